Source: an optimization exercise on an open RTL-to-GDS flow (aim: small area). Production flows keep margins and buffers that such runs may drop.
Function was checked by simulation only, so behaviour that the tests miss may differ from the original.
Runs are listed by start time; runs that overlapped did not see each other's results, and the first one shown may already differ from the original design.
The series may have gaps, and a smaller design here may also do less where the tests do not look.
No driver is modelled on the clock port, so clocking that relies on it looks cheaper here than on a real chip.
No activity file was given, so power comes from the tool's default toggle rates.

File: flow/config.mk
export PLATFORM = sky130hd
export DESIGN_NAME = VGA
export DESIGN_NICKNAME = VGA
export VERILOG_FILES = /design/flow/design.v
export SDC_FILE = /design/flow/constraint.sdc
export NUM_CORES = 4
export LEC_CHECK = 0
export CAP_MARGIN = 20
export CORE_MARGIN = 2
export CORE_UTILIZATION = 40
export SLEW_MARGIN = 20
File: flow/constraint.sdc
create_clock -name core_clock -period 10.0 [get_ports {clk}]
set_input_delay 2.0000 -clock core_clock [delete_from_list [all_inputs] [get_ports {clk}]]
set_output_delay 2.0000 -clock core_clock [all_outputs]
set_load 0.01 [all_outputs]
File: flow/design.v
module clk_divider
#(
	parameter DIVISOR = 2  
)
(
	input clk,  
	input rst_n,  
	output en  
);
reg [15:0] cnt;  
always @ (posedge clk, negedge rst_n) begin
	if (!rst_n) begin
		cnt <= 16'b0;
	end
	else begin
		cnt <= cnt + 16'b1;
		if (cnt >= (DIVISOR - 1)) begin
			cnt <= 16'b0;
		end
	end
end
assign en = (cnt == 16'b0);
endmodule
module synch
#(
	parameter HS_Tpw = 10'd95,
	parameter HS_Ts = 10'd799,
	parameter VS_Tpw = 10'd1,
	parameter VS_Ts = 10'd524,
	parameter HS_Tbp = 10'd48,
	parameter HS_Tfp = 10'd17,
	parameter VS_Tbp = 10'd33,
	parameter VS_Tfp = 10'd11
)
(
	input clk,  
	input en,  
	input rst_n,  
	output reg HS,  
	output reg VS,  
	output reg [15:0] cnt_x,  
	output reg [15:0] cnt_y  
);
reg [15:0] pixel_cnt;  
reg [15:0] line_cnt;  
always @ (posedge clk, negedge rst_n) begin
	if (!rst_n) begin
		pixel_cnt <= 16'd0;
		line_cnt <= 16'd0;
		HS <= 1'd0;
		VS <= 1'd0;
		cnt_x <= 0;
		cnt_y <= 0;
	end
	else if (en) begin
		pixel_cnt <= pixel_cnt + 16'd1;
		if (pixel_cnt == HS_Ts) begin
			pixel_cnt <= 16'd0;
			HS <= 1'd0;
			line_cnt <= line_cnt + 16'd1;
			if ((line_cnt >= (VS_Tpw + VS_Tbp)) && (line_cnt <= (VS_Ts - VS_Tfp))) begin
				cnt_y <= cnt_y + 1;
			end
			else begin 
				cnt_y <= 0;
			end
			if (line_cnt == VS_Ts) begin
				line_cnt <= 16'd0;
				VS <= 1'd0;
			end
			else if (line_cnt >= VS_Tpw)
				VS <= 1'd1;
		end
		else if (pixel_cnt >= HS_Tpw)
			HS <= 1'd1;
		if ((pixel_cnt >= (HS_Tpw + HS_Tbp)) && (pixel_cnt <= (HS_Ts - HS_Tfp))) begin
			cnt_x <= cnt_x + 1;
		end
		else
			cnt_x <= 0;
	end
end
endmodule
module controller
#(
	parameter VIDEO_W = 640,
	parameter VIDEO_H = 480,
	parameter HS_Tpw = 10'd95,
	parameter HS_Ts = 10'd799,
	parameter VS_Tpw = 10'd1,
	parameter VS_Ts = 10'd524,
	parameter HS_Tbp = 10'd48,
	parameter HS_Tfp = 10'd17,
	parameter VS_Tbp = 10'd33,
	parameter VS_Tfp = 10'd11
)
(
	input clk,  
	input en,  
	input rst_n,  
	output reg HS,  
	output reg VS,  
	output [5:0] VGA_B,  
	output [5:0] VGA_G,  
	output [5:0] VGA_R  
);
wire cHS, cVS;  
wire [15:0] pixel_cnt;  
wire [15:0] line_cnt;  
synch #( .HS_Tpw(HS_Tpw), 
			.HS_Ts(HS_Ts), 
			.VS_Tpw(VS_Tpw), 
			.VS_Ts(VS_Ts), 
			.HS_Tbp(HS_Tbp), 
			.HS_Tfp(HS_Tfp), 
			.VS_Tbp(VS_Tbp), 
			.VS_Tfp(VS_Tfp)) synchronyser
	(
		.clk(clk),
		.en(en),
		.rst_n(rst_n),
		.HS(cHS),
		.VS(cVS),
		.cnt_x(pixel_cnt),
		.cnt_y(line_cnt)
	);
integer j;
reg [3:0] squareX;  
reg [3:0] squareY;  
reg [5:0] blue;  
always @ (posedge clk, negedge rst_n) begin
	if (!rst_n) begin
		squareX <= 0;
		squareY <= 0;
		blue <= 0;
	end
	else if (en) begin
		for (j = 1; j < 17; j = j + 1) begin
			if (pixel_cnt == (VIDEO_W/16) * j) begin
				squareX <= squareX + 1;
			end
		end
		if (pixel_cnt > 0 && pixel_cnt <= VIDEO_W && line_cnt > 0 && line_cnt <= VIDEO_H/16)
			squareY <= 0;
		else if (pixel_cnt > 0 && pixel_cnt <= VIDEO_W && line_cnt > VIDEO_H/16 && line_cnt <= VIDEO_H*2/16)
			squareY <= 1;
		else if (pixel_cnt > 0 && pixel_cnt <= VIDEO_W && line_cnt > VIDEO_H*2/16 && line_cnt <= VIDEO_H*3/16)
			squareY <= 2;
		else if (pixel_cnt > 0 && pixel_cnt <= VIDEO_W && line_cnt > VIDEO_H*3/16 && line_cnt <= VIDEO_H*4/16)
			squareY <= 3;
		else if (pixel_cnt > 0 && pixel_cnt <= VIDEO_W && line_cnt > VIDEO_H*4/16 && line_cnt <= VIDEO_H*5/16)
			squareY <= 4;
		else if (pixel_cnt > 0 && pixel_cnt <= VIDEO_W && line_cnt > VIDEO_H*5/16 && line_cnt <= VIDEO_H*6/16)
			squareY <= 5;
		else if (pixel_cnt > 0 && pixel_cnt <= VIDEO_W && line_cnt > VIDEO_H*6/16 && line_cnt <= VIDEO_H*7/16)
			squareY <= 6;
		else if (pixel_cnt > 0 && pixel_cnt <= VIDEO_W && line_cnt > VIDEO_H*7/16 && line_cnt <= VIDEO_H*8/16)
			squareY <= 7;
		else if (pixel_cnt > 0 && pixel_cnt <= VIDEO_W && line_cnt > VIDEO_H*8/16 && line_cnt <= VIDEO_H*9/16)
			squareY <= 8;
		else if (pixel_cnt > 0 && pixel_cnt <= VIDEO_W && line_cnt > VIDEO_H*9/16 && line_cnt <= VIDEO_H*10/16)
			squareY <= 9;
		else if (pixel_cnt > 0 && pixel_cnt <= VIDEO_W && line_cnt > VIDEO_H*10/16 && line_cnt <= VIDEO_H*11/16)
			squareY <= 10;
		else if (pixel_cnt > 0 && pixel_cnt <= VIDEO_W && line_cnt > VIDEO_H*11/16 && line_cnt <= VIDEO_H*12/16)
			squareY <= 11;
		else if (pixel_cnt > 0 && pixel_cnt <= VIDEO_W && line_cnt > VIDEO_H*12/16 && line_cnt <= VIDEO_H*13/16)
			squareY <= 12;
		else if (pixel_cnt > 0 && pixel_cnt <= VIDEO_W && line_cnt > VIDEO_H*13/16 && line_cnt <= VIDEO_H*14/16)
			squareY <= 13;
		else if (pixel_cnt > 0 && pixel_cnt <= VIDEO_W && line_cnt > VIDEO_H*14/16 && line_cnt <= VIDEO_H*15/16)
			squareY <= 14;
		else if (pixel_cnt > 0 && pixel_cnt <= VIDEO_W && line_cnt > VIDEO_H*15/16 && line_cnt <= VIDEO_H)
			squareY <= 15;
		else 
			squareY <= 0;			
		if (pixel_cnt > 0 && pixel_cnt <= VIDEO_W && line_cnt > 0 && line_cnt <= VIDEO_H)
			blue <= 6'b000100;
		else
			blue <= 0;
	end
end
assign VGA_B = pixel_cnt <= VIDEO_W && line_cnt <= VIDEO_H ? blue : 0;
assign VGA_G = pixel_cnt <= VIDEO_W && line_cnt <= VIDEO_H ? {2'b00, squareY} : 0;
assign VGA_R = pixel_cnt <= VIDEO_W && line_cnt <= VIDEO_H ? {2'b00, squareX} : 0;
reg mHS, mVS;  
always @ (posedge clk, negedge rst_n) begin
	if (!rst_n) begin
		mHS <= 1'b0;
		mVS <= 1'b0;
		HS <= 1'b0;
		VS <= 1'b0;
	end
	else if (en) begin
		mHS <= cHS;
		mVS <= cVS;
		HS <= mHS;
		VS <= mVS;
	end
end
endmodule
module VGA
#(
	parameter HS_Tpw640_480 = 16'd95,  
	parameter HS_Ts640_480 = 16'd799,  
	parameter VS_Tpw640_480 = 16'd1,  
	parameter VS_Ts640_480 = 16'd524,  
	parameter HS_Tbp640_480 = 16'd48,  
	parameter HS_Tfp640_480 = 16'd17,  
	parameter VS_Tbp640_480 = 16'd33,  
	parameter VS_Tfp640_480 = 16'd11,  
	parameter HS_Tpw800_600 = 16'd119,  
	parameter HS_Ts800_600 = 16'd1039,  
	parameter VS_Tpw800_600 = 16'd5,  
	parameter VS_Ts800_600 = 16'd665,  
	parameter HS_Tbp800_600 = 16'd64,  
	parameter HS_Tfp800_600 = 16'd57,  
	parameter VS_Tbp800_600 = 16'd23,  
	parameter VS_Tfp800_600 = 16'd38  
)
(
	input clk,  
	input rst_n,  
	(*mark_debug = "true"*) input sw,  
	(*mark_debug = "true"*) output [5:0] VGA_B,  
	(*mark_debug = "true"*) output [5:0] VGA_G,  
	(*mark_debug = "true"*) output [5:0] VGA_R,  
	(*mark_debug = "true"*) output VGA_HS,  
	(*mark_debug = "true"*) output VGA_VS  
);
wire VGA_clk640_480;  
(*mark_debug = "true"*) wire [5:0] VGA_B640_480;  
(*mark_debug = "true"*) wire [5:0] VGA_G640_480;  
(*mark_debug = "true"*) wire [5:0] VGA_R640_480;  
wire VGA_HS640_480;  
wire VGA_VS640_480;  
wire VGA_clk800_600;  
(*mark_debug = "true"*) wire [5:0] VGA_B800_600;  
(*mark_debug = "true"*) wire [5:0] VGA_G800_600;  
(*mark_debug = "true"*) wire [5:0] VGA_R800_600;  
wire VGA_HS800_600;  
wire VGA_VS800_600;  
clk_divider #(.DIVISOR(4)) divider640_480 
	(
		.clk(clk),
		.rst_n(rst_n),
		.en(VGA_clk640_480)
	);
clk_divider #(.DIVISOR(2)) divider800_600
	(
		.clk(clk),
		.rst_n(rst_n),
		.en(VGA_clk800_600)
	);
controller #( 
			.VIDEO_W(640),
			.VIDEO_H(480),
			.HS_Tpw(HS_Tpw640_480), 
			.HS_Ts(HS_Ts640_480), 
			.VS_Tpw(VS_Tpw640_480), 
			.VS_Ts(VS_Ts640_480), 
			.HS_Tbp(HS_Tbp640_480), 
			.HS_Tfp(HS_Tfp640_480), 
			.VS_Tbp(VS_Tbp640_480), 
			.VS_Tfp(VS_Tfp640_480)) controller640_480
	(
		.clk(clk),
		.en(VGA_clk640_480),
		.rst_n(rst_n),
		.HS(VGA_HS640_480),
		.VS(VGA_VS640_480),
		.VGA_B(VGA_B640_480),
		.VGA_G(VGA_G640_480),
		.VGA_R(VGA_R640_480)
	);
controller #( 
			.VIDEO_W(800),
			.VIDEO_H(600),
			.HS_Tpw(HS_Tpw800_600), 
			.HS_Ts(HS_Ts800_600), 
			.VS_Tpw(VS_Tpw800_600), 
			.VS_Ts(VS_Ts800_600), 
			.HS_Tbp(HS_Tbp800_600), 
			.HS_Tfp(HS_Tfp800_600), 
			.VS_Tbp(VS_Tbp800_600), 
			.VS_Tfp(VS_Tfp800_600)) controller800_600
	(
		.clk(clk),
		.en(VGA_clk800_600),
		.rst_n(rst_n),
		.HS(VGA_HS800_600),
		.VS(VGA_VS800_600),
		.VGA_B(VGA_B800_600),
		.VGA_G(VGA_G800_600),
		.VGA_R(VGA_R800_600)
	);
assign VGA_B = !sw ? VGA_B640_480 : VGA_B800_600;
assign VGA_G = !sw ? VGA_G640_480 : VGA_G800_600;
assign VGA_R = !sw ? VGA_R640_480 : VGA_R800_600;
assign VGA_HS = !sw ? VGA_HS640_480 : VGA_HS800_600;
assign VGA_VS = !sw ? VGA_VS640_480 : VGA_VS800_600;
endmodule
File: flow/run.sh
#!/bin/bash
# synth_recipe.tcl (not shown) runs the flow's synth.tcl, then flattens the netlist and writes it again
# the make line also repeats each setting of config.mk as NAME=value (left out here)
make -C /OpenROAD-flow-scripts/flow DESIGN_CONFIG=/design/flow/config.mk WORK_HOME=/design/flow/orfs CLKGATE_MAP_FILE= SYNTH_SCRIPT=/design/flow/synth_recipe.tcl finish
==> results of run 1 <==
## worst max path at each step
stage	from	endpoint	slack, ns	cells after the start
2_1_floorplan	sw	VGA_B[2]	5.13	3
3_3_place_gp	sw	VGA_G[3]	3.58	5
3_5_place_dp	sw	VGA_G[1]	3.54	5
4_1_cts	sw	VGA_G[2]	3.54	5
5_1_grt	sw	VGA_G[0]	3.48	5
6_report	sw	VGA_G[1]	3.55	5
## metal layers
layer | GRT usage, % | vias up | routed length, um
met5 | 0 | - | 0
met4 | 5.35 | 0 | 320
met3 | 2.64 | 29 | 729
met2 | 28.4 | 143 | 11200
met1 | 24.2 | 4309 | 11800
li1 | - | 4386 | -
## worst max-delay path: cells and delay by family
| family | cells | cell delay (ns) |
|---|---|---|
| buffers and inverters | 3 | 1.19 |
| and+or+nand+nor | 1 | 0.97 |
| AOI/OAI and AO/OA | 1 | 0.29 |
## registers in the layout (all words and copies together), names as in the netlist, 4 cells and up
name	count
controller640_480.squareX	4
controller640_480.squareY	4
controller640_480.synchronyser.cnt_x	16
controller640_480.synchronyser.cnt_y	16
controller640_480.synchronyser.line_cnt	16
controller640_480.synchronyser.pixel_cnt	16
controller800_600.squareX	4
controller800_600.squareY	4
controller800_600.synchronyser.cnt_x	16
controller800_600.synchronyser.cnt_y	16
controller800_600.synchronyser.line_cnt	16
controller800_600.synchronyser.pixel_cnt	16
divider640_480.cnt	16
divider800_600.cnt	16
## kinds of logic (layout without fill, tap and decap cells)
group,count (synthesis),in the layout,share of synthesized area (%)
simple gates,565,565,27.0
compound gates,234,234,14.5
flops,190,190,43.5
buf+inv,119,100,4.41
xor+xnor,83,83,6.65
fa+ha+maj,29,29,3.32
mux,5,5,0.515
other cells,1,36,0.0343
## final cells by class
type,instances,share of cell area (%)
Multi-Input combinational cell,952,48.7
Inverter,47,1.47
Clock inverter,11,1.24
Clock buffer,21,3.76
Tap cell,341,3.56
Sequential cell,190,39.7
Timing Repair Buffer,21,1.62
## cell usage after synthesis, types with 15 or more instances
cell type	n	area share (%)
dfrtp_1	190	44
nand2_1	126	4.3
nor2_1	104	3.6
o21ai_0	73	3.3
nand3_1	66	3.0
clkbuf_1	59	2.0
xnor2_1	55	4.4
inv_1	47	1.6
nor3_1	44	2.0
and3_1	35	2.0
nand4_1	35	2.0
nor4_1	31	1.8
o31ai_1	31	2.1
ha_1	29	3.3
xor2_1	28	2.2
a21oi_1	27	1.2
nor2b_1	17	0.97
or3_1	15	0.86
## metrics by stage
step,hold WS (ns),cells,area (sq um),util [%]
6_report,0.472,1583,12000,44.6
5_1_grt,0.492,1583,12000,44.6
4_1_cts,0.475,1583,12000,44.6
3_5_place_dp,0.457,1551,11400,42.4
3_3_place_gp,0.447,1551,11400,42.4
2_1_floorplan,0.435,1261,11100,-
## power groups by stage
stage | clock network [mW] | registers, mW | logic, mW
finish | 0.693 | 0.775 | 0.0223
global route | 0.743 | 0.775 | 0.0273
CTS | 0.714 | 0.775 | 0.0237
detailed placement | 0 | 0.790 | 0.0237
global placement | 0 | 0.790 | 0.0235
floorplan | 0 | 0.790 | 0.00750
==> summary.txt, run 1 <==
STA
  – Worst clock skew: 0.0130 ns
  – Post-Route Setup TNS: 0 ns
  – Fin crit period: about 6.4 ns
  – Max Fclk: 0.155 GHz
  – RSZ-0062 raised after global routing: no
  – # setup viols final: 0
  – Fin. max-slew vios: 0
  – Worst slew margin: 25.4%
  – Final WS setup: between 3 and 4 ns
  – Final Cycle Share: 64.5%
  – Tightest Pin Transition: 1.11 ns
  – Final hold vios: 0

Placement
  – DPL Wire Length: 16,700 um
  – Post-place setup slack: 3.54 ns
  – GP Congestion: approximately 0.86
  – I/O Buffers: 13

Worst setup path
  – R2R Setup Slk: 6.82 ns
  – Most frequent CP cell: clkdlybuf4s50_1
  – Critical path type: primary input to output port
  – Slowest stage cell, crit path: nor4_2
  – CP Data Arrival Time: 4.45 ns
  – Critical path endpoint category: output port
  – Reg2Reg Depth: 7
  – CP required: 8.00 ns
  – Worst reg2reg endpoint: controller800_600.synchronyser.cnt_y[13]
  – Startpoint Class: primary input
  – Crit path largest cell delay: 0.97 ns
  – Worst R2R Start: divider800_600.cnt[0]
  – Largest fanout on the critical path: 9
  – Critical-path cell list: clkdlybuf4s50_1 -> inv_1 -> nor4_2 -> a22o_1 -> clkdlybuf4s50_1

Detailed routing
  – Antenna viol nets, final: 0
  – Post-Route WL: 24,000 um
  – Via count: 8,867
  – Routed len/inst: 15.1 um
  – Via density: 5.60
  – Starting DRT DRC Count: between 700 and 800
  – DRC errors left: 0
  – First-pass DRT Iterations: 5

Power
  – Leakage: 5.26 nW
  – Clock power frac: 46.5%
  – Comb power frac: 1.5%
  – VDD IR-drop max: 101 uV
  – Pint: 1.16 mW
  – Sequential Power Share: between 50 and 60%
  – Sw frac: 22.2%
  – Net Switching: 0.331 mW
  – Total power: 1.49 mW
  – Cell Pwr Density: 124 nW/um^2

Status
  – Run status: no timing/DRC/antenna violations

Floorplan
  – Area of the core: 26,900 sq um
  – Initial Util: 40.7%
  – Die Height: 169 um
  – Core Rows: 60
  – Die ar.: 28,700 sq um
  – DIE WIDTH: around 170 um
  – Top Ports: 23

Logic synthesis
  – Post-synth EDFFs: 0
  – Commonest register cell after synthesis: dfrtp_1
  – Syn Inst Count: approximately 1.2k
  – Seq/Total Area, Yosys: a little over two fifths
  – Synth Cell Area: 10,900 sq um
  – Async S/R FF share, synth: 100%
  – Ys Warns: 6
  – Synth Register Bits: 190
  – Synth unique cells: 76
  – Avg Inst Size Synth: 8.91 sq um

Cells and area
  – Diodes inserted: 0
  – # nets final: 1,261
  – Share of layout cells above drive strength 1: around 5.3%
  – Fill cells: about 2.6k
  – Storage element area: 4750 sq um
  – Area taken by multi-input logic gates: 5830 sq um
  – Commonest non-fill, non-tap cells in the layout: dfrtp_1, nand2_1, nor2_1
  – Synthesis-to-finish area growth: 9.63%
  – Most common cell after layout, fill and taps aside: dfrtp_1

Global route
  – First-pass GRT wire length: 41,400 um
  – Overall routing resource usage: 17.5%
  – Overflow after GRT: 0
  – Initial antenna violation count: 0
  – Vias in the first global route: 8,464
  – Largest net degree at the start of global routing: 81

Clock network
  – CTS buffer count: 17
  – CTS tree: yes
  – H-tree depth: 4
  – Cts repair resizes: 0
  – # Post-CTS Setup Buffers: 0
  – CTS max path bufs: 2
  – Hold-fix buffers, CTS: 0
  – Root buffer cell: clkbuf_16
  – Sink Count: 190
  – Clock slew at reported path FFs: 0.06 ns
  – Clock latency at the later pin of the worst-skew pair: approximately 0.44 ns

Flow run
  – Maxcap violations: 0

Min path
  – Hold crit path type: flip-flop to flip-flop
  – Hold path depth: 2
  – Hold EP: controller640_480.mVS
  – Hold path start: controller640_480.mVS
==> inputs of run 2 (changes only) <==
==> flow/design.v (replaced) <==
module VGA
#(
	parameter HS_Tpw640_480 = 16'd95,
	parameter HS_Ts640_480 = 16'd799,
	parameter VS_Tpw640_480 = 16'd1,
	parameter VS_Ts640_480 = 16'd524,
	parameter HS_Tbp640_480 = 16'd48,
	parameter HS_Tfp640_480 = 16'd17,
	parameter VS_Tbp640_480 = 16'd33,
	parameter VS_Tfp640_480 = 16'd11,
	parameter HS_Tpw800_600 = 16'd119,
	parameter HS_Ts800_600 = 16'd1039,
	parameter VS_Tpw800_600 = 16'd5,
	parameter VS_Ts800_600 = 16'd665,
	parameter HS_Tbp800_600 = 16'd64,
	parameter HS_Tfp800_600 = 16'd57,
	parameter VS_Tbp800_600 = 16'd23,
	parameter VS_Tfp800_600 = 16'd38
)
(
	input clk,
	input rst_n,
	input sw,
	output [5:0] VGA_B,
	output [5:0] VGA_G,
	output [5:0] VGA_R,
	output VGA_HS,
	output VGA_VS
);
reg [1:0] ph;
wire ta = (ph == 2'd0);
wire tb = ~ph[0];
always @(posedge clk, negedge rst_n)
	if (!rst_n) ph <= 2'd0;
	else ph <= ph + 2'd1;
reg [5:0] ahs;
reg [4:0] ahm;
reg [4:0] avs;
reg [4:0] avm;
reg ahsync, avsync;
wire ahs_end = (ahs == 6'd39);
wire ah_wrap = ahs_end && (ahm == 5'd19);
wire a_line  = (ahm == 5'd16) && (ahs == 6'd15);  
wire a_sync  = (ahm == 5'd16) && (ahs == 6'd17);  
wire a_hson  = (ahm == 5'd18) && (ahs == 6'd33);  
wire avs_end = (avs == 5'd29);
wire av_wrap = (avm == 5'd17) && (avs == 5'd14);
always @(posedge clk, negedge rst_n)
	if (!rst_n) begin
		ahs <= 6'd16;
		ahm <= 5'd16;
		avs <= 5'd10;
		avm <= 5'd16;
		ahsync <= 1'b0;
		avsync <= 1'b0;
	end
	else if (ta) begin
		if (ahs_end) begin
			ahs <= 6'd0;
			ahm <= ah_wrap ? 5'd0 : ahm + 5'd1;
		end
		else
			ahs <= ahs + 6'd1;
		if (a_line) begin
			if (av_wrap) begin
				avs <= 5'd0;
				avm <= 5'd0;
			end
			else if (avs_end) begin
				avs <= 5'd0;
				avm <= avm + 5'd1;
			end
			else
				avs <= avs + 5'd1;
		end
		if (a_sync)
			ahsync <= 1'b0;
		else if (a_hson)
			ahsync <= 1'b1;
		if (a_sync && avm == 5'd16 && avs == 5'd10)       
			avsync <= 1'b0;
		else if (a_sync && avm == 5'd16 && avs == 5'd12)  
			avsync <= 1'b1;
	end
wire a_hwin = (ahm < 5'd16 && !(ahm == 5'd0 && ahs == 6'd0)) || (ahm == 5'd16 && ahs == 6'd0);
wire a_on = a_hwin && !avm[4];
wire [3:0] a_r = ahm[4] ? 4'd0 : ahm[3:0];
wire [3:0] a_g = a_on ? avm[3:0] : 4'd0;
reg [5:0] bhs;
reg [4:0] bhm;
reg [5:0] bvs;
reg [4:0] bvm;
reg bhsync, bvsync;
wire bhs_end = (bhs == 6'd49);
wire bh_wrap = (bhm == 5'd20) && (bhs == 6'd39);
wire b_line  = (bhm == 5'd17) && (bhs == 6'd5);   
wire b_sync  = (bhm == 5'd17) && (bhs == 6'd7);   
wire b_hson  = (bhm == 5'd19) && (bhs == 6'd27);  
wire bvs_end = (bvs == {5'b10010, bvm[0]});        
wire bv_wrap = (bvm == 5'd17) && (bvs == 6'd28);
always @(posedge clk, negedge rst_n)
	if (!rst_n) begin
		bhs <= 6'd6;
		bhm <= 5'd17;
		bvs <= 6'd0;
		bvm <= 5'd17;
		bhsync <= 1'b0;
		bvsync <= 1'b0;
	end
	else if (tb) begin
		if (bh_wrap) begin
			bhs <= 6'd0;
			bhm <= 5'd0;
		end
		else if (bhs_end) begin
			bhs <= 6'd0;
			bhm <= bhm + 5'd1;
		end
		else
			bhs <= bhs + 6'd1;
		if (b_line) begin
			if (bv_wrap) begin
				bvs <= 6'd0;
				bvm <= 5'd0;
			end
			else if (bvs_end) begin
				bvs <= 6'd0;
				bvm <= bvm + 5'd1;
			end
			else
				bvs <= bvs + 6'd1;
		end
		if (b_sync)
			bhsync <= 1'b0;
		else if (b_hson)
			bhsync <= 1'b1;
		if (b_sync && bvm == 5'd17 && bvs == 6'd0)       
			bvsync <= 1'b0;
		else if (b_sync && bvm == 5'd17 && bvs == 6'd6)  
			bvsync <= 1'b1;
	end
wire b_hwin = (bhm < 5'd16 && !(bhm == 5'd0 && bhs == 6'd0)) || (bhm == 5'd16 && bhs == 6'd0);
wire b_on = b_hwin && !bvm[4];
wire [3:0] b_r = bhm[4] ? 4'd0 : bhm[3:0];
wire [3:0] b_g = b_on ? bvm[3:0] : 4'd0;
assign VGA_R = {2'b00, sw ? b_r : a_r};
assign VGA_G = {2'b00, sw ? b_g : a_g};
assign VGA_B = {3'b000, sw ? b_on : a_on, 2'b00};
assign VGA_HS = sw ? bhsync : ahsync;
assign VGA_VS = sw ? bvsync : avsync;
endmodule
==> run 2 against run 1 <==
Effect of this change:
- still clean
- maximum frequency is 6.6% higher
- flip-flop and latch count shrank 141
- synthesized area down 71%
- sequential share of layout area shrank 3.3 points
- largest power group unchanged
- highest routed layer unchanged
==> summary.txt, run 2 <==
Global route
  – Largest net degree at the start of global routing: 50
  – Overall routing resource usage: between 10% and 20%
  – Vias in the first global route: 2,355
  – Overflow after GRT: 0
  – First-pass GRT wire length: approximately 11,000 um
  – Initial antenna violation count: 0

Logic synthesis
  – Synth Cell Area: ~3100 sq um
  – Seq/Total Area, Yosys: 39.5%
  – Synth Area in Simple Gates: 24.0%
  – Largest family of logic cells by synthesized area: simple AND/OR/NAND/NOR gates
  – Avg Inst Size Synth: 9.34 sq um
  – Post-synth top area share: 30.3%
  – Commonest register cell after synthesis: dfrtp_1
  – Top cells by area, synth: dfrtp_1, ha_1, dfstp_2
  – Count leader, synth: dfrtp_1
  – Post-synth EDFFs: 0
  – Synth unique cells: slightly below 60
  – Adder and majority gate portion of the synthesized area: 9.97%
  – Synth Register Bits: 49
  – Syn Inst Count: 336
  – Async S/R FF share, synth: 100%
  – Synth Area in XOR/XNOR: 2.79%
  – Ys Warns: 1
  – Compound-Gate Fraction of Synth Area: 14.2%
  – Post-synth top cells: dfrtp_1, nand2_1, o21ai_0, ha_1, inv_1
  – Mux share of post-synthesis cell area: 2.35%
  – Area leader, netlist: dfrtp_1

Power
  – Net Switching: 0.0734 mW
  – Sequential Power Share: a little under three fifths
  – Sw frac: between 20% and 30%
  – Total power: 0.355 mW
  – Leakage: around 1.4 nW
  – Comb power frac: 2.3%
  – VDD IR-drop max: 43.5 uV
  – Pint: 0.281 mW
  – Cell Pwr Density: 104 nW/um^2
  – Clock power frac: 41.8%

Floorplan
  – Area of the core: 7650 sq um
  – Die ar.: 8570 sq um
  – Die Height: a little over 90 um
  – Core Rows: 32
  – Initial Util: between 40% and 50%
  – DIE WIDTH: 92.6 um
  – Top Ports: 23

STA
  – Worst clock skew: 0.00679 ns
  – Final hold vios: 0
  – RSZ-0062 raised after global routing: no
  – Fin crit period: ~6.0 ns
  – Post-Route Setup TNS: 0 ns
  – Worst slew margin: 58.8%
  – Tightest Pin Transition: just over 0.6 ns
  – # setup viols final: 0
  – Max Fclk: 0.165 GHz
  – Fin. max-slew vios: 0
  – Final Cycle Share: 60.5%

Cells and area
  – Share of layout cells above drive strength 1: roughly a tenth
  – Most common cell after layout, fill and taps aside: dfrtp_1
  – Commonest non-fill, non-tap cells in the layout: dfrtp_1, nand2_1, o21ai_0
  – Synthesis-to-finish area growth: 8.73%
  – # nets final: 372
  – Diodes inserted: 0
  – Design area: roughly 3400 sq um
  – Top Registers: ahs x6, bhs x6, bvs x6
  – Fin cells: about 450

Min path
  – Hold crit path type: flip-flop to flip-flop
  – Hold path start: ahsync

Worst setup path
  – Critical path type: primary input to output port
  – CP required: 8.00 ns
  – Largest fanout on the critical path: 12
  – Worst R2R Start: ph[0]
  – Critical path origin: sw
  – Slowest stage cell, crit path: clkdlybuf4s50_1
  – Critical path endpoint category: output port
  – CP Data Arrival Time: 4.05 ns
  – Crit path largest cell delay: slightly below 0.8 ns
  – Critical-path cell list: clkdlybuf4s50_1 -> nor3b_1 -> a22o_1 -> clkdlybuf4s50_1
  – Startpoint Class: primary input
  – Most frequent CP cell: clkdlybuf4s50_1

Clock network
  – H-tree depth: 2
  – Clock slew at reported path FFs: ~0.090 ns
  – Cts repair resizes: 0
  – CTS tree: yes
  – Clock latency at the later pin of the worst-skew pair: 0.30 ns
  – Sink Count: 49
  – Root buffer cell: clkbuf_8
  – # Post-CTS Setup Buffers: 0
  – CTS max path bufs: 2
  – CTS buffer count: 5
  – Hold-fix buffers, CTS: 0

Placement
  – GP Congestion: 0.817
  – DPL Wire Length: 4500 um
  – I/O Buffers: 13
  – # placed instances: 439
  – Post-DP Area: 3300 sq um

Flow run
  – Maxcap violations: 0

Detailed routing
  – Via count: 2,430
  – Via density: 5.44
  – Routed len/inst: 13.7 um
  – First-pass DRT Iterations: 4
  – Starting DRT DRC Count: 50
  – DRC errors left: 0
  – Post-Route WL: 6140 um
  – Antenna viol nets, final: 0

Status
  – Run status: no timing/DRC/antenna violations
==> run 2: critical path: cells and delay by family <==
family	cells	cell delay [ns]
AOI/OAI and AO/OA	1	0.22
buffers and inverters	2	1.32
and+or+nand+nor	1	0.50
==> run 2: path summary, 6_finish.rpt <==
check	to	slack [ns]	depth (start not counted)
hold reg to reg	ahsync	0.50	1
setup reg to reg	avs[4]	7.35	7
hold / removal	ahsync	0.50	1
setup / recovery	VGA_G[0]	3.95	4
min in group asynchronous	avs[2]	1.79	2
max in group asynchronous	ahm[2]	7.80	2
==> run 2: cell type report <==
| cell class | count | area (sq um) |
|---|---|---|
| inverters | 24 | 90.1 |
| clock inverters | 1 | 30.0 |
| multi-input cells | 250 | 1710 |
| well taps | 102 | 128 |
| fillers | 740 | 4240 |
| clock buffers | 7 | 86.3 |
| repair buffers | 14 | 133 |
| flip-flops and latches | 49 | 1240 |
==> run 2: through the flow <==
| step | setup WS [ns] | util (%) | hold WS [ns] |
|---|---|---|---|
| 3_3_place_gp | 4.08 | 43.1 | 0.503 |
| 5_1_grt | 3.84 | 44.6 | 0.542 |
| 2_1_floorplan | 5.34 | - | 0.458 |
| 6_report | 3.95 | 44.6 | 0.505 |
| 4_1_cts | 3.99 | 44.6 | 0.507 |
| 3_5_place_dp | 4.00 | 43.1 | 0.485 |
==> run 2: logic make-up (layout without fill, tap and decap cells) <==
logic type / after synthesis / after routing
AOI/OAI and AO/OA: 70 / 70
buffers and inverters: 45 / 46
other: 1 / 9
xor gates and xnor gates: 10 / 10
muxes: 7 / 7
and+or+nand+nor: 129 / 129
DFF: 49 / 49
adders and majority gates: 25 / 25
==> run 2: routing by layer <==
metal	vias to the layer above	GRT usage (%)	routed length, um	part of all wire [%]
li1	1197	-	-	-
met1	1185	20.7	3050	50
met2	39	26.0	2840	46
met3	9	2.60	176	2.9
met4	0	4.85	78	1.3
met5	-	0	0	0
==> run 2: power groups by stage <==
stage | Clock (mW) | Sequential [mW] | Combinational, mW
5_1_grt | 0.161 | 0.198 | 0.00988
4_1_cts | 0.154 | 0.198 | 0.00869
2_1_floorplan | 0 | 0.202 | 0.00558
3_3_place_gp | 0 | 0.202 | 0.00866
3_5_place_dp | 0 | 0.202 | 0.00865
6_report | 0.148 | 0.198 | 0.00833
==> inputs of run 3 (changes only) <==
--- a/flow/config.mk
+++ b/flow/config.mk
@@ -9,3 +9,6 @@
 export CORE_MARGIN = 2
-export CORE_UTILIZATION = 40
+export CORE_UTILIZATION = 70
+export CTS_BUF_LIST = sky130_fd_sc_hd__clkbuf_8 sky130_fd_sc_hd__clkbuf_16
+export CTS_CLUSTER_DIAMETER = 500
+export CTS_CLUSTER_SIZE = 60
 export SLEW_MARGIN = 20
==> run 3 against run 2 <==
Effect of this change:
- cell count decreased by 11%
- combinational power shrank 3.0%
- setup slack improved by 0.019 ns
- synthesized area is the same
- global-route usage up 12 points
- total power shrank 7.7%
- clock power down 18%
- core utilization is 32 points higher
- first-iteration DRC count rose to 3.5 times the previous value
- still clean
- largest power group unchanged
==> summary.txt, run 3 <==
Status
  – Run status: no timing/DRC/antenna violations

Clock network
  – CTS tree: yes
  – CTS buffer count: 5
  – CTS max path bufs: 2
  – Hold-fix buffers, CTS: 0
  – Clock slew at reported path FFs: 0.08 ns
  – Root buffer cell: clkbuf_8
  – H-tree depth: 2
  – Clock latency at the later pin of the worst-skew pair: around 0.31 ns
  – # Post-CTS Setup Buffers: 0
  – Cts repair resizes: 0
  – Sink Count: 49

Logic synthesis
  – Count leader, synth: dfrtp_1
  – Ys Warns: 1
  – Post-synth EDFFs: 0
  – Avg Inst Size Synth: 9.34 sq um
  – Synth Cell Area: 3140 sq um
  – Seq/Total Area, Yosys: 39.5%
  – Async S/R FF share, synth: 100%
  – Top cells by area, synth: dfrtp_1, ha_1, dfstp_2
  – Commonest register cell after synthesis: dfrtp_1
  – Post-synth top area share: 30.3%
  – Synth unique cells: 58
  – Synth Register Bits: 49
  – Area leader, netlist: dfrtp_1
  – Post-synth top cells: dfrtp_1, nand2_1, o21ai_0, ha_1, inv_1
  – Syn Inst Count: 336

Min path
  – Hold crit path type: flip-flop to flip-flop

Cells and area
  – Fin cells: around 400
  – # nets final: 371
  – Diodes inserted: 0
  – Commonest non-fill, non-tap cells in the layout: dfrtp_1, nand2_1, o21ai_0
  – Most common cell after layout, fill and taps aside: dfrtp_1
  – Synthesis-to-finish area growth: 5.74%
  – Utilization after layout: 76.7%
  – Top Registers: ahs x6, bhs x6, bvs x6
  – Share of layout cells above drive strength 1: a little under a tenth
  – Design area: 3320 sq um

Placement
  – # placed instances: 388
  – Post-DP Area: 3230 sq um
  – GP Congestion: 0.810
  – I/O Buffers: 13
  – DPL Wire Length: about 4500 um
  – Post-place setup slack: around 4 ns

Worst setup path
  – Critical path endpoint category: output port
  – CP Data Arrival Time: 4.03 ns
  – Slowest stage cell, crit path: clkdlybuf4s50_1
  – Crit path largest cell delay: 0.77 ns
  – Critical path type: primary input to output port
  – Buffers and inverters on the worst path: 2
  – CP required: 8.00 ns
  – Largest fanout on the critical path: 12
  – Startpoint Class: primary input
  – Most frequent CP cell: clkdlybuf4s50_1
  – Critical-path cell list: clkdlybuf4s50_1 -> nor3b_1 -> a22o_1 -> clkdlybuf4s50_1
  – Worst path top cell family by delay: buffers and inverters

STA
  – # setup viols final: 0
  – Worst clock skew: between 0.01 and 0.015 ns
  – Worst hold slack: 0.499 ns
  – Max Fclk: 0.166 GHz
  – Post-Route Setup TNS: 0 ns
  – Final hold vios: 0
  – Worst slew margin: 58.9%
  – Fin. max-slew vios: 0
  – Final Cycle Share: 60.3%
  – Fin crit period: 6.03 ns
  – RSZ-0062 raised after global routing: no
  – Final WS setup: approximately 4.0 ns
  – Tightest Pin Transition: 0.617 ns

Power
  – Pint: approximately 0.25 mW
  – Sw frac: ~22%
  – Comb power frac: 2.5%
  – Total power: 0.327 mW
  – Clock power frac: 37.0%
  – Cell Pwr Density: 98.6 nW/um^2
  – Leakage: 1.40 nW
  – VDD IR-drop max: ~58 uV
  – Sequential Power Share: 60.6%
  – Net Switching: 0.0731 mW

Global route
  – Overall routing resource usage: between 20% and 30%
  – Largest net degree at the start of global routing: 50
  – Vias in the first global route: 2,389
  – Overflow after GRT: 0
  – First-pass GRT wire length: 11,000 um
  – Initial antenna violation count: 0

Detailed routing
  – Routed len/inst: around 16 um
  – Post-Route WL: ~6300 um
  – First-pass DRT Iterations: 4
  – DRC errors left: 0
  – Via density: 6.10
  – Antenna viol nets, final: 0
  – Starting DRT DRC Count: 176
  – Via count: about 2.4k

Floorplan
  – Die Height: 71.0 um
  – Die ar.: between 5000 and 6000 sq um
  – Initial Util: between 70 and 80%
  – DIE WIDTH: 71.0 um
  – Top Ports: 23
  – Core Rows: 24
  – Area of the core: 4320 sq um

Flow run
  – Maxcap violations: 0
-- run 3: changes by cell type in the layout (fill, tap and decap cells not counted), sizes merged --
cell    before  now
bufinv       1    0
clkbuf       7    6
inv         23   25
buf          2    1
-- run 3: worst register-to-register path: stages, from the launching register on --
cell      delay [ns]
dfrtp_1         0.47
clkinv_1        0.19
ha_1            0.34
and4_1          0.28
nand4b_1        0.44
inv_1           0.36
o21ai_1         0.17
o41ai_1         0.25
-- run 3: per-layer routing --
layer  wire, um  GRT usage (%)  vias up
met5          0              0        -
met4         84           7.76        0
met3        180           3.42        8
met2       3110           47.1       41
met1       2880           36.4     1170
li1           -              -     1198
-- run 3: layout make-up --
| cell class | instances | area, sq um |
|---|---|---|
| repair buffers | 13 | 128 |
| clock inverters | 2 | 7.51 |
| clock buffers | 6 | 82.6 |
| well taps | 52 | 65.1 |
| fillers | 327 | 1010 |
| multi-input cells | 250 | 1710 |
| inverters | 24 | 90.1 |
| flip-flops and latches | 49 | 1240 |
-- run 3: path summary, 6_finish.rpt --
path | startpoint | to | slack (ns) | cells past startpoint
max | sw | VGA_G[0] | 3.97 | 4
min | bhsync | bhsync | 0.50 | 1
max reg2reg | ph[0] | avs[4] | 7.41 | 7
min reg2reg | bhsync | bhsync | 0.50 | 1
max in group asynchronous | rst_n | ahs[0] | 7.88 | 1
min in group asynchronous | rst_n | avm[3] | 1.69 | 1
-- run 3: power groups by stage --
stage | logic (mW) | registers, mW | clock network [mW]
after global placement | 0.00804 | 0.202 | 0
after detailed placement | 0.00825 | 0.202 | 0
after floorplan | 0.00558 | 0.202 | 0
final | 0.00808 | 0.198 | 0.121
after CTS | 0.00825 | 0.198 | 0.122
after global routing | 0.00935 | 0.198 | 0.128
-- run 3: logic make-up after synthesis --
family,Yosys count,synth area share (%)
AOI/OAI and AO/OA,70,14.2
muxes,7,2.35
xor gates and xnor gates,10,2.79
buffers and inverters,45,7.10
and+or+nand+nor,129,24.0
DFF,49,39.5
other,1,0.120
adders and majority gates,25,9.97
==> inputs of run 4 (changes only) <==
==> flow/flow/run.sh (new file) <==
#!/bin/bash
# Standard layout with a lighter clock tree (no dummy loads, one cluster)
# and minimum-size port buffers. Output of each make step goes to the ORFS
# logs; the overall output goes to flow.log here.
set -euo pipefail
export CTS_ARGS="-sink_clustering_enable -repair_clock_nets -sink_clustering_size 100 -sink_clustering_max_diameter 500 -buf_list sky130_fd_sc_hd__clkbuf_16 -dont_use_dummy_load"
export BUFFER_PORTS_ARGS="-buffer_cell sky130_fd_sc_hd__buf_1"
bash standard.sh > flow.log 2>&1
==> flow/standard.sh (new file) <==
#!/bin/bash
# synth_recipe.tcl (not shown) runs the flow's synth.tcl, then flattens the netlist and writes it again
# the make line also repeats each setting of config.mk as NAME=value (left out here)
make -C /OpenROAD-flow-scripts/flow DESIGN_CONFIG=/design/flow/config.mk WORK_HOME=/design/flow/orfs CLKGATE_MAP_FILE= SYNTH_SCRIPT=/design/flow/synth_recipe.tcl "${@:-finish}"
--- a/flow/config.mk
+++ b/flow/config.mk
@@ -9,6 +9,3 @@
 export CORE_MARGIN = 2
-export CORE_UTILIZATION = 70
-export CTS_BUF_LIST = sky130_fd_sc_hd__clkbuf_8 sky130_fd_sc_hd__clkbuf_16
-export CTS_CLUSTER_DIAMETER = 500
-export CTS_CLUSTER_SIZE = 60
+export CORE_UTILIZATION = 40
 export SLEW_MARGIN = 20
removed: flow/run.sh
==> run 4 against run 3 <==
Effect of this change:
- still clean
- maximum frequency grew 13%
- hold slack gained 0.0014 ns
- synthesized cell count is the same
- sequential share of layout area shrank 0.31 points
- total power grew 12%
- flip-flop and latch count is the same
- wire length grew 2.4%
- critical endpoint is now VGA_G[1]
- largest power group unchanged
==> summary.txt, run 4 <==
Clock network
  – CTS tree: yes
  – Sink Count: 49
  – H-tree depth: 2
  – Clock slew at reported path FFs: 0.06 ns
  – Hold-fix buffers, CTS: 0
  – Clock latency at the later pin of the worst-skew pair: 0.29 ns
  – CTS max path bufs: 2
  – # Post-CTS Setup Buffers: 0
  – Root buffer cell: clkbuf_16
  – CTS buffer count: 5
  – Cts repair resizes: 0

Detailed routing
  – DR WL met2: 2920 um
  – WL met3: 199 um
  – First-pass DRT Iterations: 4
  – Via count: ~2.4k
  – DRC errors left: 0
  – Antenna viol nets, final: 0
  – Routed len/inst: between 10 and 15 um
  – Via density: roughly 5.4
  – Post-Route WL: 6410 um
  – DR top layer: met4
  – Starting DRT DRC Count: 85
  – M1 wire length: between 3000 and 4000 um

Power
  – Clock power frac: between 40% and 50%
  – Sequential Power Share: 54.2%
  – Sw frac: a little over a fifth
  – Cell Pwr Density: 109 nW/um^2
  – Comb power frac: 2.2%
  – VDD IR-drop max: 56.0 uV
  – Net Switching: 0.0778 mW
  – Leakage: 1.38 nW
  – Pint: about 0.29 mW

Logic synthesis
  – Synth Area in XOR/XNOR: 2.79%
  – Mux share of post-synthesis cell area: 2.35%
  – Post-synth top area share: between 30% and 40%
  – Syn Inst Count: 336
  – Largest family of logic cells by synthesized area: simple AND/OR/NAND/NOR gates
  – Synth Area in Simple Gates: 24.0%
  – Commonest register cell after synthesis: dfrtp_1
  – Seq/Total Area, Yosys: 39.5%
  – Synth Cell Area: 3140 sq um
  – Synth Register Bits: 49
  – Post-synth EDFFs: 0
  – Count leader, synth: dfrtp_1
  – Area leader, netlist: dfrtp_1
  – Post-synth top cells: dfrtp_1, nand2_1, o21ai_0, ha_1, inv_1
  – Ys Warns: 1
  – Avg Inst Size Synth: 9.34 sq um
  – Top cells by area, synth: dfrtp_1, ha_1, dfstp_2
  – Adder and majority gate portion of the synthesized area: 9.97%
  – Async S/R FF share, synth: 100%
  – Compound-Gate Fraction of Synth Area: ~14%
  – Synth unique cells: 58

Worst setup path
  – Startpoint Class: primary input
  – Critical path endpoint category: output port
  – Largest fanout on the critical path: 12
  – Critical path origin: sw
  – CP Data Arrival Time: between 3 and 4 ns
  – Worst reg2reg endpoint: avs[4]
  – Reg2Reg Depth: 7
  – R2R Setup Slk: between 7 and 8 ns
  – CP required: around 8 ns
  – Critical Path End: VGA_G[1]
  – Worst R2R Start: ph[0]
  – Critical path type: primary input to output port

Min path
  – Hold path depth: 1
  – Hold crit path type: flip-flop to flip-flop

Global route
  – Largest net degree at the start of global routing: 50
  – Initial antenna violation count: 0
  – First-pass GRT wire length: 10,900 um
  – Overflow after GRT: 0
  – Overall routing resource usage: 15.7%
  – Vias in the first global route: 2,285

STA
  – # setup viols final: 0
  – Tightest Pin Transition: between 0.6 and 0.7 ns
  – Final hold vios: 0
  – Post-Route Setup TNS: 0 ns
  – Worst clock skew: 0.0142 ns
  – Final Cycle Share: 53.5%
  – Fin. max-slew vios: 0
  – Max Fclk: 0.187 GHz
  – Fin crit period: 5.35 ns
  – RSZ-0062 raised after global routing: no
  – Worst slew margin: 57.9%

Floorplan
  – Core Rows: 32
  – Initial Util: between 40% and 50%
  – DIE WIDTH: 92.6 um
  – Top Ports: 23
  – Area of the core: 7650 sq um
  – Die ar.: about 8600 sq um
  – Die Height: 92.6 um

Cells and area
  – Storage element area: 1240 sq um
  – Fill cells: 756
  – Top Registers: ahs x6, bhs x6, bvs x6
  – Diodes inserted: 0
  – Area taken by multi-input logic gates: 1710 sq um
  – Synthesis-to-finish area growth: 6.62%
  – Most common cell after layout, fill and taps aside: dfrtp_1
  – Commonest non-fill, non-tap cells in the layout: dfrtp_1, nand2_1, o21ai_0
  – Fin cells: around 440
  – # nets final: 372
  – Share of layout cells above drive strength 1: 9.36%

Status
  – Run status: no timing/DRC/antenna violations

Placement
  – I/O Buffers: 13
  – GP Congestion: approximately 0.8
  – # placed instances: 439
  – DPL Wire Length: 4600 um

Flow run
  – Maxcap violations: 0
==> run 4: worst min-delay path by stage <==
stage,startpoint,end
2_1_floorplan,bhsync,bhsync
3_3_place_gp,avm[4],avm[4]
3_5_place_dp,ahsync,ahsync
4_1_cts,ahsync,ahsync
5_1_grt,ahsync,ahsync
6_report,ahsync,ahsync
==> run 4: power groups by stage <==
| stage | clock [mW] | sequential [mW] | combinational, mW |
|---|---|---|---|
| 5_1_grt | 0.171 | 0.198 | 0.00921 |
| 6_report | 0.160 | 0.198 | 0.00789 |
| 3_3_place_gp | 0 | 0.202 | 0.00801 |
| 2_1_floorplan | 0 | 0.202 | 0.00558 |
| 4_1_cts | 0.165 | 0.198 | 0.00825 |
| 3_5_place_dp | 0 | 0.202 | 0.00822 |
==> run 4: stage by stage <==
stage	instance area, sq um	util, %	setup WS [ns]	hold slack (ns)	total power [mW]
3_3_place_gp	3220	42.1	4.81	0.501	0.210
4_1_cts	3350	43.8	4.67	0.504	0.371
6_report	3350	43.8	4.65	0.501	0.366
3_5_place_dp	3220	42.1	4.68	0.480	0.210
2_1_floorplan	3170	-	5.34	0.458	0.208
5_1_grt	3350	43.8	4.51	0.531	0.379
==> run 4: logic make-up (layout without fill, tap and decap cells) <==
group,after synthesis,in the layout
flip-flops,49,49
AO/OA/AOI/OAI,70,70
AND/OR/NAND/NOR,129,129
XOR/XNOR,10,10
buffers and inverters,45,43
other,1,9
multiplexers,7,7
adder cells (fa/ha/maj),25,25
==> run 4: cell type report <==
type	count	share of cell area [%]
multi-input cells	250	51.0
flip-flops and latches	49	37.1
well taps	102	3.81
clock buffers	5	3.74
inverters	24	2.69
repair buffers	14	1.72
==> run 4: metal layers <==
metal	GRT usage, %	vias to the layer above
li1	-	1198
met1	21.6	1171
met2	25.4	34
met3	2.85	5
met4	4.35	0
met5	0	-
==> run 4: worst max-delay path, cell delays in order <==
cell and delay (ns):
buf_1 0.45, nor3b_1 0.53, a22o_1 0.22, buf_1 0.15
==> inputs of run 5 (changes only) <==
==> flow/design.v (replaced) <==
module VGA
#(
	parameter HS_Tpw640_480 = 16'd95,
	parameter HS_Ts640_480 = 16'd799,
	parameter VS_Tpw640_480 = 16'd1,
	parameter VS_Ts640_480 = 16'd524,
	parameter HS_Tbp640_480 = 16'd48,
	parameter HS_Tfp640_480 = 16'd17,
	parameter VS_Tbp640_480 = 16'd33,
	parameter VS_Tfp640_480 = 16'd11,
	parameter HS_Tpw800_600 = 16'd119,
	parameter HS_Ts800_600 = 16'd1039,
	parameter VS_Tpw800_600 = 16'd5,
	parameter VS_Ts800_600 = 16'd665,
	parameter HS_Tbp800_600 = 16'd64,
	parameter HS_Tfp800_600 = 16'd57,
	parameter VS_Tbp800_600 = 16'd23,
	parameter VS_Tfp800_600 = 16'd38
)
(
	input clk,
	input rst_n,
	input sw,
	output [5:0] VGA_B,
	output [5:0] VGA_G,
	output [5:0] VGA_R,
	output VGA_HS,
	output VGA_VS
);
reg [7:0] as;
reg [4:0] am;
reg [4:0] avs;   
reg [4:0] avm;   
reg ahsync, ahw;
reg ff;          
wire a_f    = as[7] ^ as[0] ^ (~as[5] & as[6]);
wire a_end  = (as & 8'd233) == (8'd86 & 8'd233);    
wire a_s71  = (as & 8'd190) == (8'd73 & 8'd190);    
wire a_s135 = (as & 8'd159) == (8'd193 & 8'd159);   
wire a_s3   = (as & 8'd157) == (8'd106 & 8'd157);   
wire a_ev   = a_s71 && am == 5'd16;     
wire a_hson = a_s135 && am == 5'd18;    
wire avs_end = (avs == 5'd29);
wire av_wrap = (avm == 5'd17) && (avs == 5'd14);
always @(posedge clk, negedge rst_n)
	if (!rst_n) begin
		as <= 8'd244;   
		am <= 5'd16;
		avs <= 5'd9;
		avm <= 5'd16;
		ahsync <= 1'b0;
		ahw <= 1'b0;
		ff <= 1'b1;
	end
	else begin
		as <= {as[6:0], a_f};
		ff <= ff & as[7];
		if (a_end)
			am <= (am == 5'd19) ? 5'd0 : am + 5'd1;
		if (a_ev) begin
			if (av_wrap) begin
				avs <= 5'd0;
				avm <= 5'd0;
			end
			else if (avs_end) begin
				avs <= 5'd0;
				avm <= avm + 5'd1;
			end
			else
				avs <= avs + 5'd1;
		end
		if (a_ev)
			ahsync <= 1'b0;
		else if (a_hson)
			ahsync <= 1'b1;
		if (a_s3 && am[3:0] == 4'd0)
			ahw <= ~am[4];
	end
wire a_on = ahw && !avm[4];
wire [3:0] a_r = am[4] ? 4'd0 : am[3:0];
wire [3:0] a_g = a_on ? avm[3:0] : 4'd0;
wire a_vs = !ff && !(avm == 5'd16 && avs[4:1] == 4'b0101);
reg [6:0] bs;
reg [4:0] bm;
reg [5:0] bvs;   
reg [4:0] bvm;   
reg bhsync, bhw;
wire b_short = bm[4] & bm[2];                       
wire b_s79  = (bs & 7'd47) == (7'd100 & 7'd47);     
wire b_jump = b_short & b_s79;
wire b_f    = bs[6] ^ bs[1] ^ (bs[0] & ~bs[4]) ^ b_jump;
wire b_end  = (bs & 7'd109) == (7'd36 & 7'd109);    
wire b_s15  = (bs & 7'd95) == (7'd9 & 7'd95);       
wire b_s55  = (bs & 7'd126) == (7'd25 & 7'd126);    
wire b_s1   = (bs & 7'd63) == (7'd17 & 7'd63);      
wire b_ev   = b_s15 && bm == 5'd17;     
wire b_hson = b_s55 && bm == 5'd19;     
wire bvs_end = (bvs == {5'b10010, bvm[0]});         
wire bv_wrap = (bvm == 5'd17) && (bvs == 6'd28);
always @(posedge clk, negedge rst_n)
	if (!rst_n) begin
		bs <= 7'd98;    
		bm <= 5'd17;
		bvs <= 6'd36;
		bvm <= 5'd16;
		bhsync <= 1'b0;
		bhw <= 1'b0;
	end
	else begin
		bs <= {bs[5:0], b_f};
		if (b_jump)
			bm <= 5'd0;
		else if (b_end)
			bm <= bm + 5'd1;
		if (b_ev) begin
			if (bv_wrap) begin
				bvs <= 6'd0;
				bvm <= 5'd0;
			end
			else if (bvs_end) begin
				bvs <= 6'd0;
				bvm <= bvm + 5'd1;
			end
			else
				bvs <= bvs + 6'd1;
		end
		if (b_ev)
			bhsync <= 1'b0;
		else if (b_hson)
			bhsync <= 1'b1;
		if (b_s1 && bm[3:0] == 4'd0)
			bhw <= ~bm[4];
	end
wire b_on = bhw && !bvm[4];
wire [3:0] b_r = bm[4] ? 4'd0 : bm[3:0];
wire [3:0] b_g = b_on ? bvm[3:0] : 4'd0;
wire b_vs = !ff && !(bvm == 5'd17 && bvs <= 6'd5);
assign VGA_R = {2'b00, sw ? b_r : a_r};
assign VGA_G = {2'b00, sw ? b_g : a_g};
assign VGA_B = {3'b000, sw ? b_on : a_on, 2'b00};
assign VGA_HS = sw ? bhsync : ahsync;
assign VGA_VS = sw ? b_vs : a_vs;
endmodule
==> flow/flow/run.sh (replaced) <==
#!/bin/bash
# Own layout flow:
#  1. the standard synthesis (standard.sh synth);
#  2. the logic between its registers re-mapped by Yosys/ABC for area, every
#     register kept as the standard synthesis made it (same cells, same names);
#  3. the standard layout of that netlist, with port buffers of the
#     smallest buffer and a clock tree without dummy loads.
# Each tool's output goes to a log file in this folder.
set -euo pipefail
W=$PWD
R=$W/orfs/results/$FLOW_PLATFORM/VGA/base
LIB=$FLOW_HOME/platforms/$FLOW_PLATFORM/lib/sky130_fd_sc_hd__tt_025C_1v80.lib

bash standard.sh synth > std_synth.log 2>&1

python3 flow/mkcells.py $LIB $W/cells_comb.v $W/abc_dont_use.txt > mkcells.log 2>&1
cp $R/1_2_yosys.v $W/std_netlist.v
cat > $W/resyn.ys <<Y
read_liberty -lib $LIB
read_verilog -overwrite $W/cells_comb.v
read_verilog $W/std_netlist.v
hierarchy -top $FLOW_TOP
flatten
techmap
opt -purge
abc -liberty $LIB $(cat $W/abc_dont_use.txt) -script "+strash;&get,-n;&deepsyn,-T,20;&put;dc2;dch,-f;amap;topo"
rename -hide w:*.*
opt_clean -purge
hilomap -singleton -hicell sky130_fd_sc_hd__conb_1 HI -locell sky130_fd_sc_hd__conb_1 LO
splitnets
opt_clean -purge
stat -liberty $LIB
write_verilog -noattr -noexpr -nohex -nodec $W/resyn.v
Y
yosys -l $W/resyn.log -q $W/resyn.ys > /dev/null 2>&1
cp $W/resyn.v $R/1_2_yosys.v
touch $R/1_2_yosys.v

export CTS_ARGS="-sink_clustering_enable -repair_clock_nets -buf_list sky130_fd_sc_hd__clkbuf_8 -dont_use_dummy_load"
export BUFFER_PORTS_ARGS="-buffer_cell sky130_fd_sc_hd__buf_1"
bash standard.sh > std_layout.log 2>&1
==> flow/flow/mkcells.py (new file) <==
# Writes, from the platform's liberty file:
#   argv[2]: Verilog models of its combinational cells (so Yosys can re-map the
#            logic between the registers of the standard synthesis), and
#   argv[3]: ABC -dont_use arguments that leave only the size-1 logic cells.
import re, sys
lib = open(sys.argv[1]).read()
models, dont = [], []
for m in re.finditer(r'\n    cell \("(sky130_fd_sc_hd__(\w+))"\) \{(.*?)\n    \}', lib, re.S):
    name, short, body = m.group(1), m.group(2), m.group(3)
    seq = 'ff (' in body or 'latch (' in body or 'statetable' in body
    keep = (not seq and re.search(r'_(0|1)$', short) and not short.startswith((
        'lpflow', 'probe', 'clk', 'dly', 'ebuf', 'einv', 'buf', 'fill', 'tap', 'decap',
        'diode', 'conb', 'macro', 'sdf', 'sdl', 'df', 'dl', 'edf', 'sedf', 'bufinv'))
        and 'dont_use : true' not in body)
    if not keep:
        dont.append(name)
    if seq:
        continue
    pins = re.findall(r'pin \("(\w+)"\) \{(.*?)\n        \}', body, re.S)
    ins = [p for p, b in pins if 'direction : "input"' in b]
    outs = [(p, re.search(r'function : "(.*?)"', b)) for p, b in pins if 'direction : "output"' in b]
    if not outs or any(f is None for _, f in outs):
        continue
    decl = ', '.join(['input ' + i for i in ins] + ['output ' + o for o, _ in outs])
    assigns = ''.join(f"  assign {o} = {f.group(1).replace('!', '~')};\n" for o, f in outs)
    models.append(f"module {name}({decl});\n{assigns}endmodule")
open(sys.argv[2], 'w').write('\n'.join(models) + '\n')
open(sys.argv[3], 'w').write(' '.join('-dont_use ' + n for n in dont) + '\n')
print(len(models), 'models,', len(dont), 'cells not used')
==> run 5 against run 4 <==
Effect of this change:
- clock skew increased by 0.0048 ns
- flip-flop and latch count rose by 2
- sequential power increased by 5%
==> summary.txt, run 5 <==
Detailed routing
  – First-pass DRT Iterations: 4
  – Via density: 4.89
  – Routed len/inst: between 10 and 15 um
  – Post-Route WL: 3990 um
  – Antenna viol nets, final: 0
  – Starting DRT DRC Count: 89
  – Via count: between 1.5k and 2k
  – DRC errors left: 0

Worst setup path
  – Worst reg2reg endpoint: avm[4]
  – Slowest stage cell, crit path: a2111oi_0
  – Critical path origin: sw
  – Critical path type: primary input to output port
  – Critical path endpoint category: output port
  – Critical-path cell list: buf_1 -> inv_1 -> a2111oi_0 -> nor3_1 -> buf_1
  – Reg2Reg Depth: 15
  – CP Data Arrival Time: ~3.1 ns
  – Largest fanout on the critical path: 6
  – Worst R2R Start: am[0]
  – Startpoint Class: primary input
  – CP required: around 8.0 ns
  – Most frequent CP cell: buf_1
  – Crit path largest cell delay: 0.43 ns
  – R2R Setup Slk: 7.04 ns

Clock network
  – H-tree depth: 2
  – CTS buffer count: 5
  – # Post-CTS Setup Buffers: 0
  – CTS max path bufs: 2
  – CTS tree: yes
  – Clock slew at reported path FFs: 0.10 ns
  – Cts repair resizes: 0
  – Sink Count: ~50
  – Root buffer cell: clkbuf_8
  – Hold-fix buffers, CTS: 0
  – Clock latency at the later pin of the worst-skew pair: 0.30 ns

Global route
  – Vias in the first global route: 1,595
  – Largest net degree at the start of global routing: 52
  – Overall routing resource usage: 14.9%
  – Initial antenna violation count: 0
  – Overflow after GRT: 0
  – First-pass GRT wire length: 7190 um

Cells and area
  – Fill cells: about 520
  – Largest register FFs: 8
  – # nets final: 265
  – Area taken by multi-input logic gates: 782 sq um
  – Synthesis-to-finish area growth: 11.2%
  – Top Registers: as x8, bs x7, bvs x6
  – Diodes inserted: 0
  – Share of layout cells above drive strength 1: 9.62%
  – Most common cell after layout, fill and taps aside: inv_1
  – Storage element area: 1300 sq um
  – Commonest non-fill, non-tap cells in the layout: inv_1, nor2_1, dfrtp_1
  – Most flops, register: as

STA
  – Final hold vios: 0
  – Final WS setup: 4.92 ns
  – Worst clock skew: 0.0190 ns
  – Worst slew margin: 35.9%
  – Tightest Pin Transition: 0.953 ns
  – Final Cycle Share: between 50% and 60%
  – Fin. max-slew vios: 0
  – RSZ-0062 raised after global routing: no
  – Fin crit period: around 5.1 ns
  – # setup viols final: 0
  – Worst hold slack: 0.372 ns
  – Max Fclk: just under 0.2 GHz
  – Post-Route Setup TNS: 0 ns

Placement
  – I/O Buffers: 13
  – DPL Wire Length: 2950 um
  – GP Congestion: 0.794
  – Post-place setup slack: 4.89 ns

Floorplan
  – Top Ports: 23
  – Core Rows: 27
  – DIE WIDTH: about 78 um
  – Die ar.: roughly 6100 sq um
  – Initial Util: 40.8%
  – Area of the core: 5410 sq um
  – Die Height: ~78 um

Logic synthesis
  – Ys Warns: 1
  – Syn Inst Count: ~230
  – Synth Cell Area: 2200 sq um
  – Avg Inst Size Synth: roughly 9.5 sq um

Min path
  – Hold path start: as[6]
  – Hold crit path type: flip-flop to flip-flop
  – Hold path depth: 0
  – Hold EP: as[7]

Status
  – Run status: no timing/DRC/antenna violations

Flow run
  – Maxcap violations: 0

Power
  – VDD IR-drop max: 73.1 uV
  – Leakage: 0.955 nW
  – Cell Pwr Density: roughly 130 nW/um^2
run 5: how the worst max path moves through the flow:
stage / end / slack, ns / cells after the start
6_report: VGA_VS / 4.92 / 5
3_5_place_dp: VGA_VS / 4.89 / 5
3_3_place_gp: VGA_VS / 4.95 / 5
5_1_grt: VGA_VS / 4.82 / 5
2_1_floorplan: VGA_VS / 5.47 / 3
4_1_cts: VGA_VS / 4.88 / 5
run 5: where the power goes:
part,internal (mW),switching [mW]
Combinational,0.000848,0.00658
Sequential,0.207,0
Clock,0.0452,0.0591
Total,0.253,0.0657
run 5: through the flow:
step                cells  area [sq um]  total power, mW  util (%)
detailed placement    327          2380            0.218      44.1
finish                332          2450            0.318      45.3
CTS                   332          2450            0.325      45.3
global placement      327          2380            0.218      44.1
floorplan             241          2230            0.213         -
global route          332          2450            0.332      45.3
run 5: layout make-up:
type / instances / area share [%]
clock buffer: 5 / 2.81
inverter: 41 / 6.28
multi-input combinational: 149 / 31.9
sequential: 51 / 53.0
tap: 72 / 3.68
timing repair buffer: 14 / 2.35
run 5: worst max-delay path: cells and delay by family:
kind	cells	cell delay, ns
compound gates	1	0.43
buf+inv	3	0.53
simple gates	1	0.12
run 5: metal layers:
layer	vias up	share of wire [%]	global-route usage [%]	wire, um
met5	-	0	0	0
met4	0	1.6	5.26	65
met3	7	3.2	3.45	129
met2	23	45	23.4	1800
met1	739	50	20.2	1990
li1	854	-	-	-
==> inputs of run 6 (changes only) <==
--- a/flow/flow/run.sh
+++ b/flow/flow/run.sh
@@ -6,3 +6,6 @@
 #  3. the standard layout of that netlist, with port buffers of the
-#     smallest buffer and a clock tree without dummy loads.
+#     smallest buffer, one tie cell for all constant outputs, and the clock
+#     net split into four groups of flip-flops by position, each driven by
+#     one clock buffer (flow/clktree.tcl, run before CTS, which then has no
+#     clock net left to buffer).
 # Each tool's output goes to a log file in this folder.
@@ -38,3 +41,4 @@
 
-export CTS_ARGS="-sink_clustering_enable -repair_clock_nets -buf_list sky130_fd_sc_hd__clkbuf_8 -dont_use_dummy_load"
+export PRE_CTS_TCL=$W/flow/clktree.tcl
+export SKIP_REPAIR_TIE_FANOUT=1
 export BUFFER_PORTS_ARGS="-buffer_cell sky130_fd_sc_hd__buf_1"
==> flow/flow/clktree.tcl (new file) <==
# Clock distribution: the flip-flops are split into NCLK groups by position
# (k-means), each group driven by one clock buffer placed at its centre; the
# buffers' inputs hang directly on the clock port's net.
proc clk_groups {} {
  set k 4
  set cell sky130_fd_sc_hd__clkbuf_8
  set net [get_nets clk]
  set pins {}
  foreach p [get_pins -of_objects $net] {
    if {[get_property $p direction] eq "input"} { lappend pins $p }
  }
  set pts {}
  foreach p $pins {
    set inst [[sta::sta_to_db_pin $p] getInst]
    set bb [$inst getBBox]
    lappend pts [list [expr {([$bb xMin]+[$bb xMax])/2.0}] [expr {([$bb yMin]+[$bb yMax])/2.0}]]
  }
  set n [llength $pts]
  # init centres: spread along sorted x+y
  set order [lsort -real -indices [lmap q $pts {expr {[lindex $q 0]+[lindex $q 1]}}]]
  set cs {}
  for {set i 0} {$i < $k} {incr i} { lappend cs [lindex $pts [lindex $order [expr {int(($i+0.5)*$n/$k)}]]] }
  for {set it 0} {$it < 50} {incr it} {
    set asg {}
    foreach q $pts {
      set best 0; set bd 1e30
      for {set i 0} {$i < $k} {incr i} {
        set c [lindex $cs $i]
        set d [expr {abs([lindex $q 0]-[lindex $c 0]) + abs([lindex $q 1]-[lindex $c 1])}]
        if {$d < $bd} { set bd $d; set best $i }
      }
      lappend asg $best
    }
    set ncs {}
    for {set i 0} {$i < $k} {incr i} {
      set sx 0; set sy 0; set m 0
      foreach q $pts a $asg { if {$a == $i} { set sx [expr {$sx+[lindex $q 0]}]; set sy [expr {$sy+[lindex $q 1]}]; incr m } }
      if {$m > 0} { lappend ncs [list [expr {$sx/$m}] [expr {$sy/$m}]] } else { lappend ncs [lindex $cs $i] }
    }
    set cs $ncs
  }
  set dbu [[ord::get_db_block] getDbUnitsPerMicron]
  for {set i 0} {$i < $k} {incr i} {
    set g {}
    foreach p $pins a $asg { if {$a == $i} { lappend g $p } }
    if {[llength $g] == 0} continue
    set c [lindex $cs $i]
    insert_buffer -buffer_cell $cell -net clk -load_pins $g -location [list [expr {[lindex $c 0]/$dbu}] [expr {[lindex $c 1]/$dbu}]] -buffer_name clkbuf_g$i -net_name clknet_g$i
    puts "clock group $i: [llength $g] flip-flops"
  }
}
clk_groups
==> run 6 against run 5 <==
Effect of this change:
- hold slack got worse by 0.017 ns
- first-iteration DRC count is 11% lower
- wire length up 1.9%
- synthesized cell count unchanged
- critical path depth unchanged
- register-to-register slack gained 0.03 ns
- highest routed layer unchanged
- core utilization decreased by 0.81 points
- combinational power about the same
- maximum frequency rose by 0.40%
==> summary.txt, run 6 <==
Detailed routing
  – Via count: 1,598
  – DRC errors left: 0
  – Routed len/inst: 12.6 um
  – Antenna viol nets, final: 0
  – Via density: 4.95
  – Starting DRT DRC Count: 79
  – Post-Route WL: 4060 um
  – First-pass DRT Iterations: 4

Global route
  – Overall routing resource usage: 13.9%
  – Vias in the first global route: 1,567
  – Overflow after GRT: 0
  – Largest net degree at the start of global routing: 52
  – First-pass GRT wire length: 7230 um
  – Initial antenna violation count: 0

Placement
  – DPL Wire Length: 2990 um
  – # placed instances: 319
  – I/O Buffers: 13
  – GP Congestion: 0.825

Cells and area
  – # nets final: 256
  – Diodes inserted: 0
  – Top Registers: as x8, bs x7, bvs x6
  – Largest register FFs: 8
  – Storage element area: 1300 sq um
  – Fin cells: 323
  – Commonest non-fill, non-tap cells in the layout: inv_1, nor2_1, dfrtp_1
  – Share of layout cells above drive strength 1: 9.56%
  – Fill cells: 541
  – Most common cell after layout, fill and taps aside: inv_1
  – Utilization after layout: 44.5%
  – Synthesis-to-finish area growth: 9.19%
  – Most flops, register: as
  – Area taken by multi-input logic gates: between 700 and 800 sq um

STA
  – Worst slew margin: 39.1%
  – Post-Route Setup TNS: 0 ns
  – Max Fclk: 0.198 GHz
  – Fin crit period: between 5 and 6 ns
  – # setup viols final: 0
  – RSZ-0062 raised after global routing: no
  – Final hold vios: 0
  – Worst clock skew: around 0.015 ns
  – Fin. max-slew vios: 0
  – Tightest Pin Transition: 0.905 ns
  – Final Cycle Share: approximately 50%

Logic synthesis
  – Synth Cell Area: 2200 sq um
  – Ys Warns: 1
  – Avg Inst Size Synth: 9.46 sq um
  – Syn Inst Count: 233

Worst setup path
  – Startpoint Class: primary input
  – Worst path top cell family by delay: buffers and inverters
  – Reg2Reg Depth: 15
  – CP Data Arrival Time: 3.06 ns
  – Critical path endpoint category: output port
  – Critical path type: primary input to output port
  – CP required: roughly 8.0 ns
  – Slowest stage cell, crit path: a2111oi_0
  – Largest fanout on the critical path: 6
  – Crit path largest cell delay: 0.39 ns
  – R2R Setup Slk: 7.07 ns
  – Buffers and inverters on the worst path: 3
  – Critical-path cell list: buf_1 -> inv_1 -> a2111oi_0 -> nor3_1 -> buf_1
  – Critical Path Stages: 5
  – Most frequent CP cell: buf_1

Clock network
  – Hold-fix buffers, CTS: 0
  – Clock latency at the later pin of the worst-skew pair: 0.15 ns
  – Cts repair resizes: 0
  – Clock slew at reported path FFs: 0.09 ns
  – # Post-CTS Setup Buffers: 0

Min path
  – Hold path depth: 0
  – Hold crit path type: flip-flop to flip-flop

Floorplan
  – Core Rows: 27
  – Area of the core: 5410 sq um
  – DIE WIDTH: 78.2 um
  – Top Ports: 23
  – Die Height: just under 80 um
  – Die ar.: 6120 sq um
  – Initial Util: 40.8%

Power
  – VDD IR-drop max: 67.9 uV
  – Cell Pwr Density: about 130 nW/um^2
  – Leakage: approximately 0.92 nW
  – Total power: 0.303 mW

Status
  – Run status: no timing/DRC/antenna violations

Flow run
  – Maxcap violations: 0
[run 6: per-layer routing]
| layer | wire length [um] | global-route usage [%] |
|---|---|---|
| met5 | 0 | 0 |
| met4 | 59 | 1.58 |
| met3 | 93 | 0.920 |
| met2 | 1790 | 22.4 |
| met1 | 2120 | 21.4 |
[run 6: worst paths after layout]
path                       start     end
min in group asynchronous  rst_n  ahsync
max in group asynchronous  rst_n  avs[1]
setup reg to reg           am[0]  avm[4]
hold / removal             bs[5]   bs[6]
hold reg to reg            bs[5]   bs[6]
setup / recovery              sw  VGA_VS
[run 6: final cells by class, without the clock buffers]
cell class,count,area share (%)
flip-flops and latches,51,54.0
multi-input cells,141,31.2
inverters,41,6.39
well taps,72,3.74
repair buffers,14,2.39
[run 6: metrics by stage]
step	cell area [sq um]	hold WS, ns	setup slack [ns]
floorplan	2200	0.348	5.47
global placement	2350	0.356	4.95
detailed placement	2350	0.359	4.95
CTS	2410	0.359	4.94
global route	2410	0.370	4.87
finish	2410	0.355	4.94
[run 6: where the power goes]
group | leakage, nW | total, mW | switching, mW | internal, mW
Combinational | 0.246 | 0.00743 | 0.00658 | 0.000848
Clock | 0.0288 | 0.0891 | 0.0523 | 0.0368
Sequential | 0.647 | 0.206 | 0 | 0.206
==> inputs of run 7 (changes only) <==
--- a/flow/design.v
+++ b/flow/design.v
@@ -40,6 +40,6 @@
 wire a_s3   = (as & 8'd157) == (8'd106 & 8'd157);   
-wire a_ev   = a_s71 && am == 5'd16;     
-wire a_hson = a_s135 && am == 5'd18;    
-wire avs_end = (avs == 5'd29);
-wire av_wrap = (avm == 5'd17) && (avs == 5'd14);
+wire a_ev   = a_s71 && am[4] && !am[1] && !am[0];   
+wire a_hson = a_s135 && am[4] && am[1] && !am[0];  
+wire avs_end = avs[4] && avs[3] && avs[2] && avs[0];   
+wire av_wrap = avm[4] && avm[0] && avs[3] && avs[2] && avs[1];   
 always @(posedge clk, negedge rst_n)
@@ -58,3 +58,3 @@
 		if (a_end)
-			am <= (am == 5'd19) ? 5'd0 : am + 5'd1;
+			am <= (am[4] && am[1] && am[0]) ? 5'd0 : am + 5'd1;   
 		if (a_ev) begin
@@ -81,3 +81,3 @@
 wire [3:0] a_g = a_on ? avm[3:0] : 4'd0;
-wire a_vs = !ff && !(avm == 5'd16 && avs[4:1] == 4'b0101);
+wire a_vs = !ff && !(avm[4] && !avm[0] && avs[4:1] == 4'b0101);   
 reg [6:0] bs;
@@ -95,6 +95,6 @@
 wire b_s1   = (bs & 7'd63) == (7'd17 & 7'd63);      
-wire b_ev   = b_s15 && bm == 5'd17;     
-wire b_hson = b_s55 && bm == 5'd19;     
-wire bvs_end = (bvs == {5'b10010, bvm[0]});         
-wire bv_wrap = (bvm == 5'd17) && (bvs == 6'd28);
+wire b_ev   = b_s15 && bm[4] && !bm[1] && bm[0];   
+wire b_hson = b_s55 && bm[4] && bm[1] && bm[0];    
+wire bvs_end = bvs[5] && bvs[2] && (bvs[0] == bvm[0]);   
+wire bv_wrap = bvm[4] && bvm[0] && bvs[4] && bvs[3] && bvs[2];   
 always @(posedge clk, negedge rst_n)
@@ -136,3 +136,3 @@
 wire [3:0] b_g = b_on ? bvm[3:0] : 4'd0;
-wire b_vs = !ff && !(bvm == 5'd17 && bvs <= 6'd5);
+wire b_vs = !ff && !(bvm[4] && bvm[0] && !bvs[4] && !bvs[3] && !(bvs[2] && bvs[1]));   
 assign VGA_R = {2'b00, sw ? b_r : a_r};
--- a/flow/flow/run.sh
+++ b/flow/flow/run.sh
@@ -5,2 +5,3 @@
 #     register kept as the standard synthesis made it (same cells, same names);
+#     the register-free logic is rebuilt from the standard netlist's cells.
 #  3. the standard layout of that netlist, with port buffers of the
@@ -20,3 +21,6 @@
 cp $R/1_2_yosys.v $W/std_netlist.v
-cat > $W/resyn.ys <<Y
+# Three ABC runs (different random seeds) in parallel; the smallest netlist
+# is kept.
+for S in 0 1 2; do
+cat > $W/resyn_$S.ys <<Y
 read_liberty -lib $LIB
@@ -28,3 +32,3 @@
 opt -purge
-abc -liberty $LIB $(cat $W/abc_dont_use.txt) -script "+strash;&get,-n;&deepsyn,-T,20;&put;dc2;dch,-f;amap;topo"
+abc -liberty $LIB $(cat $W/abc_dont_use.txt) -script "+strash;&get,-n;&deepsyn,-T,40,-S,$S;&put;dc2;dch,-f;amap;topo"
 rename -hide w:*.*
@@ -34,10 +38,14 @@
 opt_clean -purge
-stat -liberty $LIB
-write_verilog -noattr -noexpr -nohex -nodec $W/resyn.v
+tee -o $W/resyn_$S.area stat -liberty $LIB
+write_verilog -noattr -noexpr -nohex -nodec $W/resyn_$S.v
 Y
-yosys -l $W/resyn.log -q $W/resyn.ys > /dev/null 2>&1
-cp $W/resyn.v $R/1_2_yosys.v
+yosys -l $W/resyn_$S.log -q $W/resyn_$S.ys > /dev/null 2>&1 &
+done
+wait
+BEST=$(for S in 0 1 2; do echo "$(grep 'Chip area' $W/resyn_$S.area | awk '{print $NF}') $S"; done | sort -g | head -1 | awk '{print $2}')
+echo "smallest netlist: seed $BEST" > resyn_choice.log
+cp $W/resyn_$BEST.v $R/1_2_yosys.v
 touch $R/1_2_yosys.v
 
-export PRE_CTS_TCL=$W/flow/clktree.tcl
+export PRE_CTS_TCL=$W/flow/clktree.tcl CLK_GROUPS=4 CLK_BUF=sky130_fd_sc_hd__clkbuf_8
 export SKIP_REPAIR_TIE_FANOUT=1
--- a/flow/flow/clktree.tcl
+++ b/flow/flow/clktree.tcl
@@ -4,4 +4,4 @@
 proc clk_groups {} {
-  set k 4
-  set cell sky130_fd_sc_hd__clkbuf_8
+  set k $::env(CLK_GROUPS)
+  set cell $::env(CLK_BUF)
   set net [get_nets clk]
==> run 7 against run 6 <==
Effect of this change:
- total power down 0.92%
- critical path depth up 2
- combinational power down 5.0%
- setup slack better by 0.17 ns
- clock skew up 0.0069 ns
- global-route usage up 0.090 points
- wire length down 0.71%
- sequential share of layout area up 0.51 points
- largest power group unchanged
- synthesized cell count up 0.86%
- synthesized area down 1.2%
- sequential power about the same
- core utilization up 1.6 points
==> summary.txt, run 7 <==
Status
  – Run status: no timing/DRC/antenna violations

Power
  – Cell Pwr Density: 126 nW/um^2
  – Leakage: between 0.9 and 1 nW
  – VDD IR-drop max: between 70 and 80 uV

Cells and area
  – Fill cells: 520
  – Storage element area: 1300 sq um
  – Most flops, register: as
  – Synthesis-to-finish area growth: 9.54%
  – Top Registers: as x8, bs x7, bvs x6
  – Diodes inserted: 0
  – Most common cell after layout, fill and taps aside: nor2_1
  – Commonest non-fill, non-tap cells in the layout: nor2_1, dfrtp_1, inv_1
  – Share of layout cells above drive strength 1: approximately 9.8%
  – Largest register FFs: 8
  – Design area: 2380 sq um
  – Area taken by multi-input logic gates: about 760 sq um
  – # nets final: approximately 260

Worst setup path
  – Critical path endpoint category: output port
  – Crit path largest cell delay: ~0.17 ns
  – Worst R2R Start: am[0]
  – Largest fanout on the critical path: 6
  – Worst reg2reg endpoint: avm[3]
  – CP required: roughly 8.0 ns
  – CP Data Arrival Time: 2.89 ns
  – Critical Path Stages: 7
  – Critical-path cell list: buf_1 -> inv_1 -> nand2_1 -> nor2_1 -> inv_1 -> o22ai_1 -> buf_1
  – Startpoint Class: primary input
  – Buffers and inverters on the worst path: 4
  – Worst path top cell family by delay: buffers and inverters
  – R2R Setup Slk: slightly below 7 ns
  – Critical path origin: sw
  – Reg2Reg Depth: 10
  – Critical path type: primary input to output port
  – Slowest stage cell, crit path: buf_1
  – Critical Path End: VGA_G[3]

Clock network
  – Clock latency at the later pin of the worst-skew pair: ~0.15 ns
  – Clock slew at reported path FFs: 0.09 ns
  – Cts repair resizes: 0
  – Hold-fix buffers, CTS: 0
  – # Post-CTS Setup Buffers: 0

Placement
  – I/O Buffers: 13
  – DPL Wire Length: around 3000 um
  – GP Congestion: 0.784
  – Post-DP Area: 2330 sq um

STA
  – Fin. max-slew vios: 0
  – Worst clock skew: 0.0222 ns
  – Worst slew margin: 51.2%
  – Final hold vios: 0
  – Post-Route Setup TNS: 0 ns
  – Fin crit period: 4.89 ns
  – Final Cycle Share: between 40% and 50%
  – RSZ-0062 raised after global routing: no
  – # setup viols final: 0
  – Max Fclk: 0.205 GHz
  – Tightest Pin Transition: 0.726 ns

Logic synthesis
  – Avg Inst Size Synth: roughly 9.3 sq um
  – Ys Warns: 1
  – Syn Inst Count: 235
  – Synth Cell Area: 2180 sq um

Flow run
  – Maxcap violations: 0

Global route
  – First-pass GRT wire length: 7210 um
  – Vias in the first global route: 1,582
  – Overflow after GRT: 0
  – Overall routing resource usage: 14.0%
  – Initial antenna violation count: 0
  – Largest net degree at the start of global routing: 52

Detailed routing
  – First-pass DRT Iterations: 4
  – Via count: approximately 1.6k
  – DRC errors left: 0
  – Routed len/inst: between 10 and 15 um
  – Via density: 4.88
  – Antenna viol nets, final: 0
  – Starting DRT DRC Count: 55
  – Post-Route WL: around 4000 um

Floorplan
  – Core Rows: 26
  – Top Ports: 23
  – Initial Util: 42.1%
  – Die Height: 77.8 um
  – Die ar.: 6050 sq um
  – DIE WIDTH: 77.8 um
  – Area of the core: 5170 sq um

Min path
  – Hold crit path type: flip-flop to flip-flop
-- run 7: worst min-delay path by stage --
stage,startpoint,endpoint,cells after the start
after floorplan,as[1],as[2],0
after global placement,as[4],as[5],0
after detailed placement,as[4],as[5],0
after CTS,as[4],as[5],0
after global routing,as[4],as[5],0
final,as[4],as[5],0
-- run 7: final cells by class, without the clock buffers --
type / instances / area share (%)
Tap cell: 70 / 3.67
Timing Repair Buffer: 15 / 2.73
Multi-Input combinational cell: 152 / 31.8
Sequential cell: 51 / 54.5
Inverter: 32 / 5.04
-- run 7: stage by stage --
step | hold WS (ns) | setup WS [ns] | instances | total power [mW] | utilization (%)
3_5_place_dp | 0.359 | 5.09 | 320 | 0.218 | 45.0
6_report | 0.339 | 5.11 | 324 | 0.300 | 46.1
2_1_floorplan | 0.347 | 5.42 | 235 | 0.213 | -
3_3_place_gp | 0.357 | 5.18 | 320 | 0.218 | 45.0
4_1_cts | 0.359 | 5.09 | 324 | 0.285 | 46.1
5_1_grt | 0.349 | 4.94 | 324 | 0.313 | 46.1
-- run 7: metal layers --
metal,vias to the layer above,wire (um),global-route usage [%],share of wire (%)
met3,5,113,1.28,2.8
met5,-,0,0,0
met4,0,44,1.25,1.1
met1,738,2010,20.1,50
met2,16,1860,24.0,46
li1,822,-,-,-
-- run 7: power breakdown --
part | switching, mW | total [mW] | internal, mW
clock | 0.0499 | 0.0866 | 0.0367
sequential | 0 | 0.207 | 0.207
combinational | 0.00632 | 0.00706 | 0.000739
==> inputs of run 8 (changes only) <==
--- a/flow/design.v
+++ b/flow/design.v
@@ -29,8 +29,12 @@
 );
-reg [7:0] as;
-reg [4:0] am;
+reg [7:0] asx;   
+reg [4:0] amx;   
+wire [7:0] as = ~asx;
+wire [4:0] am = amx ^ 5'd16;
 reg [4:0] avs;   
-reg [4:0] avm;   
+reg [4:0] avmx;  
+wire [4:0] avm = avmx ^ 5'd16;
 reg ahsync, ahw;
-reg ff;          
+reg ffx;         
+wire ff = ~ffx;
 wire a_f    = as[7] ^ as[0] ^ (~as[5] & as[6]);
@@ -42,30 +46,27 @@
 wire a_hson = a_s135 && am[4] && am[1] && !am[0];  
-wire avs_end = avs[4] && avs[3] && avs[2] && avs[0];   
-wire av_wrap = avm[4] && avm[0] && avs[3] && avs[2] && avs[1];   
+wire av_wrap = avm[4] && avm[0] && avs[2] && avs[0];   
+wire [15:0] av_g = 16'h8FBF;
+wire av_f = avs[4] ^ av_g[avs[3:0]] ^ av_wrap;
+wire avs_end = avs[4] && !avs[3] && avs[2] && avs[0];   
 always @(posedge clk, negedge rst_n)
 	if (!rst_n) begin
-		as <= 8'd244;   
-		am <= 5'd16;
-		avs <= 5'd9;
-		avm <= 5'd16;
+		asx <= 8'd11;   
+		amx <= 5'd0;    
+		avs <= 5'd24;   
+		avmx <= 5'd0;   
 		ahsync <= 1'b0;
 		ahw <= 1'b0;
-		ff <= 1'b1;
+		ffx <= 1'b0;
 	end
 	else begin
-		as <= {as[6:0], a_f};
-		ff <= ff & as[7];
+		asx <= ~{as[6:0], a_f};
+		ffx <= ffx | ~as[7];
 		if (a_end)
-			am <= (am[4] && am[1] && am[0]) ? 5'd0 : am + 5'd1;   
+			amx <= ((am[4] && am[1] && am[0]) ? 5'd0 : am + 5'd1) ^ 5'd16;   
 		if (a_ev) begin
-			if (av_wrap) begin
-				avs <= 5'd0;
-				avm <= 5'd0;
-			end
-			else if (avs_end) begin
-				avs <= 5'd0;
-				avm <= avm + 5'd1;
-			end
-			else
-				avs <= avs + 5'd1;
+			avs <= {avs[3:0], av_f};
+			if (av_wrap)
+				avmx <= 5'd16;
+			else if (avs_end)
+				avmx <= (avm + 5'd1) ^ 5'd16;
 		end
@@ -81,7 +82,10 @@
 wire [3:0] a_g = a_on ? avm[3:0] : 4'd0;
-wire a_vs = !ff && !(avm[4] && !avm[0] && avs[4:1] == 4'b0101);   
+wire a_vs = !ff && !(avm[4] && !avm[0] && avs[3:0] == 4'b0000);   
 reg [6:0] bs;
-reg [4:0] bm;
-reg [5:0] bvs;   
-reg [4:0] bvm;   
+reg [4:0] bmx;   
+reg [5:0] bvsx;  
+reg [4:0] bvmx;  
+wire [4:0] bm = bmx ^ 5'd17;
+wire [5:0] bvs = bvsx ^ 6'd36;
+wire [4:0] bvm = bvmx ^ 5'd16;
 reg bhsync, bhw;
@@ -102,5 +106,5 @@
 		bs <= 7'd98;    
-		bm <= 5'd17;
-		bvs <= 6'd36;
-		bvm <= 5'd16;
+		bmx <= 5'd0;    
+		bvsx <= 6'd0;   
+		bvmx <= 5'd0;   
 		bhsync <= 1'b0;
@@ -111,16 +115,16 @@
 		if (b_jump)
-			bm <= 5'd0;
+			bmx <= 5'd17;
 		else if (b_end)
-			bm <= bm + 5'd1;
+			bmx <= (bm + 5'd1) ^ 5'd17;
 		if (b_ev) begin
 			if (bv_wrap) begin
-				bvs <= 6'd0;
-				bvm <= 5'd0;
+				bvsx <= 6'd36;
+				bvmx <= 5'd16;
 			end
 			else if (bvs_end) begin
-				bvs <= 6'd0;
-				bvm <= bvm + 5'd1;
+				bvsx <= 6'd36;
+				bvmx <= (bvm + 5'd1) ^ 5'd16;
 			end
 			else
-				bvs <= bvs + 6'd1;
+				bvsx <= (bvs + 6'd1) ^ 6'd36;
 		end
--- a/flow/flow/run.sh
+++ b/flow/flow/run.sh
@@ -21,5 +21,5 @@
 cp $R/1_2_yosys.v $W/std_netlist.v
-# Three ABC runs (different random seeds) in parallel; the smallest netlist
+# Four ABC runs (different random seeds) in parallel; the smallest netlist
 # is kept.
-for S in 0 1 2; do
+for S in 0 1 2 3; do
 cat > $W/resyn_$S.ys <<Y
@@ -32,3 +32,3 @@
 opt -purge
-abc -liberty $LIB $(cat $W/abc_dont_use.txt) -script "+strash;&get,-n;&deepsyn,-T,40,-S,$S;&put;dc2;dch,-f;amap;topo"
+abc -liberty $LIB $(cat $W/abc_dont_use.txt) -script "+strash;&get,-n;&deepsyn,-T,30,-S,$S;&put;dc2;dch,-f;amap;topo"
 rename -hide w:*.*
@@ -44,3 +44,3 @@
 wait
-BEST=$(for S in 0 1 2; do echo "$(grep 'Chip area' $W/resyn_$S.area | awk '{print $NF}') $S"; done | sort -g | head -1 | awk '{print $2}')
+BEST=$(for S in 0 1 2 3; do echo "$(grep 'Chip area' $W/resyn_$S.area | awk '{print $NF}') $S"; done | sort -g | head -1 | awk '{print $2}')
 echo "smallest netlist: seed $BEST" > resyn_choice.log
==> run 8 against run 7 <==
Effect of this change:
- core utilization decreased by 0.12 points
- flip-flop and latch count unchanged
- hold slack improved by 0.039 ns
- largest power group unchanged
- sequential power about the same
- cell area decreased by 0.89%
- combinational power decreased by 4.7%
- still clean
==> summary.txt, run 8 <==
Global route
  – Largest net degree at the start of global routing: 52
  – Vias in the first global route: 1,536
  – Overflow after GRT: 0
  – First-pass GRT wire length: 7030 um
  – Overall routing resource usage: 13.9%
  – Initial antenna violation count: 0

Placement
  – Post-DP Area: 2310 sq um
  – GP Congestion: roughly 0.81
  – DPL Wire Length: 2890 um
  – Post-place setup slack: roughly 5.1 ns
  – I/O Buffers: 13

Worst setup path
  – Critical path type: primary input to output port
  – CP required: 8.00 ns
  – Critical path endpoint category: output port
  – Largest fanout on the critical path: 6
  – Startpoint Class: primary input
  – CP Data Arrival Time: 2.89 ns

STA
  – Fin crit period: between 4 and 5 ns
  – Fin. max-slew vios: 0
  – Final WS setup: 5.11 ns
  – Tightest Pin Transition: 0.947 ns
  – Final Cycle Share: 48.9%
  – Post-Route Setup TNS: 0 ns
  – Final hold vios: 0
  – RSZ-0062 raised after global routing: no
  – Worst clock skew: 0.0164 ns
  – Max Fclk: 0.205 GHz
  – # setup viols final: 0
  – Worst slew margin: 36.3%

Power
  – Cell Pwr Density: 127 nW/um^2
  – Leakage: 0.969 nW
  – VDD IR-drop max: 86.6 uV

Cells and area
  – Commonest non-fill, non-tap cells in the layout: dfrtp_1, inv_1, nor2_1
  – Most flops, register: asx
  – Design area: 2360 sq um
  – Most common cell after layout, fill and taps aside: dfrtp_1
  – Top Registers: asx x8, bs x7, bvsx x6
  – Diodes inserted: 0
  – Largest register FFs: 8
  – Synthesis-to-finish area growth: 9.63%
  – Fill cells: 541
  – # nets final: 253
  – Share of layout cells above drive strength 1: just over 6%

Floorplan
  – DIE WIDTH: 77.4 um
  – Area of the core: 5140 sq um
  – Core Rows: 26
  – Initial Util: 41.9%
  – Die Height: 77.4 um
  – Top Ports: 23
  – Die ar.: 5990 sq um

Logic synthesis
  – Syn Inst Count: 229
  – Synth Cell Area: roughly 2200 sq um
  – Ys Warns: 1
  – Avg Inst Size Synth: 9.41 sq um

Clock network
  – Hold-fix buffers, CTS: 0
  – Clock latency at the later pin of the worst-skew pair: 0.15 ns
  – Clock slew at reported path FFs: approximately 0.07 ns
  – Cts repair resizes: 0
  – # Post-CTS Setup Buffers: 0

Detailed routing
  – Antenna viol nets, final: 0
  – Starting DRT DRC Count: 82
  – Via density: 5.01
  – Routed len/inst: ~12 um
  – Via count: 1,593
  – DRC errors left: 0
  – Post-Route WL: 3900 um
  – First-pass DRT Iterations: 4

Flow run
  – Maxcap violations: 0

Status
  – Run status: no timing/DRC/antenna violations

Min path
  – Hold crit path type: flip-flop to flip-flop
-- run 8: final cells by class, without the clock buffers --
type                       instances  area [sq um]  share of cell area, %
inverter                          39           146                   6.19
multi-input combinational        139           723                   30.6
sequential                        51          1290                   54.4
tap                               70          87.6                   3.71
timing repair buffer              15          65.1                   2.75
-- run 8: metrics by stage --
| stage | hold WS, ns | total power, mW | cells | util [%] |
|---|---|---|---|---|
| finish | 0.378 | 0.300 | 318 | 46.0 |
| global route | 0.390 | 0.311 | 318 | 46.0 |
| CTS | 0.364 | 0.284 | 318 | 46.0 |
| detailed placement | 0.364 | 0.217 | 314 | 44.9 |
| global placement | 0.357 | 0.217 | 314 | 44.9 |
| floorplan | 0.354 | 0.212 | 229 | - |
-- run 8: routing by layer --
layer | vias to the layer above | track usage [%] | wire length (um)
met4 | 0 | 2.32 | 76
met2 | 22 | 21.1 | 1610
met5 | - | 0 | 0
met3 | 6 | 0.930 | 152
met1 | 736 | 22.3 | 2060
li1 | 829 | - | -
-- run 8: critical path, cell delays in order --
cell	delay [ns]
buf_1	0.13
inv_1	0.13
o41ai_1	0.36
a41oi_1	0.10
buf_1	0.16
-- run 8: final timing paths --
check                           endpoint   start  cells past startpoint  slack (ns)
worst max-delay path              VGA_VS      sw                      5        5.11
worst min-delay path              asx[6]  asx[5]                      0        0.38
worst max register to register    avs[0]  asx[7]                     10        7.47
worst min register to register    asx[6]  asx[5]                      0        0.38
max in group asynchronous         asx[6]   rst_n                      2        7.62
min in group asynchronous        avmx[2]   rst_n                      2        1.94
-- run 8: report_power, final --
| group | internal [mW] | switching (mW) | leakage [nW] |
|---|---|---|---|
| Clock | 0.0367 | 0.0505 | 0.0288 |
| Combinational | 0.000702 | 0.00603 | 0.285 |
| Sequential | 0.206 | 0 | 0.655 |
==> inputs of run 9 (changes only) <==
--- a/flow/design.v
+++ b/flow/design.v
@@ -35,6 +35,5 @@
 reg [4:0] avmx;  
-wire [4:0] avm = avmx ^ 5'd16;
+wire [4:0] avm = avmx ^ 5'd24;
+wire first = avm[4] && avm[3];
 reg ahsync, ahw;
-reg ffx;         
-wire ff = ~ffx;
 wire a_f    = as[7] ^ as[0] ^ (~as[5] & as[6]);
@@ -58,3 +57,2 @@
 		ahw <= 1'b0;
-		ffx <= 1'b0;
 	end
@@ -62,3 +60,2 @@
 		asx <= ~{as[6:0], a_f};
-		ffx <= ffx | ~as[7];
 		if (a_end)
@@ -68,5 +65,7 @@
 			if (av_wrap)
-				avmx <= 5'd16;
+				avmx <= 5'd24;
 			else if (avs_end)
-				avmx <= (avm + 5'd1) ^ 5'd16;
+				avmx <= (avm + 5'd1) ^ 5'd24;
+			else if (first)
+				avmx <= 5'd16 ^ 5'd24;
 		end
@@ -82,3 +81,3 @@
 wire [3:0] a_g = a_on ? avm[3:0] : 4'd0;
-wire a_vs = !ff && !(avm[4] && !avm[0] && avs[3:0] == 4'b0000);   
+wire a_vs = !first && !(avm[4] && !avm[0] && avs[3:0] == 4'b0000);   
 reg [6:0] bs;
@@ -140,3 +139,3 @@
 wire [3:0] b_g = b_on ? bvm[3:0] : 4'd0;
-wire b_vs = !ff && !(bvm[4] && bvm[0] && !bvs[4] && !bvs[3] && !(bvs[2] && bvs[1]));   
+wire b_vs = !first && !(bvm[4] && bvm[0] && !bvs[4] && !bvs[3] && !(bvs[2] && bvs[1]));   
 assign VGA_R = {2'b00, sw ? b_r : a_r};
--- a/flow/flow/run.sh
+++ b/flow/flow/run.sh
@@ -5,3 +5,5 @@
 #     register kept as the standard synthesis made it (same cells, same names);
-#     the register-free logic is rebuilt from the standard netlist's cells.
+#     the logic is rebuilt from the standard netlist's cells and re-mapped
+#     eight ways (ABC deepsyn with four seeds, with and without dc2); the
+#     smallest result is kept (resyn_choice.log).
 #  3. the standard layout of that netlist, with port buffers of the
@@ -21,6 +23,7 @@
 cp $R/1_2_yosys.v $W/std_netlist.v
-# Four ABC runs (different random seeds) in parallel; the smallest netlist
-# is kept.
-for S in 0 1 2 3; do
-cat > $W/resyn_$S.ys <<Y
+# Eight ABC runs (four random seeds, each with and without dc2 before
+# mapping), four at a time; the smallest netlist is kept.
+resyn() {
+  local S=$1 PRE=$2 I=$1$2
+  cat > $W/resyn_$I.ys <<Y
 read_liberty -lib $LIB
@@ -32,3 +35,3 @@
 opt -purge
-abc -liberty $LIB $(cat $W/abc_dont_use.txt) -script "+strash;&get,-n;&deepsyn,-T,30,-S,$S;&put;dc2;dch,-f;amap;topo"
+abc -liberty $LIB $(cat $W/abc_dont_use.txt) -script "+strash;&get,-n;&deepsyn,-T,30,-S,$S;&put;$PRE;dch,-f;amap;topo"
 rename -hide w:*.*
@@ -38,11 +41,15 @@
 opt_clean -purge
-tee -o $W/resyn_$S.area stat -liberty $LIB
-write_verilog -noattr -noexpr -nohex -nodec $W/resyn_$S.v
+tee -o $W/resyn_$I.area stat -liberty $LIB
+write_verilog -noattr -noexpr -nohex -nodec $W/resyn_$I.v
 Y
-yosys -l $W/resyn_$S.log -q $W/resyn_$S.ys > /dev/null 2>&1 &
+  yosys -l $W/resyn_$I.log -q $W/resyn_$I.ys > /dev/null 2>&1
+}
+for PRE in strash dc2; do
+  for S in 0 1 2 3; do resyn $S $PRE & done
+  wait
 done
-wait
-BEST=$(for S in 0 1 2 3; do echo "$(grep 'Chip area' $W/resyn_$S.area | awk '{print $NF}') $S"; done | sort -g | head -1 | awk '{print $2}')
-echo "smallest netlist: seed $BEST" > resyn_choice.log
-cp $W/resyn_$BEST.v $R/1_2_yosys.v
+BEST=$(for f in $W/resyn_*.area; do echo "$(grep 'Chip area' $f | awk '{print $NF}') $(basename $f .area)"; done | sort -g | head -1 | awk '{print $2}')
+for f in $W/resyn_*.area; do echo "$(basename $f .area): $(grep 'Chip area' $f | awk '{print $NF}')"; done > resyn_choice.log
+echo "kept: $BEST" >> resyn_choice.log
+cp $W/$BEST.v $R/1_2_yosys.v
 touch $R/1_2_yosys.v
==> run 9 against run 8 <==
Effect of this change:
- still clean
- clock skew up 0.018 ns
- sequential power down 2%
- via count unchanged
- synthesized area down 1.7%
- global-route usage about the same
- critical path type unchanged
- largest cell class unchanged
==> summary.txt, run 9 <==
STA
  – Final hold vios: 0
  – RSZ-0062 raised after global routing: no
  – Fin crit period: 5.15 ns
  – Fin. max-slew vios: 0
  – Worst slew margin: 40.1%
  – Final Cycle Share: 51.5%
  – Worst clock skew: approximately 0.035 ns
  – Tightest Pin Transition: 0.891 ns
  – # setup viols final: 0
  – Max Fclk: between 0.15 and 0.2 GHz
  – Post-Route Setup TNS: 0 ns

Power
  – Leakage: 0.945 nW
  – Sequential Power Share: just under 70%
  – VDD IR-drop max: 74.2 uV
  – Clock power frac: 29.1%
  – Pint: 0.240 mW
  – Cell Pwr Density: approximately 130 nW/um^2
  – Comb power frac: 2.4%
  – Net Switching: 0.0555 mW
  – Sw frac: 18.8%

Min path
  – Hold path start: bs[5]
  – Hold EP: bs[6]
  – Hold crit path type: flip-flop to flip-flop
  – Hold path depth: 0

Cells and area
  – Diodes inserted: 0
  – Fin cells: roughly 310
  – Fill cells: 501
  – Storage element area: ~1300 sq um
  – Area taken by multi-input logic gates: 734 sq um
  – Most common cell after layout, fill and taps aside: dfrtp_1
  – # nets final: around 250
  – Top Registers: asx x8, bs x7, bvsx x6
  – Largest register FFs: 8
  – Synthesis-to-finish area growth: 9.44%
  – Utilization after layout: 45.4%
  – Most flops, register: asx
  – Share of layout cells above drive strength 1: 5.76%
  – Commonest non-fill, non-tap cells in the layout: dfrtp_1, inv_1, nor2_1

Global route
  – Largest net degree at the start of global routing: between 50 and 60
  – First-pass GRT wire length: 7050 um
  – Overflow after GRT: 0
  – Initial antenna violation count: 0
  – Vias in the first global route: 1,503
  – Overall routing resource usage: 13.9%

Logic synthesis
  – Avg Inst Size Synth: 9.42 sq um
  – Ys Warns: 1
  – Syn Inst Count: 225
  – Synth Cell Area: around 2100 sq um

Clock network
  – Hold-fix buffers, CTS: 0
  – # Post-CTS Setup Buffers: 0
  – Clock slew at reported path FFs: 0.07 ns
  – Cts repair resizes: 0
  – Clock latency at the later pin of the worst-skew pair: between 0.15 and 0.2 ns

Worst setup path
  – Startpoint Class: primary input
  – Critical path endpoint category: output port
  – Reg2Reg Depth: 10
  – CP Data Arrival Time: 3.15 ns
  – CP required: roughly 8.0 ns
  – Worst reg2reg endpoint: avmx[3]
  – Critical path type: primary input to output port
  – Worst R2R Start: amx[0]
  – Largest fanout on the critical path: 5
  – R2R Setup Slk: approximately 7 ns
  – Critical path origin: sw

Floorplan
  – Core Rows: 26
  – Die ar.: 5900 sq um
  – Top Ports: 23
  – Die Height: 76.8 um
  – Initial Util: 41.5%
  – DIE WIDTH: 76.8 um
  – Area of the core: 5110 sq um

Placement
  – # placed instances: 309
  – DPL Wire Length: about 2900 um
  – I/O Buffers: 13
  – GP Congestion: 0.794

Flow run
  – Maxcap violations: 0

Detailed routing
  – Antenna viol nets, final: 0
  – First-pass DRT Iterations: 4
  – Starting DRT DRC Count: 91
  – Via density: 5.09
  – Via count: 1,593
  – Post-Route WL: approximately 3900 um
  – DRC errors left: 0
  – Routed len/inst: 12.5 um

Status
  – Run status: no timing/DRC/antenna violations
## run 9: layer usage
metal	vias up	share of wire (%)	global-route usage, %	routed length [um]
met2	25	43	21.8	1680
met4	0	1.9	2.00	73
met3	5	3.4	0.941	132
met5	-	0	0	0
met1	742	52	21.6	2010
li1	821	-	-	-
## run 9: worst max-delay path by stage
stage / to / cells past startpoint / slack (ns)
floorplan: VGA_G[0] / 4 / 5.39
detailed placement: VGA_G[1] / 6 / 4.85
global placement: VGA_G[0] / 6 / 4.92
global route: VGA_G[1] / 6 / 4.66
CTS: VGA_G[1] / 6 / 4.85
finish: VGA_G[1] / 6 / 4.85
## run 9: worst max-delay path: stages
cell     delay (ns)
buf_1          0.22
inv_1          0.14
nor3_1         0.32
inv_1          0.12
o22ai_1        0.17
buf_1          0.17
## run 9: power groups by stage
stage,clock network [mW],logic [mW],registers [mW]
4_1_cts,0.0663,0.00745,0.206
2_1_floorplan,0,0.00206,0.206
3_3_place_gp,0,0.00735,0.206
3_5_place_dp,0,0.00740,0.206
6_report,0.0861,0.00694,0.202
5_1_grt,0.0980,0.00831,0.202
## run 9: layout make-up, without the clock buffers
| type | instances | area share (%) |
|---|---|---|
| inverter | 33 | 5.34 |
| sequential | 50 | 54.4 |
| multi-input combinational | 142 | 31.7 |
| timing repair buffer | 14 | 2.48 |
| tap | 70 | 3.78 |
## run 9: stage by stage
stage | instance area, sq um | hold WS, ns | power [mW] | setup slack (ns)
after floorplan | 2120 | 0.354 | 0.208 | 5.39
after global routing | 2320 | 0.386 | 0.309 | 4.66
final | 2320 | 0.378 | 0.295 | 4.85
after global placement | 2260 | 0.356 | 0.213 | 4.92
after CTS | 2320 | 0.360 | 0.280 | 4.85
after detailed placement | 2260 | 0.360 | 0.213 | 4.85
==> inputs of run 10 (changes only) <==
--- a/flow/design.v
+++ b/flow/design.v
@@ -32,3 +32,3 @@
 wire [7:0] as = ~asx;
-wire [4:0] am = amx ^ 5'd16;
+wire [4:0] am = amx ^ 5'd24;
 reg [4:0] avs;   
@@ -37,3 +37,3 @@
 wire first = avm[4] && avm[3];
-reg ahsync, ahw;
+reg ahw;
 wire a_f    = as[7] ^ as[0] ^ (~as[5] & as[6]);
@@ -55,3 +55,2 @@
 		avmx <= 5'd0;   
-		ahsync <= 1'b0;
 		ahw <= 1'b0;
@@ -61,3 +60,7 @@
 		if (a_end)
-			amx <= ((am[4] && am[1] && am[0]) ? 5'd0 : am + 5'd1) ^ 5'd16;   
+			amx <= ((am[4] && am[1] && am[0]) ? 5'd0 : am + 5'd1) ^ 5'd24;   
+		else if (a_ev)
+			amx <= (am | 5'd8) ^ 5'd24;    
+		else if (a_hson)
+			amx <= (am & 5'd23) ^ 5'd24;   
 		if (a_ev) begin
@@ -71,6 +74,2 @@
 		end
-		if (a_ev)
-			ahsync <= 1'b0;
-		else if (a_hson)
-			ahsync <= 1'b1;
 		if (a_s3 && am[3:0] == 4'd0)
@@ -80,2 +79,3 @@
 wire [3:0] a_r = am[4] ? 4'd0 : am[3:0];
+wire ahsync = !(am[4] && am[3]);
 wire [3:0] a_g = a_on ? avm[3:0] : 4'd0;
@@ -86,6 +86,6 @@
 reg [4:0] bvmx;  
-wire [4:0] bm = bmx ^ 5'd17;
+wire [4:0] bm = bmx ^ 5'd25;
 wire [5:0] bvs = bvsx ^ 6'd36;
 wire [4:0] bvm = bvmx ^ 5'd16;
-reg bhsync, bhw;
+reg bhw;
 wire b_short = bm[4] & bm[2];                       
@@ -108,3 +108,2 @@
 		bvmx <= 5'd0;   
-		bhsync <= 1'b0;
 		bhw <= 1'b0;
@@ -114,5 +113,9 @@
 		if (b_jump)
-			bmx <= 5'd17;
+			bmx <= 5'd25;
 		else if (b_end)
-			bmx <= (bm + 5'd1) ^ 5'd17;
+			bmx <= (bm + 5'd1) ^ 5'd25;
+		else if (b_ev)
+			bmx <= (bm | 5'd8) ^ 5'd25;    
+		else if (b_hson)
+			bmx <= (bm & 5'd23) ^ 5'd25;   
 		if (b_ev) begin
@@ -129,6 +132,2 @@
 		end
-		if (b_ev)
-			bhsync <= 1'b0;
-		else if (b_hson)
-			bhsync <= 1'b1;
 		if (b_s1 && bm[3:0] == 4'd0)
@@ -138,2 +137,3 @@
 wire [3:0] b_r = bm[4] ? 4'd0 : bm[3:0];
+wire bhsync = !(bm[4] && bm[3]);
 wire [3:0] b_g = b_on ? bvm[3:0] : 4'd0;
==> run 10 against run 9 <==
Effect of this change:
- clock power decreased by 2.3%
- synthesized area decreased by 1.5%
- synthesized cell count decreased by 0.44%
==> summary.txt, run 10 <==
Min path
  – Hold path depth: 0
  – Hold crit path type: flip-flop to flip-flop
  – Hold EP: bs[6]
  – Hold path start: bs[5]

Worst setup path
  – Critical path type: primary input to output port
  – CP required: 8.00 ns
  – R2R Setup Slk: ~7 ns
  – Worst path top cell family by delay: buffers and inverters
  – Critical-path cell list: buf_1 -> inv_1 -> nor3_1 -> inv_1 -> o22ai_1 -> buf_1
  – CP Data Arrival Time: 2.98 ns
  – Startpoint Class: primary input
  – Reg2Reg Depth: 11
  – Worst R2R Start: bmx[4]
  – Crit path largest cell delay: 0.31 ns
  – Worst reg2reg endpoint: bvmx[4]
  – Slowest stage cell, crit path: nor3_1
  – Critical path endpoint category: output port
  – Buffers and inverters on the worst path: 4
  – Largest fanout on the critical path: 6

STA
  – Tightest Pin Transition: 0.699 ns
  – Fin. max-slew vios: 0
  – Final Cycle Share: between 40% and 50%
  – Worst slew margin: between 50% and 60%
  – Worst clock skew: 0.0207 ns
  – Final hold vios: 0
  – Fin crit period: ~5 ns
  – Post-Route Setup TNS: 0 ns
  – RSZ-0062 raised after global routing: no
  – # setup viols final: 0
  – Max Fclk: 0.201 GHz

Power
  – Leakage: about 0.94 nW
  – Clock power frac: 29.5%
  – VDD IR-drop max: just over 70 uV
  – Total power: 0.285 mW
  – Cell Pwr Density: 125 nW/um^2
  – Net Switching: 0.0534 mW
  – Sequential Power Share: 68.1%
  – Pint: 0.232 mW
  – Sw frac: 18.8%
  – Comb power frac: 2.4%

Cells and area
  – Synthesis-to-finish area growth: 9.59%
  – Fill cells: approximately 510
  – Diodes inserted: 0
  – # nets final: 247
  – Commonest non-fill, non-tap cells in the layout: dfrtp_1, inv_1, nor2_1
  – Most common cell after layout, fill and taps aside: dfrtp_1
  – Area taken by multi-input logic gates: 741 sq um
  – Most flops, register: asx
  – Share of layout cells above drive strength 1: 5.79%
  – Largest register FFs: 8
  – Top Registers: asx x8, bs x7, bvsx x6
  – Storage element area: 1210 sq um

Logic synthesis
  – Ys Warns: 1
  – Syn Inst Count: 224
  – Avg Inst Size Synth: just over 9 sq um
  – Synth Cell Area: 2090 sq um

Detailed routing
  – Via count: roughly 1.6k
  – First-pass DRT Iterations: 4
  – DRC errors left: 0
  – Starting DRT DRC Count: about 100
  – Post-Route WL: 3960 um
  – Antenna viol nets, final: 0
  – Via density: 5.03
  – Routed len/inst: between 10 and 15 um

Floorplan
  – Top Ports: 23
  – Area of the core: ~5100 sq um
  – Die ar.: 5810 sq um
  – Die Height: 76.2 um
  – Core Rows: 26
  – Initial Util: 41.1%
  – DIE WIDTH: about 76 um

Global route
  – Vias in the first global route: 1,545
  – Overall routing resource usage: 14.0%
  – Overflow after GRT: 0
  – Largest net degree at the start of global routing: 49
  – Initial antenna violation count: 0
  – First-pass GRT wire length: between 6000 and 7000 um

Clock network
  – Cts repair resizes: 0
  – Clock latency at the later pin of the worst-skew pair: 0.14 ns
  – Clock slew at reported path FFs: 0.09 ns
  – # Post-CTS Setup Buffers: 0
  – Hold-fix buffers, CTS: 0

Placement
  – I/O Buffers: 13
  – GP Congestion: 0.761
  – DPL Wire Length: 2930 um

Flow run
  – Maxcap violations: 0

Status
  – Run status: no timing/DRC/antenna violations
==> run 10: layout make-up, without the clock buffers <==
type | instances | share of cell area [%]
inverter | 36 | 5.91
timing repair buffer | 14 | 2.52
tap | 70 | 3.83
sequential | 48 | 53.0
multi-input combinational | 140 | 32.4
==> run 10: worst max path at each step <==
stage                           to  cells after the start  slack [ns]  startpoint
after global placement    VGA_G[0]                      6        5.10          sw
after global routing      VGA_G[0]                      6        4.82          sw
after CTS                 VGA_G[0]                      6        5.00          sw
final                     VGA_G[0]                      6        5.02          sw
after detailed placement  VGA_G[0]                      6        5.01          sw
after floorplan           VGA_G[0]                      4        5.37          sw
==> run 10: through the flow <==
stage	setup slack (ns)	std cells	hold slack, ns	util [%]	cell area, sq um
3_3_place_gp	5.10	308	0.360	44.0	2230
3_5_place_dp	5.01	308	0.361	44.0	2230
6_report	5.02	312	0.363	45.1	2290
2_1_floorplan	5.37	224	0.354	-	2090
4_1_cts	5.00	312	0.363	45.1	2290
5_1_grt	4.82	312	0.366	45.1	2290
==> run 10: per-layer routing <==
layer / track usage (%) / part of all wire (%)
met5: 0 / 0
met4: 2.55 / 1.9
met3: 1.18 / 2.7
met2: 21.5 / 41
met1: 22.0 / 55
==> run 10: power by group through the flow <==
stage,clock (mW),sequential (mW),combinational [mW]
2_1_floorplan,0,0.198,0.00209
3_3_place_gp,0,0.198,0.00701
3_5_place_dp,0,0.198,0.00707
4_1_cts,0.0651,0.198,0.00709
5_1_grt,0.0951,0.194,0.00809
6_report,0.0841,0.194,0.00670
==> inputs of run 11 (changes only) <==
--- a/flow/design.v
+++ b/flow/design.v
@@ -29,5 +29,4 @@
 );
-reg [7:0] asx;   
+reg [7:0] as;
 reg [4:0] amx;   
-wire [7:0] as = ~asx;
 wire [4:0] am = amx ^ 5'd24;
@@ -37,8 +36,7 @@
 wire first = avm[4] && avm[3];
-reg ahw;
-wire a_f    = as[7] ^ as[0] ^ (~as[5] & as[6]);
-wire a_end  = (as & 8'd233) == (8'd86 & 8'd233);    
-wire a_s71  = (as & 8'd190) == (8'd73 & 8'd190);    
-wire a_s135 = (as & 8'd159) == (8'd193 & 8'd159);   
-wire a_s3   = (as & 8'd157) == (8'd106 & 8'd157);   
+wire a_f    = as[7] ^ (~as[4] & (as[5] | as[6]));
+wire a_end  = (as & 8'd59) == 8'd0;      
+wire a_s71  = (as & 8'd231) == 8'd65;    
+wire a_s135 = (as & 8'd251) == 8'd137;   
+wire a_first = (as & 8'd85) == 8'd0 || (as & 8'd170) == 8'd0;   
 wire a_ev   = a_s71 && am[4] && !am[1] && !am[0];   
@@ -51,3 +49,3 @@
 	if (!rst_n) begin
-		asx <= 8'd11;   
+		as <= 8'd133;   
 		amx <= 5'd0;    
@@ -55,6 +53,5 @@
 		avmx <= 5'd0;   
-		ahw <= 1'b0;
 	end
 	else begin
-		asx <= ~{as[6:0], a_f};
+		as <= {as[6:0], a_f};
 		if (a_end)
@@ -74,5 +71,4 @@
 		end
-		if (a_s3 && am[3:0] == 4'd0)
-			ahw <= ~am[4];
 	end
+wire ahw = !am[4] ^ (am[3:0] == 4'd0 && a_first);
 wire a_on = ahw && !avm[4];
@@ -89,11 +85,10 @@
 wire [4:0] bvm = bvmx ^ 5'd16;
-reg bhw;
 wire b_short = bm[4] & bm[2];                       
-wire b_s79  = (bs & 7'd47) == (7'd100 & 7'd47);     
+wire b_s79  = (bs & 7'd79) == 7'd79;     
 wire b_jump = b_short & b_s79;
-wire b_f    = bs[6] ^ bs[1] ^ (bs[0] & ~bs[4]) ^ b_jump;
-wire b_end  = (bs & 7'd109) == (7'd36 & 7'd109);    
-wire b_s15  = (bs & 7'd95) == (7'd9 & 7'd95);       
-wire b_s55  = (bs & 7'd126) == (7'd25 & 7'd126);    
-wire b_s1   = (bs & 7'd63) == (7'd17 & 7'd63);      
+wire b_f    = bs[6] ^ (~bs[0] | (bs[3] & ~bs[5])) ^ b_jump;
+wire b_end  = (bs & 7'd119) == 7'd7;     
+wire b_s15  = (bs & 7'd127) == 7'd85;    
+wire b_s55  = (bs & 7'd111) == 7'd102;   
+wire b_first = (bs & 7'd31) == 7'd31;    
 wire b_ev   = b_s15 && bm[4] && !bm[1] && bm[0];   
@@ -104,3 +99,3 @@
 	if (!rst_n) begin
-		bs <= 7'd98;    
+		bs <= 7'd21;    
 		bmx <= 5'd0;    
@@ -108,3 +103,2 @@
 		bvmx <= 5'd0;   
-		bhw <= 1'b0;
 	end
@@ -132,5 +126,4 @@
 		end
-		if (b_s1 && bm[3:0] == 4'd0)
-			bhw <= ~bm[4];
 	end
+wire bhw = !bm[4] ^ (bm[3:0] == 4'd0 && b_first);
 wire b_on = bhw && !bvm[4];
==> run 11 against run 10 <==
Effect of this change:
- largest cell class unchanged
- combinational power increased by about 20%
- critical path type unchanged
- total power decreased by 2.9%
- first-iteration DRC count decreased by 13%
==> summary.txt, run 11 <==
Cells and area
  – Largest register FFs: 8
  – Fill cells: 475
  – Diodes inserted: 0
  – Top Registers: as x8, bs x7, bvsx x6
  – Commonest non-fill, non-tap cells in the layout: dfrtp_1, inv_1, nor2_1
  – # nets final: between 200 and 250
  – Synthesis-to-finish area growth: 9.65%
  – Fin cells: 305
  – Share of layout cells above drive strength 1: 5.88%
  – Most flops, register: as
  – Most common cell after layout, fill and taps aside: dfrtp_1

Worst setup path
  – Critical-path cell list: buf_1 -> inv_1 -> nor2_1 -> o21ai_0 -> o22ai_1 -> buf_1
  – CP Data Arrival Time: between 3 and 4 ns
  – Buffers and inverters on the worst path: 3
  – Startpoint Class: primary input
  – Largest fanout on the critical path: 5
  – Reg2Reg Depth: 9
  – Crit path largest cell delay: around 0.47 ns
  – Worst path top cell family by delay: compound AO/OA/AOI/OAI gates
  – CP required: 8.00 ns
  – Worst R2R Start: as[5]
  – Worst reg2reg endpoint: avmx[4]
  – R2R Setup Slk: 7.23 ns
  – Slowest stage cell, crit path: o21ai_0
  – Critical path type: primary input to output port
  – Critical path endpoint category: output port
  – Most frequent CP cell: buf_1

Detailed routing
  – Routed len/inst: 13.2 um
  – Post-Route WL: 4020 um
  – DR WL met2: 1760 um
  – Starting DRT DRC Count: 90
  – First-pass DRT Iterations: 4
  – M1 wire length: 2010 um
  – Via density: around 5.2
  – DR top layer: met4
  – DRC errors left: 0
  – Via count: 1,588
  – Antenna viol nets, final: 0
  – WL met3: 176 um

Power
  – Leakage: about 0.9 nW
  – Total power: around 0.28 mW
  – VDD IR-drop max: 60.7 uV
  – Cell Pwr Density: between 100 and 150 nW/um^2

Placement
  – Post-place setup slack: 4.96 ns
  – # placed instances: 301
  – DPL Wire Length: 2960 um
  – I/O Buffers: 13
  – GP Congestion: 0.712

STA
  – Max Fclk: between 0.15 and 0.2 GHz
  – Fin. max-slew vios: 0
  – RSZ-0062 raised after global routing: no
  – Worst clock skew: 0.0115 ns
  – Fin crit period: 5.04 ns
  – Worst slew margin: ~44%
  – Tightest Pin Transition: 0.828 ns
  – Worst hold slack: 0.406 ns
  – Final WS setup: 4.96 ns
  – Final hold vios: 0
  – Final Cycle Share: 50.4%
  – # setup viols final: 0
  – Post-Route Setup TNS: 0 ns

Min path
  – Hold crit path type: flip-flop to flip-flop
  – Hold path depth: 0
  – Hold path start: as[1]
  – Hold EP: as[2]

Floorplan
  – Die ar.: 5680 sq um
  – Core Rows: 25
  – Area of the core: between 4000 and 5000 sq um
  – DIE WIDTH: 75.3 um
  – Die Height: 75.3 um
  – Initial Util: 42.3%
  – Top Ports: 23

Clock network
  – Cts repair resizes: 0
  – Clock latency at the later pin of the worst-skew pair: 0.14 ns
  – # Post-CTS Setup Buffers: 0
  – Clock slew at reported path FFs: 0.08 ns
  – Hold-fix buffers, CTS: 0

Logic synthesis
  – Avg Inst Size Synth: slightly above 9 sq um
  – Synth Cell Area: approximately 2000 sq um
  – Syn Inst Count: between 200 and 250
  – Ys Warns: 1

Status
  – Run status: no timing/DRC/antenna violations

Flow run
  – Maxcap violations: 0

Global route
  – Initial antenna violation count: 0
  – Vias in the first global route: 1,479
  – Overflow after GRT: 0
  – Largest net degree at the start of global routing: 47
  – Overall routing resource usage: 15.2%
  – First-pass GRT wire length: between 6000 and 7000 um
[run 11: cell type report, without the clock buffers]
cell class,instances,area (sq um),area share (%)
Sequential cell,46,1160,52.0
Multi-Input combinational cell,137,736,33.0
Inverter,37,139,6.22
Tap cell,67,83.8,3.76
Timing Repair Buffer,14,57.6,2.58
[run 11: power by group]
part / total [mW] / switching (mW) / internal [mW]
registers: 0.186 / 0 / 0.186
clock network: 0.0827 / 0.0461 / 0.0366
logic: 0.00807 / 0.00674 / 0.00133
[run 11: through the flow]
stage / instance area (sq um) / util [%]
detailed placement: 2180 / 45.2
CTS: 2230 / 46.3
global placement: 2180 / 45.2
global route: 2230 / 46.3
floorplan: 2040 / -
finish: 2230 / 46.3
[run 11: worst max path at each step]
stage	slack, ns	to	from	depth (start not counted)
4_1_cts	4.94	VGA_G[2]	sw	6
6_report	4.96	VGA_G[0]	sw	6
3_3_place_gp	5.04	VGA_G[0]	sw	6
3_5_place_dp	4.96	VGA_G[2]	sw	6
5_1_grt	4.78	VGA_G[2]	sw	6
2_1_floorplan	5.33	VGA_G[1]	sw	5
[run 11: worst reg2reg max path: cells and delay by family (launching register included)]
kind | cells | cell delay (ns)
AOI/OAI and AO/OA | 1 | 0.10
and+or+nand+nor | 8 | 2.13
DFF | 1 | 0.41
[run 11: layer usage]
| layer | GRT usage, % | vias to the layer above |
|---|---|---|
| met4 | 2.14 | 0 |
| met5 | 0 | - |
| li1 | - | 804 |
| met1 | 23.9 | 753 |
| met3 | 1.32 | 5 |
| met2 | 23.8 | 26 |
==> inputs of run 12 (changes only) <==
--- a/flow/flow/run.sh
+++ b/flow/flow/run.sh
@@ -56,3 +56,3 @@
 
-export PRE_CTS_TCL=$W/flow/clktree.tcl CLK_GROUPS=4 CLK_BUF=sky130_fd_sc_hd__clkbuf_8
+export PRE_CTS_TCL=$W/flow/clktree.tcl CLK_GROUPS=3 CLK_BUF=sky130_fd_sc_hd__clkbuf_8
 export SKIP_REPAIR_TIE_FANOUT=1
==> run 12 against run 11 <==
Effect of this change:
- sequential power hardly changed
- setup slack lost 0.025 ns
- total power down 2.8%
- register-to-register slack got worse by 0.02 ns
- flip-flop and latch count unchanged
- cell count fell by 0.33%
- first-iteration DRC count shrank 5.6%
- maximum frequency fell by 0.49%
==> summary.txt, run 12 <==
STA
  – Worst slew margin: 45.0%
  – Final Cycle Share: between 50% and 60%
  – Fin crit period: approximately 5.1 ns
  – RSZ-0062 raised after global routing: no
  – Fin. max-slew vios: 0
  – Worst hold slack: 0.407 ns
  – Post-Route Setup TNS: 0 ns
  – Final WS setup: 4.93 ns
  – Tightest Pin Transition: 0.818 ns
  – # setup viols final: 0
  – Final hold vios: 0
  – Worst clock skew: 0.0271 ns
  – Max Fclk: 0.197 GHz

Floorplan
  – Top Ports: 23
  – Die Height: approximately 75 um
  – Area of the core: 4820 sq um
  – DIE WIDTH: 75.3 um
  – Core Rows: 25
  – Initial Util: 42.3%
  – Die ar.: approximately 5700 sq um

Power
  – Clock power frac: 27.9%
  – Sw frac: 20.0%
  – Comb power frac: 3.0%
  – Total power: 0.269 mW
  – VDD IR-drop max: roughly 76 uV
  – Pint: 0.215 mW
  – Cell Pwr Density: 121 nW/um^2
  – Sequential Power Share: between 60% and 70%
  – Net Switching: 0.0539 mW
  – Leakage: 0.909 nW

Worst setup path
  – Critical path endpoint category: output port
  – R2R Setup Slk: 7.21 ns
  – Slowest stage cell, crit path: o21ai_0
  – Critical path type: primary input to output port
  – Buffers and inverters on the worst path: 3
  – Worst R2R Start: as[5]
  – Worst path top cell family by delay: compound AO/OA/AOI/OAI gates
  – Startpoint Class: primary input
  – Critical-path cell list: buf_1 -> inv_1 -> nor2_1 -> o21ai_0 -> o22ai_1 -> buf_1
  – CP Data Arrival Time: just over 3 ns
  – Most frequent CP cell: buf_1
  – Crit path largest cell delay: 0.49 ns
  – CP required: 8.00 ns
  – Reg2Reg Depth: 9
  – Worst reg2reg endpoint: avmx[4]
  – Largest fanout on the critical path: 5

Cells and area
  – Largest register FFs: 8
  – Fin cells: 304
  – Most common cell after layout, fill and taps aside: dfrtp_1
  – Commonest non-fill, non-tap cells in the layout: dfrtp_1, inv_1, nor2_1
  – Utilization after layout: 46.1%
  – Top Registers: as x8, bs x7, bvsx x6
  – Most flops, register: as
  – Design area: 2220 sq um
  – # nets final: roughly 240
  – Share of layout cells above drive strength 1: 5.49%
  – Fill cells: 479
  – Synthesis-to-finish area growth: 8.97%
  – Diodes inserted: 0

Detailed routing
  – Starting DRT DRC Count: 85
  – Routed len/inst: around 13 um
  – Via density: 5.23
  – DRC errors left: 0
  – Via count: approximately 1.6k
  – Post-Route WL: 4030 um
  – Antenna viol nets, final: 0
  – First-pass DRT Iterations: 4

Min path
  – Hold path start: bs[3]
  – Hold path depth: 0
  – Hold EP: bs[4]
  – Hold crit path type: flip-flop to flip-flop

Clock network
  – Hold-fix buffers, CTS: 0
  – Clock latency at the later pin of the worst-skew pair: between 0.15 and 0.2 ns
  – Clock slew at reported path FFs: 0.08 ns
  – Cts repair resizes: 0
  – # Post-CTS Setup Buffers: 0

Placement
  – I/O Buffers: 13
  – Post-DP Area: 2180 sq um
  – DPL Wire Length: 2960 um
  – Post-place setup slack: 4.96 ns
  – # placed instances: 301
  – GP Congestion: 0.712

Global route
  – Initial antenna violation count: 0
  – Overall routing resource usage: 15.2%
  – Overflow after GRT: 0
  – First-pass GRT wire length: 6960 um
  – Vias in the first global route: ~1.5k
  – Largest net degree at the start of global routing: 47

Logic synthesis
  – Syn Inst Count: 220
  – Synth Cell Area: ~2000 sq um
  – Ys Warns: 1
  – Avg Inst Size Synth: 9.25 sq um

Flow run
  – Maxcap violations: 0

Status
  – Run status: no timing/DRC/antenna violations
[run 12: power groups by stage]
stage | combinational (mW) | sequential [mW] | clock [mW]
after global routing | 0.00959 | 0.186 | 0.0835
after CTS | 0.00843 | 0.190 | 0.0552
after global placement | 0.00836 | 0.190 | 0
after detailed placement | 0.00839 | 0.190 | 0
final | 0.00803 | 0.186 | 0.0750
after floorplan | 0.00309 | 0.190 | 0
[run 12: how the worst max path moves through the flow]
stage / startpoint / to / slack, ns / cells after the start
4_1_cts: sw / VGA_G[2] / 4.94 / 6
3_3_place_gp: sw / VGA_G[0] / 5.04 / 6
6_report: sw / VGA_G[3] / 4.93 / 6
3_5_place_dp: sw / VGA_G[2] / 4.96 / 6
2_1_floorplan: sw / VGA_G[1] / 5.33 / 5
5_1_grt: sw / VGA_G[2] / 4.78 / 6
[run 12: layout make-up, without the clock buffers]
cell class	count	area [sq um]	area share, %
well taps	67	83.8	3.78
inverters	37	139	6.26
flip-flops and latches	46	1160	52.3
multi-input cells	137	736	33.2
repair buffers	14	57.6	2.59
[run 12: metal layers]
metal / GRT usage, % / part of all wire (%) / vias up
li1: - / - / 803
met1: 23.7 / 50 / 749
met2: 24.1 / 44 / 32
met3: 1.32 / 4.4 / 6
met4: 1.56 / 1.4 / 0
met5: 0 / 0 / -
==> inputs of run 13 (changes only) <==
--- a/flow/config.mk
+++ b/flow/config.mk
@@ -10,2 +10,3 @@
 export CORE_UTILIZATION = 40
+export PLACE_DENSITY = 0.9
 export SLEW_MARGIN = 20
==> run 13 against run 12 <==
Effect of this change:
- still clean
- total power decreased by 0.82%
- register-to-register slack about the same
- die area unchanged
- wire length increased by 0.94%
- clock skew decreased by 0.0025 ns
- hold slack improved by 0.0068 ns
- global-route usage increased by 0.35 points
- largest cell class unchanged
==> summary.txt, run 13 <==
Status
  – Run status: no timing/DRC/antenna violations

Clock network
  – Hold-fix buffers, CTS: 0
  – # Post-CTS Setup Buffers: 0
  – Clock slew at reported path FFs: 0.09 ns
  – Clock latency at the later pin of the worst-skew pair: 0.17 ns
  – Cts repair resizes: 0

STA
  – Fin crit period: 5.13 ns
  – Max Fclk: 0.195 GHz
  – Worst slew margin: a little under half
  – Fin. max-slew vios: 0
  – # setup viols final: 0
  – Final hold vios: 0
  – Post-Route Setup TNS: 0 ns
  – Tightest Pin Transition: 0.816 ns
  – Final Cycle Share: 51.3%
  – Worst clock skew: around 0.025 ns
  – RSZ-0062 raised after global routing: no

Flow run
  – Maxcap violations: 0

Cells and area
  – Most common cell after layout, fill and taps aside: dfrtp_1
  – Top Registers: as x8, bs x7, bvsx x6
  – Synthesis-to-finish area growth: 8.73%
  – Share of layout cells above drive strength 1: 5.08%
  – Storage element area: 1160 sq um
  – Commonest non-fill, non-tap cells in the layout: dfrtp_1, inv_1, nor2_1
  – Design area: 2210 sq um
  – Diodes inserted: 0
  – Utilization after layout: a little under half
  – Largest register FFs: 8
  – # nets final: 241
  – Most flops, register: as
  – Fill cells: 472
  – Area taken by multi-input logic gates: 736 sq um

Global route
  – First-pass GRT wire length: between 7000 and 8000 um
  – Initial antenna violation count: 0
  – Largest net degree at the start of global routing: 47
  – Vias in the first global route: 1,598
  – Overflow after GRT: 0
  – Overall routing resource usage: between 15 and 20%

Floorplan
  – Area of the core: slightly below 5000 sq um
  – DIE WIDTH: 75.3 um
  – Initial Util: 42.3%
  – Die ar.: 5680 sq um
  – Top Ports: 23
  – Die Height: ~75 um
  – Core Rows: 25

Power
  – VDD IR-drop max: 83.5 uV
  – Leakage: 0.905 nW
  – Cell Pwr Density: 121 nW/um^2

Placement
  – Post-DP Area: 2170 sq um
  – GP Congestion: 0.877
  – DPL Wire Length: 3090 um
  – I/O Buffers: 13

Detailed routing
  – Starting DRT DRC Count: 102
  – Routed len/inst: 13.4 um
  – Via density: 5.39
  – Antenna viol nets, final: 0
  – First-pass DRT Iterations: 4
  – Via count: between 1.5k and 2k
  – Post-Route WL: 4070 um
  – DRC errors left: 0

Logic synthesis
  – Avg Inst Size Synth: 9.25 sq um
  – Synth Cell Area: 2040 sq um
  – Syn Inst Count: between 200 and 250
  – Ys Warns: 1

Worst setup path
  – Critical path type: primary input to output port
  – CP Data Arrival Time: 3.13 ns
  – CP required: 8.00 ns
  – Critical path endpoint category: output port
  – Startpoint Class: primary input
  – Largest fanout on the critical path: 5

Min path
  – Hold crit path type: flip-flop to flip-flop
## run 13: cell types whose count changed in the layout (fill, tap and decap cells not counted), sizes merged
cell    before  now
clkbuf       4    3
## run 13: path summary, 6_finish.rpt
path | to | from | depth (start not counted) | slack, ns
worst max-delay path | VGA_G[0] | sw | 6 | 4.87
worst min-delay path | bs[4] | bs[3] | 0 | 0.41
worst max register to register | avmx[3] | as[5] | 10 | 7.20
worst min register to register | bs[4] | bs[3] | 0 | 0.41
max in group asynchronous | bvmx[4] | rst_n | 1 | 7.79
min in group asynchronous | amx[4] | rst_n | 1 | 1.82
## run 13: metal layers
metal	GRT usage, %	vias up	wire, um
met1	23.0	787	1890
met5	0	-	0
li1	-	802	-
met3	1.32	4	240
met4	1.75	0	44
met2	26.0	40	1890
## run 13: area by class of cell, without the clock buffers
type                            instances  area share, %
Inverter                               37           6.27
Multi-Input combinational cell        137           33.2
Tap cell                               67           3.79
Timing Repair Buffer                   13           2.37
Sequential cell                        46           52.5
## run 13: worst max-delay path, stage by stage
cell     delay, ns
buf_1         0.11
inv_1         0.10
nor2_1        0.07
o21ai_0       0.53
o22ai_1       0.16
buf_1         0.17
## run 13: power breakdown
part / internal [mW] / switching, mW
Clock: 0.0278 / 0.0453
Sequential: 0.186 / 0
Combinational: 0.00119 / 0.00660
## run 13: metrics by stage
stage / power [mW] / worst slack (ns) / hold WS [ns] / std cells
after global placement: 0.197 / 5.05 / 0.392 / 300
final: 0.267 / 4.87 / 0.414 / 303
after CTS: 0.253 / 4.90 / 0.397 / 303
after global routing: 0.277 / 4.76 / 0.423 / 303
after floorplan: 0.193 / 5.33 / 0.366 / 220
after detailed placement: 0.198 / 4.91 / 0.389 / 300
==> inputs of run 14 (changes only) <==
--- a/flow/flow/run.sh
+++ b/flow/flow/run.sh
@@ -10,3 +10,3 @@
 #     smallest buffer, one tie cell for all constant outputs, and the clock
-#     net split into four groups of flip-flops by position, each driven by
+#     net split into three groups of flip-flops by position, each driven by
 #     one clock buffer (flow/clktree.tcl, run before CTS, which then has no
==> run 14 against run 13 <==
Effect of this change:
- register-to-register slack hardly changed
- cell count stayed put
- cell area stayed put
- largest cell class unchanged
- maximum frequency stayed put
- wire length stayed put
==> summary.txt, run 14 <==
Global route
  – Overflow after GRT: 0
  – First-pass GRT wire length: 7160 um
  – Vias in the first global route: 1,598
  – Initial antenna violation count: 0
  – Largest net degree at the start of global routing: 47
  – Overall routing resource usage: 15.5%

STA
  – RSZ-0062 raised after global routing: no
  – Worst slew margin: a little under half
  – Max Fclk: 0.195 GHz
  – Final Cycle Share: about half
  – Worst clock skew: 0.0245 ns
  – Final hold vios: 0
  – # setup viols final: 0
  – Fin crit period: 5.13 ns
  – Fin. max-slew vios: 0
  – Post-Route Setup TNS: 0 ns
  – Tightest Pin Transition: between 0.8 and 0.9 ns

Power
  – Leakage: 0.905 nW
  – VDD IR-drop max: 83.5 uV
  – Cell Pwr Density: 121 nW/um^2

Detailed routing
  – Starting DRT DRC Count: 102
  – First-pass DRT Iterations: 4
  – Antenna viol nets, final: 0
  – Via density: ~5.4
  – DRC errors left: 0
  – Via count: roughly 1.6k
  – Routed len/inst: 13.4 um
  – Post-Route WL: 4070 um

Min path
  – Hold EP: bs[4]
  – Hold crit path type: flip-flop to flip-flop
  – Hold path depth: 0
  – Hold path start: bs[3]

Floorplan
  – Die Height: 75.3 um
  – Area of the core: 4820 sq um
  – Initial Util: between 40% and 50%
  – Core Rows: 25
  – Die ar.: 5680 sq um
  – DIE WIDTH: ~75 um
  – Top Ports: 23

Cells and area
  – Largest register FFs: 8
  – Most flops, register: as
  – Synthesis-to-finish area growth: 8.73%
  – # nets final: 241
  – Most common cell after layout, fill and taps aside: dfrtp_1
  – Share of layout cells above drive strength 1: 5.08%
  – Utilization after layout: a little under half
  – Top Registers: as x8, bs x7, bvsx x6
  – Commonest non-fill, non-tap cells in the layout: dfrtp_1, inv_1, nor2_1
  – Diodes inserted: 0

Flow run
  – Maxcap violations: 0

Worst setup path
  – CP Data Arrival Time: 3.13 ns
  – Reg2Reg Depth: 10
  – Most frequent CP cell: buf_1
  – R2R Setup Slk: 7.20 ns
  – Worst R2R Start: as[5]
  – Worst reg2reg endpoint: avmx[3]
  – Slowest stage cell, crit path: o21ai_0
  – Critical path type: primary input to output port
  – Critical-path cell list: buf_1 -> inv_1 -> nor2_1 -> o21ai_0 -> o22ai_1 -> buf_1
  – Critical path endpoint category: output port
  – CP required: 8.00 ns
  – Largest fanout on the critical path: 5
  – Startpoint Class: primary input
  – Crit path largest cell delay: roughly 0.53 ns

Logic synthesis
  – Avg Inst Size Synth: 9.25 sq um
  – Ys Warns: 1
  – Synth Cell Area: 2040 sq um
  – Syn Inst Count: 220

Placement
  – DPL Wire Length: 3090 um
  – I/O Buffers: 13
  – GP Congestion: 0.877

Clock network
  – Clock slew at reported path FFs: 0.09 ns
  – Cts repair resizes: 0
  – # Post-CTS Setup Buffers: 0
  – Clock latency at the later pin of the worst-skew pair: 0.17 ns
  – Hold-fix buffers, CTS: 0

Status
  – Run status: no timing/DRC/antenna violations
## run 14: worst max-delay path by stage
stage | start | endpoint | slack (ns) | cells past startpoint
2_1_floorplan | sw | VGA_G[1] | 5.33 | 5
3_3_place_gp | sw | VGA_G[1] | 5.05 | 7
3_5_place_dp | sw | VGA_G[0] | 4.91 | 6
4_1_cts | sw | VGA_G[0] | 4.90 | 6
5_1_grt | sw | VGA_G[0] | 4.76 | 6
6_report | sw | VGA_G[0] | 4.87 | 6
## run 14: per-layer routing
metal | GRT usage, % | up-vias | share of wire, %
met3 | 1.32 | 4 | 5.9
met4 | 1.75 | 0 | 1.1
met5 | 0 | - | 0
li1 | - | 802 | -
met2 | 26.0 | 40 | 46
met1 | 23.0 | 787 | 47
## run 14: through the flow
stage	total power, mW	hold WS [ns]	cell area (sq um)	worst slack (ns)	std cells
floorplan	0.193	0.366	2040	5.33	220
global placement	0.197	0.392	2170	5.05	300
detailed placement	0.198	0.389	2170	4.91	300
CTS	0.253	0.397	2210	4.90	303
global route	0.277	0.423	2210	4.76	303
finish	0.267	0.414	2210	4.87	303
## run 14: power breakdown
| group | internal (mW) | total [mW] | switching (mW) |
|---|---|---|---|
| Sequential | 0.186 | 0.186 | 0 |
| Combinational | 0.00119 | 0.00779 | 0.00660 |
| Clock | 0.0278 | 0.0730 | 0.0453 |
| Total | 0.215 | 0.267 | 0.0519 |
## run 14: critical path, delay by kind of cell
family,cells,cell delay [ns]
compound gates,2,0.69
buf+inv,3,0.38
simple gates,1,0.07
## run 14: final cells by class, without the clock buffers
| class | count | area [sq um] |
|---|---|---|
| multi-input combinational | 137 | 736 |
| fill | 472 | 2600 |
| tap | 67 | 83.8 |
| sequential | 46 | 1160 |
| timing repair buffer | 13 | 52.6 |
| inverter | 37 | 139 |
==> inputs of run 15 (changes only) <==
--- a/flow/design.v
+++ b/flow/design.v
@@ -36,7 +36,7 @@
 wire first = avm[4] && avm[3];
-wire a_f    = as[7] ^ (~as[4] & (as[5] | as[6]));
-wire a_end  = (as & 8'd59) == 8'd0;      
-wire a_s71  = (as & 8'd231) == 8'd65;    
-wire a_s135 = (as & 8'd251) == 8'd137;   
-wire a_first = (as & 8'd85) == 8'd0 || (as & 8'd170) == 8'd0;   
+wire a_f    = as[7] ^ (as[5] | (as[2] & ~as[6]));
+wire a_end  = (as & 8'd63) == 8'd32;     
+wire a_s71  = (as & 8'd143) == 8'd6;     
+wire a_s135 = (as & 8'd111) == 8'd38;    
+wire a_first = (as & 8'd62) == 8'd0 || (as & 8'd124) == 8'd0;   
 wire a_ev   = a_s71 && am[4] && !am[1] && !am[0];   
@@ -49,3 +49,3 @@
 	if (!rst_n) begin
-		as <= 8'd133;   
+		as <= 8'd180;   
 		amx <= 5'd0;    
==> run 15 against run 14 <==
Effect of this change:
- flip-flop and latch count is the same
- highest routed layer unchanged
- sequential power is essentially flat
- synthesized cell count grew 0.91%
- clock power shrank 2%
- still clean on timing, DRC and antenna
- largest power group unchanged
==> summary.txt, run 15 <==
Clock network
  – Hold-fix buffers, CTS: 0
  – # Post-CTS Setup Buffers: 0
  – Clock latency at the later pin of the worst-skew pair: 0.16 ns
  – Clock slew at reported path FFs: 0.07 ns
  – Cts repair resizes: 0

Global route
  – Initial antenna violation count: 0
  – Overall routing resource usage: between 10% and 20%
  – First-pass GRT wire length: 6680 um
  – Largest net degree at the start of global routing: 47
  – Overflow after GRT: 0
  – Vias in the first global route: between 1.5k and 2k

Floorplan
  – Area of the core: 4790 sq um
  – DIE WIDTH: 75.1 um
  – Die ar.: 5640 sq um
  – Die Height: approximately 75 um
  – Top Ports: 23
  – Core Rows: 25
  – Initial Util: between 40% and 50%

Detailed routing
  – Starting DRT DRC Count: 119
  – DRC errors left: 0
  – Via density: 5.19
  – Routed len/inst: between 10 and 15 um
  – Antenna viol nets, final: 0
  – Via count: between 1.5k and 2k
  – Post-Route WL: 3930 um
  – First-pass DRT Iterations: 4

STA
  – Post-Route Setup TNS: 0 ns
  – Fin. max-slew vios: 0
  – Tightest Pin Transition: 0.957 ns
  – Worst slew margin: 36.2%
  – Fin crit period: 5.11 ns
  – RSZ-0062 raised after global routing: no
  – Final hold vios: 0
  – # setup viols final: 0
  – Worst clock skew: 0.0275 ns
  – Max Fclk: 0.196 GHz
  – Final Cycle Share: 51.1%

Cells and area
  – Diodes inserted: 0
  – Share of layout cells above drive strength 1: 5.46%
  – Most flops, register: as
  – Commonest non-fill, non-tap cells in the layout: inv_1, dfrtp_1, nand2_1
  – Top Registers: as x8, bs x7, bvsx x6
  – Synthesis-to-finish area growth: 8.66%
  – # nets final: 243
  – Utilization after layout: 45.9%
  – Largest register FFs: 8
  – Design area: 2200 sq um

Placement
  – Post-DP Area: about 2200 sq um
  – DPL Wire Length: roughly 3000 um
  – GP Congestion: roughly 0.81
  – I/O Buffers: 13

Worst setup path
  – Reg2Reg Depth: 13
  – R2R Setup Slk: 6.85 ns
  – Critical path type: primary input to output port
  – CP required: 8.00 ns
  – CP Data Arrival Time: 3.11 ns
  – Worst R2R Start: bmx[4]
  – Startpoint Class: primary input
  – Worst reg2reg endpoint: bvmx[4]
  – Largest fanout on the critical path: 5
  – Critical path endpoint category: output port

Power
  – Cell Pwr Density: about 120 nW/um^2
  – Leakage: 0.886 nW
  – VDD IR-drop max: 80.2 uV

Min path
  – Hold path depth: 0
  – Hold crit path type: flip-flop to flip-flop
  – Hold path start: as[4]
  – Hold EP: as[5]

Logic synthesis
  – Ys Warns: 1
  – Avg Inst Size Synth: 9.11 sq um
  – Syn Inst Count: ~220
  – Synth Cell Area: about 2000 sq um

Flow run
  – Maxcap violations: 0

Status
  – Run status: no timing/DRC/antenna violations
## run 15: cell types whose count changed in the layout (fill, tap and decap cells not counted), sizes merged, moves of 2 or more
cell | before | now
a211o | 0 | 2
a31oi | 0 | 2
nand2 | 16 | 27
nand3 | 7 | 5
nor2 | 28 | 24
nor3 | 13 | 8
nor3b | 2 | 0
nor4 | 5 | 7
o21a | 5 | 1
o21ai | 14 | 16
o22ai | 13 | 15
o32a | 2 | 0
or4 | 2 | 0
## run 15: routing by layer
| layer | track usage (%) | up-vias | routed length [um] |
|---|---|---|---|
| met4 | 1.19 | 0 | 21 |
| met5 | 0 | - | 0 |
| met3 | 1.07 | 2 | 138 |
| met2 | 26.9 | 31 | 2000 |
| met1 | 20.3 | 749 | 1770 |
| li1 | - | 800 | - |
## run 15: area by class of cell, without the clock buffers
class	instances	area (sq um)
inverter	37	139
fill	462	2590
tap	67	83.8
sequential	46	1160
timing repair buffer	13	50.0
multi-input combinational	139	721
## run 15: metrics by stage
step | setup slack, ns | hold slack [ns] | total power, mW | cells
after detailed placement | 4.92 | 0.360 | 0.196 | 302
after global routing | 4.80 | 0.373 | 0.275 | 305
after CTS | 4.92 | 0.359 | 0.251 | 305
after floorplan | 5.31 | 0.351 | 0.192 | 222
after global placement | 4.99 | 0.355 | 0.196 | 302
final | 4.89 | 0.367 | 0.264 | 305
## run 15: worst max-delay path by stage
| stage | start | to | depth (start not counted) |
|---|---|---|---|
| 4_1_cts | sw | VGA_G[1] | 7 |
| 3_5_place_dp | sw | VGA_G[1] | 7 |
| 2_1_floorplan | sw | VGA_G[0] | 5 |
| 6_report | sw | VGA_G[1] | 7 |
| 5_1_grt | sw | VGA_G[1] | 7 |
| 3_3_place_gp | sw | VGA_B[2] | 6 |
## run 15: critical path, stage by stage
cell     delay [ns]
buf_1          0.13
inv_1          0.11
nand2_1        0.08
a21oi_1        0.12
o21ai_0        0.22
o22ai_1        0.27
buf_1          0.17
## run 15: power breakdown
| group | leakage, nW | switching, mW | internal, mW |
|---|---|---|---|
| Sequential | 0.591 | 0 | 0.186 |
| Clock | 0.0216 | 0.0438 | 0.0277 |
| Combinational | 0.273 | 0.00580 | 0.000675 |
==> inputs of run 16 (changes only) <==
--- a/flow/design.v
+++ b/flow/design.v
@@ -32,3 +32,4 @@
 wire [4:0] am = amx ^ 5'd24;
-reg [4:0] avs;   
+reg [4:0] avdx;  
+wire [4:0] avd = avdx ^ 5'd20;
 reg [4:0] avmx;  
@@ -43,6 +44,4 @@
 wire a_hson = a_s135 && am[4] && am[1] && !am[0];  
-wire av_wrap = avm[4] && avm[0] && avs[2] && avs[0];   
-wire [15:0] av_g = 16'h8FBF;
-wire av_f = avs[4] ^ av_g[avs[3:0]] ^ av_wrap;
-wire avs_end = avs[4] && !avs[3] && avs[2] && avs[0];   
+wire avs_end = avd == 5'd0;
+wire av_wrap = avm[4] && avm[0];   
 always @(posedge clk, negedge rst_n)
@@ -51,3 +50,3 @@
 		amx <= 5'd0;    
-		avs <= 5'd24;   
+		avdx <= 5'd0;   
 		avmx <= 5'd0;   
@@ -63,9 +62,11 @@
 		if (a_ev) begin
-			avs <= {avs[3:0], av_f};
-			if (av_wrap)
-				avmx <= 5'd24;
-			else if (avs_end)
-				avmx <= (avm + 5'd1) ^ 5'd24;
-			else if (first)
-				avmx <= 5'd16 ^ 5'd24;
+			if (avs_end) begin
+				avdx <= ((avm[4] && !avm[0]) ? 5'd14 : 5'd29) ^ 5'd20;
+				avmx <= (av_wrap ? 5'd0 : avm + 5'd1) ^ 5'd24;
+			end
+			else begin
+				avdx <= (avd - 5'd1) ^ 5'd20;
+				if (first)
+					avmx <= 5'd16 ^ 5'd24;
+			end
 		end
@@ -77,9 +78,8 @@
 wire [3:0] a_g = a_on ? avm[3:0] : 4'd0;
-wire a_vs = !first && !(avm[4] && !avm[0] && avs[3:0] == 4'b0000);   
+wire a_vs = !first && !(avm[4] && !avm[0] && avd[4:1] == 4'b1001);   
 reg [6:0] bs;
 reg [4:0] bmx;   
-reg [5:0] bvsx;  
+reg [5:0] bvd;   
 reg [4:0] bvmx;  
 wire [4:0] bm = bmx ^ 5'd25;
-wire [5:0] bvs = bvsx ^ 6'd36;
 wire [4:0] bvm = bvmx ^ 5'd16;
@@ -95,4 +95,4 @@
 wire b_hson = b_s55 && bm[4] && bm[1] && bm[0];    
-wire bvs_end = bvs[5] && bvs[2] && (bvs[0] == bvm[0]);   
-wire bv_wrap = bvm[4] && bvm[0] && bvs[4] && bvs[3] && bvs[2];   
+wire bvs_end = bvd == 6'd0;
+wire bv_wrap = bvm[4] && bvm[0];   
 always @(posedge clk, negedge rst_n)
@@ -101,3 +101,3 @@
 		bmx <= 5'd0;    
-		bvsx <= 6'd0;   
+		bvd <= 6'd0;    
 		bvmx <= 5'd0;   
@@ -115,12 +115,8 @@
 		if (b_ev) begin
-			if (bv_wrap) begin
-				bvsx <= 6'd36;
-				bvmx <= 5'd16;
-			end
-			else if (bvs_end) begin
-				bvsx <= 6'd36;
-				bvmx <= (bvm + 5'd1) ^ 5'd16;
+			if (bvs_end) begin
+				bvd <= (bvm[4] && !bvm[0]) ? 6'd28 : bvm[0] ? 6'd36 : 6'd37;
+				bvmx <= (bv_wrap ? 5'd0 : bvm + 5'd1) ^ 5'd16;
 			end
 			else
-				bvsx <= (bvs + 6'd1) ^ 6'd36;
+				bvd <= bvd - 6'd1;
 		end
@@ -132,3 +128,3 @@
 wire [3:0] b_g = b_on ? bvm[3:0] : 4'd0;
-wire b_vs = !first && !(bvm[4] && bvm[0] && !bvs[4] && !bvs[3] && !(bvs[2] && bvs[1]));   
+wire b_vs = !first && !(bvm[4] && bvm[0] && bvd[4] && (bvd[3] || (bvd[2] && bvd[1] && bvd[0])));   
 assign VGA_R = {2'b00, sw ? b_r : a_r};
==> run 16 against run 15 <==
Effect of this change:
- synthesized area shrank 1.4%
- first-iteration DRC count fell by 39%
- maximum frequency fell by 0.71%
- combinational power rose by 4.2%
- critical path depth grew 1
- synthesized cell count fell by 1.4%
- largest cell class unchanged
==> summary.txt, run 16 <==
Detailed routing
  – Starting DRT DRC Count: 72
  – Via density: 5.23
  – First-pass DRT Iterations: 5
  – Routed len/inst: 12.7 um
  – Via count: 1,580
  – Post-Route WL: just under 4000 um
  – DRC errors left: 0
  – Antenna viol nets, final: 0

Global route
  – Largest net degree at the start of global routing: 47
  – First-pass GRT wire length: 6850 um
  – Overflow after GRT: 0
  – Vias in the first global route: ~1.6k
  – Overall routing resource usage: about 15%
  – Initial antenna violation count: 0

Worst setup path
  – CP required: 8.00 ns
  – Critical path type: primary input to output port
  – R2R Setup Slk: 6.87 ns
  – CP Data Arrival Time: 3.14 ns
  – Worst R2R Start: bs[0]
  – Critical Path End: VGA_G[0]
  – Crit path largest cell delay: 0.38 ns
  – Slowest stage cell, crit path: o21ai_0
  – Largest fanout on the critical path: 5
  – Critical-path cell list: buf_1 -> inv_1 -> nor2_1 -> o21ai_0 -> inv_1 -> nand2_1 -> o21ai_0 -> buf_1
  – Startpoint Class: primary input
  – Critical path origin: sw
  – Reg2Reg Depth: 12
  – Critical path endpoint category: output port
  – Worst reg2reg endpoint: bvmx[4]

Clock network
  – Hold-fix buffers, CTS: 0
  – Cts repair resizes: 0
  – Clock slew at reported path FFs: 0.09 ns
  – # Post-CTS Setup Buffers: 0
  – Clock latency at the later pin of the worst-skew pair: 0.16 ns

STA
  – Worst slew margin: 46.1%
  – Final hold vios: 0
  – Worst clock skew: 0.0123 ns
  – # setup viols final: 0
  – Tightest Pin Transition: approximately 0.80 ns
  – RSZ-0062 raised after global routing: no
  – Max Fclk: 0.194 GHz
  – Fin crit period: 5.14 ns
  – Fin. max-slew vios: 0
  – Final Cycle Share: around half
  – Post-Route Setup TNS: 0 ns

Cells and area
  – Storage element area: 1160 sq um
  – Fill cells: 455
  – Utilization after layout: 45.7%
  – Commonest non-fill, non-tap cells in the layout: dfrtp_1, nor2_1, inv_1
  – Largest register FFs: 8
  – Diodes inserted: 0
  – Fin cells: 302
  – Share of layout cells above drive strength 1: 4.68%
  – Most flops, register: as
  – Synthesis-to-finish area growth: 8.91%
  – Most common cell after layout, fill and taps aside: dfrtp_1
  – Area taken by multi-input logic gates: just over 700 sq um
  – # nets final: 240
  – Top Registers: as x8, bs x7, bvd x6

Floorplan
  – Area of the core: 4750 sq um
  – Top Ports: 23
  – Core Rows: 25
  – Die ar.: 5560 sq um
  – Initial Util: 41.9%
  – Die Height: ~75 um
  – DIE WIDTH: 74.6 um

Flow run
  – Maxcap violations: 0

Logic synthesis
  – Syn Inst Count: 219
  – Synth Cell Area: 1990 sq um
  – Ys Warns: 1
  – Avg Inst Size Synth: 9.10 sq um

Placement
  – GP Congestion: 0.847
  – I/O Buffers: 13
  – # placed instances: 299
  – DPL Wire Length: 2870 um

Power
  – VDD IR-drop max: 51.0 uV
  – Leakage: a little under 1 nW
  – Cell Pwr Density: 122 nW/um^2

Status
  – Run status: no timing/DRC/antenna violations

Min path
  – Hold crit path type: flip-flop to flip-flop
==> run 16: metal layers <==
layer / track usage (%) / part of all wire (%)
met1: 19.8 / 44
met2: 27.0 / 51
met5: 0 / 0
met3: 1.63 / 4.5
met4: 1.79 / 0.99
==> run 16: worst min path at each step <==
stage | start | end | depth (start not counted)
after floorplan | as[4] | as[5] | 0
final | as[4] | as[5] | 0
after global placement | as[4] | as[5] | 0
after CTS | as[4] | as[5] | 0
after global routing | as[4] | as[5] | 0
after detailed placement | as[4] | as[5] | 0
==> run 16: per-stage QoR <==
stage          cell area [sq um]  hold WS, ns  power [mW]  setup slack [ns]
2_1_floorplan               1990        0.351       0.192              5.28
3_3_place_gp                2130        0.357       0.196              4.92
3_5_place_dp                2130        0.359       0.196              4.85
4_1_cts                     2170        0.359       0.252              4.85
5_1_grt                     2170        0.380       0.275              4.68
6_report                    2170        0.370       0.265              4.86
==> run 16: where the power goes <==
part	internal (mW)	total [mW]	switching, mW
combinational	0.000811	0.00674	0.00593
sequential	0.186	0.186	0
clock	0.0277	0.0725	0.0448
total	0.215	0.265	0.0507
==> run 16: cell type report, without the clock buffers <==
type,instances,share of cell area [%]
sequential,46,53.4
multi-input combinational,141,32.9
inverter,32,5.53
tap,67,3.86
timing repair buffer,13,2.42
==> run 16: worst max-delay path: cells and delay by family <==
family	cells	cell delay, ns
buffers and inverters	4	0.52
and+or+nand+nor	2	0.16
AOI/OAI and AO/OA	2	0.45
==> inputs of run 17 (changes only) <==
--- a/flow/flow/run.sh
+++ b/flow/flow/run.sh
@@ -6,3 +6,3 @@
 #     the logic is rebuilt from the standard netlist's cells and re-mapped
-#     eight ways (ABC deepsyn with four seeds, with and without dc2); the
+#     sixteen ways (ABC deepsyn with eight seeds, with and without dc2); the
 #     smallest result is kept (resyn_choice.log).
@@ -23,3 +23,3 @@
 cp $R/1_2_yosys.v $W/std_netlist.v
-# Eight ABC runs (four random seeds, each with and without dc2 before
+# Sixteen ABC runs (eight random seeds, each with and without dc2 before
 # mapping), four at a time; the smallest netlist is kept.
@@ -47,4 +47,6 @@
 for PRE in strash dc2; do
-  for S in 0 1 2 3; do resyn $S $PRE & done
-  wait
+  for B in 0 4; do
+    for S in $B $((B+1)) $((B+2)) $((B+3)); do resyn $S $PRE & done
+    wait
+  done
 done
==> run 17 against run 16 <==
Effect of this change:
- still clean
- register-to-register slack got worse by 0.09 ns
- critical path depth decreased by 2
- clock skew increased by 0.0052 ns
- hold slack improved by 0.0054 ns
- via count decreased by 1.9%
- sequential power about the same
- setup slack got worse by 0.048 ns
- critical path type unchanged
==> summary.txt, run 17 <==
Detailed routing
  – Via count: around 1.6k
  – DRC errors left: 0
  – Antenna viol nets, final: 0
  – Post-Route WL: about 3700 um
  – First-pass DRT Iterations: 4
  – Starting DRT DRC Count: 115
  – Via density: between 5 and 6
  – Routed len/inst: 12.4 um

Clock network
  – # Post-CTS Setup Buffers: 0
  – Clock slew at reported path FFs: 0.10 ns
  – Clock latency at the later pin of the worst-skew pair: 0.16 ns
  – Cts repair resizes: 0
  – Hold-fix buffers, CTS: 0

Cells and area
  – Synthesis-to-finish area growth: 8.95%
  – # nets final: 237
  – Top Registers: as x8, bs x7, bvd x6
  – Most common cell after layout, fill and taps aside: dfrtp_1
  – Area taken by multi-input logic gates: 701 sq um
  – Storage element area: 1160 sq um
  – Diodes inserted: 0
  – Share of layout cells above drive strength 1: under 10%
  – Largest register FFs: 8
  – Most flops, register: as
  – Fill cells: 466
  – Commonest non-fill, non-tap cells in the layout: dfrtp_1, inv_1, nor2_1
  – Design area: 2160 sq um

STA
  – Final Cycle Share: 51.9%
  – Tightest Pin Transition: about 0.73 ns
  – Final hold vios: 0
  – # setup viols final: 0
  – Worst slew margin: 51.2%
  – Worst clock skew: 0.0176 ns
  – Post-Route Setup TNS: 0 ns
  – RSZ-0062 raised after global routing: no
  – Fin. max-slew vios: 0
  – Fin crit period: slightly above 5 ns
  – Worst hold slack: 0.375 ns
  – Max Fclk: 0.193 GHz

Worst setup path
  – Startpoint Class: primary input
  – Critical path endpoint category: output port
  – Crit path largest cell delay: between 0.2 and 0.3 ns
  – Critical path type: primary input to output port
  – CP Data Arrival Time: 3.19 ns
  – Critical-path cell list: buf_1 -> nand2_1 -> a21oi_1 -> o21ai_0 -> o22ai_1 -> buf_1
  – Worst path top cell family by delay: compound AO/OA/AOI/OAI gates
  – CP required: 8.00 ns
  – Buffers and inverters on the worst path: 2
  – Most frequent CP cell: buf_1
  – Largest fanout on the critical path: 6
  – Slowest stage cell, crit path: buf_1

Placement
  – GP Congestion: roughly 0.9
  – I/O Buffers: 13
  – Post-DP Area: approximately 2100 sq um
  – DPL Wire Length: 2800 um

Global route
  – Vias in the first global route: 1,403
  – First-pass GRT wire length: 6020 um
  – Largest net degree at the start of global routing: between 40 and 50
  – Overflow after GRT: 0
  – Overall routing resource usage: 13.2%
  – Initial antenna violation count: 0

Floorplan
  – Top Ports: 23
  – Initial Util: between 40% and 50%
  – Die Height: 74.4 um
  – DIE WIDTH: 74.4 um
  – Die ar.: 5540 sq um
  – Core Rows: 25
  – Area of the core: 4750 sq um

Power
  – Total power: about 0.27 mW
  – VDD IR-drop max: 86.1 uV
  – Cell Pwr Density: ~120 nW/um^2
  – Leakage: 0.924 nW

Logic synthesis
  – Ys Warns: 1
  – Syn Inst Count: 216
  – Synth Cell Area: 1980 sq um
  – Avg Inst Size Synth: between 9 and 10 sq um

Min path
  – Hold crit path type: flip-flop to flip-flop

Status
  – Run status: no timing/DRC/antenna violations

Flow run
  – Maxcap violations: 0
[run 17: per-layer routing]
metal  wire (um)  global-route usage (%)  vias to the layer above
met5           0                       0                        -
met3         110                    1.08                        3
met1        1730                    17.9                      763
met4          18                    1.19                        0
li1            -                       -                      764
met2        1840                    24.2                       20
[run 17: metrics by stage]
step	setup slack, ns	utilization [%]	std cells
final	4.81	45.5	299
after detailed placement	4.84	44.6	296
after CTS	4.81	45.4	299
after floorplan	5.34	-	216
after global routing	4.66	45.5	299
after global placement	4.89	44.6	296
[run 17: path summary, 6_finish.rpt]
check	start	end	slack [ns]	cells past startpoint
min in group asynchronous	rst_n	as[3]	1.82	1
setup / recovery	sw	VGA_G[2]	4.81	6
hold reg to reg	as[4]	as[5]	0.38	0
setup reg to reg	bs[0]	bvmx[4]	6.78	12
max in group asynchronous	rst_n	bs[4]	7.78	1
hold / removal	as[4]	as[5]	0.38	0
[run 17: worst reg2reg max path, delay by kind of cell, from the launching register on]
family	cells	cell delay, ns
AO/OA/AOI/OAI	3	0.55
flip-flops	1	0.57
AND/OR/NAND/NOR	9	1.99
[run 17: final cells by class, without the clock buffers]
cell class                      count  share of cell area, %
Inverter                           33                   5.73
Tap cell                           67                   3.88
Sequential cell                    46                   53.6
Timing Repair Buffer               13                   2.43
Multi-Input combinational cell    137                   32.4
[run 17: where the power goes]
group	switching (mW)	internal, mW
logic	0.00581	0.000799
registers	0	0.186
clock network	0.0448	0.0277
total	0.0506	0.215

[what the ideal ports hide]
Ports are ideal in the flow. The routed layouts listed here were re-timed in OpenROAD.
Step 1 sets driving cells, clkbuf_16 on the clock port and buf_2 on the other inputs (assumed; they add their load-dependent delay and slew).
Step 2 times the ports against the registers' clock, not the clock port: input delays grow and output delays shrink by t, the midpoint of the rising clock arrivals with the driver on.
Slacks: ideal ports / drivers / drivers and shift; pairs: ideal ports / drivers.
| run | t, ns | setup WS [ns] | clock arrival spread, ns | slew at the worst register clock pin (ns) | worst data-port slew with drivers (ns) |
|---|---|---|---|---|---|
| run 1 | 0.476 | 3.554 / 3.529 / 3.529 | 0.014 / 0.014 | 0.08 / 0.08 | 0.04 |
| run 2 | 0.329 | 3.954 / 3.929 / 3.929 | 0.007 / 0.007 | 0.09 / 0.09 | 0.03 |
| run 3 | 0.330 | 3.973 / 3.948 / 3.948 | 0.010 / 0.011 | 0.09 / 0.09 | 0.03 |
| run 4 | 0.322 | 4.649 / 4.625 / 4.625 | 0.014 / 0.015 | 0.07 / 0.07 | 0.03 |
| run 5 | 0.319 | 4.922 / 4.900 / 4.900 | 0.025 / 0.025 | 0.10 / 0.10 | 0.03 |
| run 6 | 0.196 | 4.942 / 4.921 / 4.921 | 0.015 / 0.015 | 0.09 / 0.09 | 0.03 |
| run 7 | 0.192 | 5.112 / 5.076 / 5.076 | 0.022 / 0.022 | 0.09 / 0.09 | 0.04 |
| run 8 | 0.197 | 5.114 / 5.091 / 5.091 | 0.017 / 0.017 | 0.09 / 0.09 | 0.03 |
| run 9 | 0.197 | 4.854 / 4.833 / 4.833 | 0.034 / 0.035 | 0.10 / 0.10 | 0.03 |
| run 10 | 0.191 | 5.016 / 4.987 / 4.987 | 0.025 / 0.025 | 0.09 / 0.09 | 0.03 |
| run 11 | 0.193 | 4.957 / 4.927 / 4.927 | 0.011 / 0.012 | 0.08 / 0.08 | 0.04 |
| run 12 | 0.203 | 4.933 / 4.902 / 4.902 | 0.029 / 0.029 | 0.11 / 0.11 | 0.04 |
| run 13 | 0.198 | 4.865 / 4.833 / 4.833 | 0.026 / 0.027 | 0.11 / 0.11 | 0.04 |
| run 14 | 0.198 | 4.865 / 4.833 / 4.833 | 0.026 / 0.027 | 0.11 / 0.11 | 0.04 |
| run 15 | 0.190 | 4.893 / 4.869 / 4.869 | 0.028 / 0.028 | 0.11 / 0.11 | 0.03 |
| run 16 | 0.198 | 4.856 / 4.835 / 4.835 | 0.013 / 0.013 | 0.10 / 0.10 | 0.03 |
| run 17 | 0.196 | 4.808 / 4.777 / 4.777 | 0.018 / 0.017 | 0.10 / 0.10 | 0.03 |
After both steps every run listed still meets setup and hold. For run 7, which loses most, drivers alone change the setup slack by -0.036 ns; drivers and shift together by -0.036 ns.
